What follows belongs to an exercise in optimizing a design on an open flow for small area; a production flow would make more cautious choices.
Where RTL was checked, it was by simulation tests only, not by an equivalence proof against the original.
Order is by start time. A run may have started before the one above it ended, and the first run may already hold edits.
Some runs may be left out. An edit can pass the tests and still lose a function that they never use.
Only the layout flow was run in run 15; the RTL was not checked for function there.
Power figures rest on the tool's default switching activity, not on a simulated workload.

**flow/xyz.mem**
```
0110000111101000
1111101000110000
0110110001100100
1111110001000000
0110000101100000
1111101010111000
0110010010100000
1111000111110000
0110101101010100
1111110111110100
0110111111010000
1111111111010100
0110100111110000
1111010110111000
0110110111101000
1111100111101000
0110010110100000
1111010011100000
0110110011001000
1111110010100000
0110110100101000
1111010100110000
0110111001111000
1111010111011000
0110001001001000
1111000110010000
0110001101110000
1111010110111000
0110001100110000
1111010110101000
0000000000000000
0000000000000000
```
**flow/run.sh**
```bash
#!/bin/bash
# synth_recipe.tcl (not shown) runs the flow's synth.tcl, then flattens the netlist and writes it again
# the make line also repeats each setting of config.mk as NAME=value (left out here)
make -C /OpenROAD-flow-scripts/flow DESIGN_CONFIG=/design/flow/config.mk WORK_HOME=/design/flow/orfs CLKGATE_MAP_FILE= SYNTH_SCRIPT=/design/flow/synth_recipe.tcl finish
```
**flow/config.mk**
```make
export PLATFORM = sky130hd
export DESIGN_NAME = accel
export DESIGN_NICKNAME = accel
export VERILOG_FILES = /design/flow/design.v
export SDC_FILE = /design/flow/constraint.sdc
export NUM_CORES = 4
export LEC_CHECK = 0
export CAP_MARGIN = 20
export CORE_MARGIN = 2
export CORE_UTILIZATION = 40
export SLEW_MARGIN = 20
```
**flow/constraint.sdc**
```tcl
create_clock -name core_clock -period 25.0 [get_ports {clk}]
set_input_delay 5.0000 -clock core_clock [delete_from_list [all_inputs] [get_ports {clk}]]
set_output_delay 5.0000 -clock core_clock [all_outputs]
set_load 0.01 [all_outputs]
```
**flow/design.v**
```verilog
module clock_divider #(parameter FREQ = 2)
(
    input clk,
    input rst,
    output tick
);
localparam clk_freq = 50_000;  
localparam count_max = clk_freq/(2*FREQ);
reg [31:0] count;
reg clk_div;
always @(posedge clk)
    begin
        if(rst==1'b1)
            begin
            count <= 32'b0;
            end
        else if(count == count_max-1)
            begin
            count <= 32'b0;
            end
        else
            begin
            count <= count + 1;
            end
    end
always @(posedge clk)
    begin
        if(rst==1)
            begin
            clk_div <= 1'b0;
            end
        else if(count == count_max-1)
            begin
            clk_div <= ~clk_div;
            end
        else
            begin
            clk_div <= clk_div;
            end
    end
assign tick = (count == count_max-1) && !clk_div;
endmodule
module seg7(
	input [3:0] in,
	output reg [6:0] display
);
always @(in)
begin
	case(in)
		0:
			display = 7'b1000000;
		1:
			display = 7'h79;
		2:
			display = 7'h24;
		3:
			display = 7'h30;
		4:
			display = 7'h19;
		5:
			display = 7'h12;
		6:
			display = 7'h02;
		7:
			display = 7'h78;
		8:
			display = 7'h00;	
		9:
			display = 7'h18;
		default:
			display = 7'h11;
	endcase
end
endmodule
module rom (
    input clk,
    input rst,
    output reg [19:0] rom_x, rom_y, rom_z  
);
    reg [15:0] rom [0:31]; 
    reg [4:0] index_x;
	 reg [4:0] index_y;
	 reg [4:0] index_z;
	wire clkdiv;
	clock_divider #(.FREQ(1)) clk_div (
		.clk(clk),
		.rst(rst),
		.tick(clkdiv)
	);
    initial begin
        $readmemb("xyz.mem", rom);
    end
	always @(posedge clk)
	begin
			 rom_x <= rom[index_x];
			 rom_y <= rom[index_y];
			 rom_z <= rom[index_z];
	end
    always @(posedge clk) begin
        if (rst) begin
            index_x <= 0;
				index_y <= 1;
				index_z <= 2;
        end 
        else if (clkdiv) begin
            if (index_z <= 30) begin  
               index_x <= index_x + 3;
					index_y <= index_y + 3;
					index_z <= index_z + 3;
					end
					else begin
					index_x <= 0;
				   index_y <= 1;
				   index_z <= 2;
				   end
          end
        end
endmodule
module pwm (
    input clk,          
    input select,
	 input rst,
	 input grab,
	 input signx, signy, signz,
	 input [15:0] data_x, data_y, data_z,
    output reg out1, out2, out3, out4
);
localparam FREQ = 100;
localparam PERIOD = 20'd999_999;
localparam MIN_PULSE = 20'd25_000;  
localparam MAX_PULSE = 20'd125_000;  
localparam CENTER_PULSE = 20'd65_000;
localparam COUNTER_CODO = 20'd10_000; 
localparam STEP = 20'd1_000;
reg [19:0] counter;
reg [19:0] target_pulsex;
reg [19:0] target_pulsey;
reg [19:0] target_pulsez;
reg [19:0] target_pulseg;
wire [19:0] rom_x;
wire [19:0] rom_y;
wire [19:0] rom_z;
wire clkdiv;
clock_divider #(.FREQ(FREQ)) clk_div (
	.clk(clk),
	.rst(rst),
	.tick(clkdiv)
);
rom romemory (
	.clk(clk),
	.rst(rst),
	.rom_x(rom_x),
	.rom_y(rom_y),
	.rom_z(rom_z)
);
always @(posedge clk) begin
    if (rst)
        counter <= 0;
    else if (counter < PERIOD)
        counter <= counter + 1;
    else
        counter <= 0;
end
always @(posedge clk) begin
    if (rst) begin
        target_pulsex <= CENTER_PULSE;
		  target_pulsey <= CENTER_PULSE;
		  target_pulsez <= CENTER_PULSE;
		  target_pulseg <= CENTER_PULSE;
    end
    else if (clkdiv) begin
	 if(grab)
		target_pulseg <= MAX_PULSE;
	 else
		target_pulseg <= MIN_PULSE;
        if (select == 0) begin
				if(signx == 0)
					target_pulsex <= (data_x*185)+75000;
				else
					target_pulsex <= ((data_x*-1)*185)+75000;
				if(signy == 0)
					target_pulsey <= (data_y*185)+75000;
				else
					target_pulsey <= ((data_y*-1)*185)+75000;
				if(signz == 0)
					target_pulsez <= (data_z*185)+75000;
				else
					target_pulsez <= ((data_z*-1)*185)+75000;
       end
		 else
		 begin
			target_pulsex <= rom_x;
			target_pulsey <= rom_y;
			target_pulsez <= rom_z;
		 end
    end
end
always @(*) begin
    out1 = (counter < target_pulsex);
	 out2 = (counter < target_pulsey);
	 out3 = (counter < target_pulsez);
	 out4 = (counter < target_pulseg);
end
endmodule
module accel (
   input                clk,
   input                rst,
   input        [15:0]  data_x,
   input        [15:0]  data_y,
   input        [15:0]  data_z,
   input                select,    
   input                grab,      
   output       [6:0]   HEX0,
   output       [6:0]   HEX1,
   output       [6:0]   HEX2,
   output       [6:0]   HEX3,
   output       [6:0]   HEX4,
   output       [6:0]   HEX5,
   output       [9:0]   LEDR,
   output               servo_x,   
   output               servo_y,   
   output               servo_z,   
   output               servo_g    
   );
wire clk_2_hz;
clock_divider #(.FREQ(2)) DIVISOR_REFRESH 
(
.clk(clk),
.rst(rst),
.tick(clk_2_hz)
);
reg [15:0] data_x_reg, data_y_reg, data_z_reg;
reg signx, signy, signz;
always @(posedge clk)
begin
	if (rst)
	begin
		data_x_reg <= 0;
		data_y_reg <= 0;
		data_z_reg <= 0;
		signx <= 0;
		signy <= 0;
		signz <= 0;
	end
	else if (clk_2_hz)
	begin
	if(data_x[15] == 1)
	begin
		data_x_reg <= (~data_x + 1);
		signx <= 1;
	end
	else
	begin
		data_x_reg <= data_x;
		signx <= 0;
	end
	if(data_y[15] == 1)
	begin
		data_y_reg <= (~data_y + 1);
		signy <= 1;
	end
	else
	begin
		data_y_reg <= data_y;
		signy <= 0;
	end
	if(data_z[15] == 1)
	begin
		data_z_reg <= (~data_z + 1);
		signz <= 1;
	end
	else
	begin
		data_z_reg <= data_z;
		signz <= 0;
	end
	end
end
wire [3:0] unidades_x = data_x_reg %10;
wire [3:0] decenas_x = (data_x_reg/10)%10;
wire [3:0] centenas_x = (data_x_reg /100)%10;
wire [3:0] decenas_y = (data_y_reg/10)%10;
wire [3:0] centenas_y = (data_y_reg/100)%10;
seg7 s0 (
   .in      (unidades_x),
   .display (HEX0) );
seg7 s1 (
   .in      (decenas_x),
   .display (HEX1) );
seg7 s2 (
   .in      (centenas_x),
   .display (HEX2) );
seg7 s3 (
   .in      ({3'b000, signx}),
   .display (HEX3) );
seg7 s4 ( .in(decenas_y), .display(HEX4) );
seg7 s5 ( .in(centenas_y), .display(HEX5) );
assign LEDR = data_z_reg[9:0];
pwm control(
	.clk(clk),
	.select(select),
	.rst(rst),
	.data_x(data_x_reg),
	.data_y(data_y_reg),
	.data_z(data_z_reg),
	.grab(grab),
	.out1(servo_x),
	.out2(servo_y),
	.out3(servo_z),
	.out4(servo_g),
	.signx(signx),
	.signy(signy),
	.signz(signz)
);
endmodule
```
==> results of run 1 <==
[metal layers]
metal	up-vias	wire [um]	GRT usage [%]	share of wire, %
met5	-	51	0	0.027
met4	6	4530	5.30	2.4
met3	299	8800	2.24	4.7
met2	1538	87700	38.5	47
met1	28700	86600	30.9	46
li1	29000	-	-	-
[final cells by class]
cell class,count,area [um^2],area share [%]
Multi-Input combinational cell,6743,52900,77.1
Sequential cell,286,5730,8.35
Inverter,878,3300,4.82
Timing Repair Buffer,332,2790,4.07
Tap cell,2058,2570,3.76
Clock buffer,52,1060,1.55
Clock inverter,18,235,0.343
Antenna cell,1,2.50,0.00365
[repair_timing]
item	CTS	global route
buffers inserted	10	21
setup endpoints to repair	14	27
gates resized for setup	18	89
pin swaps	7	16
[Yosys cell counts, types with 22 or more instances]
library cell,instances
mux2i_1,119
buf_2,22
clkbuf_1,234
nand3_1,246
ha_1,619
a211o_1,46
nor2_1,799
o21bai_1,102
nor4_1,66
nand2_1,615
a2111oi_0,31
nor3_1,205
o211a_1,26
o21ai_0,364
nor2b_1,73
and2_1,87
o21a_1,40
xor2_1,215
o31ai_1,59
a211oi_1,137
xnor2_1,511
or2_2,42
o22ai_1,51
o211ai_1,73
inv_1,870
and3_1,92
a21oi_1,563
a31oi_1,92
nand2b_1,94
a21o_1,86
a22oi_1,28
a21boi_0,32
dfxtp_1,286
buf_1,24
fa_1,438
mux2_2,35
nand4_1,76
buf_4,40
maj3_1,25
o21ai_1,37
or3_1,65
[cells by family after synthesis]
group                    count (synthesis)  synth area share [%]
other                                    2                0.0119
AO/OA/AOI/OAI                         2116                  22.8
adder cells (fa/ha/maj)               1082                  26.6
XOR/XNOR                               733                  10.3
buffers and inverters                 1223                  7.85
multiplexers                           160                  2.66
AND/OR/NAND/NOR                       2649                  20.6
flip-flops                             286                  9.09
[worst max-delay path: cells and delay by family (launching register included)]
family | cells | cell delay [ns]
buffers and inverters | 11 | 2.28
xor gates and xnor gates | 1 | 0.11
DFF | 1 | 0.31
muxes | 5 | 1.37
and+or+nand+nor | 26 | 7.51
adders and majority gates | 3 | 0.86
AOI/OAI and AO/OA | 22 | 6.26
[worst paths after layout]
path	slack, ns	cells past startpoint	to
hold / removal	0.45	1	control.target_pulseg[12]
hold reg to reg	0.45	1	control.target_pulseg[12]
setup / recovery	0.68	68	HEX4[4]
setup reg to reg	14.58	34	control.target_pulsez[19]
[metrics by stage]
stage	TNS (ns)	setup slack [ns]
after global routing	-0.589	-0.194
after floorplan	0	2.85
after detailed placement	-0.185	-0.158
after global placement	0	0.0836
after CTS	0	0.0343
final	0	0.680
==> results_dict.tcl, run 1 <==
set metrics [dict create \
    outcome "finished clean" \
    cp-startpoint "data_y_reg[5]" \
    gr-total-overflow 0 \
    ys_types 164 \
    wire_per_inst_um 18.1 \
    die_h_um 401 \
    ant_nets 0 \
    numCtsBuffers 38 \
    clk_pin_slew_ns 0.06 \
    routed_wirelength_um 188000 \
    max_slew_margin_pct 30.7 \
    fill_cells 15800 \
    yosysTopAreaCell "fa_1" \
    reg.largest.list "DIVISOR_REFRESH.count x32, control.clk_div.count x32, control.romemory.clk_div.count x32" \
    fin_util_pct 43.9 \
    layout_commonest_cell "inv_1" \
    finalHoldViolations 0 \
    synth_cells 8251 \
    ys_seq_area_share_pct 9.09 \
    cp_slowest_cell "or4_1" \
    holdCritStartpoint "control.target_pulseg[12]" \
    r2r-start "data_z_reg[2]" \
    num_vias 59500 \
    floorplan.rows 145 \
    dieWidth_um 401 \
    fin_nets 9388 \
    dp_hpwl_um 150000 \
    fmax_mhz 41.1 \
    io_buffers 104 \
    synth_edf_count 0 \
    cts_tree "done" \
    final_cell_area_um2 68600 \
    drc 0 \
    cp_common_cell "buf_4" \
    core-area_um2 156000 \
    min_period_ns 24.32 \
    cts_max_level 2 \
    io_pins 108 \
    die_area_um2 161000 \
    synthFlopType "dfxtp_1" \
    clock_latency_ns 0.59 \
    synthTopCellsByArea "fa_1 14%, ha_1 12%, dfxtp_1 9.1%" \
    synthArstFlopShare_pct 0 \
    dp.cells 10300 \
    crit_required_ns 20.00 \
    clk_path_buf_depth 3 \
    cap_violations 0 \
    avgSynthCellArea_um2 7.63 \
    ys_ff_latch 286 \
    dr.pass1.iters 6 \
    syn_area_um2 63000 \
    setup_viol 0 \
    fin_cells 10400 \
    drive_above_1_share_pct 7.44 \
    cp_max_fo 16 \
    hp-class "reg2reg" \
    grt_pass1_wl_um 306000 \
    detail_route.vias_per_cell 5.74 \
    initial_core_util_pct 40.3 \
    crit_arrival_ns 19.32 \
    dpl_cell_area_um2 66500 \
    synth_top_cell_area_share_pct 13.9 \
    cp-start-kind "register" \
    worstSetupPathType "reg2out" \
    rsz0062_at_grt "true" \
    clock-root-buffer "clkbuf_16" \
    grt_pass1_vias 57500 \
    final_cell_mix "868 x inv_1, 791 x nor2_1, 618 x ha_1, 613 x nand2_1, 560 x a21oi_1" \
    max_stage_delay_ns 0.58 \
    ys_warn_count 7 \
    track_usage_pct 22.7 \
    drtIter0Drc 4231 \
    tightest_slew_ns 1.03 \
    syn_to_final_growth_pct 8.88 \
    period_share_pct 97.3 \
    place_congestion 0.953 \
    holdWs_ns 0.453 \
    critPathCaptureType "primary output" \
    clkSinkCount 286 \
    cts_hold_buffers 0 \
    grt_max_degree 80 \
    antenna_found_initial 4 \
    slew_viol_final 0 \
    skew_ns 0.0359 \
]
Power of run 1 is not shown: the default activity estimate is doubtful for this run.
==> run 2, diff against run 1 <==
==> flow/design.v (replaced) <==
module clock_divider (
    input             clk,
    input             rst,
    output reg [19:0] c,
    output reg [6:0]  b,
    output reg [4:0]  a,
    output            tick500,   
    output            sample,    
    output            romstep    
);
function [19:0] inc20;
    input [19:0] x;
    integer i;
    reg all;
    begin
        all = 1'b1;
        for (i = 0; i < 20; i = i + 1) begin
            inc20[i] = x[i] ^ all;
            all = all & x[i];
        end
    end
endfunction
wire cwrap = c[19] & c[18] & c[17] & c[16] & c[14] & c[9] &
             c[5] & c[4] & c[3] & c[2] & c[1] & c[0];
wire bwrap = b[6] & b[5] & b[4] & b[3] & b[2];
wire awrap = a[4] & a[3];
always @(posedge clk) begin
    if (rst | cwrap)
        c <= 20'd0;
    else
        c <= inc20(c);
end
always @(posedge clk) begin
    if (rst | bwrap)
        b <= 7'd0;
    else
        b <= b + 7'd1;
end
always @(posedge clk) begin
    if (rst | (bwrap & awrap))
        a <= 5'd0;
    else if (bwrap)
        a <= a + 5'd1;
end
assign tick500 = bwrap & ~c[1] & c[0];
assign sample  = bwrap & awrap & ~c[2] & c[1] & c[0];
assign romstep = bwrap & awrap & ~c[3] & c[2] & c[1] & c[0];
endmodule
module seg7(
	input [3:0] in,
	output reg [6:0] display
);
always @(in)
begin
	case(in)
		0:
			display = 7'b1000000;
		1:
			display = 7'h79;
		2:
			display = 7'h24;
		3:
			display = 7'h30;
		4:
			display = 7'h19;
		5:
			display = 7'h12;
		6:
			display = 7'h02;
		7:
			display = 7'h78;
		8:
			display = 7'h00;	
		9:
			display = 7'h18;
		default:
			display = 7'h11;
	endcase
end
endmodule
module rom (
    input      [4:0]  idx,
    output     [15:0] rom_x, rom_y, rom_z
);
    reg [15:0] mem [0:31];
    initial begin
        $readmemb("xyz.mem", mem);
    end
    assign rom_x = mem[idx];
    assign rom_y = mem[idx + 5'd1];
    assign rom_z = mem[idx + 5'd2];
endmodule
module pwm (
    input             clk,
    input             rst,
    input             select,
    input             grab,
    input             tick,       
    input             sample,     
    input             romstep,    
    input      [19:0] counter,
    input      [6:0]  step,       
    input      [15:0] data_x, data_y, data_z,   
    output            out1, out2, out3, out4
);
reg        tinit;    
reg        gsel;     
reg        busy;     
reg [4:0]  idx;      
reg [19:0] scr_x, scr_y, scr_z;
reg [19:0] tgt_x, tgt_y, tgt_z;
reg [6:0]  dl;       
reg [2:0]  cy;       
always @(posedge clk) begin
    if (rst)
        tinit <= 1'b1;
    else if (tick)
        tinit <= 1'b0;
end
always @(posedge clk) begin
    if (rst)
        idx <= 5'd0;
    else if (romstep) begin
        if (idx == 5'd29)           
            idx <= 5'd0;
        else
            idx <= idx + 5'd3;
    end
end
wire [15:0] rom_x, rom_y, rom_z;
rom romemory (.idx(idx), .rom_x(rom_x), .rom_y(rom_y), .rom_z(rom_z));
wire act_x = busy & (step < 7'd20);
wire act_y = busy & (step >= 7'd20) & (step < 7'd40);
wire act_z = busy & (step >= 7'd40);
wire last  = (step == 7'd19) | (step == 7'd39) | (step == 7'd59);
localparam [59:0] KB = {20'd75000, 20'd75000, 20'd75000};
wire kbit = KB[step[5:0]];
wire sbit = act_x ? scr_x[0] : act_y ? scr_y[0] : scr_z[0];
wire [3:0] sum = sbit + dl[2] + dl[3] + dl[4] + dl[6] + kbit + cy;
always @(posedge clk) begin
    if (rst)
        busy <= 1'b1;
    else if (sample)
        busy <= 1'b1;
    else if (step == 7'd59)
        busy <= 1'b0;
end
always @(posedge clk) begin
    if (rst | ~busy | last) begin
        dl <= 7'd0;
        cy <= 3'd0;
    end
    else begin
        dl <= {dl[5:0], sbit};
        cy <= sum[3:1];
    end
end
always @(posedge clk) begin
    if (rst) begin
        scr_x <= 20'd0;
        scr_y <= 20'd0;
        scr_z <= 20'd0;
    end
    else if (sample) begin
        scr_x <= {{4{data_x[15]}}, data_x};
        scr_y <= {{4{data_y[15]}}, data_y};
        scr_z <= {{4{data_z[15]}}, data_z};
    end
    else begin
        if (act_x) scr_x <= {sum[0], scr_x[19:1]};
        if (act_y) scr_y <= {sum[0], scr_y[19:1]};
        if (act_z) scr_z <= {sum[0], scr_z[19:1]};
    end
end
always @(posedge clk) begin
    if (tick) begin
        gsel  <= grab;
        tgt_x <= select ? {4'd0, rom_x} : scr_x;
        tgt_y <= select ? {4'd0, rom_y} : scr_y;
        tgt_z <= select ? {4'd0, rom_z} : scr_z;
    end
end
function lt20;
    input [19:0] p, q;
    integer i;
    reg r;
    begin
        r = 1'b0;
        for (i = 0; i < 20; i = i + 1)
            r = (p[i] ^ q[i]) ? q[i] : r;
        lt20 = r;
    end
endfunction
wire lt_c = counter < 20'd65000;
wire lt_g = gsel ? (counter < 20'd125000) : (counter < 20'd25000);
assign out1 = tinit ? lt_c : lt20(counter, tgt_x);
assign out2 = tinit ? lt_c : lt20(counter, tgt_y);
assign out3 = tinit ? lt_c : lt20(counter, tgt_z);
assign out4 = tinit ? lt_c : lt_g;
endmodule
module accel (
   input                clk,
   input                rst,
   input        [15:0]  data_x,
   input        [15:0]  data_y,
   input        [15:0]  data_z,
   input                select,    
   input                grab,      
   output       [6:0]   HEX0,
   output       [6:0]   HEX1,
   output       [6:0]   HEX2,
   output       [6:0]   HEX3,
   output       [6:0]   HEX4,
   output       [6:0]   HEX5,
   output       [9:0]   LEDR,
   output               servo_x,   
   output               servo_y,   
   output               servo_z,   
   output               servo_g    
   );
wire [19:0] counter;
wire [6:0] step;
wire [4:0] blk;
wire tick, sample, romstep;
clock_divider timebase (
    .clk(clk), .rst(rst), .c(counter), .b(step), .a(blk),
    .tick500(tick), .sample(sample), .romstep(romstep));
function [15:0] absv;
    input [15:0] v;
    integer i;
    reg any;
    begin
        any = 1'b0;
        for (i = 0; i < 16; i = i + 1) begin
            absv[i] = v[i] ^ (v[15] & any);
            any = any | v[i];
        end
    end
endfunction
function [3:0] add3;
    input [3:0] d;
    reg ge5;
    begin
        ge5 = d[3] | (d[2] & (d[1] | d[0]));
        add3[3] = ge5;
        add3[2] = (d[2] & ~d[1] & ~d[0]) | (d[3] & d[0]);
        add3[1] = (d[1] & ~d[2]) | (d[2] & d[1] & d[0]) | (d[3] & ~d[0]);
        add3[0] = d[0] ^ ge5;
    end
endfunction
function [11:0] bcd3;
    input [15:0] m;
    integer i;
    reg [11:0] d;
    begin
        d = 12'd0;
        for (i = 15; i >= 0; i = i - 1) begin
            d[3:0]  = add3(d[3:0]);
            d[7:4]  = add3(d[7:4]);
            d[11:8] = add3(d[11:8]);
            d = {d[10:0], m[i]};
        end
        bcd3 = d;
    end
endfunction
wire [15:0] mag_x = absv(data_x);
wire [15:0] mag_y = absv(data_y);
wire [15:0] mag_z = absv(data_z);
wire [11:0] bx = bcd3(mag_x);
wire [11:0] by = bcd3(mag_y);
reg [11:0] dig_x;    
reg        signx;
reg [7:0]  dig_y;    
reg [9:0]  led_z;    
always @(posedge clk) begin
    if (rst) begin
        dig_x <= 12'd0;
        signx <= 1'b0;
        dig_y <= 8'd0;
        led_z <= 10'd0;
    end
    else if (sample) begin
        dig_x <= bx;
        signx <= data_x[15];
        dig_y <= by[11:4];
        led_z <= mag_z[9:0];
    end
end
seg7 s0 (.in(dig_x[3:0]),      .display(HEX0));
seg7 s1 (.in(dig_x[7:4]),      .display(HEX1));
seg7 s2 (.in(dig_x[11:8]),     .display(HEX2));
seg7 s3 (.in({3'b000, signx}), .display(HEX3));
seg7 s4 (.in(dig_y[3:0]),      .display(HEX4));
seg7 s5 (.in(dig_y[7:4]),      .display(HEX5));
assign LEDR = led_z;
pwm control (
    .clk(clk), .rst(rst), .select(select), .grab(grab),
    .tick(tick), .sample(sample), .romstep(romstep), .counter(counter),
    .step(step), .data_x(data_x), .data_y(data_y), .data_z(data_z),
    .out1(servo_x), .out2(servo_y), .out3(servo_z), .out4(servo_g));
endmodule
--- a/flow/config.mk
+++ b/flow/config.mk
@@ -5,7 +5,9 @@
 export SDC_FILE = /design/flow/constraint.sdc
 export NUM_CORES = 4
 export LEC_CHECK = 0
+export ABC_AREA = 1
 export CAP_MARGIN = 20
 export CORE_MARGIN = 2
 export CORE_UTILIZATION = 40
 export SLEW_MARGIN = 20
+export SYNTH_HIERARCHICAL = 1
==> results_dict.tcl, run 2 <==
set metrics [dict create \
    ys_seq_area_share_pct 28.3 \
    outcome "finished clean" \
    gr-total-overflow 0 \
    r2r-start "timebase.c[1]" \
    detail_route.vias_per_cell 5.07 \
    cp_common_cell "nand2_1" \
    yosysMostFrequentCell "nand2_1" \
    dr.pass1.iters 5 \
    synthTopCellsByCount "667 x nand2_1, 370 x inv_1, 185 x nor2_1" \
    powerDensity_nw_per_um2 77.3 \
    track_usage_pct 21.7 \
    tightest_slew_ns 1.03 \
    cts_max_level 1 \
    crit_required_ns 25.42 \
    clkSinkCount 201 \
    dp_hpwl_um 35500 \
    antenna_found_initial 1 \
    finalHoldViolations 0 \
    routed_wirelength_um 46400 \
    finalSetupTns_ns 0 \
    clk_pin_slew_ns 0.06 \
    synth_cells 2497 \
    slew_viol_final 0 \
    ir_drop_v 0.0000614 \
    cp.buffers_inverters 3 \
    pwr-share-seq_pct 23.7 \
    syn_area_um2 16300 \
    power.share.clock_pct 24.7 \
    fmax_mhz 96.0 \
    rrSetupSlack_ns 20.96 \
    num_vias 15800 \
    synthFlopType "dfxtp_1" \
    die_h_um 206 \
    io_pins 108 \
    ys_ff_latch 201 \
    report.power.total_w 0.00143 \
    numCtsBuffers 24 \
    floorplan.rows 74 \
    p_leak_nw 8.57 \
    synthArstFlopShare_pct 0 \
    place_congestion 0.908 \
    final_cell_mix "667 x nand2_1, 370 x inv_1, 185 x nor2_1, 164 x nand3_1, 153 x o21ai_0" \
    max_stage_delay_ns 0.52 \
    syn_to_final_growth_pct 12.9 \
    combPwrFrac_pct 51.7 \
    post_cts_resized 0 \
    grt_max_degree 84 \
    cp.depth 65 \
    ys_warn_count 11 \
    initial_core_util_pct 40.3 \
    hold_depth 2 \
    ant_nets 0 \
    grt_pass1_vias 14700 \
    critical-path-top-delay-family "simple AND/OR/NAND/NOR gates" \
    period_share_pct 41.7 \
    synth_top_cell_area_share_pct 17.1 \
    avgSynthCellArea_um2 6.55 \
    grt_pass1_wl_um 74800 \
    layout_commonest_cell "nand2_1" \
    clock-root-buffer "clkbuf_16" \
    core-area_um2 40600 \
    drive_above_1_share_pct 11.2 \
    postCtsSetupBuffers 0 \
    synthTopCellsByArea "dfxtp_1 17%, nand2_1 15%, edfxtp_1 11%" \
    hp-class "reg2reg" \
    r2r_cells 20 \
    cap_violations 0 \
    cts_hold_buffers 0 \
    cts_tree "done" \
    rsz0062_at_grt "false" \
    p_int_w 0.000785 \
    fin_nets 2683 \
    cp_max_fo 7 \
    ys_types 60 \
    min_period_ns 10.41 \
    p_sw_share_pct 45.0 \
    worstSetupPathType "in2reg" \
    synth_edf_count 61 \
    yosysTopAreaCell "dfxtp_1" \
    clock_latency_ns 0.53 \
    crit_arrival_ns 10.83 \
    setup_viol 0 \
    dieWidth_um 206 \
    r2r_end "timebase.c[19]" \
    holdPathEnd "control.dl[6]" \
    clk_path_buf_depth 3 \
    io_buffers 104 \
    cp-start-kind "input pin" \
    cp_slowest_cell "clkdlybuf4s50_1" \
    switching_power_w 0.000642 \
    drtIter0Drc 1238 \
    fill_cells 4157 \
    diodes 0 \
    holdCritStartpoint "control.dl[5]" \
    drc 0 \
    die_area_um2 42500 \
    critPathCaptureType "register" \
    max_slew_margin_pct 30.5 \
    wire_per_inst_um 14.9 \
    skew_ns 0.0159 \
]
## run 2: cell count changes in the layout (fill, tap and decap cells not counted), moves of 207 or more
| cell | previous run | this run |
|---|---|---|
| nor2_1 | 791 | 185 |
| o21ai_0 | 360 | 153 |
| buf_4 | 224 | 10 |
| fa_1 | 438 | 4 |
| ha_1 | 618 | 62 |
| inv_1 | 868 | 370 |
| a21oi_1 | 560 | 72 |
| xnor2_1 | 502 | 6 |
## run 2: how the worst max path moves through the flow
stage,from,endpoint,slack [ns]
after detailed placement,data_x[0],dig_x[5],14.10
after global routing,data_x[0],dig_x[5],13.60
final,data_x[0],dig_x[5],14.59
after CTS,data_x[0],dig_x[1],14.63
after floorplan,data_x[0],dig_x[1],15.45
after global placement,data_x[0],dig_x[1],14.29
## run 2: metrics by stage
| stage | hold slack, ns | setup WS [ns] | cell area, um^2 | instances | util (%) |
|---|---|---|---|---|---|
| after floorplan | 0.394 | 15.45 | 16400 | 2508 | - |
| after global placement | 0.397 | 14.29 | 17700 | 3071 | 43.6 |
| after detailed placement | 0.405 | 14.10 | 17700 | 3071 | 43.6 |
| after CTS | 0.414 | 14.63 | 18500 | 3115 | 45.5 |
| after global routing | 0.428 | 13.60 | 18500 | 3115 | 45.5 |
| final | 0.412 | 14.59 | 18500 | 3115 | 45.5 |
## run 2: tightest hold or removal path: cells and delay by family, from the launching register on
kind / cells / cell delay, ns
flip-flops: 1 / 0.30
AND/OR/NAND/NOR: 1 / 0.03
buffers and inverters: 1 / 0.04
## run 2: cell families (layout without fill, tap and decap cells)
family / Yosys count / count (layout) / synth area share (%)
simple gates: 1185 / 1185 / 32.1
xor+xnor: 41 / 41 / 2.29
mux: 25 / 25 / 1.72
buf+inv: 510 / 585 / 13.0
fa+ha+maj: 66 / 66 / 5.23
flops: 201 / 201 / 28.3
other cells: 2 / 13 / 0.0459
compound gates: 467 / 467 / 17.2
## run 2: routing by layer
metal  global-route usage [%]  wire length (um)  vias up
li1                         -                 -     8206
met1                     30.2             22400     7176
met2                     36.0             20700      356
met3                     2.25              2330       54
met4                     5.64               994        2
met5                        0                11        -
## run 2: area by class of cell
cell class | instances | area (um^2) | share of cell area, %
Multi-Input combinational cell | 1797 | 9630 | 52.2
Sequential cell | 201 | 4630 | 25.1
Inverter | 427 | 1630 | 8.85
Timing Repair Buffer | 114 | 1110 | 5.99
Tap cell | 532 | 666 | 3.61
Clock buffer | 28 | 636 | 3.44
Clock inverter | 16 | 154 | 0.834
## run 2: modules after synthesis, one instance, submodules excluded
module         copies in the design  flops+latches  cells
pwm                               1            138    860
accel                             1             31    885
rom                               1              0    388
clock_divider                     1             32    166
seg7                              6              0     33
## run 2: power groups by stage
stage	Clock (W)	Sequential [W]	Combinational (W)
2_1_floorplan	0	0.000344	0.000610
3_3_place_gp	0	0.000345	0.000699
3_5_place_dp	0	0.000345	0.000732
4_1_cts	0.000360	0.000338	0.000734
5_1_grt	0.000370	0.000338	0.000851
6_report	0.000352	0.000338	0.000737
==> run 3, diff against run 2 <==
==> flow/design.v (replaced) <==
module clock_divider (
    input             clk,
    input             rst,
    output reg [19:0] c,
    output reg [6:0]  b,
    output reg [4:0]  a,
    output            tick500,   
    output            sample,    
    output            romstep    
);
function [19:0] inc;
    input [19:0] x;
    integer i;
    reg all;
    begin
        all = 1'b1;
        for (i = 0; i < 20; i = i + 1) begin
            inc[i] = x[i] ^ all;
            all = all & x[i];
        end
    end
endfunction
wire cwrap = c[19] & c[18] & c[17] & c[16] & c[14] & c[9] &
             c[5] & c[4] & c[3] & c[2] & c[1] & c[0];
wire bwrap = b[6] & b[5] & b[4] & b[3] & b[2];
wire awrap = a[4] & a[3];
always @(posedge clk) begin
    if (rst | cwrap)
        c <= 20'd0;
    else
        c <= inc(c);
end
always @(posedge clk) begin
    if (rst | bwrap)
        b <= 7'd0;
    else
        b <= inc({13'd0, b});
end
always @(posedge clk) begin
    if (rst | (bwrap & awrap))
        a <= 5'd0;
    else if (bwrap)
        a <= inc({15'd0, a});
end
assign tick500 = bwrap & ~c[1] & c[0];
assign sample  = bwrap & awrap & ~c[2] & c[1] & c[0];
assign romstep = bwrap & awrap & ~c[3] & c[2] & c[1] & c[0];
endmodule
module seg7(
    input  [3:0] in,
    output [6:0] display
);
wire [3:0] d = in;
assign display[0] = ~(d[3] | (d[2] & d[0]) | (~d[2] & ~d[0]) | d[1]);
assign display[1] = ~((~d[1] & ~d[0]) | ~d[2] | (d[1] & d[0]));
assign display[2] = ~d[2] & d[1] & ~d[0];
assign display[3] = (d[2] & ~d[1] & ~d[0]) | (~d[2] & ~d[1] & d[0]) | (d[2] & d[1] & d[0]);
assign display[4] = (d[2] & ~d[1]) | d[0];
assign display[5] = (~d[2] & d[1]) | (~d[3] & ~d[2] & d[0]) | (d[1] & d[0]);
assign display[6] = (~d[3] & ~d[2] & ~d[1]) | (d[2] & d[1] & d[0]);
endmodule
module rom (
    input  [4:0]  idx,
    output [15:0] rom_x, rom_y, rom_z
);
    reg [15:0] mem [0:31];
    initial begin
        $readmemb("xyz.mem", mem);
    end
    wire [31:0] oh = 32'd1 << idx;
    function [15:0] pick;
        input [31:0] o;
        input integer off;
        integer i;
        reg [15:0] r;
        begin
            r = 16'd0;
            for (i = 0; i < 32; i = i + 1)
                r = r | ({16{o[i]}} & mem[(i + off) % 32]);
            pick = r;
        end
    endfunction
    assign rom_x = pick(oh, 0);
    assign rom_y = pick(oh, 1);
    assign rom_z = pick(oh, 2);
endmodule
module pwm (
    input             clk,
    input             rst,
    input             select,
    input             grab,
    input             tick,       
    input             sample,     
    input             romstep,    
    input      [19:0] counter,
    input      [6:0]  step,       
    input      [15:0] data_x, data_y, data_z,   
    output            out1, out2, out3, out4
);
reg        tinit;    
reg        gsel;     
reg        busy;     
reg [4:0]  idx;      
reg [19:0] scr_x, scr_y, scr_z;
reg [19:0] tgt_x, tgt_y, tgt_z;
reg [6:0]  dl;       
reg [2:0]  cy;       
always @(posedge clk) begin
    if (rst)
        tinit <= 1'b1;
    else if (tick)
        tinit <= 1'b0;
end
always @(posedge clk) begin
    if (rst)
        idx <= 5'd0;
    else if (romstep) begin
        if (idx == 5'd29)           
            idx <= 5'd0;
        else
            idx <= idx + 5'd3;
    end
end
wire [15:0] rom_x, rom_y, rom_z;
rom romemory (.idx(idx), .rom_x(rom_x), .rom_y(rom_y), .rom_z(rom_z));
wire act_x = busy & (step < 7'd20);
wire act_y = busy & (step >= 7'd20) & (step < 7'd40);
wire act_z = busy & (step >= 7'd40);
wire last  = (step == 7'd19) | (step == 7'd39) | (step == 7'd59);
localparam [63:0] KB = {4'd0, 20'd75000, 20'd75000, 20'd75000};
wire kbit = KB[step[5:0]];
wire sbit = act_x ? scr_x[0] : act_y ? scr_y[0] : scr_z[0];
wire [3:0] sum = sbit + dl[2] + dl[3] + dl[4] + dl[6] + kbit + cy;
always @(posedge clk) begin
    if (rst | sample)
        busy <= 1'b1;
    else if (step == 7'd59)
        busy <= 1'b0;
end
always @(posedge clk) begin
    if (rst | ~busy | last) begin
        dl <= 7'd0;
        cy <= 3'd0;
    end
    else begin
        dl <= {dl[5:0], sbit};
        cy <= sum[3:1];
    end
end
wire        load = rst | sample;
wire [15:0] ix = rst ? 16'd0 : data_x;
wire [15:0] iy = rst ? 16'd0 : data_y;
wire [15:0] iz = rst ? 16'd0 : data_z;
always @(posedge clk) begin
    if (load) begin
        scr_x <= {{4{ix[15]}}, ix};
        scr_y <= {{4{iy[15]}}, iy};
        scr_z <= {{4{iz[15]}}, iz};
    end
    else begin
        scr_x <= {act_x ? sum[0] : scr_x[0], scr_x[19:1]};
        scr_y <= {act_y ? sum[0] : scr_y[0], scr_y[19:1]};
        scr_z <= {act_z ? sum[0] : scr_z[0], scr_z[19:1]};
    end
end
always @(posedge clk) begin
    if (tick) begin
        gsel  <= grab;
        tgt_x <= select ? {4'd0, rom_x} : {scr_x[10:0], scr_x[19:11]};
        tgt_y <= select ? {4'd0, rom_y} : {scr_y[10:0], scr_y[19:11]};
        tgt_z <= select ? {4'd0, rom_z} : {scr_z[10:0], scr_z[19:11]};
    end
end
function lt20;
    input [19:0] p, q;
    integer i;
    reg r;
    begin
        r = 1'b0;
        for (i = 0; i < 20; i = i + 1)
            r = (p[i] ^ q[i]) ? q[i] : r;
        lt20 = r;
    end
endfunction
wire lt_c = lt20(counter, 20'd65000);
wire lt_g = gsel ? lt20(counter, 20'd125000) : lt20(counter, 20'd25000);
assign out1 = tinit ? lt_c : lt20(counter, tgt_x);
assign out2 = tinit ? lt_c : lt20(counter, tgt_y);
assign out3 = tinit ? lt_c : lt20(counter, tgt_z);
assign out4 = tinit ? lt_c : lt_g;
endmodule
module bcd (
    input  [15:0] v,
    output [11:0] d
);
function [3:0] add3;
    input [3:0] d;
    reg ge5;
    begin
        ge5 = d[3] | (d[2] & (d[1] | d[0]));
        add3[3] = ge5;
        add3[2] = (d[2] & ~d[1] & ~d[0]) | (d[3] & d[0]);
        add3[1] = (d[1] & ~d[2]) | (d[2] & d[1] & d[0]) | (d[3] & ~d[0]);
        add3[0] = d[0] ^ ge5;
    end
endfunction
function [11:0] add12;
    input [11:0] a, b;
    input ci;
    integer i;
    reg cy;
    begin
        cy = ci;
        for (i = 0; i < 12; i = i + 1) begin
            add12[i] = a[i] ^ b[i] ^ cy;
            cy = (a[i] & b[i]) | (a[i] & cy) | (b[i] & cy);
        end
    end
endfunction
wire        s = v[15];
wire [15:0] x = v ^ {16{s}};
wire [11:0] t = add12({2'b00, x[9:0]}, {3'b000, x[15:10], 3'b000}, s);
wire [11:0] m = add12(t, {2'b00, x[15:10], 4'b0000}, 1'b0);
reg [11:0] r;
integer i;
always @(*) begin
    r = 12'd0;
    for (i = 11; i >= 0; i = i - 1) begin
        r[3:0]  = add3(r[3:0]);
        r[7:4]  = add3(r[7:4]);
        r[11:8] = add3(r[11:8]);
        r = {r[10:0], m[i]};
    end
end
assign d = r;
endmodule
module accel (
   input                clk,
   input                rst,
   input        [15:0]  data_x,
   input        [15:0]  data_y,
   input        [15:0]  data_z,
   input                select,    
   input                grab,      
   output       [6:0]   HEX0,
   output       [6:0]   HEX1,
   output       [6:0]   HEX2,
   output       [6:0]   HEX3,
   output       [6:0]   HEX4,
   output       [6:0]   HEX5,
   output       [9:0]   LEDR,
   output               servo_x,   
   output               servo_y,   
   output               servo_z,   
   output               servo_g    
   );
wire [19:0] counter;
wire [6:0] step;
wire [4:0] blk;
wire tick, sample, romstep;
clock_divider timebase (
    .clk(clk), .rst(rst), .c(counter), .b(step), .a(blk),
    .tick500(tick), .sample(sample), .romstep(romstep));
wire [11:0] bx, by;
bcd conv_x (.v(data_x), .d(bx));
bcd conv_y (.v(data_y), .d(by));
reg [9:0] mag_z;
reg any;
integer i;
always @(*) begin
    any = 1'b0;
    for (i = 0; i < 10; i = i + 1) begin
        mag_z[i] = data_z[i] ^ (data_z[15] & any);
        any = any | data_z[i];
    end
end
reg [11:0] dig_x;    
reg        signx;
reg [7:0]  dig_y;    
reg [9:0]  led_z;    
always @(posedge clk) begin
    if (rst) begin
        dig_x <= 12'd0;
        signx <= 1'b0;
        dig_y <= 8'd0;
        led_z <= 10'd0;
    end
    else if (sample) begin
        dig_x <= bx;
        signx <= data_x[15];
        dig_y <= by[11:4];
        led_z <= mag_z;
    end
end
seg7 s0 (.in(dig_x[3:0]),  .display(HEX0));
seg7 s1 (.in(dig_x[7:4]),  .display(HEX1));
seg7 s2 (.in(dig_x[11:8]), .display(HEX2));
seg7 s4 (.in(dig_y[3:0]),  .display(HEX4));
seg7 s5 (.in(dig_y[7:4]),  .display(HEX5));
assign HEX3 = {1'b1, signx, signx, signx, 2'b00, signx};
assign LEDR = led_z;
pwm control (
    .clk(clk), .rst(rst), .select(select), .grab(grab),
    .tick(tick), .sample(sample), .romstep(romstep), .counter(counter),
    .step(step), .data_x(data_x), .data_y(data_y), .data_z(data_z),
    .out1(servo_x), .out2(servo_y), .out3(servo_z), .out4(servo_g));
endmodule
--- a/flow/config.mk
+++ b/flow/config.mk
@@ -10,4 +10,3 @@
 export CORE_MARGIN = 2
 export CORE_UTILIZATION = 40
 export SLEW_MARGIN = 20
-export SYNTH_HIERARCHICAL = 1
==> results_dict.tcl, run 3 <==
set metrics [dict create \
    initial_core_util_pct 40.6 \
    grt_max_degree 54 \
    ys_ff_latch 201 \
    ys_seq_area_share_pct 35.0 \
    min_period_ns 11.81 \
    rsz0062_at_grt "false" \
    synth_top_cell_area_share_pct 21.2 \
    clock_latency_ns 0.52 \
    floorplan.rows 66 \
    powerDensity_nw_per_um2 106 \
    yosysTopAreaCell "dfxtp_1" \
    cts_tree "done" \
    r2r_cells 20 \
    cp-start-kind "input pin" \
    die_area_um2 34600 \
    muxShareOfSynthArea_pct 0 \
    yosysMostFrequentCell "nand2_1" \
    synthFlopType "dfxtp_1" \
    io_pins 108 \
    clkSinkCount 201 \
    routed_wirelength_um 41700 \
    num_vias 12800 \
    final_cell_mix "350 x nand2_1, 328 x inv_1, 231 x nor2_1, 150 x o21ai_0, 140 x dfxtp_1" \
    synthSimpleGateAreaFrac_pct 27.2 \
    die_h_um 186 \
    grt_pass1_wl_um 64900 \
    p_int_w 0.000852 \
    clock-root-buffer "clkbuf_16" \
    skew_ns 0.0166 \
    antenna_found_initial 2 \
    critPathCaptureType "register" \
    synthArstFlopShare_pct 0 \
    fin_cells 2459 \
    clk_path_buf_depth 3 \
    drive_above_1_share_pct 8.09 \
    dr.pass1.iters 5 \
    max_slew_margin_pct 37.9 \
    cp_slowest_cell "clkdlybuf4s50_1" \
    finalHoldViolations 0 \
    postCtsSetupBuffers 0 \
    period_share_pct 47.3 \
    ant_nets 0 \
    holdPathEnd "control.dl[6]" \
    ir_drop_v 0.0000972 \
    layout_commonest_cell "nand2_1" \
    fmax_mhz 84.6 \
    dp.cells 2414 \
    drtIter0Drc 904 \
    max_stage_delay_ns 0.89 \
    pwr-share-seq_pct 20.4 \
    cts_hold_buffers 0 \
    tightest_slew_ns 0.929 \
    worstSetupPathType "in2reg" \
    switching_power_w 0.000802 \
    clk_pin_slew_ns 0.06 \
    syn_area_um2 13300 \
    ys_types 53 \
    combPwrFrac_pct 58.6 \
    synth_xor_area_share_pct 2.57 \
    finalSetupTns_ns 0 \
    dieWidth_um 186 \
    wire_per_inst_um 16.9 \
    core-area_um2 32600 \
    cap_violations 0 \
    hp-class "reg2reg" \
    p_sw_share_pct 48.5 \
    numCtsBuffers 24 \
    gr-total-overflow 0 \
    seqCellArea_um2 4630 \
    synth_edf_count 61 \
    power.share.clock_pct 21.0 \
    cp_max_fo 20 \
    post_cts_resized 0 \
    fin_nets 2122 \
    r2r-start "timebase.c[1]" \
    syn_to_final_growth_pct 17.6 \
    drc 0 \
    place_congestion 0.935 \
    r2r_end "timebase.c[19]" \
    synthTopCellsByCount "351 x nand2_1, 328 x inv_1, 232 x nor2_1" \
    synthTopCellsByArea "dfxtp_1 21%, edfxtp_1 14%, nand2_1 9.9%" \
    track_usage_pct 24.1 \
    synthAdderAreaFrac_pct 7.54 \
    holdCritStartpoint "control.dl[5]" \
    io_buffers 104 \
    rrSetupSlack_ns 20.65 \
    synth_top_family_by_area "simple AND/OR/NAND/NOR gates" \
    ys_warn_count 5 \
    hold_depth 2 \
    outcome "finished clean" \
    avgSynthCellArea_um2 6.98 \
    crit_arrival_ns 12.22 \
    cts_max_level 1 \
    multiInputGateArea_um2 7150 \
    synth_compound_area_share_pct 16.2 \
    slew_viol_final 0 \
    p_leak_nw 7.00 \
    cp_common_cell "nand2_2" \
    synth_cells 1898 \
    grt_pass1_vias 12000 \
    setup_viol 0 \
    fill_cells 3335 \
    detail_route.vias_per_cell 5.21 \
    crit_required_ns 25.40 \
    dp_hpwl_um 32600 \
]
[run 3: changes by cell type in the layout (fill, tap and decap cells not counted), moves of 26 or more]
cell     before  now
nor2_1      185  231
inv_2        50   18
o21ai_1      47   15
nor3_1       13   39
nand2_1     667  350
inv_1       370  328
nand2_2      76   46
nand3_1     164   81
[run 3: critical path: cells and delay by family]
| family | cells | cell delay (ns) |
|---|---|---|
| buffers and inverters | 6 | 1.27 |
| and+or+nand+nor | 36 | 2.94 |
| AOI/OAI and AO/OA | 1 | 0.20 |
| xor gates and xnor gates | 1 | 0.15 |
| adders and majority gates | 9 | 2.66 |
[run 3: how the worst max path moves through the flow]
stage | depth (start not counted) | startpoint | endpoint | slack [ns]
after floorplan | 56 | data_x[15] | dig_x[5] | 13.68
after global placement | 53 | data_x[15] | dig_x[1] | 12.91
after detailed placement | 53 | data_x[15] | dig_x[1] | 12.66
after CTS | 53 | data_x[15] | dig_x[1] | 13.21
after global routing | 50 | data_x[15] | dig_x[5] | 12.51
final | 53 | data_x[15] | dig_x[1] | 13.19
[run 3: kinds of logic after synthesis]
logic type / count (synthesis)
other: 2
DFF: 201
and+or+nand+nor: 826
xor gates and xnor gates: 38
AOI/OAI and AO/OA: 364
buffers and inverters: 395
adders and majority gates: 72
[run 3: area by class of cell]
type	count	share of cell area [%]
Clock buffer	29	4.18
Tap cell	442	3.55
Inverter	350	8.43
Antenna cell	1	0.0161
Clock inverter	15	0.860
Sequential cell	201	29.8
Multi-Input combinational cell	1303	45.9
Timing Repair Buffer	118	7.33
[run 3: through the flow]
| step | cell area (um^2) | hold slack, ns | total power [W] | worst slack [ns] | utilization (%) |
|---|---|---|---|---|---|
| after global routing | 15600 | 0.433 | 0.00180 | 12.51 | 47.7 |
| after CTS | 15600 | 0.412 | 0.00165 | 13.21 | 47.7 |
| after floorplan | 13300 | 0.394 | 0.00113 | 13.68 | - |
| final | 15600 | 0.408 | 0.00165 | 13.19 | 47.8 |
| after detailed placement | 14800 | 0.403 | 0.00130 | 12.66 | 45.3 |
| after global placement | 14800 | 0.399 | 0.00126 | 12.91 | 45.3 |
[run 3: power groups by stage]
| stage | sequential (W) | combinational [W] | clock, W |
|---|---|---|---|
| floorplan | 0.000344 | 0.000787 | 0 |
| global placement | 0.000344 | 0.000916 | 0 |
| detailed placement | 0.000344 | 0.000951 | 0 |
| CTS | 0.000337 | 0.000956 | 0.000355 |
| global route | 0.000337 | 0.00109 | 0.000366 |
| finish | 0.000337 | 0.000968 | 0.000347 |
[run 3: metal layers]
layer | share of wire [%] | track usage, % | routed length [um] | vias to the layer above
met5 | 0.031 | 0 | 13 | -
met4 | 1.8 | 5.04 | 768 | 2
met2 | 46 | 40.1 | 19000 | 398
li1 | - | - | - | 6389
met3 | 5.8 | 3.42 | 2440 | 57
met1 | 47 | 33.4 | 19500 | 5976
==> run 4, diff against run 3 <==
==> flow/flow/run.sh (new file) <==
#!/bin/bash
# Layout flow: the standard ORFS flow (standard.sh) with three changes
# that only affect how small the layout comes out:
#  - synthesis is the standard flow's own script, except that ABC maps the logic with an
#    area recipe (flow/area.abc: deepsyn, choices, area mapping);
#  - every port still gets a buffer, but the smallest one (buf_1);
#  - clock tree: clkbuf_8 buffers, clusters of at most 14 sinks, no dummy
#    loads.
# Each tool's full output goes to the ORFS logs and to flow.log here.
set -euo pipefail
WORK=$PWD

# synth_recipe.tcl with ABC's -script argument pointed at flow/area.abc
{
    echo 'proc abc {args} {'
    echo '    set i [lsearch -exact $args -script]'
    echo "    if {\$i >= 0} { lset args [expr {\$i + 1}] {$WORK/flow/area.abc} }"
    echo '    yosys abc {*}$args'
    echo '}'
    cat "$WORK/synth_recipe.tcl"
} > "$WORK/flow_synth.tcl"

bash "$WORK/standard.sh" \
    "SYNTH_SCRIPT=$WORK/flow_synth.tcl" \
    "BUFFER_PORTS_ARGS=-buffer_cell sky130_fd_sc_hd__buf_1" \
    "CTS_ARGS=-sink_clustering_enable -repair_clock_nets -dont_use_dummy_load -buf_list sky130_fd_sc_hd__clkbuf_8 -sink_clustering_size 14 -sink_clustering_max_diameter 60" \
    finish > "$WORK/flow.log" 2>&1
==> flow/flow/area.abc (new file) <==
strash
&get -n
&deepsyn -T 60
&put
dch -f
map -a
topo
==> flow/standard.sh (new file) <==
#!/bin/bash
# synth_recipe.tcl (not shown) runs the flow's synth.tcl, then flattens the netlist and writes it again
# the make line also repeats each setting of config.mk as NAME=value (left out here)
make -C /OpenROAD-flow-scripts/flow DESIGN_CONFIG=/design/flow/config.mk WORK_HOME=/design/flow/orfs CLKGATE_MAP_FILE= SYNTH_SCRIPT=/design/flow/synth_recipe.tcl "${@:-finish}"
--- a/flow/config.mk
+++ b/flow/config.mk
@@ -5,7 +5,6 @@
 export SDC_FILE = /design/flow/constraint.sdc
 export NUM_CORES = 4
 export LEC_CHECK = 0
-export ABC_AREA = 1
 export CAP_MARGIN = 20
 export CORE_MARGIN = 2
 export CORE_UTILIZATION = 40
removed: flow/run.sh
==> results_dict.tcl, run 4 <==
set metrics [dict create \
    clkSinkCount 201 \
    synth_top_cell_area_share_pct 22.9 \
    finalSetupTns_ns 0 \
    cap_violations 0 \
    cp-start-kind "input pin" \
    synth_cells 1652 \
    cts_max_level 1 \
    final_cell_area_um2 13500 \
    ys_ff_latch 201 \
    syn_to_final_growth_pct 10.2 \
    ir_drop_v 0.000166 \
    yosysMostFrequentCell "clkinv_1" \
    clk_path_buf_depth 3 \
    synth_edf_count 61 \
    layout_commonest_cell "clkinv_1" \
    grt_pass1_wl_um 59100 \
    r2r_cells 20 \
    cts_hold_buffers 0 \
    drive_above_1_share_pct 2.97 \
    critPathCaptureType "register" \
    grt_pass1_vias 11000 \
    clk_pin_slew_ns 0.09 \
    postCtsSetupBuffers 0 \
    p_leak_nw 5.07 \
    synthTopCellsByArea "dfxtp_1 23%, edfxtp_1 15%, clkinv_1 9.4%" \
    cp_common_cell "clkinv_1" \
    worstSetupPathType "in2reg" \
    powerDensity_nw_per_um2 99.5 \
    skew_ns 0.0584 \
    slew_viol_final 0 \
    die_h_um 179 \
    numCtsBuffers 24 \
    diodes 0 \
    ys_seq_area_share_pct 37.8 \
    synthTopCellsByCount "306 x clkinv_1, 284 x nor2_1, 219 x nand2_1" \
    ant_nets 0 \
    min_period_ns 13.05 \
    outcome "finished clean" \
    track_usage_pct 23.9 \
    wire_per_inst_um 17.7 \
    yosysTopAreaCell "dfxtp_1" \
    dpl_cell_area_um2 13200 \
    dr.pass1.iters 6 \
    dp_hpwl_um 29900 \
    avgSynthCellArea_um2 7.42 \
    ys_warn_count 5 \
    tightest_slew_ns 0.852 \
    cp_slowest_cell "buf_1" \
    fmax_mhz 76.6 \
    grt_max_degree 68 \
    place_congestion 1.05 \
    crit_arrival_ns 13.44 \
    fin_nets 1909 \
    crit_required_ns 25.40 \
    initial_core_util_pct 40.4 \
    final_cell_mix "305 x clkinv_1, 282 x nor2_1, 219 x nand2_1, 140 x dfxtp_1, 136 x o21ai_0" \
    synthFlopType "dfxtp_1" \
    post_cts_resized 0 \
    core-area_um2 30300 \
    drc 0 \
    num_vias 12000 \
    drtIter0Drc 905 \
    antenna_found_initial 0 \
    clock_latency_ns 0.56 \
    floorplan.rows 64 \
    cp_max_fo 14 \
    syn_area_um2 12300 \
    io_pins 108 \
    setup_viol 0 \
    hold_depth 2 \
    max_stage_delay_ns 0.60 \
    io_buffers 104 \
    max_slew_margin_pct 43.0 \
    hp-class "reg2reg" \
    ys_types 45 \
    rsz0062_at_grt "false" \
    clock-root-buffer "clkbuf_8" \
    die_area_um2 32100 \
    period_share_pct 52.2 \
    finalHoldViolations 0 \
    gr-total-overflow 0 \
    cts_tree "done" \
    dieWidth_um 179 \
    routed_wirelength_um 38500 \
    detail_route.vias_per_cell 5.51 \
    synthArstFlopShare_pct 0 \
]
[run 4: final cells by class]
class | instances | area, um^2
Timing Repair Buffer | 113 | 458
Tap cell | 396 | 495
Inverter | 306 | 1150
Sequential cell | 201 | 4630
Fill cell | 3077 | 16800
Clock buffer | 24 | 330
Multi-Input combinational cell | 1139 | 6450
[run 4: layer usage]
metal / up-vias / share of wire [%] / GRT usage, %
li1: 5889 / - / -
met1: 5503 / 45 / 33.1
met2: 486 / 43 / 37.2
met3: 118 / 6.9 / 3.67
met4: 0 / 4.5 / 9.76
met5: - / 0 / 0
[run 4: worst max-delay path, delay by kind of cell]
family	cells	cell delay (ns)
AND/OR/NAND/NOR	21	2.85
XOR/XNOR	3	0.56
AO/OA/AOI/OAI	7	1.15
buffers and inverters	11	1.58
adder cells (fa/ha/maj)	7	2.24
[run 4: final timing paths]
kind / to / slack [ns] / startpoint
min reg2reg: control.dl[6] / 0.37 / control.dl[5]
max reg2reg: timebase.c[19] / 20.63 / timebase.c[0]
max: dig_x[7] / 11.95 / data_x[15]
min: control.dl[6] / 0.37 / control.dl[5]
[run 4: logic make-up (layout without fill, tap and decap cells)]
group                      Yosys count  after routing  synth area share [%]
buffers and inverters              313            443                  9.80
and+or+nand+nor                    602            602                  19.6
DFF                                201            201                  37.8
xor gates and xnor gates            44             44                  3.14
muxes                                1              1                0.0817
AOI/OAI and AO/OA                  417            417                  21.3
other                                2              3                0.0613
adders and majority gates           72             72                  8.14
[run 4: per-stage QoR]
| step | hold WS, ns | worst slack, ns | total power, W | cells | utilization [%] |
|---|---|---|---|---|---|
| after global routing | 0.376 | 10.98 | 0.00148 | 2179 | 44.5 |
| after CTS | 0.376 | 12.02 | 0.00134 | 2179 | 44.5 |
| after global placement | 0.393 | 11.72 | 0.00114 | 2155 | 43.4 |
| after detailed placement | 0.392 | 11.45 | 0.00114 | 2155 | 43.4 |
| after floorplan | 0.388 | 12.88 | 0.000979 | 1653 | - |
| final | 0.374 | 11.95 | 0.00135 | 2179 | 44.5 |
[run 4: report_power, final]
group	switching (W)	total (W)	leakage [nW]	internal (W)
sequential	0.00000245	0.000339	1.68	0.000337
combinational	0.000555	0.000809	3.21	0.000255
clock	0.000112	0.000197	0.173	0.0000848
total	0.000669	0.00135	5.07	0.000676
==> run 5, diff against run 4 <==
--- a/flow/flow/run.sh
+++ b/flow/flow/run.sh
@@ -23,5 +23,5 @@
 bash "$WORK/standard.sh" \
     "SYNTH_SCRIPT=$WORK/flow_synth.tcl" \
     "BUFFER_PORTS_ARGS=-buffer_cell sky130_fd_sc_hd__buf_1" \
-    "CTS_ARGS=-sink_clustering_enable -repair_clock_nets -dont_use_dummy_load -buf_list sky130_fd_sc_hd__clkbuf_8 -sink_clustering_size 14 -sink_clustering_max_diameter 60" \
+    "CTS_ARGS=-sink_clustering_enable -repair_clock_nets -dont_use_dummy_load -buf_list sky130_fd_sc_hd__clkbuf_8 -sink_clustering_size 20 -sink_clustering_max_diameter 40" \
     finish > "$WORK/flow.log" 2>&1
==> flow/flow/area.abc (replaced) <==
strash
&get -n
&deepsyn -T 60
&dch -f
&nf -R 1000 -p -F 8 -A 8 -E 100
&put
topo
==> results_dict.tcl, run 5 <==
set metrics [dict create \
    grt_max_degree 77 \
    outcome "finished clean" \
    finalHoldViolations 0 \
    r2r_end "control.cy[1]" \
    holdCritStartpoint "control.scr_x[17]" \
    yosysMostFrequentCell "nand2_1" \
    final.setup.worst_slack_ns 11.71 \
    p_leak_nw 5.00 \
    tightest_slew_ns 0.909 \
    cp_slowest_cell "buf_1" \
    post_cts_resized 0 \
    r2r_cells 14 \
    hold_depth 2 \
    synth_edf_count 61 \
    crit_required_ns 25.47 \
    layout_commonest_cell "nand2_1" \
    min_period_ns 13.29 \
    postCtsSetupBuffers 0 \
    drive_above_1_share_pct 3.17 \
    powerDensity_nw_per_um2 106 \
    num_vias 10800 \
    wl_met2_um 15100 \
    core-area_um2 29600 \
    routed_wirelength_um 33900 \
    cts_tree "done" \
    synthArstFlopShare_pct 0 \
    wire_per_inst_um 17.8 \
    dieWidth_um 177 \
    dpl_cell_area_um2 12900 \
    syn_to_final_growth_pct 11.5 \
    syn_area_um2 12000 \
    top_layer "met4" \
    drc 0 \
    ant_nets 0 \
    clock-root-buffer "clkbuf_8" \
    dr.pass1.iters 8 \
    synthTopCellsByCount "154 x nand2_1, 142 x nor2_1, 140 x dfxtp_1" \
    numCtsBuffers 31 \
    synth_top_cell_area_share_pct 23.4 \
    cp_common_cell "fa_1" \
    io_buffers 104 \
    crit_arrival_ns 13.75 \
    final_cell_area_um2 13300 \
    gr-total-overflow 0 \
    ys_warn_count 5 \
    final_cell_mix "154 x nand2_1, 140 x nor2_1, 140 x dfxtp_1, 103 x o21ai_0, 103 x buf_1" \
    avgSynthCellArea_um2 8.72 \
    cts_hold_buffers 0 \
    synthTopCellsByArea "dfxtp_1 23%, edfxtp_1 15%, ha_1 6.2%" \
    cp_max_fo 14 \
    multiInputGateArea_um2 7000 \
    setup_viol 0 \
    dp_hpwl_um 25200 \
    fmax_mhz 75.3 \
    yosysTopAreaCell "dfxtp_1" \
    clk_path_buf_depth 3 \
    seqCellArea_um2 4630 \
    max_slew_margin_pct 39.2 \
    cp-start-kind "input pin" \
    clk_pin_slew_ns 0.07 \
    drtIter0Drc 1138 \
    worstSetupPathType "in2reg" \
    floorplan.rows 63 \
    max_stage_delay_ns 0.61 \
    post-place-ws_ns 11.20 \
    diodes 0 \
    cap_violations 0 \
    antenna_found_initial 0 \
    rsz0062_at_grt "false" \
    initial_core_util_pct 40.5 \
    ys_ff_latch 201 \
    drt-met1-wl_um 15400 \
    period_share_pct 53.1 \
    grt_pass1_vias 10200 \
    track_usage_pct 21.5 \
    critPathCaptureType "register" \
    clock_latency_ns 0.60 \
    dr_wl_met3_um 2410 \
    fill_cells 3003 \
    rrSetupSlack_ns 20.55 \
    detail_route.vias_per_cell 5.66 \
    holdWs_ns 0.415 \
    place_congestion 0.957 \
    io_pins 108 \
    fin_nets 1640 \
    clkSinkCount 201 \
    synthFlopType "dfxtp_1" \
    ys_types 64 \
    synth_cells 1372 \
    slew_viol_final 0 \
    ys_seq_area_share_pct 38.7 \
    ir_drop_v 0.000159 \
    grt_pass1_wl_um 54400 \
    r2r-start "timebase.b[5]" \
    finalSetupTns_ns 0 \
    die_area_um2 31300 \
    hp-class "reg2reg" \
    cts_max_level 1 \
    die_h_um 177 \
    holdPathEnd "control.scr_x[16]" \
    skew_ns 0.0514 \
]
==> run 5: cell families (layout without fill, tap and decap cells) <==
logic type / Yosys count / after routing / share of synthesized area [%]
simple gates: 513 / 513 / 20.2
compound gates: 410 / 410 / 23.0
flops: 201 / 201 / 38.7
fa+ha+maj: 87 / 87 / 9.60
buf+inv: 86 / 227 / 2.92
xor+xnor: 66 / 66 / 4.83
mux: 7 / 7 / 0.596
other cells: 2 / 3 / 0.0628
==> run 5: metrics by stage <==
step           power [W]  utilization (%)  instances
2_1_floorplan    0.00103                -       1373
3_3_place_gp     0.00118             43.7       1873
3_5_place_dp     0.00119             43.7       1873
4_1_cts          0.00141             45.1       1904
5_1_grt          0.00155             45.1       1904
6_report         0.00142             45.1       1904
==> run 5: worst max-delay path, delay by kind of cell <==
family                     cells  cell delay, ns
xor gates and xnor gates       2            0.39
and+or+nand+nor               12            2.01
AOI/OAI and AO/OA             13            2.95
adders and majority gates      8            2.57
buffers and inverters          4            0.83
==> run 5: worst max-delay path by stage <==
stage,endpoint,start,slack (ns)
finish,dig_x[7],data_x[15],11.71
global route,dig_x[6],data_x[15],10.78
CTS,dig_x[7],data_x[15],11.76
detailed placement,dig_x[7],data_x[15],11.20
global placement,dig_x[7],data_x[15],11.55
floorplan,dig_x[7],data_x[0],12.73
==> run 5: layout make-up <==
| type | count | area share, % |
|---|---|---|
| Clock buffer | 31 | 3.20 |
| Inverter | 79 | 2.22 |
| Multi-Input combinational cell | 1086 | 52.5 |
| Sequential cell | 201 | 34.8 |
| Tap cell | 390 | 3.66 |
| Timing Repair Buffer | 117 | 3.67 |
==> run 5: layer usage <==
| layer | GRT usage, % | vias up |
|---|---|---|
| li1 | - | 5295 |
| met1 | 30.0 | 5023 |
| met2 | 33.5 | 380 |
| met3 | 3.65 | 73 |
| met4 | 7.16 | 0 |
| met5 | 0 | - |
==> run 5: power breakdown <==
group          total (W)  internal, W  switching, W  leakage, nW
combinational   0.000857     0.000320      0.000537         3.09
sequential      0.000338     0.000337    0.00000135         1.69
clock           0.000223     0.000108      0.000115        0.223
==> run 6, diff against run 5 <==
--- a/flow/flow/run.sh
+++ b/flow/flow/run.sh
@@ -23,5 +23,5 @@
 bash "$WORK/standard.sh" \
     "SYNTH_SCRIPT=$WORK/flow_synth.tcl" \
     "BUFFER_PORTS_ARGS=-buffer_cell sky130_fd_sc_hd__buf_1" \
-    "CTS_ARGS=-sink_clustering_enable -repair_clock_nets -dont_use_dummy_load -buf_list sky130_fd_sc_hd__clkbuf_8 -sink_clustering_size 20 -sink_clustering_max_diameter 40" \
+    "CTS_ARGS=-sink_clustering_enable -repair_clock_nets -dont_use_dummy_load -buf_list sky130_fd_sc_hd__clkbuf_4 -sink_clustering_size 10 -sink_clustering_max_diameter 50" \
     finish > "$WORK/flow.log" 2>&1
==> results_dict.tcl, run 6 <==
set metrics [dict create \
    yosysTopAreaCell "dfxtp_1" \
    grt_pass1_wl_um 54400 \
    p_leak_nw 4.91 \
    slew_viol_final 0 \
    rrSetupSlack_ns 20.52 \
    worstSetupPathType "in2reg" \
    muxShareOfSynthArea_pct 0.596 \
    critical-path-top-delay-family "compound AO/OA/AOI/OAI gates" \
    clock_latency_ns 0.69 \
    combPwrFrac_pct 63.4 \
    num_vias 10800 \
    cp-startpoint "data_x[15]" \
    syn_to_final_growth_pct 9.67 \
    track_usage_pct 21.5 \
    synth_xor_area_share_pct 4.83 \
    post_cts_resized 0 \
    yosysMostFrequentCell "nand2_1" \
    p_sw_share_pct 47.7 \
    antenna_found_initial 1 \
    hp-class "reg2reg" \
    report.power.total_w 0.00135 \
    r2r_end "control.cy[1]" \
    detail_route.vias_per_cell 5.68 \
    critPathCaptureType "register" \
    ys_warn_count 5 \
    setup_viol 0 \
    synthAdderAreaFrac_pct 9.60 \
    seqCellArea_um2 4630 \
    cp_max_fo 14 \
    synth_compound_area_share_pct 23.0 \
    period_share_pct 53.0 \
    switching_power_w 0.000644 \
    skew_ns 0.0602 \
    powerDensity_nw_per_um2 103 \
    cp_common_cell "fa_1" \
    avgSynthCellArea_um2 8.72 \
    clk_path_buf_depth 3 \
    place_congestion 0.957 \
    synthFlopType "dfxtp_1" \
    r2r_cells 14 \
    outcome "finished clean" \
    clk_pin_slew_ns 0.11 \
    cts_hold_buffers 0 \
    ant_nets 0 \
    power.share.clock_pct 11.6 \
    synth_edf_count 61 \
    ir_drop_v 0.000158 \
    cts_max_level 1 \
    die_h_um 177 \
    cp-start-kind "input pin" \
    grt_max_degree 77 \
    min_period_ns 13.24 \
    grt_pass1_vias 10100 \
    layout_commonest_cell "nand2_1" \
    fmax_mhz 75.5 \
    multiInputGateArea_um2 7000 \
    wire_per_inst_um 17.9 \
    crit_required_ns 25.56 \
    drtIter0Drc 1046 \
    cp_slowest_cell "a32oi_1" \
    postCtsSetupBuffers 0 \
    final_cell_mix "154 x nand2_1, 140 x nor2_1, 140 x dfxtp_1, 103 x o21ai_0, 103 x buf_1" \
    initial_core_util_pct 40.5 \
    cp.buffers_inverters 4 \
    tightest_slew_ns 0.923 \
    io_buffers 104 \
    core-area_um2 29600 \
    endpoint "dig_x[7]" \
    drc 0 \
    synthArstFlopShare_pct 0 \
    crit_arrival_ns 13.80 \
    synthTopCellsByCount "154 x nand2_1, 142 x nor2_1, 140 x dfxtp_1" \
    max_slew_margin_pct 38.2 \
    numCtsBuffers 28 \
    synthTopCellsByArea "dfxtp_1 23%, edfxtp_1 15%, ha_1 6.2%" \
    dieWidth_um 177 \
    p_int_w 0.000707 \
    dpl_cell_area_um2 12900 \
    cts_tree "done" \
    io_pins 108 \
    fin_nets 1637 \
    synth_cells 1372 \
    ys_ff_latch 201 \
    finalHoldViolations 0 \
    die_area_um2 31300 \
    fill_cells 3018 \
    clock-root-buffer "clkbuf_4" \
    cp.depth 39 \
    cap_violations 0 \
    synthSimpleGateAreaFrac_pct 20.2 \
    pwr-share-seq_pct 25.0 \
    dr.pass1.iters 6 \
    routed_wirelength_um 34000 \
    ys_seq_area_share_pct 38.7 \
    r2r-start "timebase.b[5]" \
    dp_hpwl_um 25200 \
    rsz0062_at_grt "false" \
    max_stage_delay_ns 0.62 \
    finalSetupTns_ns 0 \
    clkSinkCount 201 \
    synth_top_family_by_area "compound AO/OA/AOI/OAI gates" \
    ys_types 64 \
    gr-total-overflow 0 \
    final_cell_area_um2 13100 \
    syn_area_um2 12000 \
    drive_above_1_share_pct 2.98 \
    floorplan.rows 63 \
    synth_top_cell_area_share_pct 23.4 \
]
==> run 6: changes by cell type in the layout (fill, tap and decap cells not counted) <==
cell and delta:
clkbuf_4 +28, clkbuf_8 -31, diode_2 +1
==> run 6: worst register-to-register path: stages, from the launching register on <==
cell,delay [ns]
dfxtp_1,0.41
nor2_1,0.24
a21boi_0,0.16
nor4b_1,0.67
o21ai_0,0.30
ha_1,0.39
fa_1,0.54
clkinv_1,0.08
fa_1,0.47
clkinv_1,0.06
ha_1,0.17
clkinv_1,0.08
fa_1,0.37
xor2_1,0.17
nor4_1,0.26
==> run 6: cell type report <==
class	instances	area share (%)
diodes	1	0.0191
clock buffers	28	1.60
inverters	79	2.26
multi-input cells	1086	53.4
flip-flops and latches	201	35.3
well taps	390	3.72
repair buffers	117	3.73
==> run 6: how the worst min path moves through the flow <==
stage                 startpoint                 to  cells past startpoint
6_report           control.dl[1]      control.dl[2]                      1
3_3_place_gp       control.dl[1]      control.dl[2]                      1
5_1_grt        control.scr_y[13]  control.scr_y[12]                      1
2_1_floorplan      control.dl[0]      control.dl[1]                      1
4_1_cts        control.scr_y[13]  control.scr_y[12]                      1
3_5_place_dp       control.dl[1]      control.dl[2]                      1
==> run 6: kinds of logic (layout without fill, tap and decap cells) <==
logic type,Yosys count,after routing
compound gates,410,410
xor+xnor,66,66
fa+ha+maj,87,87
other cells,2,4
buf+inv,86,224
flops,201,201
simple gates,513,513
mux,7,7
==> run 6: metrics by stage <==
| step | hold slack, ns | worst slack (ns) | utilization, % | std cells |
|---|---|---|---|---|
| floorplan | 0.407 | 12.73 | - | 1373 |
| global placement | 0.413 | 11.55 | 43.7 | 1873 |
| detailed placement | 0.422 | 11.20 | 43.7 | 1873 |
| CTS | 0.440 | 11.88 | 44.4 | 1901 |
| global route | 0.457 | 10.87 | 44.4 | 1902 |
| finish | 0.442 | 11.76 | 44.4 | 1902 |
==> run 6: per-layer routing <==
layer  up-vias  global-route usage [%]  share of wire [%]
li1       5314                       -                  -
met1      5045                    30.1                 46
met2       368                    33.4                 44
met3        81                    3.33                6.3
met4         0                    7.85                3.2
met5         -                       0                  0
==> run 6: power groups by stage <==
| stage | sequential, W | clock (W) | combinational [W] |
|---|---|---|---|
| floorplan | 0.000346 | 0 | 0.000686 |
| global placement | 0.000345 | 0 | 0.000831 |
| detailed placement | 0.000345 | 0 | 0.000840 |
| CTS | 0.000338 | 0.000164 | 0.000848 |
| global route | 0.000338 | 0.000177 | 0.000972 |
| finish | 0.000338 | 0.000157 | 0.000857 |
==> run 7, diff against run 6 <==
--- a/flow/design.v
+++ b/flow/design.v
@@ -95,13 +95,14 @@
     input      [19:0] counter,
     input      [6:0]  step,       
     input      [15:0] data_x, data_y, data_z,   
-    output            out1, out2, out3, out4
+    output            out1, out2, out3, out4,
+    output reg [19:0] scr_y
 );
 reg        tinit;    
 reg        gsel;     
 reg        busy;     
 reg [4:0]  idx;      
-reg [19:0] scr_x, scr_y, scr_z;
+reg [19:0] scr_x, scr_z;
 reg [19:0] tgt_x, tgt_y, tgt_z;
 reg [6:0]  dl;       
 reg [2:0]  cy;       
@@ -261,9 +262,12 @@
 clock_divider timebase (
     .clk(clk), .rst(rst), .c(counter), .b(step), .a(blk),
     .tick500(tick), .sample(sample), .romstep(romstep));
-wire [11:0] bx, by;
-bcd conv_x (.v(data_x), .d(bx));
-bcd conv_y (.v(data_y), .d(by));
+wire [19:0] scr_y;
+reg         ycvt;    
+wire [11:0] bx;
+bcd conv (.v(ycvt ? scr_y[15:0] : data_x), .d(bx));
+always @(posedge clk)
+    ycvt <= sample & ~rst;
 reg [9:0] mag_z;
 reg any;
 integer i;
@@ -285,23 +289,28 @@
         dig_y <= 8'd0;
         led_z <= 10'd0;
     end
-    else if (sample) begin
-        dig_x <= bx;
-        signx <= data_x[15];
-        dig_y <= by[11:4];
-        led_z <= mag_z;
+    else begin
+        if (sample) begin
+            dig_x <= bx;
+            signx <= data_x[15];
+            led_z <= mag_z;
+        end
+        if (ycvt)
+            dig_y <= bx[11:4];
     end
 end
+wire [7:0] show_y = ycvt ? bx[11:4] : dig_y;
 seg7 s0 (.in(dig_x[3:0]),  .display(HEX0));
 seg7 s1 (.in(dig_x[7:4]),  .display(HEX1));
 seg7 s2 (.in(dig_x[11:8]), .display(HEX2));
-seg7 s4 (.in(dig_y[3:0]),  .display(HEX4));
-seg7 s5 (.in(dig_y[7:4]),  .display(HEX5));
+seg7 s4 (.in(show_y[3:0]), .display(HEX4));
+seg7 s5 (.in(show_y[7:4]), .display(HEX5));
 assign HEX3 = {1'b1, signx, signx, signx, 2'b00, signx};
 assign LEDR = led_z;
 pwm control (
     .clk(clk), .rst(rst), .select(select), .grab(grab),
     .tick(tick), .sample(sample), .romstep(romstep), .counter(counter),
     .step(step), .data_x(data_x), .data_y(data_y), .data_z(data_z),
-    .out1(servo_x), .out2(servo_y), .out3(servo_z), .out4(servo_g));
+    .out1(servo_x), .out2(servo_y), .out3(servo_z), .out4(servo_g),
+    .scr_y(scr_y));
 endmodule
--- a/flow/flow/run.sh
+++ b/flow/flow/run.sh
@@ -4,7 +4,7 @@
 #  - synthesis is the standard flow's own script, except that ABC maps the logic with an
 #    area recipe (flow/area.abc: deepsyn, choices, area mapping);
 #  - every port still gets a buffer, but the smallest one (buf_1);
-#  - clock tree: clkbuf_8 buffers, clusters of at most 14 sinks, no dummy
+#  - clock tree: clkbuf_4 buffers, small sink clusters, no dummy
 #    loads.
 # Each tool's full output goes to the ORFS logs and to flow.log here.
 set -euo pipefail
@@ -23,5 +23,5 @@
 bash "$WORK/standard.sh" \
     "SYNTH_SCRIPT=$WORK/flow_synth.tcl" \
     "BUFFER_PORTS_ARGS=-buffer_cell sky130_fd_sc_hd__buf_1" \
-    "CTS_ARGS=-sink_clustering_enable -repair_clock_nets -dont_use_dummy_load -buf_list sky130_fd_sc_hd__clkbuf_4 -sink_clustering_size 10 -sink_clustering_max_diameter 50" \
+    "CTS_ARGS=-sink_clustering_enable -repair_clock_nets -dont_use_dummy_load -buf_list sky130_fd_sc_hd__clkbuf_4 -sink_clustering_size 8 -sink_clustering_max_diameter 40" \
     finish > "$WORK/flow.log" 2>&1
==> results_dict.tcl, run 7 <==
set metrics [dict create \
    yosysMostFrequentCell "dfxtp_1" \
    finalHoldViolations 0 \
    clk_pin_slew_ns 0.08 \
    synth_cells 1175 \
    num_vias 9307 \
    syn_to_final_growth_pct 10.3 \
    clk_path_buf_depth 3 \
    r2r-start "ycvt" \
    setup_viol 0 \
    ys_types 60 \
    crit_required_ns 20.00 \
    synthTopCellsByArea "dfxtp_1 26%, edfxtp_1 17%, ha_1 5.7%" \
    track_usage_pct 21.8 \
    io_pins 108 \
    fill_cells 2694 \
    post_cts_resized 0 \
    ir_drop_v 0.000194 \
    die_area_um2 28700 \
    yosysTopAreaCell "dfxtp_1" \
    numCtsBuffers 37 \
    fin_nets 1435 \
    outcome "finished clean" \
    antenna_found_initial 1 \
    holdCritStartpoint "control.dl[1]" \
    routed_wirelength_um 31400 \
    dieWidth_um 169 \
    io_buffers 104 \
    slew_viol_final 0 \
    final_cell_area_um2 12100 \
    cts_tree "done" \
    die_h_um 169 \
    cts_hold_buffers 0 \
    drive_above_1_share_pct 3.87 \
    synthArstFlopShare_pct 0 \
    synth_top_cell_area_share_pct 25.8 \
    tightest_slew_ns 0.807 \
    wl_met2_um 13900 \
    seqCellArea_um2 4650 \
    clock_latency_ns 0.66 \
    powerDensity_nw_per_um2 106 \
    wire_per_inst_um 18.9 \
    cts_max_level 2 \
    synth_edf_count 61 \
    initial_core_util_pct 40.7 \
    min_period_ns 21.12 \
    skew_ns 0.151 \
    max_stage_delay_ns 0.52 \
    fmax_mhz 47.3 \
    finalSetupTns_ns 0 \
    floorplan.rows 60 \
    r2r_cells 47 \
    holdPathEnd "control.dl[2]" \
    syn_area_um2 10900 \
    final_cell_mix "141 x dfxtp_1, 125 x nand2_1, 103 x buf_1, 101 x nor2_1, 81 x o21ai_0" \
    drtIter0Drc 773 \
    clock-root-buffer "clkbuf_4" \
    period_share_pct 84.5 \
    layout_commonest_cell "dfxtp_1" \
    cp-start-kind "input pin" \
    multiInputGateArea_um2 5960 \
    rsz0062_at_grt "false" \
    holdWs_ns 0.399 \
    ant_nets 0 \
    ys_warn_count 5 \
    synthTopCellsByCount "141 x dfxtp_1, 125 x nand2_1, 102 x nor2_1" \
    worstSetupPathType "in2out" \
    grt_pass1_wl_um 48900 \
    grt_pass1_vias 8839 \
    clkSinkCount 202 \
    ys_seq_area_share_pct 42.6 \
    dr.pass1.iters 9 \
    postCtsSetupBuffers 0 \
    rrSetupSlack_ns 13.65 \
    grt_max_degree 77 \
    dp_hpwl_um 23800 \
    hp-class "reg2reg" \
    dr_wl_met3_um 2090 \
    cap_violations 0 \
    synthFlopType "dfxtp_1" \
    cp_slowest_cell "fa_1" \
    drc 0 \
    drt-met1-wl_um 14400 \
    dpl_cell_area_um2 11800 \
    critPathCaptureType "primary output" \
    crit_arrival_ns 16.12 \
    ys_ff_latch 202 \
    fin_util_pct 44.9 \
    core-area_um2 26900 \
    gr-total-overflow 0 \
    place_congestion 0.996 \
    p_leak_nw 4.55 \
    r2r_end "dig_y[1]" \
    cp_max_fo 15 \
    detail_route.vias_per_cell 5.61 \
    hold_depth 1 \
    cp_common_cell "fa_1" \
    top_layer "met4" \
    avgSynthCellArea_um2 9.30 \
    max_slew_margin_pct 45.7 \
]
==> run 7: cell count changes after synthesis, moves of 12 or more <==
cell | before | now
nor2_1 | 142 | 102
a21oi_1 | 79 | 47
nor2b_1 | 31 | 63
maj3_1 | 15 | 44
nand2_1 | 154 | 125
and2_0 | 41 | 18
o21ai_0 | 103 | 81
xor2_1 | 34 | 16
mux2i_1 | 6 | 22
o31ai_1 | 16 | 2
xnor2_1 | 32 | 20
==> run 7: through the flow <==
stage,instances,worst slack (ns),power (W)
6_report,1660,3.88,0.00128
5_1_grt,1660,2.86,0.00141
4_1_cts,1659,3.91,0.00129
3_5_place_dp,1622,3.95,0.00111
3_3_place_gp,1622,4.30,0.00109
2_1_floorplan,1176,4.32,0.000978
==> run 7: layout make-up <==
type / instances / share of cell area [%]
inverters: 75 / 2.33
diodes: 1 / 0.0208
repair buffers: 112 / 3.75
clock buffers: 37 / 2.30
flip-flops and latches: 202 / 38.6
multi-input cells: 892 / 49.5
well taps: 341 / 3.54
==> run 7: worst max-delay path, delay by kind of cell <==
kind	cells	cell delay (ns)
compound gates	9	2.49
xor+xnor	8	1.43
fa+ha+maj	10	3.43
buf+inv	8	1.08
mux	1	0.20
simple gates	15	2.48
==> run 7: metal layers <==
layer | global-route usage (%) | up-vias
li1 | - | 4546
met1 | 29.5 | 4357
met2 | 34.7 | 330
met3 | 4.62 | 74
met4 | 7.21 | 0
met5 | 0 | -
==> run 7: logic make-up after synthesis <==
group	after synthesis	synth area share (%)
simple gates	437	19.6
compound gates	285	17.5
flops	202	42.6
fa+ha+maj	107	12.1
buf+inv	82	3.06
xor+xnor	36	2.88
mux	24	2.22
other cells	2	0.0687
==> run 7: how the worst max path moves through the flow <==
stage | start | to | slack (ns) | cells past startpoint
2_1_floorplan | data_x[15] | HEX4[0] | 4.32 | 48
3_3_place_gp | data_x[15] | HEX4[0] | 4.30 | 51
3_5_place_dp | data_x[15] | HEX4[0] | 3.95 | 51
4_1_cts | data_x[15] | HEX4[0] | 3.91 | 51
5_1_grt | data_x[15] | HEX4[0] | 2.86 | 51
6_report | data_x[15] | HEX4[0] | 3.88 | 51
==> run 7: power breakdown <==
group	internal (W)	switching [W]	leakage, nW	total (W)
registers	0.000337	0.00000128	1.66	0.000339
logic	0.000296	0.000468	2.72	0.000764
clock network	0.0000679	0.000109	0.170	0.000177
total	0.000701	0.000578	4.55	0.00128
==> run 8, diff against run 7 <==
--- a/flow/flow/run.sh
+++ b/flow/flow/run.sh
@@ -23,5 +23,5 @@
 bash "$WORK/standard.sh" \
     "SYNTH_SCRIPT=$WORK/flow_synth.tcl" \
     "BUFFER_PORTS_ARGS=-buffer_cell sky130_fd_sc_hd__buf_1" \
-    "CTS_ARGS=-sink_clustering_enable -repair_clock_nets -dont_use_dummy_load -buf_list sky130_fd_sc_hd__clkbuf_4 -sink_clustering_size 8 -sink_clustering_max_diameter 40" \
+    "CTS_ARGS=-sink_clustering_enable -repair_clock_nets -dont_use_dummy_load -buf_list sky130_fd_sc_hd__clkbuf_4 -sink_clustering_size 10 -sink_clustering_max_diameter 50" \
     finish > "$WORK/flow.log" 2>&1
==> results_dict.tcl, run 8 <==
set metrics [dict create \
    ys_types 60 \
    ant_nets 0 \
    final_cell_mix "141 x dfxtp_1, 125 x nand2_1, 103 x buf_1, 101 x nor2_1, 81 x o21ai_0" \
    final_cell_area_um2 12000 \
    fin_nets 1427 \
    worstSetupPathType "in2out" \
    cts_tree "done" \
    finalHoldViolations 0 \
    critPathCaptureType "primary output" \
    grt_max_degree 77 \
    skew_ns 0.0902 \
    p_leak_nw 4.51 \
    detail_route.vias_per_cell 5.60 \
    clock-root-buffer "clkbuf_4" \
    syn_to_final_growth_pct 9.78 \
    cts_max_level 1 \
    die_area_um2 28700 \
    synthFlopType "dfxtp_1" \
    die_h_um 169 \
    seqCellArea_um2 4650 \
    initial_core_util_pct 40.7 \
    pwr-share-seq_pct 26.8 \
    synthArstFlopShare_pct 0 \
    period_share_pct 84.4 \
    holdWs_ns 0.392 \
    routed_wirelength_um 31200 \
    max_slew_margin_pct 44.9 \
    combPwrFrac_pct 60.6 \
    fill_cells 2700 \
    tightest_slew_ns 0.819 \
    track_usage_pct 21.7 \
    powerDensity_nw_per_um2 105 \
    critical-path-top-delay-family "adder cells" \
    crit_arrival_ns 16.11 \
    layout_commonest_cell "dfxtp_1" \
    slew_viol_final 0 \
    yosysTopAreaCell "dfxtp_1" \
    outcome "finished clean" \
    drtIter0Drc 769 \
    multiInputGateArea_um2 5960 \
    clk_path_buf_depth 3 \
    cp-start-kind "input pin" \
    cp_common_cell "fa_1" \
    grt_pass1_wl_um 48900 \
    finalSetupTns_ns 0 \
    cp.buffers_inverters 8 \
    dieWidth_um 169 \
    p_sw_share_pct 45.6 \
    place_congestion 0.996 \
    cts_hold_buffers 0 \
    gr-total-overflow 0 \
    post_cts_resized 0 \
    cap_violations 0 \
    io_buffers 104 \
    fmax_mhz 47.4 \
    synth_top_cell_area_share_pct 25.8 \
    wire_per_inst_um 18.9 \
    rsz0062_at_grt "false" \
    p_int_w 0.000686 \
    ys_ff_latch 202 \
    dp_hpwl_um 23800 \
    dr.pass1.iters 6 \
    synth_cells 1175 \
    power.share.clock_pct 12.6 \
    max_stage_delay_ns 0.53 \
    num_vias 9255 \
    min_period_ns 21.11 \
    hp-class "reg2reg" \
    dpl_cell_area_um2 11800 \
    ir_drop_v 0.000195 \
    ys_warn_count 5 \
    switching_power_w 0.000575 \
    clk_pin_slew_ns 0.10 \
    grt_pass1_vias 8818 \
    numCtsBuffers 29 \
    yosysMostFrequentCell "dfxtp_1" \
    cp_max_fo 15 \
    ys_seq_area_share_pct 42.6 \
    clkSinkCount 202 \
    floorplan.rows 60 \
    cp_slowest_cell "fa_1" \
    synthTopCellsByArea "dfxtp_1 26%, edfxtp_1 17%, ha_1 5.7%" \
    drive_above_1_share_pct 3.28 \
    antenna_found_initial 1 \
    synthTopCellsByCount "141 x dfxtp_1, 125 x nand2_1, 102 x nor2_1" \
    synth_edf_count 61 \
    setup_viol 0 \
    postCtsSetupBuffers 0 \
    syn_area_um2 10900 \
    drc 0 \
    crit_required_ns 20.00 \
    core-area_um2 26900 \
    clock_latency_ns 0.70 \
    io_pins 108 \
    avgSynthCellArea_um2 9.30 \
]
run 8: cell counts after synthesis:
Identical to the previous run, type by type.
run 8: worst reg2reg max path, delay by kind of cell, from the launching register on:
family / cells / cell delay, ns
and+or+nand+nor: 13 / 1.79
DFF: 1 / 0.77
buffers and inverters: 6 / 0.91
adders and majority gates: 10 / 3.43
xor gates and xnor gates: 8 / 1.47
muxes: 1 / 0.28
AOI/OAI and AO/OA: 9 / 2.54
run 8: final cells by class:
class,count,share of cell area (%)
clock buffers,29,1.81
well taps,341,3.56
diodes,1,0.0209
flip-flops and latches,202,38.8
inverters,75,2.35
multi-input cells,892,49.7
repair buffers,112,3.76
run 8: per-layer routing:
layer | vias to the layer above | global-route usage [%] | routed length [um]
met2 | 309 | 35.2 | 13800
li1 | 4527 | - | -
met3 | 85 | 3.73 | 1980
met4 | 0 | 6.61 | 1000
met1 | 4334 | 29.7 | 14400
met5 | - | 0 | 0
run 8: path summary, 6_finish.rpt:
check | startpoint | end | slack [ns] | cells after the start
max | data_x[15] | HEX4[0] | 3.89 | 51
min | control.scr_x[17] | control.scr_x[16] | 0.39 | 2
max reg2reg | ycvt | dig_y[1] | 13.73 | 47
min reg2reg | control.scr_x[17] | control.scr_x[16] | 0.39 | 2
run 8: metrics by stage:
step | util, % | instances | power (W) | worst slack, ns
after floorplan | - | 1176 | 0.000978 | 4.32
after global placement | 43.8 | 1622 | 0.00109 | 4.30
after detailed placement | 43.8 | 1622 | 0.00111 | 3.95
after CTS | 44.6 | 1651 | 0.00127 | 3.91
after global routing | 44.6 | 1652 | 0.00139 | 2.86
final | 44.6 | 1652 | 0.00126 | 3.89
run 8: kinds of logic after synthesis:
family / Yosys count / share of synthesized area, %
XOR/XNOR: 36 / 2.88
buffers and inverters: 82 / 3.06
AND/OR/NAND/NOR: 437 / 19.6
AO/OA/AOI/OAI: 285 / 17.5
flip-flops: 202 / 42.6
other: 2 / 0.0687
adder cells (fa/ha/maj): 107 / 12.1
multiplexers: 24 / 2.22
run 8: power by group through the flow:
stage                     Clock, W  Combinational (W)  Sequential (W)
after floorplan                  0           0.000633        0.000346
after global placement           0           0.000747        0.000346
after detailed placement         0           0.000762        0.000346
after CTS                 0.000167           0.000768        0.000339
after global routing      0.000178           0.000875        0.000339
final                     0.000159           0.000764        0.000339
==> run 9, diff against run 8 <==
==> flow/flow/run.sh (replaced) <==
#!/bin/bash
set -euo pipefail
WORK=$PWD

# synth_recipe.tcl with ABC's -script argument pointed at flow/area.abc
{
    echo 'proc abc {args} {'
    echo '    set i [lsearch -exact $args -script]'
    echo "    if {\$i >= 0} { lset args [expr {\$i + 1}] {$WORK/flow/area.abc} }"
    echo '    yosys abc {*}$args'
    echo '}'
    cat "$WORK/synth_recipe.tcl"
} > "$WORK/flow_synth.tcl"

bash "$WORK/standard.sh" \
    "SYNTH_SCRIPT=$WORK/flow_synth.tcl" \
    SYNTH_HIERARCHICAL=1 \
    "BUFFER_PORTS_ARGS=-buffer_cell sky130_fd_sc_hd__buf_1" \
    "CTS_ARGS=-sink_clustering_enable -repair_clock_nets -dont_use_dummy_load -buf_list sky130_fd_sc_hd__clkbuf_4 -sink_clustering_size 8 -sink_clustering_max_diameter 40" \
    finish > "$WORK/flow.log" 2>&1
==> flow/flow/area.abc (replaced) <==
strash
&get -n
&deepsyn -I 10 -J 20
&dch -f
&nf -R 1000 -p -F 8 -A 8 -E 100
&put
topo
==> results_dict.tcl, run 9 <==
set metrics [dict create \
    cts_tree "done" \
    synth_top_cell_area_share_pct 25.8 \
    crit_arrival_ns 16.37 \
    antenna_found_initial 1 \
    seqCellArea_um2 4650 \
    yosysMostFrequentCell "dfxtp_1" \
    pwr-share-seq_pct 26.4 \
    worstSetupPathType "in2out" \
    hp-class "reg2reg" \
    cts_max_level 2 \
    skew_ns 0.0668 \
    synth_cells 1119 \
    clk_path_buf_depth 3 \
    synthAdderAreaFrac_pct 7.15 \
    die_h_um 169 \
    combPwrFrac_pct 59.4 \
    avgSynthCellArea_um2 9.76 \
    p_sw_share_pct 45.3 \
    fin_nets 1373 \
    tightest_slew_ns 0.986 \
    cts_hold_buffers 0 \
    clock_latency_ns 0.64 \
    grt_pass1_vias 8579 \
    numCtsBuffers 38 \
    layout_commonest_cell "dfxtp_1" \
    ys_ff_latch 202 \
    dp_hpwl_um 21200 \
    place_congestion 0.908 \
    syn_to_final_growth_pct 10.5 \
    p_leak_nw 4.70 \
    fill_cells 2638 \
    post_cts_resized 0 \
    synth_xor_area_share_pct 2.81 \
    die_area_um2 28600 \
    dpl_cell_area_um2 11800 \
    muxShareOfSynthArea_pct 7.79 \
    core-area_um2 26900 \
    detail_route.vias_per_cell 5.64 \
    dr.pass1.iters 6 \
    outcome "finished clean" \
    clkSinkCount 202 \
    setup_viol 0 \
    io_buffers 104 \
    critPathCaptureType "primary output" \
    crit_required_ns 20.00 \
    cp-start-kind "input pin" \
    num_vias 9066 \
    synth_compound_area_share_pct 19.9 \
    track_usage_pct 20.6 \
    synth_edf_count 61 \
    finalSetupTns_ns 0 \
    rsz0062_at_grt "false" \
    min_period_ns 21.37 \
    initial_core_util_pct 40.6 \
    multiInputGateArea_um2 5920 \
    drive_above_1_share_pct 4.90 \
    clock-root-buffer "clkbuf_4" \
    period_share_pct 85.5 \
    gr-total-overflow 0 \
    cap_violations 0 \
    drtIter0Drc 758 \
    ys_types 60 \
    synthSimpleGateAreaFrac_pct 15.9 \
    max_stage_delay_ns 0.68 \
    ys_warn_count 11 \
    synthTopCellsByArea "dfxtp_1 26%, edfxtp_1 17%, mux2_1 7.4%" \
    cp_max_fo 16 \
    synthTopCellsByCount "141 x dfxtp_1, 91 x nand2_1, 76 x nor2_1" \
    fmax_mhz 46.8 \
    max_slew_margin_pct 33.5 \
    clk_pin_slew_ns 0.09 \
    powerDensity_nw_per_um2 106 \
    dieWidth_um 169 \
    ys_seq_area_share_pct 42.6 \
    synth_top_family_by_area "compound AO/OA/AOI/OAI gates" \
    wire_per_inst_um 18.1 \
    cp_slowest_cell "mux2_1" \
    drc 0 \
    final_cell_mix "141 x dfxtp_1, 103 x buf_1, 91 x nand2_1, 73 x nor2_1" \
    grt_pass1_wl_um 46700 \
    slew_viol_final 0 \
    ir_drop_v 0.000226 \
    postCtsSetupBuffers 0 \
    yosysTopAreaCell "dfxtp_1" \
    ant_nets 0 \
    power.share.clock_pct 14.2 \
    final_cell_area_um2 12100 \
    syn_area_um2 10900 \
    routed_wirelength_um 29000 \
    grt_max_degree 61 \
    switching_power_w 0.000581 \
    synthFlopType "dfxtp_1" \
    p_int_w 0.000701 \
    synthArstFlopShare_pct 0 \
    finalHoldViolations 0 \
    floorplan.rows 60 \
    report.power.total_w 0.00128 \
    io_pins 108 \
]
## run 9: cell types whose count changed in the layout (fill, tap and decap cells not counted), sizes merged, moves of 10 or more
cell	previous run	this run
ha	50	40
o31ai	2	12
o21ai	81	49
maj3	44	0
mux2	2	72
nand2	125	91
a22oi	11	23
a22o	50	62
nor2b	63	74
nor2	102	76
mux2i	22	4
o22ai	14	30
## run 9: power groups by stage
stage | Sequential (W) | Clock, W | Combinational, W
finish | 0.000339 | 0.000181 | 0.000762
global route | 0.000339 | 0.000202 | 0.000878
global placement | 0.000346 | 0 | 0.000738
detailed placement | 0.000346 | 0 | 0.000761
CTS | 0.000338 | 0.000190 | 0.000764
floorplan | 0.000345 | 0 | 0.000628
## run 9: area by class of cell
type,count,area share [%]
clock buffers,38,2.36
diodes,1,0.0207
inverters,70,2.18
well taps,341,3.53
repair buffers,121,4.30
multi-input cells,834,49.1
flip-flops and latches,202,38.6
## run 9: path summary, 6_finish.rpt
kind,startpoint,to,slack (ns),cells after the start
max,data_x[15],HEX4[5],3.63,51
min,control.scr_z[18],control.scr_z[17],0.40,2
max reg2reg,control.scr_y[15],dig_y[1],13.96,44
min reg2reg,control.scr_z[18],control.scr_z[17],0.40,2
## run 9: cell families after synthesis
family / count (synthesis)
and+or+nand+nor: 352
AOI/OAI and AO/OA: 308
DFF: 202
buffers and inverters: 89
muxes: 76
adders and majority gates: 54
xor gates and xnor gates: 35
other: 3
## run 9: per-layer routing
metal  vias to the layer above  GRT usage [%]  wire (um)
met4                         0           6.47        717
met3                        52           3.24       1780
met5                         -              0          0
li1                       4401              -          -
met2                       292           32.0      12800
met1                      4321           29.5      13800
## run 9: worst max-delay path, delay by kind of cell
| family | cells | cell delay (ns) |
|---|---|---|
| mux | 2 | 1.05 |
| simple gates | 16 | 2.36 |
| buf+inv | 6 | 0.64 |
| xor+xnor | 7 | 1.22 |
| compound gates | 9 | 2.20 |
| fa+ha+maj | 11 | 3.85 |
## run 9: per-module statistics from Yosys, one instance, submodules excluded
module         times used  flops+latches  cells  cell area [um^2]
seg7                    5              0     14              72.6
bcd                     1              0    171              1170
pwm                     1            138    484              5860
rom                     1              0    160               885
clock_divider           1             32    114              1280
accel                   1             32    120              1360
## run 9: per-stage QoR
stage,setup slack (ns),hold WS [ns],util [%],std cells
CTS,3.59,0.394,44.9,1606
finish,3.63,0.397,44.9,1607
global route,2.39,0.415,44.9,1607
global placement,4.09,0.416,43.9,1568
floorplan,4.85,0.414,-,1125
detailed placement,3.64,0.427,43.9,1568
==> run 10, diff against run 9 <==
--- a/flow/flow/run.sh
+++ b/flow/flow/run.sh
@@ -1,4 +1,12 @@
 #!/bin/bash
+# Layout flow: the standard ORFS flow (standard.sh) with three changes
+# that only affect how small the layout comes out:
+#  - synthesis is the standard flow's own script, except that ABC maps the logic with an
+#    area recipe (flow/area.abc: deepsyn, choices, area mapping);
+#  - every port still gets a buffer, but the smallest one (buf_1);
+#  - clock tree: clkbuf_4 buffers, small sink clusters, no dummy
+#    loads.
+# Each tool's full output goes to the ORFS logs and to flow.log here.
 set -euo pipefail
 WORK=$PWD
 
@@ -14,7 +22,7 @@
 
 bash "$WORK/standard.sh" \
     "SYNTH_SCRIPT=$WORK/flow_synth.tcl" \
-    SYNTH_HIERARCHICAL=1 \
+    CORE_UTILIZATION=65 PLACE_DENSITY=0.75 \
     "BUFFER_PORTS_ARGS=-buffer_cell sky130_fd_sc_hd__buf_1" \
-    "CTS_ARGS=-sink_clustering_enable -repair_clock_nets -dont_use_dummy_load -buf_list sky130_fd_sc_hd__clkbuf_4 -sink_clustering_size 8 -sink_clustering_max_diameter 40" \
+    "CTS_ARGS=-sink_clustering_enable -repair_clock_nets -dont_use_dummy_load -buf_list sky130_fd_sc_hd__clkbuf_4 -sink_clustering_size 10 -sink_clustering_max_diameter 50" \
     finish > "$WORK/flow.log" 2>&1
==> results_dict.tcl, run 10 <==
set metrics [dict create \
    track_usage_pct 35.2 \
    rsz0062_at_grt "false" \
    cp_slowest_cell "fa_1" \
    fill_cells 1242 \
    synthTopCellsByArea "dfxtp_1 26%, edfxtp_1 17%, ha_1 5.8%" \
    core-area_um2 16500 \
    finalSetupTns_ns 0 \
    clock_latency_ns 0.66 \
    synth_edf_count 61 \
    synth_cells 1186 \
    fin_cells 1539 \
    synth_top_family_by_area "simple AND/OR/NAND/NOR gates" \
    finalHoldViolations 0 \
    drtIter0Drc 1056 \
    grt_pass1_wl_um 49200 \
    numCtsBuffers 25 \
    crit_required_ns 20.00 \
    synthFlopType "dfxtp_1" \
    report.power.total_w 0.00126 \
    tightest_slew_ns 0.949 \
    ys_warn_count 5 \
    drc 0 \
    initial_core_util_pct 66.0 \
    outcome "finished clean" \
    dp_hpwl_um 24000 \
    clk_pin_slew_ns 0.11 \
    dr.pass1.iters 6 \
    grt_max_degree 77 \
    ys_seq_area_share_pct 42.8 \
    cts_tree "done" \
    floorplan.rows 47 \
    yosysTopAreaCell "dfxtp_1" \
    synthSimpleGateAreaFrac_pct 19.5 \
    max_slew_margin_pct 36.7 \
    p_sw_share_pct 45.6 \
    cap_violations 0 \
    max_stage_delay_ns 0.53 \
    synth_top_cell_area_share_pct 26.0 \
    io_buffers 104 \
    fmax_mhz 47.0 \
    pwr-share-seq_pct 26.9 \
    synthArstFlopShare_pct 0 \
    die_h_um 133 \
    io_pins 108 \
    cp-start-kind "input pin" \
    cp_common_cell "fa_1" \
    ys_ff_latch 202 \
    p_int_w 0.000685 \
    min_period_ns 21.29 \
    num_vias 9939 \
    syn_to_final_growth_pct 8.13 \
    p_leak_nw 4.44 \
    powerDensity_nw_per_um2 107 \
    ys_types 60 \
    critPathCaptureType "primary output" \
    synthAdderAreaFrac_pct 9.81 \
    clkSinkCount 202 \
    period_share_pct 85.1 \
    layout_commonest_cell "dfxtp_1" \
    post_cts_resized 0 \
    grt_pass1_vias 9411 \
    power.share.clock_pct 11.7 \
    dp.cells 1512 \
    die_area_um2 17800 \
    yosysMostFrequentCell "dfxtp_1" \
    clock-root-buffer "clkbuf_4" \
    postCtsSetupBuffers 0 \
    drive_above_1_share_pct 2.89 \
    synthTopCellsByCount "141 x dfxtp_1, 122 x nor2_1, 115 x nand2_1" \
    skew_ns 0.0464 \
    antenna_found_initial 4 \
    switching_power_w 0.000574 \
    dieWidth_um 133 \
    setup_viol 0 \
    fin_nets 1434 \
    detail_route.vias_per_cell 6.46 \
    synth_compound_area_share_pct 19.2 \
    avgSynthCellArea_um2 9.16 \
    cp_max_fo 15 \
    final_cell_mix "141 x dfxtp_1, 121 x nor2_1, 115 x nand2_1, 103 x buf_1, 91 x o21ai_0" \
    muxShareOfSynthArea_pct 2.41 \
    cts_hold_buffers 0 \
    slew_viol_final 0 \
    routed_wirelength_um 31700 \
    ir_drop_v 0.000227 \
    gr-total-overflow 0 \
    ant_nets 0 \
    cts_max_level 1 \
    syn_area_um2 10900 \
    worstSetupPathType "in2out" \
    synth_xor_area_share_pct 2.90 \
    wire_per_inst_um 20.6 \
    hp-class "reg2reg" \
    clk_path_buf_depth 3 \
    place_congestion 0.987 \
    combPwrFrac_pct 61.3 \
    crit_arrival_ns 16.29 \
]
run 10: cell count changes after synthesis, sizes merged, moves of 23 or more:
cell,change
o21ai,+42
nor2,+46
mux2,-71
a22o,-23
nand2,+24
run 10: final timing paths:
path	start	to	slack, ns	cells past startpoint
hold reg to reg	control.scr_z[16]	control.scr_z[15]	0.41	2
hold / removal	control.scr_z[16]	control.scr_z[15]	0.41	2
setup / recovery	data_x[15]	HEX5[5]	3.71	51
setup reg to reg	ycvt	dig_y[1]	13.72	47
run 10: routing by layer:
| layer | track usage, % | up-vias | wire, um |
|---|---|---|---|
| met2 | 55.9 | 549 | 14300 |
| met5 | 0 | - | 31 |
| met1 | 46.1 | 4682 | 12500 |
| li1 | - | 4576 | - |
| met3 | 8.22 | 128 | 3330 |
| met4 | 15.7 | 4 | 1570 |
run 10: critical path: cells and delay by family:
kind            cells  cell delay, ns
mux                 2            0.60
xor+xnor            6            1.27
fa+ha+maj          10            3.50
compound gates     10            2.41
simple gates       15            2.53
buf+inv             8            0.96
run 10: layout make-up:
cell class              instances  area, um^2  share of cell area [%]
multi-input cells             897        5870                    50.0
flip-flops and latches        202        4650                    39.6
inverters                      81         304                    2.59
clock buffers                  25         188                    1.60
well taps                     220         275                    2.34
diodes                          2        5.00                  0.0426
repair buffers                112         452                    3.84
run 10: per-stage QoR:
| stage | area, um^2 | setup slack (ns) | utilization (%) | hold slack [ns] |
|---|---|---|---|---|
| 2_1_floorplan | 10900 | 4.23 | - | 0.407 |
| 6_report | 11700 | 3.71 | 71.4 | 0.406 |
| 3_3_place_gp | 11600 | 4.52 | 70.2 | 0.410 |
| 4_1_cts | 11700 | 3.78 | 71.3 | 0.423 |
| 3_5_place_dp | 11600 | 3.81 | 70.2 | 0.427 |
| 5_1_grt | 11700 | 2.73 | 71.3 | 0.447 |
run 10: cell families after synthesis:
group,after synthesis
AND/OR/NAND/NOR,439
multiplexers,26
flip-flops,202
buffers and inverters,88
AO/OA/AOI/OAI,312
adder cells (fa/ha/maj),81
XOR/XNOR,36
other,2
run 10: power groups by stage:
| stage | logic [W] | registers, W | clock network (W) |
|---|---|---|---|
| floorplan | 0.000625 | 0.000346 | 0 |
| global placement | 0.000719 | 0.000346 | 0 |
| detailed placement | 0.000753 | 0.000346 | 0 |
| CTS | 0.000760 | 0.000339 | 0.000149 |
| global route | 0.000863 | 0.000339 | 0.000159 |
| finish | 0.000772 | 0.000339 | 0.000148 |
==> run 11, diff against run 10 <==
--- a/flow/flow/run.sh
+++ b/flow/flow/run.sh
@@ -24,5 +24,5 @@
     "SYNTH_SCRIPT=$WORK/flow_synth.tcl" \
     CORE_UTILIZATION=65 PLACE_DENSITY=0.75 \
     "BUFFER_PORTS_ARGS=-buffer_cell sky130_fd_sc_hd__buf_1" \
-    "CTS_ARGS=-sink_clustering_enable -repair_clock_nets -dont_use_dummy_load -buf_list sky130_fd_sc_hd__clkbuf_4 -sink_clustering_size 10 -sink_clustering_max_diameter 50" \
+    "CTS_ARGS=-sink_clustering_enable -repair_clock_nets -dont_use_dummy_load -buf_list sky130_fd_sc_hd__clkbuf_4 -sink_clustering_size 8 -sink_clustering_max_diameter 40" \
     finish > "$WORK/flow.log" 2>&1
==> results_dict.tcl, run 11 <==
set metrics [dict create \
    synthTopCellsByArea "dfxtp_1 26%, edfxtp_1 17%, ha_1 5.8%" \
    yosysMostFrequentCell "dfxtp_1" \
    ys_warn_count 5 \
    cp-start-kind "input pin" \
    antenna_found_initial 4 \
    grt_max_degree 77 \
    seqCellArea_um2 4650 \
    clk_path_buf_depth 3 \
    num_vias 9836 \
    final_cell_area_um2 11800 \
    p_int_w 0.000695 \
    worstSetupPathType "in2out" \
    clk_pin_slew_ns 0.08 \
    ant_nets 0 \
    finalHoldViolations 0 \
    drc 0 \
    postCtsSetupBuffers 0 \
    crit_required_ns 20.00 \
    drtIter0Drc 1023 \
    dp.cells 1512 \
    rsz0062_at_grt "false" \
    die_h_um 133 \
    routed_wirelength_um 31600 \
    dr.pass1.iters 7 \
    setup_viol 0 \
    layout_commonest_cell "dfxtp_1" \
    clock_latency_ns 0.65 \
    max_slew_margin_pct 39.3 \
    syn_area_um2 10900 \
    min_period_ns 21.30 \
    power.share.clock_pct 12.6 \
    skew_ns 0.0562 \
    track_usage_pct 35.3 \
    clock-root-buffer "clkbuf_4" \
    cp_slowest_cell "fa_1" \
    ir_drop_v 0.000227 \
    cp_common_cell "fa_1" \
    p_leak_nw 4.47 \
    fin_cells 1545 \
    post-place-ws_ns 3.81 \
    finalSetupTns_ns 0 \
    synth_cells 1186 \
    grt_pass1_wl_um 49200 \
    switching_power_w 0.000578 \
    cap_violations 0 \
    wire_per_inst_um 20.5 \
    final_cell_mix "141 x dfxtp_1, 121 x nor2_1, 115 x nand2_1, 103 x buf_1, 91 x o21ai_0" \
    synthFlopType "dfxtp_1" \
    powerDensity_nw_per_um2 108 \
    period_share_pct 85.2 \
    die_area_um2 17800 \
    holdWs_ns 0.446 \
    ys_ff_latch 202 \
    synth_edf_count 61 \
    dpl_cell_area_um2 11600 \
    synth_top_cell_area_share_pct 26.0 \
    synthTopCellsByCount "141 x dfxtp_1, 122 x nor2_1, 115 x nand2_1" \
    hp-class "reg2reg" \
    critPathCaptureType "primary output" \
    crit_arrival_ns 16.30 \
    io_buffers 104 \
    combPwrFrac_pct 60.8 \
    post_cts_resized 0 \
    cts_hold_buffers 0 \
    fill_cells 1237 \
    ys_types 60 \
    multiInputGateArea_um2 5870 \
    numCtsBuffers 31 \
    dieWidth_um 133 \
    p_sw_share_pct 45.4 \
    drive_above_1_share_pct 3.33 \
    grt_pass1_vias 9423 \
    synthArstFlopShare_pct 0 \
    io_pins 108 \
    tightest_slew_ns 0.910 \
    pwr-share-seq_pct 26.6 \
    cts_max_level 1 \
    floorplan.rows 47 \
    core-area_um2 16500 \
    place_congestion 0.987 \
    avgSynthCellArea_um2 9.16 \
    final.setup.worst_slack_ns 3.70 \
    fin_nets 1440 \
    clkSinkCount 202 \
    cp_max_fo 15 \
    max_stage_delay_ns 0.53 \
    syn_to_final_growth_pct 8.54 \
    initial_core_util_pct 66.0 \
    detail_route.vias_per_cell 6.37 \
    yosysTopAreaCell "dfxtp_1" \
    dp_hpwl_um 24000 \
    gr-total-overflow 0 \
    cts_tree "done" \
    slew_viol_final 0 \
    outcome "finished clean" \
    ys_seq_area_share_pct 42.8 \
    fmax_mhz 46.9 \
]
==> run 11: cell counts after synthesis <==
No cell type changed its count.
==> run 11: cell families (layout without fill, tap and decap cells) <==
group | count (synthesis) | after routing | share of synthesized area [%]
buffers and inverters | 88 | 224 | 3.28
muxes | 26 | 26 | 2.41
other | 2 | 5 | 0.0691
and+or+nand+nor | 439 | 439 | 19.5
adders and majority gates | 81 | 81 | 9.81
xor gates and xnor gates | 36 | 36 | 2.90
AOI/OAI and AO/OA | 312 | 312 | 19.2
DFF | 202 | 202 | 42.8
==> run 11: path summary, 6_finish.rpt <==
check / endpoint / slack [ns] / depth (start not counted) / start
setup reg to reg: dig_y[1] / 13.75 / 47 / ycvt
hold reg to reg: control.dl[2] / 0.45 / 1 / control.dl[1]
hold / removal: control.dl[2] / 0.45 / 1 / control.dl[1]
setup / recovery: HEX5[5] / 3.70 / 51 / data_x[15]
==> run 11: routing by layer <==
metal / up-vias / wire length [um] / track usage (%)
met5: - / 31 / 0
met4: 4 / 1390 / 14.0
met3: 95 / 3360 / 9.44
met2: 508 / 14500 / 56.9
met1: 4642 / 12300 / 45.5
li1: 4587 / - / -
==> run 11: through the flow <==
step,power [W],utilization (%)
detailed placement,0.00110,70.2
CTS,0.00126,71.6
global placement,0.00107,70.2
finish,0.00127,71.6
global route,0.00138,71.6
floorplan,0.000970,-
==> run 11: power by group through the flow <==
stage | clock network [W] | logic, W | registers [W]
3_3_place_gp | 0 | 0.000719 | 0.000346
5_1_grt | 0.000175 | 0.000862 | 0.000339
3_5_place_dp | 0 | 0.000753 | 0.000346
4_1_cts | 0.000161 | 0.000758 | 0.000339
6_report | 0.000160 | 0.000774 | 0.000339
2_1_floorplan | 0 | 0.000625 | 0.000346
==> run 11: final cells by class <==
type,instances,share of cell area [%]
timing repair buffer,112,3.83
multi-input combinational,897,49.8
clock buffer,31,1.97
sequential,202,39.5
inverter,81,2.58
antenna,2,0.0424
tap,220,2.33
==> run 11: worst max-delay path, delay by kind of cell <==
kind,cells,cell delay (ns)
AO/OA/AOI/OAI,10,2.41
AND/OR/NAND/NOR,15,2.51
XOR/XNOR,6,1.27
buffers and inverters,8,0.97
multiplexers,2,0.61
adder cells (fa/ha/maj),10,3.49
==> run 12, diff against run 11 <==
--- a/flow/flow/run.sh
+++ b/flow/flow/run.sh
@@ -2,7 +2,8 @@
 # Layout flow: the standard ORFS flow (standard.sh) with three changes
 # that only affect how small the layout comes out:
 #  - synthesis is the standard flow's own script, except that ABC maps the logic with an
-#    area recipe (flow/area.abc: deepsyn, choices, area mapping);
+#    area recipe (flow/area.abc: two rounds of deepsyn, choices and area
+#    mapping);
 #  - every port still gets a buffer, but the smallest one (buf_1);
 #  - clock tree: clkbuf_4 buffers, small sink clusters, no dummy
 #    loads.
@@ -24,5 +25,5 @@
     "SYNTH_SCRIPT=$WORK/flow_synth.tcl" \
     CORE_UTILIZATION=65 PLACE_DENSITY=0.75 \
     "BUFFER_PORTS_ARGS=-buffer_cell sky130_fd_sc_hd__buf_1" \
-    "CTS_ARGS=-sink_clustering_enable -repair_clock_nets -dont_use_dummy_load -buf_list sky130_fd_sc_hd__clkbuf_4 -sink_clustering_size 8 -sink_clustering_max_diameter 40" \
+    "CTS_ARGS=-sink_clustering_enable -repair_clock_nets -dont_use_dummy_load -buf_list sky130_fd_sc_hd__clkbuf_4 -sink_clustering_size 10 -sink_clustering_max_diameter 50" \
     finish > "$WORK/flow.log" 2>&1
==> flow/flow/area.abc (replaced) <==
strash
&get -n
&deepsyn -I 10 -J 20
&dch -f
&nf -R 1000 -p -F 8 -A 8 -E 100
&put
strash
&get -n
&deepsyn -I 10 -J 20
&dch -f
&nf -R 1000 -p -F 8 -A 8 -E 100
&put
topo
==> results_dict.tcl, run 12 <==
set metrics [dict create \
    layout_commonest_cell "dfxtp_1" \
    ir_drop_v 0.000365 \
    outcome "finished clean" \
    grt_pass1_wl_um 47700 \
    dpl_cell_area_um2 11600 \
    finalHoldViolations 0 \
    ant_nets 0 \
    fill_cells 1260 \
    post_cts_resized 0 \
    io_buffers 104 \
    drc 0 \
    yosysTopAreaCell "dfxtp_1" \
    synthFlopType "dfxtp_1" \
    detail_route.vias_per_cell 6.37 \
    synthArstFlopShare_pct 0 \
    cts_tree "done" \
    synthTopCellsByArea "dfxtp_1 26%, edfxtp_1 17%, ha_1 5.8%" \
    hold_depth 1 \
    setup_viol 0 \
    synth_top_cell_area_share_pct 26.0 \
    wire_per_inst_um 19.7 \
    critPathCaptureType "primary output" \
    powerDensity_nw_per_um2 105 \
    syn_to_final_growth_pct 8.31 \
    die_area_um2 17800 \
    routed_wirelength_um 30300 \
    track_usage_pct 33.8 \
    ys_ff_latch 202 \
    fmax_mhz 47.9 \
    clk_path_buf_depth 3 \
    final_cell_area_um2 11800 \
    max_stage_delay_ns 0.53 \
    finalSetupTns_ns 0 \
    period_share_pct 83.4 \
    drive_above_1_share_pct 3.11 \
    ys_types 62 \
    grt_pass1_vias 9269 \
    place_congestion 1.04 \
    initial_core_util_pct 66.0 \
    synth_cells 1186 \
    seqCellArea_um2 4650 \
    clock_latency_ns 0.66 \
    skew_ns 0.0719 \
    floorplan.rows 47 \
    avgSynthCellArea_um2 9.16 \
    crit_arrival_ns 15.86 \
    clk_pin_slew_ns 0.11 \
    clock-root-buffer "clkbuf_4" \
    io_pins 108 \
    tightest_slew_ns 0.905 \
    dieWidth_um 133 \
    num_vias 9821 \
    ys_seq_area_share_pct 42.8 \
    ys_warn_count 5 \
    numCtsBuffers 25 \
    grt_max_degree 79 \
    postCtsSetupBuffers 0 \
    rsz0062_at_grt "false" \
    fin_nets 1437 \
    fin_util_pct 71.5 \
    p_leak_nw 4.56 \
    gr-total-overflow 0 \
    max_slew_margin_pct 39.0 \
    cp_slowest_cell "fa_1" \
    r2r_cells 49 \
    cp_max_fo 15 \
    final_cell_mix "141 x dfxtp_1, 135 x nand2_1, 103 x buf_1, 102 x nor2_1, 94 x o21ai_0" \
    worstSetupPathType "in2out" \
    antenna_found_initial 1 \
    dr.pass1.iters 6 \
    dp_hpwl_um 22800 \
    slew_viol_final 0 \
    syn_area_um2 10900 \
    core-area_um2 16500 \
    cap_violations 0 \
    report.power.total_w 0.00124 \
    hp-class "reg2reg" \
    cp-start-kind "input pin" \
    cts_max_level 1 \
    yosysMostFrequentCell "dfxtp_1" \
    clkSinkCount 202 \
    cts_hold_buffers 0 \
    drtIter0Drc 815 \
    synth_edf_count 61 \
    multiInputGateArea_um2 5870 \
    die_h_um 133 \
    synthTopCellsByCount "141 x dfxtp_1, 135 x nand2_1, 103 x nor2_1" \
    crit_required_ns 20.00 \
    min_period_ns 20.86 \
]
-- run 12: final timing paths --
check | start | to | slack (ns)
hold reg to reg | control.scr_x[13] | control.scr_x[12] | 0.42
hold / removal | control.scr_x[13] | control.scr_x[12] | 0.42
setup reg to reg | ycvt | dig_y[1] | 13.51
setup / recovery | data_x[15] | HEX5[0] | 4.14
-- run 12: area by class of cell --
cell class,instances,area share (%)
multi-input combinational,897,49.9
sequential,202,39.6
timing repair buffer,115,4.03
inverter,81,2.58
tap,220,2.34
clock buffer,25,1.59
antenna,1,0.0213
-- run 12: routing by layer --
layer  GRT usage [%]  vias up  part of all wire, %
li1                -     4586                    -
met1            43.7     4648                   40
met2            57.7      494                   48
met3            6.16       93                  8.5
met4            10.7        0                  3.4
met5               0        -                    0
-- run 12: critical path, delay by kind of cell --
family | cells | cell delay, ns
AND/OR/NAND/NOR | 20 | 2.96
adder cells (fa/ha/maj) | 10 | 3.44
XOR/XNOR | 5 | 0.99
buffers and inverters | 7 | 0.83
AO/OA/AOI/OAI | 10 | 2.46
multiplexers | 1 | 0.15
-- run 12: logic make-up after synthesis --
group                      count (synthesis)  share of synthesized area, %
AOI/OAI and AO/OA                        325                          20.1
xor gates and xnor gates                  33                          2.66
adders and majority gates                 73                          9.08
buffers and inverters                     88                          3.28
DFF                                      202                          42.8
muxes                                     29                          2.68
other                                      2                        0.0691
and+or+nand+nor                          434                          19.3
-- run 12: stage by stage --
stage / instances / setup WS [ns] / hold slack, ns
after detailed placement: 1515 / 4.30 / 0.441
after CTS: 1540 / 4.30 / 0.424
after global placement: 1515 / 4.93 / 0.418
after floorplan: 1187 / 4.69 / 0.414
after global routing: 1541 / 3.37 / 0.445
final: 1541 / 4.14 / 0.419
-- run 12: where the power goes --
group,leakage (nW),internal (W),total (W),switching [W]
clock,0.115,0.0000459,0.000147,0.000101
combinational,2.76,0.000266,0.000756,0.000489
sequential,1.68,0.000337,0.000339,0.00000129
total,4.56,0.000649,0.00124,0.000591
==> run 13, diff against run 12 <==
--- a/flow/flow/run.sh
+++ b/flow/flow/run.sh
@@ -1,9 +1,11 @@
 #!/bin/bash
-# Layout flow: the standard ORFS flow (standard.sh) with three changes
-# that only affect how small the layout comes out:
+# Layout flow: the standard ORFS flow (standard.sh) with these changes,
+# which only affect how small the layout comes out:
 #  - synthesis is the standard flow's own script, except that ABC maps the logic with an
 #    area recipe (flow/area.abc: two rounds of deepsyn, choices and area
-#    mapping);
+#    mapping), and adders are left to ABC instead of being extracted into
+#    fixed full/half-adder cells first (ADDER_MAP_FILE empty);
+#  - placement at 65% core utilization;
 #  - every port still gets a buffer, but the smallest one (buf_1);
 #  - clock tree: clkbuf_4 buffers, small sink clusters, no dummy
 #    loads.
@@ -23,6 +25,7 @@
 
 bash "$WORK/standard.sh" \
     "SYNTH_SCRIPT=$WORK/flow_synth.tcl" \
+    ADDER_MAP_FILE= \
     CORE_UTILIZATION=65 PLACE_DENSITY=0.75 \
     "BUFFER_PORTS_ARGS=-buffer_cell sky130_fd_sc_hd__buf_1" \
     "CTS_ARGS=-sink_clustering_enable -repair_clock_nets -dont_use_dummy_load -buf_list sky130_fd_sc_hd__clkbuf_4 -sink_clustering_size 10 -sink_clustering_max_diameter 50" \
==> results_dict.tcl, run 13 <==
set metrics [dict create \
    cp_common_cell "nor2_1" \
    p_int_w 0.000563 \
    rsz0062_at_grt "false" \
    post_cts_resized 0 \
    final_cell_mix "141 x dfxtp_1, 132 x nand2_1, 119 x nor2_1, 103 x buf_1, 73 x a21oi_1" \
    crit_arrival_ns 15.72 \
    cp_max_fo 10 \
    max_stage_delay_ns 0.79 \
    clk_path_buf_depth 3 \
    syn_area_um2 10200 \
    grt_pass1_wl_um 43300 \
    dp_hpwl_um 20200 \
    layout_commonest_cell "dfxtp_1" \
    max_slew_margin_pct 26.9 \
    synth_top_cell_area_share_pct 27.7 \
    period_share_pct 82.9 \
    drive_above_1_share_pct 3.23 \
    ys_types 65 \
    synthTopCellsByArea "dfxtp_1 28%, edfxtp_1 18%, nand2_1 4.9%" \
    outcome "finished clean" \
    dp.cells 1455 \
    drc 0 \
    clk_pin_slew_ns 0.09 \
    dr.pass1.iters 8 \
    fin_cells 1482 \
    skew_ns 0.0801 \
    drtIter0Drc 800 \
    pwr-share-seq_pct 34.6 \
    cap_violations 0 \
    cts_tree "done" \
    cp_slowest_cell "mux2i_1" \
    ir_drop_v 0.000240 \
    grt_max_degree 82 \
    initial_core_util_pct 66.7 \
    tightest_slew_ns 1.07 \
    routed_wirelength_um 28200 \
    core-area_um2 15300 \
    finalSetupTns_ns 0 \
    io_pins 108 \
    ant_nets 0 \
    worstSetupPathType "in2out" \
    die_area_um2 16700 \
    cp-start-kind "input pin" \
    hp-class "reg2reg" \
    avgSynthCellArea_um2 8.96 \
    dieWidth_um 129 \
    synth_cells 1135 \
    synth_edf_count 61 \
    cts_hold_buffers 0 \
    yosysMostFrequentCell "dfxtp_1" \
    io_buffers 104 \
    power.share.clock_pct 15.5 \
    detail_route.vias_per_cell 6.43 \
    cts_max_level 1 \
    clock-root-buffer "clkbuf_4" \
    grt_pass1_vias 8466 \
    setup_viol 0 \
    crit_required_ns 20.00 \
    powerDensity_nw_per_um2 88.3 \
    synthArstFlopShare_pct 0 \
    gr-total-overflow 0 \
    yosysTopAreaCell "dfxtp_1" \
    fmax_mhz 48.3 \
    postCtsSetupBuffers 0 \
    finalHoldViolations 0 \
    syn_to_final_growth_pct 8.81 \
    fin_nets 1324 \
    synthFlopType "dfxtp_1" \
    ys_warn_count 5 \
    track_usage_pct 32.8 \
    num_vias 9535 \
    clock_latency_ns 0.67 \
    combPwrFrac_pct 49.9 \
    numCtsBuffers 26 \
    p_leak_nw 3.93 \
    critPathCaptureType "primary output" \
    antenna_found_initial 1 \
    floorplan.rows 45 \
    die_h_um 129 \
    min_period_ns 20.72 \
    ys_seq_area_share_pct 45.8 \
    synthTopCellsByCount "141 x dfxtp_1, 132 x nand2_1, 120 x nor2_1" \
    wire_per_inst_um 19.0 \
    switching_power_w 0.000414 \
    place_congestion 1.01 \
    p_sw_share_pct 42.4 \
    clkSinkCount 202 \
    slew_viol_final 0 \
    ys_ff_latch 202 \
]
[run 13: kinds of logic after synthesis]
group / synth area share [%]
AND/OR/NAND/NOR: 21.3
AO/OA/AOI/OAI: 22.3
flip-flops: 45.8
buffers and inverters: 2.14
XOR/XNOR: 4.31
multiplexers: 2.48
adder cells (fa/ha/maj): 1.57
other: 0.0738
[run 13: worst paths after layout]
kind / slack (ns) / cells past startpoint / to / from
worst max-delay path: 4.28 / 47 / HEX4[5] / data_x[15]
worst min-delay path: 0.44 / 1 / control.dl[6] / control.dl[5]
worst max register to register: 14.30 / 43 / dig_y[3] / ycvt
worst min register to register: 0.44 / 1 / control.dl[6] / control.dl[5]
[run 13: final cells by class]
class / count / area, um^2
Antenna cell: 1 / 2.50
Clock buffer: 26 / 195
Fill cell: 1218 / 4190
Inverter: 44 / 165
Multi-Input combinational cell: 883 / 5310
Sequential cell: 202 / 4650
Tap cell: 211 / 264
Timing Repair Buffer: 115 / 474
[run 13: critical path, delay by kind of cell]
kind	cells	cell delay, ns
and+or+nand+nor	19	3.59
AOI/OAI and AO/OA	15	3.52
adders and majority gates	3	1.21
muxes	3	1.18
xor gates and xnor gates	5	0.95
buffers and inverters	2	0.25
[run 13: through the flow]
stage	util [%]	setup WS (ns)	area [um^2]	hold slack [ns]	total power, W
2_1_floorplan	-	5.81	10200	0.407	0.000732
3_3_place_gp	71.2	5.12	10900	0.411	0.000809
3_5_place_dp	71.2	4.48	10900	0.419	0.000823
4_1_cts	72.5	4.48	11100	0.440	0.000973
5_1_grt	72.5	3.28	11100	0.446	0.00104
6_report	72.5	4.28	11100	0.437	0.000978
[run 13: power by group through the flow]
stage / Combinational [W] / Clock (W) / Sequential [W]
after floorplan: 0.000385 / 0 / 0.000347
after global placement: 0.000463 / 0 / 0.000346
after detailed placement: 0.000477 / 0 / 0.000346
after CTS: 0.000480 / 0.000154 / 0.000339
after global routing: 0.000538 / 0.000165 / 0.000339
final: 0.000488 / 0.000151 / 0.000339
[run 13: metal layers]
layer,share of wire [%],wire length (um),GRT usage (%),vias to the layer above
met4,4.1,1150,12.8,0
met1,42,11900,44.3,4438
met5,0,0,0,-
li1,-,-,-,4487
met3,8.3,2330,5.04,101
met2,46,12800,53.5,509
==> run 14, diff against run 13 <==
--- a/flow/flow/run.sh
+++ b/flow/flow/run.sh
@@ -5,7 +5,8 @@
 #    area recipe (flow/area.abc: two rounds of deepsyn, choices and area
 #    mapping), and adders are left to ABC instead of being extracted into
 #    fixed full/half-adder cells first (ADDER_MAP_FILE empty);
-#  - placement at 65% core utilization;
+#  - placement at 65% core utilization, not timing driven (the clock period
+#    leaves ample slack), so it adds no buffers of its own;
 #  - every port still gets a buffer, but the smallest one (buf_1);
 #  - clock tree: clkbuf_4 buffers, small sink clusters, no dummy
 #    loads.
@@ -26,7 +27,7 @@
 bash "$WORK/standard.sh" \
     "SYNTH_SCRIPT=$WORK/flow_synth.tcl" \
     ADDER_MAP_FILE= \
-    CORE_UTILIZATION=65 PLACE_DENSITY=0.75 \
+    CORE_UTILIZATION=65 PLACE_DENSITY=0.75 GPL_TIMING_DRIVEN=0 \
     "BUFFER_PORTS_ARGS=-buffer_cell sky130_fd_sc_hd__buf_1" \
     "CTS_ARGS=-sink_clustering_enable -repair_clock_nets -dont_use_dummy_load -buf_list sky130_fd_sc_hd__clkbuf_4 -sink_clustering_size 10 -sink_clustering_max_diameter 50" \
     finish > "$WORK/flow.log" 2>&1
==> results_dict.tcl, run 14 <==
set metrics [dict create \
    yosysMostFrequentCell "dfxtp_1" \
    ant_nets 0 \
    pwr-share-seq_pct 33.5 \
    synth_edf_count 61 \
    avgSynthCellArea_um2 8.96 \
    clkSinkCount 202 \
    cp_max_fo 10 \
    syn_area_um2 10200 \
    fill_cells 1216 \
    tightest_slew_ns 1.03 \
    setup_viol 0 \
    crit_arrival_ns 15.86 \
    die_h_um 129 \
    slew_viol_final 0 \
    layout_commonest_cell "dfxtp_1" \
    synthTopCellsByArea "dfxtp_1 28%, edfxtp_1 18%, nand2_1 4.9%" \
    period_share_pct 83.4 \
    critical-path-top-delay-family "simple AND/OR/NAND/NOR gates" \
    postCtsSetupBuffers 0 \
    dr.pass1.iters 10 \
    numCtsBuffers 27 \
    track_usage_pct 32.8 \
    floorplan.rows 45 \
    report.power.total_w 0.00101 \
    r2r_end "dig_y[3]" \
    gr-total-overflow 0 \
    detail_route.vias_per_cell 6.28 \
    holdCritStartpoint "control.scr_y[16]" \
    drive_above_1_share_pct 3.77 \
    ys_ff_latch 202 \
    yosysTopAreaCell "dfxtp_1" \
    max_slew_margin_pct 31.0 \
    finalHoldViolations 0 \
    r2r_cells 42 \
    outcome "finished clean" \
    rsz0062_at_grt "false" \
    hp-class "reg2reg" \
    met1_usage_pct 45.0 \
    initial_core_util_pct 66.7 \
    grt_use_met2_pct 53.1 \
    drc 0 \
    clk_path_buf_depth 3 \
    power.share.clock_pct 15.3 \
    cts_hold_buffers 0 \
    max_stage_delay_ns 0.64 \
    synthFlopType "dfxtp_1" \
    met3_usage_pct 5.86 \
    syn_to_final_growth_pct 10.2 \
    min_period_ns 20.86 \
    synth_top_cell_area_share_pct 27.7 \
    num_vias 9332 \
    holdPathEnd "control.scr_y[15]" \
    ys_types 65 \
    cp_slowest_cell "mux2i_2" \
    skew_ns 0.0460 \
    ys_warn_count 5 \
    wire_per_inst_um 18.5 \
    powerDensity_nw_per_um2 90.5 \
    synthTopCellsByCount "141 x dfxtp_1, 132 x nand2_1, 120 x nor2_1" \
    clk_pin_slew_ns 0.11 \
    cap_violations 0 \
    crit_required_ns 20.00 \
    rrSetupSlack_ns 13.84 \
    p_sw_share_pct 44.1 \
    routed_wirelength_um 27500 \
    cp-start-kind "input pin" \
    clock-root-buffer "clkbuf_4" \
    clock_latency_ns 0.67 \
    ir_drop_v 0.000392 \
    fin_cells 1486 \
    die_area_um2 16700 \
    dp.cells 1457 \
    grt_pass1_wl_um 43700 \
    cp-startpoint "data_x[15]" \
    finalSetupTns_ns 0 \
    critPathCaptureType "primary output" \
    worstSetupPathType "in2out" \
    cp.buffers_inverters 2 \
    hold_depth 2 \
    antenna_found_initial 1 \
    fin_nets 1328 \
    fin_util_pct 73.4 \
    cts_max_level 1 \
    dieWidth_um 129 \
    io_buffers 104 \
    ys_seq_area_share_pct 45.8 \
    drtIter0Drc 854 \
    busiest_layer "met2" \
    dp_hpwl_um 19800 \
    final_cell_mix "140 x dfxtp_1, 132 x nand2_1, 119 x nor2_1, 102 x buf_1, 73 x a21oi_1" \
    synthArstFlopShare_pct 0 \
    core-area_um2 15300 \
    synth_cells 1135 \
    grt_pass1_vias 8544 \
    switching_power_w 0.000447 \
    p_leak_nw 3.99 \
    r2r-start "ycvt" \
    fmax_mhz 47.9 \
    combPwrFrac_pct 51.2 \
    post_cts_resized 0 \
    place_congestion 0.974 \
    cts_tree "done" \
    grt_max_degree 54 \
    cp_common_cell "nor2_1" \
    p_int_w 0.000567 \
    io_pins 108 \
]
==> run 14: how the worst max path moves through the flow <==
stage                     endpoint  slack (ns)  depth (start not counted)
after floorplan            HEX4[5]        5.81                         45
after global placement     HEX4[5]        4.17                         47
after detailed placement   HEX4[5]        4.16                         47
after CTS                  HEX4[5]        4.12                         47
after global routing       HEX4[5]        2.91                         47
final                      HEX4[5]        4.14                         47
==> run 14: stage by stage <==
| step | instance area [um^2] | worst slack, ns | hold WS, ns |
|---|---|---|---|
| after floorplan | 10200 | 5.81 | 0.407 |
| after global placement | 10800 | 4.17 | 0.411 |
| after detailed placement | 11000 | 4.16 | 0.419 |
| after CTS | 11200 | 4.12 | 0.407 |
| after global routing | 11200 | 2.91 | 0.431 |
| final | 11200 | 4.14 | 0.413 |
==> run 14: tightest hold or removal path: stages (launching register included) <==
cell and delay [ns]:
dfxtp_1 0.31, nand2_1 0.05, nand2_1 0.04
==> run 14: logic make-up after synthesis <==
group | synth area share, %
simple gates | 21.3
flops | 45.8
buf+inv | 2.14
mux | 2.48
fa+ha+maj | 1.57
xor+xnor | 4.31
other cells | 0.0738
compound gates | 22.3
==> run 14: cell type report <==
type	instances	area [um^2]	share of cell area, %
well taps	211	264	2.36
diodes	1	2.50	0.0223
plain buffers	7	52.6	0.469
inverters	44	166	1.48
flip-flops and latches	202	4660	41.5
repair buffers	111	543	4.85
clock buffers	27	203	1.81
multi-input cells	883	5320	47.5
==> run 14: layer usage <==
layer | vias to the layer above | wire, um
met1 | 4376 | 11700
met3 | 70 | 2190
li1 | 4495 | -
met2 | 391 | 12700
met5 | - | 0
met4 | 0 | 858
==> run 14: power groups by stage <==
stage | logic, W | registers [W] | clock network, W
2_1_floorplan | 0.000385 | 0.000347 | 0
3_3_place_gp | 0.000510 | 0.000347 | 0
3_5_place_dp | 0.000521 | 0.000347 | 0
4_1_cts | 0.000524 | 0.000340 | 0.000157
5_1_grt | 0.000584 | 0.000340 | 0.000169
6_report | 0.000519 | 0.000340 | 0.000155
==> run 15, diff against run 14 <==
--- a/flow/design.v
+++ b/flow/design.v
@@ -179,7 +179,7 @@
     begin
         r = 1'b0;
         for (i = 0; i < 20; i = i + 1)
-            r = (p[i] ^ q[i]) ? q[i] : r;
+            r = (q[i] & ~p[i]) | (q[i] & r) | (~p[i] & r);
         lt20 = r;
     end
 endfunction
--- a/flow/flow/run.sh
+++ b/flow/flow/run.sh
@@ -5,8 +5,7 @@
 #    area recipe (flow/area.abc: two rounds of deepsyn, choices and area
 #    mapping), and adders are left to ABC instead of being extracted into
 #    fixed full/half-adder cells first (ADDER_MAP_FILE empty);
-#  - placement at 65% core utilization, not timing driven (the clock period
-#    leaves ample slack), so it adds no buffers of its own;
+#  - placement at 65% core utilization;
 #  - every port still gets a buffer, but the smallest one (buf_1);
 #  - clock tree: clkbuf_4 buffers, small sink clusters, no dummy
 #    loads.
@@ -27,7 +26,7 @@
 bash "$WORK/standard.sh" \
     "SYNTH_SCRIPT=$WORK/flow_synth.tcl" \
     ADDER_MAP_FILE= \
-    CORE_UTILIZATION=65 PLACE_DENSITY=0.75 GPL_TIMING_DRIVEN=0 \
+    CORE_UTILIZATION=65 PLACE_DENSITY=0.75 \
     "BUFFER_PORTS_ARGS=-buffer_cell sky130_fd_sc_hd__buf_1" \
     "CTS_ARGS=-sink_clustering_enable -repair_clock_nets -dont_use_dummy_load -buf_list sky130_fd_sc_hd__clkbuf_4 -sink_clustering_size 10 -sink_clustering_max_diameter 50" \
     finish > "$WORK/flow.log" 2>&1
==> results_dict.tcl, run 15 <==
set metrics [dict create \
    grt_pass1_wl_um 42400 \
    ys_warn_count 5 \
    clock-root-buffer "clkbuf_4" \
    r2r_end "dig_y[1]" \
    drive_above_1_share_pct 3.20 \
    die_h_um 129 \
    p_leak_nw 3.81 \
    r2r-start "ycvt" \
    skew_ns 0.0608 \
    die_area_um2 16700 \
    final_cell_mix "141 x dfxtp_1, 132 x nand2_1, 114 x nor2_1, 103 x buf_1, 82 x o21ai_0" \
    r2r_cells 41 \
    ir_drop_v 0.000143 \
    syn_to_final_growth_pct 8.78 \
    grt_max_degree 61 \
    cp-start-kind "input pin" \
    multiInputGateArea_um2 5290 \
    ys_ff_latch 202 \
    powerDensity_nw_per_um2 86.6 \
    finalHoldViolations 0 \
    numCtsBuffers 25 \
    cts_tree "done" \
    period_share_pct 80.0 \
    clk_pin_slew_ns 0.10 \
    holdCritStartpoint "control.scr_x[16]" \
    detail_route.vias_per_cell 6.23 \
    fin_nets 1334 \
    synthTopCellsByArea "dfxtp_1 28%, edfxtp_1 18%, nand2_1 4.9%" \
    track_usage_pct 31.9 \
    worstSetupPathType "in2out" \
    min_period_ns 19.99 \
    outcome "finished clean" \
    max_stage_delay_ns 0.75 \
    post_cts_resized 0 \
    synthTopCellsByCount "141 x dfxtp_1, 132 x nand2_1, 115 x nor2_1" \
    io_buffers 104 \
    crit_arrival_ns 14.99 \
    dp_hpwl_um 19600 \
    routed_wirelength_um 27000 \
    dieWidth_um 129 \
    antenna_found_initial 1 \
    grt_pass1_vias 8185 \
    ant_nets 0 \
    drc 0 \
    wire_per_inst_um 18.1 \
    hold_depth 2 \
    finalSetupTns_ns 0 \
    critPathCaptureType "primary output" \
    tightest_slew_ns 1.10 \
    setup_viol 0 \
    core-area_um2 15300 \
    gr-total-overflow 0 \
    synth_cells 1145 \
    clkSinkCount 202 \
    cts_max_level 1 \
    cts_hold_buffers 0 \
    cap_violations 0 \
    rsz0062_at_grt "false" \
    dpl_cell_area_um2 10900 \
    cp_common_cell "nand2_1" \
    avgSynthCellArea_um2 8.92 \
    ys_seq_area_share_pct 45.6 \
    layout_commonest_cell "dfxtp_1" \
    holdPathEnd "control.scr_x[15]" \
    cp_slowest_cell "a211oi_1" \
    io_pins 108 \
    seqCellArea_um2 4650 \
    synthArstFlopShare_pct 0 \
    crit_required_ns 20.00 \
    slew_viol_final 0 \
    fill_cells 1215 \
    initial_core_util_pct 66.9 \
    cp_max_fo 12 \
    synth_top_cell_area_share_pct 27.7 \
    hp-class "reg2reg" \
    drtIter0Drc 1071 \
    dr.pass1.iters 6 \
    final_cell_area_um2 11100 \
    yosysTopAreaCell "dfxtp_1" \
    max_slew_margin_pct 26.0 \
    place_congestion 0.990 \
    clock_latency_ns 0.66 \
    fmax_mhz 50.0 \
    rrSetupSlack_ns 14.84 \
    floorplan.rows 45 \
    synth_edf_count 61 \
    ys_types 59 \
    syn_area_um2 10200 \
    yosysMostFrequentCell "dfxtp_1" \
    num_vias 9302 \
    postCtsSetupBuffers 0 \
    clk_path_buf_depth 3 \
    synthFlopType "dfxtp_1" \
    report.power.total_w 0.000962 \
]
[run 15: changes by cell type in the layout (fill, tap and decap cells not counted), sizes merged, moves of 5 or more]
cell,previous run,this run
o211ai,4,11
and2,13,7
a21oi,73,68
nor2b,39,45
nor4,10,2
a211oi,15,8
o21ai,64,82
o21a,4,9
xor2,16,22
clkinv,44,58
nor2,120,115
[run 15: worst max path at each step]
stage          startpoint       to  cells after the start
6_report       data_x[15]  HEX5[1]                     46
5_1_grt        data_x[15]  HEX5[1]                     44
3_5_place_dp   data_x[15]  HEX5[1]                     46
3_3_place_gp   data_x[15]  HEX5[1]                     46
4_1_cts        data_x[15]  HEX5[1]                     46
2_1_floorplan  data_x[15]  HEX4[1]                     43
[run 15: critical path: cells and delay by family]
family | cells | cell delay [ns]
AO/OA/AOI/OAI | 15 | 4.61
XOR/XNOR | 6 | 1.11
adder cells (fa/ha/maj) | 2 | 0.79
buffers and inverters | 4 | 0.59
multiplexers | 2 | 0.39
AND/OR/NAND/NOR | 17 | 2.48
[run 15: cell families (layout without fill, tap and decap cells)]
group / count (synthesis) / in the layout / share of synthesized area, %
flops: 202 / 202 / 45.6
simple gates: 429 / 429 / 19.8
buf+inv: 66 / 200 / 2.68
xor+xnor: 56 / 56 / 4.80
compound gates: 349 / 349 / 23.0
fa+ha+maj: 15 / 15 / 1.47
mux: 26 / 26 / 2.59
other cells: 2 / 4 / 0.0736
[run 15: metrics by stage]
| stage | utilization (%) | instances | hold slack [ns] | setup slack (ns) |
|---|---|---|---|---|
| CTS | 72.8 | 1491 | 0.436 | 5.30 |
| detailed placement | 71.5 | 1466 | 0.425 | 5.38 |
| global placement | 71.5 | 1466 | 0.424 | 6.01 |
| finish | 72.8 | 1492 | 0.437 | 5.01 |
| floorplan | - | 1146 | 0.414 | 6.40 |
| global route | 72.8 | 1492 | 0.451 | 3.94 |
[run 15: final cells by class]
class                      instances  area share (%)
timing repair buffer             116            4.34
tap                              211            2.38
antenna                            1          0.0225
multi-input combinational        878            47.7
sequential                       202            41.9
clock buffer                      25            1.69
inverter                          59            1.99
[run 15: routing by layer]
metal  GRT usage, %  wire length (um)  share of wire (%)  up-vias
met5              0                 0                  0        -
met4           10.8               880                3.3        0
met3           3.47              1790                6.6       63
met2           51.4             12400                 46      374
met1           45.4             12000                 44     4375
li1               -                 -                  -     4490
[run 15: report_power, final]
part           total, W  switching, W  internal (W)
clock network  0.000148      0.000102     0.0000459
registers      0.000338    0.00000126      0.000337
logic          0.000476      0.000306      0.000170
total          0.000962      0.000409      0.000553
==> run 16, diff against run 15 <==
--- a/flow/design.v
+++ b/flow/design.v
@@ -179,7 +179,7 @@
     begin
         r = 1'b0;
         for (i = 0; i < 20; i = i + 1)
-            r = (q[i] & ~p[i]) | (q[i] & r) | (~p[i] & r);
+            r = (p[i] ^ q[i]) ? q[i] : r;
         lt20 = r;
     end
 endfunction
--- a/flow/flow/run.sh
+++ b/flow/flow/run.sh
@@ -5,7 +5,7 @@
 #    area recipe (flow/area.abc: two rounds of deepsyn, choices and area
 #    mapping), and adders are left to ABC instead of being extracted into
 #    fixed full/half-adder cells first (ADDER_MAP_FILE empty);
-#  - placement at 65% core utilization;
+#  - placement at 75% core utilization;
 #  - every port still gets a buffer, but the smallest one (buf_1);
 #  - clock tree: clkbuf_4 buffers, small sink clusters, no dummy
 #    loads.
@@ -26,7 +26,7 @@
 bash "$WORK/standard.sh" \
     "SYNTH_SCRIPT=$WORK/flow_synth.tcl" \
     ADDER_MAP_FILE= \
-    CORE_UTILIZATION=65 PLACE_DENSITY=0.75 \
+    CORE_UTILIZATION=75 PLACE_DENSITY=0.85 \
     "BUFFER_PORTS_ARGS=-buffer_cell sky130_fd_sc_hd__buf_1" \
     "CTS_ARGS=-sink_clustering_enable -repair_clock_nets -dont_use_dummy_load -buf_list sky130_fd_sc_hd__clkbuf_4 -sink_clustering_size 10 -sink_clustering_max_diameter 50" \
     finish > "$WORK/flow.log" 2>&1
==> results_dict.tcl, run 16 <==
set metrics [dict create \
    cts_hold_buffers 0 \
    slew_viol_final 0 \
    avgSynthCellArea_um2 8.96 \
    rsz0062_at_grt "false" \
    fin_nets 1325 \
    die_h_um 120 \
    cp-startpoint "data_x[15]" \
    clk_path_buf_depth 3 \
    busiest_layer "met2" \
    fmax_mhz 47.2 \
    gr-total-overflow 0 \
    yosysTopAreaCell "dfxtp_1" \
    antenna_found_initial 1 \
    synth_cells 1135 \
    cts_tree "done" \
    max_stage_delay_ns 0.78 \
    period_share_pct 84.7 \
    met3_usage_pct 6.13 \
    cp_slowest_cell "mux2i_1" \
    io_buffers 104 \
    cp_common_cell "nor2_1" \
    rrSetupSlack_ns 13.83 \
    clkSinkCount 202 \
    place_congestion 1.04 \
    skew_ns 0.0450 \
    ys_types 65 \
    cts_max_level 1 \
    routed_wirelength_um 29900 \
    p_leak_nw 3.94 \
    synthArstFlopShare_pct 0 \
    synthFlopType "dfxtp_1" \
    grt_pass1_wl_um 46900 \
    r2r_end "dig_y[3]" \
    outcome "finished clean" \
    die_area_um2 14500 \
    holdCritStartpoint "control.scr_z[19]" \
    core-area_um2 13200 \
    postCtsSetupBuffers 0 \
    clk_pin_slew_ns 0.11 \
    grt_pass1_vias 9110 \
    yosysMostFrequentCell "dfxtp_1" \
    initial_core_util_pct 76.8 \
    crit_required_ns 20.00 \
    setup_viol 0 \
    cap_violations 0 \
    hold_depth 2 \
    dieWidth_um 120 \
    cp_max_fo 10 \
    synth_edf_count 61 \
    clock-root-buffer "clkbuf_4" \
    multiInputGateArea_um2 5310 \
    holdPathEnd "control.scr_z[18]" \
    hp-class "reg2reg" \
    num_vias 9919 \
    tightest_slew_ns 1.05 \
    seqCellArea_um2 4650 \
    worstSetupPathType "in2out" \
    grt_max_degree 87 \
    finalSetupTns_ns 0 \
    ant_nets 0 \
    detail_route.vias_per_cell 6.85 \
    drc 0 \
    numCtsBuffers 25 \
    max_slew_margin_pct 28.1 \
    r2r-start "ycvt" \
    wire_per_inst_um 20.7 \
    powerDensity_nw_per_um2 89.7 \
    ir_drop_v 0.000350 \
    io_pins 108 \
    synthTopCellsByCount "141 x dfxtp_1, 132 x nand2_1, 120 x nor2_1" \
    layout_commonest_cell "dfxtp_1" \
    dr.pass1.iters 7 \
    critPathCaptureType "primary output" \
    floorplan.rows 42 \
    holdWs_ns 0.433 \
    dp_hpwl_um 21400 \
    clock_latency_ns 0.64 \
    cp-start-kind "input pin" \
    ys_ff_latch 202 \
    final_cell_mix "141 x dfxtp_1, 132 x nand2_1, 119 x nor2_1, 103 x buf_1, 73 x a21oi_1" \
    ys_seq_area_share_pct 45.8 \
    drive_above_1_share_pct 3.30 \
    syn_area_um2 10200 \
    met1_usage_pct 53.6 \
    crit_arrival_ns 16.18 \
    track_usage_pct 40.6 \
    min_period_ns 21.18 \
    r2r_cells 43 \
    finalHoldViolations 0 \
    ys_warn_count 5 \
    fill_cells 803 \
    synth_top_cell_area_share_pct 27.7 \
    grt_use_met2_pct 67.1 \
    post_cts_resized 0 \
    syn_to_final_growth_pct 8.45 \
    synthTopCellsByArea "dfxtp_1 28%, edfxtp_1 18%, nand2_1 4.9%" \
    drtIter0Drc 1387 \
]
run 16: changes by cell type after synthesis, sizes merged, moves of 5 or more:
cell / change
a211oi: +7
a21oi: +5
and2: +6
clkinv: -15
nor2: +5
nor2b: -6
nor4: +8
o211ai: -7
o21a: -5
o21ai: -18
xor2: -6
run 16: cells by family after synthesis:
| group | count (synthesis) | synth area share, % |
|---|---|---|
| other | 2 | 0.0738 |
| DFF | 202 | 45.8 |
| xor gates and xnor gates | 50 | 4.31 |
| muxes | 25 | 2.48 |
| buffers and inverters | 51 | 2.14 |
| AOI/OAI and AO/OA | 334 | 22.3 |
| and+or+nand+nor | 455 | 21.3 |
| adders and majority gates | 16 | 1.57 |
run 16: cell type report:
class / instances / area share (%)
flip-flops and latches: 202 / 42.2
well taps: 176 / 2.00
clock buffers: 25 / 1.70
repair buffers: 117 / 4.43
inverters: 44 / 1.50
diodes: 1 / 0.0227
multi-input cells: 883 / 48.2
run 16: critical path, delay by kind of cell:
kind,cells,cell delay (ns)
XOR/XNOR,5,1.00
buffers and inverters,2,0.26
AO/OA/AOI/OAI,15,3.69
AND/OR/NAND/NOR,19,3.75
multiplexers,3,1.21
adder cells (fa/ha/maj),3,1.25
run 16: worst max-delay path by stage:
stage          depth (start not counted)  endpoint
2_1_floorplan                         45   HEX4[5]
3_3_place_gp                          47   HEX4[5]
3_5_place_dp                          47   HEX4[5]
4_1_cts                               47   HEX4[5]
5_1_grt                               47   HEX4[5]
6_report                              47   HEX4[5]
run 16: through the flow:
stage | setup slack, ns | utilization, % | instances | total power [W] | area, um^2
2_1_floorplan | 5.81 | - | 1136 | 0.000732 | 10200
3_3_place_gp | 5.15 | 81.9 | 1422 | 0.000800 | 10800
3_5_place_dp | 4.46 | 81.9 | 1422 | 0.000819 | 10800
4_1_cts | 4.11 | 83.3 | 1447 | 0.000968 | 11000
5_1_grt | 2.78 | 83.3 | 1448 | 0.00105 | 11000
6_report | 3.82 | 83.3 | 1448 | 0.000990 | 11000
run 16: where the power goes:
part / switching [W] / leakage [nW] / internal, W
logic: 0.000325 / 2.13 / 0.000178
registers: 0.00000126 / 1.70 / 0.000337
clock network: 0.000101 / 0.115 / 0.0000460
run 16: per-layer routing:
layer / vias up / wire length [um]
li1: 4486 / -
met1: 4558 / 11200
met2: 725 / 14000
met3: 150 / 3260
met4: 0 / 1490
met5: - / 0
==> run 17, diff against run 16 <==
--- a/flow/flow/run.sh
+++ b/flow/flow/run.sh
@@ -5,7 +5,7 @@
 #    area recipe (flow/area.abc: two rounds of deepsyn, choices and area
 #    mapping), and adders are left to ABC instead of being extracted into
 #    fixed full/half-adder cells first (ADDER_MAP_FILE empty);
-#  - placement at 75% core utilization;
+#  - placement at 80% core utilization;
 #  - every port still gets a buffer, but the smallest one (buf_1);
 #  - clock tree: clkbuf_4 buffers, small sink clusters, no dummy
 #    loads.
@@ -26,7 +26,7 @@
 bash "$WORK/standard.sh" \
     "SYNTH_SCRIPT=$WORK/flow_synth.tcl" \
     ADDER_MAP_FILE= \
-    CORE_UTILIZATION=75 PLACE_DENSITY=0.85 \
+    CORE_UTILIZATION=80 PLACE_DENSITY=0.9 \
     "BUFFER_PORTS_ARGS=-buffer_cell sky130_fd_sc_hd__buf_1" \
     "CTS_ARGS=-sink_clustering_enable -repair_clock_nets -dont_use_dummy_load -buf_list sky130_fd_sc_hd__clkbuf_4 -sink_clustering_size 10 -sink_clustering_max_diameter 50" \
     finish > "$WORK/flow.log" 2>&1
==> results_dict.tcl, run 17 <==
set metrics [dict create \
    critical-path-top-delay-family "simple AND/OR/NAND/NOR gates" \
    cts_hold_buffers 0 \
    fin_util_pct 87.7 \
    max_slew_margin_pct 32.1 \
    clk_path_buf_depth 3 \
    synthTopCellsByArea "dfxtp_1 28%, edfxtp_1 18%, nand2_1 4.9%" \
    cp-start-kind "input pin" \
    finalHoldViolations 0 \
    syn_to_final_growth_pct 7.97 \
    synth_top_cell_area_share_pct 27.7 \
    synthFlopType "dfxtp_1" \
    post_cts_resized 0 \
    outcome "finished clean" \
    final_cell_mix "141 x dfxtp_1, 132 x nand2_1, 119 x nor2_1, 103 x buf_1, 73 x a21oi_1" \
    min_period_ns 21.22 \
    drtIter0Drc 1587 \
    die_h_um 117 \
    core-area_um2 12500 \
    avgSynthCellArea_um2 8.96 \
    postCtsSetupBuffers 0 \
    clkSinkCount 202 \
    cts_tree "done" \
    max_stage_delay_ns 0.58 \
    track_usage_pct 44.8 \
    cp.buffers_inverters 2 \
    skew_ns 0.0537 \
    numCtsBuffers 24 \
    drc 0 \
    drive_above_1_share_pct 2.92 \
    routed_wirelength_um 30700 \
    floorplan.rows 41 \
    clock_latency_ns 0.67 \
    cp_common_cell "nor2_1" \
    synthArstFlopShare_pct 0 \
    ant_nets 0 \
    grt_max_degree 87 \
    setup_viol 0 \
    yosysTopAreaCell "dfxtp_1" \
    num_vias 10100 \
    worstSetupPathType "in2out" \
    synth_edf_count 61 \
    p_leak_nw 3.91 \
    die_area_um2 13600 \
    synth_cells 1135 \
    io_pins 108 \
    fmax_mhz 47.1 \
    layout_commonest_cell "dfxtp_1" \
    cp_slowest_cell "mux2i_2" \
    ir_drop_v 0.000286 \
    period_share_pct 84.9 \
    cts_max_level 1 \
    clk_pin_slew_ns 0.10 \
    synthTopCellsByCount "141 x dfxtp_1, 132 x nand2_1, 120 x nor2_1" \
    grt_pass1_wl_um 47300 \
    gr-total-overflow 0 \
    antenna_found_initial 0 \
    cap_violations 0 \
    ys_types 65 \
    dieWidth_um 117 \
    critPathCaptureType "primary output" \
    finalSetupTns_ns 0 \
    diodes 0 \
    syn_area_um2 10200 \
    ys_seq_area_share_pct 45.8 \
    crit_arrival_ns 16.22 \
    rsz0062_at_grt "false" \
    ys_warn_count 5 \
    powerDensity_nw_per_um2 92.6 \
    cp_max_fo 10 \
    grt_pass1_vias 9274 \
    place_congestion 1.06 \
    hp-class "reg2reg" \
    detail_route.vias_per_cell 7.04 \
    dr.pass1.iters 8 \
    crit_required_ns 20.00 \
    clock-root-buffer "clkbuf_4" \
    slew_viol_final 0 \
    tightest_slew_ns 1.01 \
    yosysMostFrequentCell "dfxtp_1" \
    io_buffers 104 \
    initial_core_util_pct 81.3 \
    ys_ff_latch 202 \
    rrSetupSlack_ns 13.68 \
    wire_per_inst_um 21.4 \
    dp_hpwl_um 21300 \
    fin_nets 1319 \
]
run 17: cell types whose count changed in the layout (fill, tap and decap cells not counted), sizes merged:
cell,delta
buf,-5
clkbuf,-1
diode,-1
run 17: cell type report:
cell class              count  area [um^2]
multi-input cells         883         5320
flip-flops and latches    202         4650
fillers                   647         1530
repair buffers            112          452
well taps                 172          215
clock buffers              24          180
inverters                  44          165
run 17: path summary, 6_finish.rpt:
check / startpoint / to / depth (start not counted)
worst min-delay path: control.scr_x[9] / control.scr_x[8] / 1
worst max-delay path: data_x[15] / HEX4[5] / 47
worst max register to register: ycvt / dig_y[3] / 43
worst min register to register: control.scr_x[9] / control.scr_x[8] / 1
run 17: cell families after synthesis:
family	synth area share, %
simple gates	21.3
buf+inv	2.14
compound gates	22.3
other cells	0.0738
fa+ha+maj	1.57
flops	45.8
xor+xnor	4.31
mux	2.48
run 17: through the flow:
step           power (W)  cells  area [um^2]  setup WS [ns]  hold slack [ns]
6_report         0.00102   1437        11000           3.78            0.434
5_1_grt          0.00107   1437        11000           3.03            0.460
4_1_cts         0.000989   1437        11000           3.92            0.442
3_5_place_dp    0.000834   1413        10800           4.11            0.435
3_3_place_gp    0.000796   1413        10800           5.13            0.413
2_1_floorplan   0.000732   1136        10200           5.81            0.407
run 17: routing by layer:
metal	routed length, um	vias to the layer above	global-route usage (%)	part of all wire [%]
met1	10700	4575	55.3	35
met3	3800	200	9.60	12
met5	0	-	0	0
met2	14300	882	74.4	46
met4	1900	0	23.0	6.2
li1	-	4456	-	-
run 17: power by group:
part | internal, W | switching (W) | leakage, nW
Combinational | 0.000178 | 0.000350 | 2.11
Clock | 0.0000441 | 0.000105 | 0.110
Sequential | 0.000338 | 0.00000262 | 1.70

==> separate check: timing with driven ports <==
Ports are ideal in the flow. The routed layouts listed here were re-timed in OpenROAD.
Step 1 sets driving cells, clkbuf_16 on the clock port and buf_2 on the other inputs (assumed; they add their load-dependent delay and slew).
Step 2, shift: input delay + t, output delay - t, t = (earliest + latest rising clock arrival at the registers) / 2. This alone moves slack from input paths to output paths.
Three values: ideal, step 1, step 2; two values: the first two.
| run | t, ns | setup slack, ns | worst hold slack (ns) | worst setup path after step 2 |
|---|---|---|---|---|
| run 1 | 0.631 | 0.680 / 0.618 / 1.250 | 0.453 / 0.453 / 0.453 | register to output |
| run 2 | 0.577 | 14.586 / 14.608 / 14.031 | 0.412 / 0.412 / 0.412 | input to register |
| run 3 | 0.557 | 13.185 / 13.208 / 12.651 | 0.408 / 0.408 / 0.408 | input to register |
| run 4 | 0.577 | 11.952 / 11.966 / 11.389 | 0.374 / 0.374 / 0.374 | input to register |
| run 5 | 0.617 | 11.713 / 11.732 / 11.115 | 0.415 / 0.415 / 0.415 | input to register |
| run 6 | 0.705 | 11.760 / 11.775 / 11.071 | 0.442 / 0.442 / 0.442 | input to register |
| run 7 | 0.635 | 3.880 / 3.860 / 3.860 | 0.399 / 0.399 / 0.399 | input to output |
| run 8 | 0.697 | 3.891 / 3.871 / 3.871 | 0.392 / 0.392 / 0.392 | input to output |
| run 9 | 0.649 | 3.630 / 3.601 / 3.601 | 0.397 / 0.397 / 0.397 | input to output |
| run 10 | 0.674 | 3.714 / 3.694 / 3.694 | 0.406 / 0.406 / 0.406 | input to output |
| run 11 | 0.664 | 3.698 / 3.678 / 3.678 | 0.446 / 0.446 / 0.446 | input to output |
| run 12 | 0.668 | 4.142 / 4.121 / 4.121 | 0.419 / 0.419 / 0.419 | input to output |
| run 13 | 0.672 | 4.283 / 4.261 / 4.261 | 0.437 / 0.437 / 0.437 | input to output |
| run 14 | 0.688 | 4.138 / 4.109 / 4.109 | 0.413 / 0.413 / 0.413 | input to output |
| run 15 | 0.664 | 5.006 / 4.981 / 4.981 | 0.437 / 0.437 / 0.437 | input to output |
| run 16 | 0.651 | 3.825 / 3.805 / 3.805 | 0.433 / 0.433 / 0.433 | input to output |
| run 17 | 0.678 | 3.778 / 3.751 / 3.751 | 0.434 / 0.434 / 0.434 | input to output |
After both steps every run listed still meets setup and hold. For run 6, which loses most, drivers alone change the setup slack by +0.015 ns; drivers and shift together by -0.689 ns.
